From an optimization exercise on the open Yosys and OpenROAD flow, aimed at small area and a short achievable clock period; shortcuts taken in it are not production practice. Function was checked by simulation only, so behaviour that the tests miss may differ from the original. The runs stand in the order in which they began. Some may have run side by side, so a run need not build on the results above it, and the first need not be the original design. Some runs may be left out. An edit can pass the tests and still lose a function that they never use. Power is estimated from default activity; no workload was simulated.

--- flow/run.sh ---
#!/bin/bash
# synth_recipe.tcl (not shown) runs the flow's synth.tcl, then flattens the netlist and writes it again
# the make line also repeats each setting of config.mk as NAME=value (left out here)
make -C /OpenROAD-flow-scripts/flow DESIGN_CONFIG=/design/flow/config.mk WORK_HOME=/design/flow/orfs CLKGATE_MAP_FILE= SYNTH_SCRIPT=/design/flow/synth_recipe.tcl finish
--- flow/config.mk ---
export PLATFORM = sky130hd
export DESIGN_NAME = rvcpu
export DESIGN_NICKNAME = rvcpu
export VERILOG_FILES = /design/flow/design.v
export SDC_FILE = /design/flow/constraint.sdc
export NUM_CORES = 8
export LEC_CHECK = 0
export CAP_MARGIN = 20
export CORE_MARGIN = 2
export CORE_UTILIZATION = 30
export SLEW_MARGIN = 20
--- flow/constraint.sdc ---
create_clock -name core_clock -period 16.0 [get_ports {clk}]
set_input_delay 3.2000 -clock core_clock [delete_from_list [all_inputs] [get_ports {clk}]]
set_output_delay 3.2000 -clock core_clock [all_outputs]
set_load 0.01 [all_outputs]
--- flow/design.v ---
module pc (
    input wire clk,
    input wire rst,
    input wire [63:0] prdt_pc_i,
    input wire [63:0] id_pc_i,
    input wire id_pc_ena,
    input wire [63:0] ex_pc_i,
    input wire ex_pc_ena,
    input wire pc_stall,
    output reg [63:0] pc,
    output wire ce
    );
    always @(posedge clk) begin
        if(rst == 1'b1) begin
            pc <= 64'h00000000_80000000;
        end
        else begin
            if      (ex_pc_ena) pc <= ex_pc_i;
            else if (id_pc_ena) pc <= id_pc_i;
            else if (pc_stall == 1'b1) begin 
                pc <= pc;
            end
            else begin
                pc <= prdt_pc_i;              
            end
        end
    end
    assign ce = (rst == 1'b1)?1'b0:1'b1;
endmodule
module mini_id_bpu (
    input wire rst,
    input wire [31:0]     inst_i,
    input wire [63:0] pc_i,
    output wire x1_read_ena,
    input  wire [63:0]     x1_data,
    output wire [63:0] prdt_pc_o
    );
    wire [63:0] prdt_pc_add_op1, prdt_pc_add_op2, prdt_pc_temp;
    wire [6 :0] opcode  = inst_i[6:0];
    wire [20:1] j_imm;
    assign {j_imm[20],j_imm[10:1],j_imm[11],j_imm[19:12]} = inst_i[31:12];
    wire [11:0] i_imm   = inst_i[31:20];
    wire [12:1] b_imm;
    assign {b_imm[12],b_imm[10:5],b_imm[4:1],b_imm[11]} = {inst_i[31:25],inst_i[11:7]};
    wire inst_jal,inst_jalr,inst_bxx;
    assign inst_jal     = (opcode[6:2] == 5'b11011) && (opcode[1:0] == 2'b11);
    assign inst_jalr    = (opcode[6:2] == 5'b11001)&& (opcode[1:0] == 2'b11);
    assign inst_bxx     = (opcode[6:2] == 5'b11000) && (opcode[1:0] == 2'b11);
    assign x1_read_ena  = (rst == 1'b1) ? 0 : inst_jalr;
    assign prdt_pc_add_op1 = inst_jalr ? x1_data : pc_i;
    assign prdt_pc_add_op2 = inst_jal ? {{44{j_imm[20]}},j_imm[20:1]<<1}:
                             inst_bxx ? {{52{b_imm[12]}},b_imm[12:1]<<1}:
                            inst_jalr ?    {{52{i_imm[11]}},i_imm[11:0]}:
                                                                   64'd4;
    assign prdt_pc_temp = prdt_pc_add_op1 + prdt_pc_add_op2;
    assign prdt_pc_o    = (rst == 1'b1)? 64'h0000_0000_0000_0000:(inst_jalr ? {prdt_pc_temp[63:1],1'b0}: prdt_pc_temp);
endmodule
module if_id (
    input wire clk,
    input wire rst,
    input wire [63:0] if_pc,
    input wire [31:0] if_inst,
    input wire if_id_flush,
    input wire if_id_bubble,
    input wire if_inst_valid,
    output wire if_inst_ready,
    input wire [4:0] stall_ctrl,
    output wire if_stall_req,
    output reg [63:0] id_pc,
    output reg [31:0] id_inst
    );
    always@(posedge clk) begin
        if(rst == 1'b1|if_id_flush) begin
            id_pc   <= 64'h0000_0000_0000_0000;
            id_inst <= 32'h0000_0000;
        end
        else if((stall_ctrl[1] == 1'b1) && (stall_ctrl[2] == 1'b0) && (stall_ctrl[4:3]==2'b00)) begin
            id_pc   <= 64'h0000_0000_0000_0000;
            id_inst <= 32'h0000_0000;
        end
        else if((stall_ctrl[0]==1'b1) && (stall_ctrl[1] == 1'b1) && (stall_ctrl[2] == 1'b1)) begin
            id_pc   <= id_pc;
            id_inst <= id_inst;
        end
        else begin
            if(if_id_bubble) begin
                id_pc   <= 64'h0000_0000_0000_0000;
                id_inst <= 32'h0000_0000;
            end
            else begin
                id_pc   <= if_pc;
                id_inst <= if_inst;
            end
        end
    end
    assign if_stall_req = (rst == 1'b1) ? 1'b0:(if_inst_valid == 1'b0);
    assign if_inst_ready = (stall_ctrl[1] == 1'b0);
endmodule
module regfile (
    input wire clk,
    input wire rst,
    input wire  [4 :0] waddr,
    input wire  [63:0] wdata,
    input wire  we,
    input  wire  [4 :0] raddr1,
    output wire  [63:0] rdata1,
    input  wire  re1,
    input  wire [4 :0] raddr2,
    output wire [63:0] rdata2,
    input  wire re2,
    input  wire  x1_read_ena,
    output wire [63:0] x1_data
    );
    reg [63:0] regs [31:0];
    integer i;
    always @(posedge clk) begin
        if(rst == 1'b1) begin
            for (i = 0;i<32 ;i=i+1 ) begin 
                regs[i] <= 64'h0000_0000_0000_0000;
            end
        end
        else begin
            if(we == 1'b1 && waddr!=5'h0) begin
                regs[waddr] <= wdata;
            end
        end
    end
    assign rdata1  = ((rst == 1'b0)&&(re1 == 1'b1))?
      ((waddr==raddr1)&&(we==1'b1) ? wdata:regs[raddr1] ):
                                                        64'h0000_0000_0000_0000;
    assign rdata2  = ((rst == 1'b0)&&(re2 == 1'b1))?
      ((waddr==raddr2)&&(we==1'b1) ? wdata:regs[raddr2] ):
                                                        64'h0000_0000_0000_0000;
    assign x1_data = ((rst == 1'b0)&&(x1_read_ena==1'b1))?
              ((waddr == 5'b00001)&&(we==1'b1) ? wdata:regs[1]):
                                                              64'h0000_0000_0000_0000;
endmodule
module id (
    input wire rst,
    input wire [31:0] inst_i,
    input wire [63:0] pc_i,
    input wire [63:0] op1_data_i,
    input wire [63:0] op2_data_i,
    output wire [4 :0] op1_addr_o,
    output wire [4 :0] op2_addr_o,
    output wire op1_read_o,
    output wire op2_read_o,
    input wire [63:0] ex_rd_data,
    input wire [4 :0] ex_rd_addr,
    input wire ex_rd_ena,
    input wire [7:0]ex_inst_type,  
    input wire [63:0] mem_rd_data,
    input wire [4 :0] mem_rd_addr,
    input wire mem_rd_ena,
    input wire wb_rd_ena,
    input wire [4 :0] wb_rd_addr,
    output wire id_stall_req,
    input wire if_stall_req,
    output wire [7:0] inst_type,
    output wire [7:0] inst_opcode,
    output reg [63:0] op1_o,
    output reg [63:0] op2_o,
    output wire rd_w_ena,
    output wire [4 :0] rd_w_addr,
    output wire [63:0] pc_o,
    output wire [11:0] store_addr_offset,
    output wire [2 :0] mem_op_sel,
    output wire jalr_pc_ena,
    output wire [63:0]jalr_pc,
    output wire id_flush
    );
    wire [6:0]   opcode;
    wire [4:0]   rd;
    wire [2:0]   funct3;
    wire [4:0]   rs1;
    wire [11:0]  imm;
    assign opcode   = inst_i[6:0];
    assign rd       = inst_i[11:7];
    assign funct3   = inst_i[14:12];
    assign rs1      = inst_i[19:15];
    assign imm      = inst_i[31:20];
    wire [6:0]   funct7;
    wire [4:0]   rs2;
    assign funct7   = inst_i[31:25];
    assign rs2      = inst_i[24:20];
    wire [19:0]  u_imm;
    assign u_imm    = inst_i[31:12];
    wire [11:0] s_imm;
    assign s_imm = {inst_i[31:25], inst_i[11:7]};
    assign inst_type[7]   = (rst == 1'b1) ? 0:(opcode[6:2] == 5'b11100);
    assign inst_type[6]   = (rst == 1'b1) ? 0:(opcode[6:2] == 5'b01110);
    assign inst_type[5]   = (rst == 1'b1) ? 0:(opcode[6:2] == 5'b00110); 
    assign inst_type[4]   = (rst == 1'b1) ? 0:(opcode[6:2] == 5'b00100); 
    assign inst_type[3]   = (rst == 1'b1) ? 0:(opcode[6:2] == 5'b01100);
    assign inst_type[2]   = (rst == 1'b1) ? 0:(opcode[6:2] == 5'b11000);
    assign inst_type[1]   = (rst == 1'b1) ? 0:(opcode[6:2] == 5'b00000) && (opcode[1:0]==2'b11);
    assign inst_type[0]   = (rst == 1'b1) ? 0:(opcode[6:2] == 5'b01000);
    wire inst_lui         = (rst == 1'b1) ? 0:(opcode[6:2] == 5'b01101);
    wire inst_auipc       = (rst == 1'b1) ? 0:(opcode[6:2] == 5'b00101);
    wire inst_jal         = (rst == 1'b1) ? 0:(opcode[6:2] == 5'b11011);
    wire inst_jalr        = (rst == 1'b1) ? 0:(opcode[6:2] == 5'b11001);
    wire inst_jump        = inst_jal|inst_jalr;
    wire inst_addi  = inst_type[4] & ~funct3[2] & ~funct3[1] & ~funct3[0];
    wire inst_slti  = inst_type[4] & ~funct3[2] &  funct3[1] & ~funct3[0];
    wire inst_sltiu = inst_type[4] & ~funct3[2] &  funct3[1] &  funct3[0];
    wire inst_xori  = inst_type[4] &  funct3[2] & ~funct3[1] & ~funct3[0];
    wire inst_ori   = inst_type[4] &  funct3[2] &  funct3[1] & ~funct3[0];
    wire inst_andi  = inst_type[4] &  funct3[2] &  funct3[1] &  funct3[0];
    wire inst_slli  = inst_type[4] & ~funct3[2] & ~funct3[1] &  funct3[0];
    wire inst_srli  = inst_type[4] &  funct3[2] & ~funct3[1] &  funct3[0] & ~imm[10];
    wire inst_srai  = inst_type[4] &  funct3[2] & ~funct3[1] &  funct3[0] &  imm[10];
    wire inst_addiw = inst_type[5] & ~funct3[2] & ~funct3[1] & ~funct3[0];
    wire inst_slliw = inst_type[5] & ~funct3[2] & ~funct3[1] &  funct3[0];
    wire inst_srliw = inst_type[5] &  funct3[2] & ~funct3[1] &  funct3[0] & ~imm[10];
    wire inst_sraiw = inst_type[5] &  funct3[2] & ~funct3[1] &  funct3[0] &  imm[10];
    wire inst_add   = inst_type[3]  & ~funct3[2] & ~funct3[1] & ~funct3[0] & ~funct7[5];
    wire inst_sub   = inst_type[3]  & ~funct3[2] & ~funct3[1] & ~funct3[0] &  funct7[5];
    wire inst_sll   = inst_type[3]  & ~funct3[2] & ~funct3[1] &  funct3[0] ;
    wire inst_slt   = inst_type[3]  & ~funct3[2] &  funct3[1] & ~funct3[0] ;
    wire inst_sltu  = inst_type[3]  & ~funct3[2] &  funct3[1] &  funct3[0] ;
    wire inst_xor   = inst_type[3]  &  funct3[2] & ~funct3[1] & ~funct3[0] ;
    wire inst_srl   = inst_type[3]  &  funct3[2] & ~funct3[1] &  funct3[0] & ~funct7[5];
    wire inst_sra   = inst_type[3]  &  funct3[2] & ~funct3[1] &  funct3[0] &  funct7[5];
    wire inst_or    = inst_type[3]  &  funct3[2] &  funct3[1] & ~funct3[0] ;
    wire inst_and   = inst_type[3]  &  funct3[2] &  funct3[1] &  funct3[0] ;
    wire inst_addw = inst_type[6] & ~funct3[2] & ~funct3[1] & ~funct3[0] & ~imm[10];
    wire inst_subw = inst_type[6] & ~funct3[2] & ~funct3[1] & ~funct3[0] &  imm[10];
    wire inst_sllw = inst_type[6] & ~funct3[2] & ~funct3[1] &  funct3[0];
    wire inst_srlw = inst_type[6] &  funct3[2] & ~funct3[1] &  funct3[0] & ~imm[10];
    wire inst_sraw = inst_type[6] &  funct3[2] & ~funct3[1] &  funct3[0] &  imm[10];
    wire inst_beq   = inst_type[2]  & ~funct3[2] & ~funct3[1] & ~funct3[0] ;
    wire inst_bne   = inst_type[2]  & ~funct3[2] & ~funct3[1] &  funct3[0] ;
    wire inst_blt   = inst_type[2]  &  funct3[2] & ~funct3[1] & ~funct3[0] ;
    wire inst_bge   = inst_type[2]  &  funct3[2] & ~funct3[1] &  funct3[0] ;
    wire inst_bltu  = inst_type[2]  &  funct3[2] &  funct3[1] & ~funct3[0] ;
    wire inst_bgeu  = inst_type[2]  &  funct3[2] &  funct3[1] &  funct3[0] ;
    wire inst_csrrw = inst_type[7]  & ~funct3[2] & ~funct3[1] &  funct3[0] ;
    wire inst_csrrs = inst_type[7]  & ~funct3[2] &  funct3[1] & ~funct3[0] ;
    wire inst_csrrc = inst_type[7]  & ~funct3[2] &  funct3[1] &  funct3[0] ;
    wire inst_csrrwi= inst_type[7]  &  funct3[2] & ~funct3[1] &  funct3[0] ;
    wire inst_csrrsi= inst_type[7]  &  funct3[2] &  funct3[1] & ~funct3[0] ;
    wire inst_csrrci= inst_type[7]  &  funct3[2] &  funct3[1] &  funct3[0] ;
    wire inst_csr_rs1 = inst_csrrw | inst_csrrs | inst_csrrc;
    wire inst_csr_imm = inst_csrrwi | inst_csrrsi |inst_csrrci;
    wire inst_ecall   = inst_type[7]  & ~funct3[2] & ~funct3[1] & ~funct3[0] && (imm == 12'd0);
    wire inst_mret    = inst_type[7]  & ~funct3[2] & ~funct3[1] & ~funct3[0] && (funct7 == 7'b0011000);
    assign inst_opcode[0] = (  rst == 1'b1 ) ? 0 : inst_csrrc |inst_beq  |inst_addi | inst_srai|inst_slt |inst_sra|inst_auipc|inst_slliw|inst_subw;
    assign inst_opcode[1] = (  rst == 1'b1 ) ? 0 : inst_csrrwi|inst_bne  |inst_slti | inst_srai|inst_sltu|inst_or |inst_jal  |inst_sraiw|inst_sllw;
    assign inst_opcode[2] = (  rst == 1'b1 ) ? 0 : inst_csrrsi|inst_blt  |inst_sltiu| inst_add |inst_slt |inst_and|inst_jalr |inst_sraiw|inst_srlw;
    assign inst_opcode[3] = (  rst == 1'b1 ) ? 0 : inst_csrrci|inst_bge  |inst_xori | inst_add |inst_sltu|inst_lui|inst_addiw|inst_slliw|inst_sraw;
    assign inst_opcode[4] = (  rst == 1'b1 ) ? 0 : inst_ecall |inst_bltu |inst_ori  | inst_sub |inst_xor |inst_sra|inst_addiw|inst_srliw|inst_sllw;
    assign inst_opcode[5] = (  rst == 1'b1 ) ? 0 : inst_mret  |inst_bgeu |inst_andi | inst_sub |inst_srl |inst_or |inst_jalr |inst_addw |inst_subw;
    assign inst_opcode[6] = (  rst == 1'b1 ) ? 0 :            |inst_csrrw|inst_slli | inst_sll |inst_xor |inst_and|inst_jal  |inst_addw |inst_sraw;
    assign inst_opcode[7] = (  rst == 1'b1 ) ? 0 :            |inst_csrrs|inst_srli | inst_sll |inst_srl |inst_lui|inst_auipc|inst_srliw|inst_srlw;
    wire   op1_load_relate,op2_load_relate;
    assign op1_load_relate = (rst == 1'b1) ? 0 : op1_read_o && (ex_inst_type == 8'b0000_0010) && (op1_addr_o == ex_rd_addr);
    assign op2_load_relate = (rst == 1'b1) ? 0 : op2_read_o && (ex_inst_type == 8'b0000_0010) && (op2_addr_o == ex_rd_addr);
    assign id_stall_req    = (rst == 1'b1) ? 0 : op1_load_relate | op2_load_relate | (id_flush && if_stall_req);
    assign pc_o = (rst == 1'b1) ? 64'h0000_0000_0000_0000 : pc_i;
    assign op1_read_o = 1'b0 | inst_type[6]|inst_type[5]|inst_type[4]|inst_type[3]|inst_jalr|inst_type[2]|inst_type[1]|inst_type[0]|inst_csr_rs1;
    assign op1_addr_o = op1_read_o ? rs1 : 5'd0;
    assign op2_read_o = 1'b0 | inst_type[3] | inst_type[2] | inst_type[0]|inst_type[6];
    assign op2_addr_o = op2_read_o ? rs2 : 0;
    assign rd_w_ena   = (rd != 5'd0)&&(inst_type[6]|inst_type[5]|inst_type[4] |inst_type[3]|inst_lui|inst_auipc|inst_jump|inst_type[1]|inst_type[7]);
    assign rd_w_addr  = rd_w_ena   ? rd  : 0;
    assign store_addr_offset = inst_type[1] ?   imm:
                               inst_type[0] ? s_imm:
                                              12'd0;
    assign mem_op_sel = (rst == 1'b1) ? 3'b000 : funct3;
    wire ex_op1,mem_op1;
    assign ex_op1  =  (ex_rd_addr == op1_addr_o)  && ex_rd_ena;
    assign mem_op1 =  (mem_rd_addr == op1_addr_o) && mem_rd_ena;
    always @(*) begin
        if(rst == 1'b1 ) begin op1_o = 64'h0000_0000_0000_0000;    end
        else if (op1_read_o) 
        begin 
            if(ex_op1)       begin op1_o = ex_rd_data ;  end
            else if(mem_op1) begin op1_o = mem_rd_data;  end
            else             begin op1_o = op1_data_i ;  end
        end
        else if(inst_auipc|inst_jal) begin op1_o = pc_i;             end
        else if(inst_csr_imm)        begin op1_o = {{59{1'b0}},rs1}; end
        else                         begin op1_o = 64'h0000_0000_0000_0000;        end
    end
    wire ex_op2, mem_op2;
    assign ex_op2  = (ex_rd_addr  == op2_addr_o)  &&  ex_rd_ena;
    assign mem_op2 = (mem_rd_addr == op2_addr_o) && mem_rd_ena;
    always @(*) begin
        if(rst == 1'b1) begin op2_o = 64'h0000_0000_0000_0000; end
        else if(op2_read_o)
        begin 
            if      (ex_op2)  begin op2_o = ex_rd_data ;  end
            else if(mem_op2)  begin op2_o = mem_rd_data;  end
            else              begin op2_o = op2_data_i;   end
        end
        else if (inst_type[4]|inst_type[5]|inst_type[7]) begin op2_o = {{52{imm[11]}},imm};    end
        else if (inst_lui|inst_auipc)                    begin op2_o = {{44{u_imm[19]}},u_imm};end
        else if (inst_jump)                              begin op2_o = pc_i;                   end
        else                                             begin op2_o = 64'h0000_0000_0000_0000;              end
    end
    wire wb_op1;
    assign wb_op1 = (wb_rd_addr == op1_addr_o) && wb_rd_ena;
    wire [63:0] jalr_pc_temp = {{52{imm[11]}},imm}+op1_o;
    wire   predict_success = ~ex_op1 & ~mem_op1 & ~wb_op1 & (op1_addr_o == 5'd1);
    assign jalr_pc_ena = (rst == 1'b1) ? 0 : inst_jalr && ~predict_success;
    assign jalr_pc     = inst_jalr ? {jalr_pc_temp[63:1], 1'b0 & jalr_pc_temp[0]} : 64'h0000_0000_0000_0000;
    assign id_flush = (rst == 1'b1) ? 1'b0 : 
                              jalr_pc_ena ?  1'b1 :
                                             1'b0;
endmodule
module id_ex (
    input wire clk,
    input wire rst,
    input wire id_ex_bubble,
    input wire [4:0] stall_ctrl,
    input wire [63:0] id_pc,
    input wire [7:0] id_inst_type,
    input wire [7:0] id_inst_opcode,
    input wire [63:0] id_op1,
    input wire [63:0] id_op2,
    input wire id_rd_ena,
    input wire [4 :0] id_rd_addr,
    input wire [11:0] id_addr_offset,
    input wire [2 :0] id_ls_sel,
    output reg [63:0] ex_pc,
    output reg [7:0] ex_inst_type,
    output reg [7:0] ex_inst_opcode,
    output reg [63:0] ex_op1,
    output reg [63:0] ex_op2,
    output reg ex_rd_ena,
    output reg [4 :0] ex_rd_addr,
    output reg [11:0] ex_addr_offset,
    output reg [2 :0] ex_ls_sel
    );
    always @(posedge clk) begin
        if(rst == 1'b1) begin
            ex_pc                <= 64'h0000_0000_0000_0000;
            ex_inst_type         <= 8'd0;
            ex_inst_opcode       <= 8'd0;
            ex_op1               <= 64'd0;
            ex_op2               <= 64'd0;
            ex_rd_ena            <= 1'b0;
            ex_rd_addr           <= 5'd0;
            ex_addr_offset       <= 12'd0;
            ex_ls_sel            <= 3'd0;
        end
        else if((stall_ctrl[2] == 1'b0) && (stall_ctrl[4:3]==2'b00)) begin
            if(id_ex_bubble) begin
                ex_pc                <= 64'h0000_0000_0000_0000;
                ex_inst_type         <= 8'd0;
                ex_inst_opcode       <= 8'd0;
                ex_op1               <= 64'd0;
                ex_op2               <= 64'd0;
                ex_rd_ena            <= 1'b0;
                ex_rd_addr           <= 5'd0;
                ex_addr_offset       <= 12'd0;
                ex_ls_sel            <= 3'd0;
            end
            else begin
                ex_pc          <= id_pc;
                ex_inst_type   <= id_inst_type;
                ex_inst_opcode <= id_inst_opcode;
                ex_op1         <= id_op1;
                ex_op2         <= id_op2;
                ex_rd_ena      <= id_rd_ena;
                ex_rd_addr     <= id_rd_addr;
                ex_addr_offset <= id_addr_offset;
                ex_ls_sel      <= id_ls_sel;            
            end
        end
        else if((stall_ctrl[1:0]==2'b11)&&(stall_ctrl[2] == 1'b1) && (stall_ctrl[3]==1'b0) ) begin
            ex_pc                <= 64'h0000_0000_0000_0000;
            ex_inst_type         <= 8'd0;
            ex_inst_opcode       <= 8'd0;
            ex_op1               <= 64'd0;
            ex_op2               <= 64'd0;
            ex_rd_ena            <= 1'b0;
            ex_rd_addr           <= 5'd0;
            ex_addr_offset       <= 12'd0;
            ex_ls_sel            <= 3'd0;
        end
        else begin
            ex_pc                <= ex_pc;
            ex_inst_type         <= ex_inst_type;
            ex_inst_opcode       <= ex_inst_opcode;
            ex_op1               <= ex_op1;
            ex_op2               <= ex_op2;
            ex_rd_ena            <= ex_rd_ena;
            ex_rd_addr           <= ex_rd_addr;
            ex_addr_offset       <= ex_addr_offset;
            ex_ls_sel            <= ex_ls_sel;
        end
    end
endmodule
module csr (
    input wire clk,
    input wire rst,
    input [63:0] pc_i,
    input wire csr_wr_en,
    input wire csr_rd_en,
    input wire [11:0] csr_idx,
    input wire cmt_mret_ena,
    input wire ecall_trap_ena,
    input wire [63:0]trap_mcause_value,
    input wire tmr_intr_ena,
    output wire tmr_trap_ena,
    output wire [63:0] read_csr_data,
    input  wire [63:0] wbck_csr_data,
    input  wire ex_stall
    );
    wire sel_mcycle = (csr_idx == 12'hb00);
    wire rd_mcycle  = csr_rd_en && sel_mcycle;
    wire wr_mcycle  = csr_wr_en && sel_mcycle;
    reg [63:0] csr_mcycle;
    always @(posedge clk) begin
        if(rst == 1'b1) begin
            csr_mcycle <= 64'h0000_0000_0000_0000;
        end
        else if(wr_mcycle) begin
            csr_mcycle <= wbck_csr_data;
        end
        else begin
            csr_mcycle <= csr_mcycle + 64'd1;
        end
    end
    wire sel_mstatus = (csr_idx == 12'h300);
    wire rd_mstatus  = sel_mstatus && csr_rd_en;
    wire wr_mstatus  = sel_mstatus && csr_wr_en;
    wire mstatus_mpie_ena = 
                 wr_mstatus   | 
                 cmt_mret_ena | 
                 (ecall_trap_ena | tmr_trap_ena) ;
    wire mstatus_mpie_nxt = (ecall_trap_ena|tmr_trap_ena) ? csr_mstatus_mie :
                                             cmt_mret_ena ? 1'b1            :
                                               wr_mstatus ? wbck_csr_data[7]:
                                                            csr_mstatus_mpie;
    reg csr_mstatus_mpie;
    always @(posedge clk) begin
        if(rst == 1'b1) begin
            csr_mstatus_mpie <= 1'b0;
        end
        else if(mstatus_mpie_ena & ~ex_stall) begin  
            csr_mstatus_mpie <= mstatus_mpie_nxt;
        end
        else begin
            csr_mstatus_mpie <= csr_mstatus_mpie;
        end
    end
    wire mstatus_mie_ena = mstatus_mpie_ena;
    wire mstatus_mie_nxt = (ecall_trap_ena|tmr_trap_ena) ? 1'b0            :
                                            cmt_mret_ena ? csr_mstatus_mpie:
                                              wr_mstatus ? wbck_csr_data[3]:
                                                           csr_mstatus_mie ;
    reg csr_mstatus_mie;
    always @(posedge clk) begin
        if(rst == 1'b1) begin
            csr_mstatus_mie <= 1'b0;
        end 
        else if(mstatus_mie_ena & ~ex_stall) begin  
            csr_mstatus_mie <= mstatus_mie_nxt;
        end 
        else begin
            csr_mstatus_mie <= csr_mstatus_mie;
        end      
    end
    wire mstatus_mpp_ena = mstatus_mpie_ena;
    wire [1:0] mstatus_mpp_nxt = (ecall_trap_ena|tmr_trap_ena) ? 2'b11               :
                                                  cmt_mret_ena ? 2'b00               :
                                                    wr_mstatus ? wbck_csr_data[12:11]:
                                                                 csr_mstatus_mpp     ;
    reg [1:0] csr_mstatus_mpp;
    always @(posedge clk) begin
        if(rst == 1'b1) begin
            csr_mstatus_mpp <= 2'b00;
        end
        else if(mstatus_mpp_ena) begin
            csr_mstatus_mpp <= mstatus_mpp_nxt;
        end
        else begin
            csr_mstatus_mpp <= csr_mstatus_mpp;
        end
    end
    wire [1:0] csr_mstatus_xs;
    assign csr_mstatus_xs = 2'b00;
    reg [1:0] csr_mstatus_fs;
    always @(posedge clk) begin
        if(rst == 1'b1) begin
            csr_mstatus_fs <= 2'b00;
        end
        else if(wr_mstatus) begin
            csr_mstatus_fs <= wbck_csr_data[14:13];
        end
        else begin
            csr_mstatus_fs <= csr_mstatus_fs;
        end
    end
    wire csr_mstatus_sd = (csr_mstatus_xs == 2'b11) | (csr_mstatus_fs == 2'b11);
    wire [63:0] csr_mstatus;
    assign csr_mstatus[63]    = csr_mstatus_sd  ;    
    assign csr_mstatus[62:36] = 27'd0           ;    
    assign csr_mstatus[35:34] = 2'b00           ;    
    assign csr_mstatus[33:32] = 2'b00           ;    
    assign csr_mstatus[31:23] = 9'd0            ;    
    assign csr_mstatus[22:17] = 6'd0            ;    
    assign csr_mstatus[16:15] = csr_mstatus_xs  ;    
    assign csr_mstatus[14:13] = csr_mstatus_fs  ;    
    assign csr_mstatus[12:11] = csr_mstatus_mpp ;    
    assign csr_mstatus[10: 9] = 2'b00           ;    
    assign csr_mstatus[8]     = 1'b0            ;    
    assign csr_mstatus[7]     = csr_mstatus_mpie;    
    assign csr_mstatus[6]     = 1'b0            ;    
    assign csr_mstatus[5]     = 1'b0            ;    
    assign csr_mstatus[4]     = 1'b0            ;    
    assign csr_mstatus[3]     = csr_mstatus_mie ;    
    assign csr_mstatus[2]     = 1'b0            ;    
    assign csr_mstatus[1]     = 1'b0            ;    
    assign csr_mstatus[0]     = 1'b0            ;    
    wire sel_mtvec = (csr_idx == 12'h305);
    wire rd_mtvec  = (sel_mtvec && csr_rd_en) | ecall_trap_ena | tmr_trap_ena;
    wire wr_mtvec  = sel_mtvec && csr_wr_en;
    reg [63:2] csr_mtvec_base;
    always @(posedge clk) begin
        if(rst == 1'b1) begin
            csr_mtvec_base <= 62'd0;
        end
        else if(wr_mtvec) begin
            csr_mtvec_base <= wbck_csr_data[63:2];
        end
        else begin
            csr_mtvec_base <= csr_mtvec_base;
        end
    end
    wire [1:0] csr_mtvec_mode;
    assign csr_mtvec_mode = 2'b00;
    wire [63:0] csr_mtvec;
    assign csr_mtvec = {csr_mtvec_base,csr_mtvec_mode};
    wire sel_mepc = (csr_idx == 12'h341);
    wire rd_mepc  = (sel_mepc && csr_rd_en)  | cmt_mret_ena;
    wire wr_mepc  = (sel_mepc && csr_wr_en)  | ecall_trap_ena | tmr_trap_ena;
    reg [63:0] csr_mepc;
    always @(posedge clk) begin
        if(rst == 1'b1) begin
            csr_mepc <= 64'h0000_0000_0000_0000;
        end
        else if(wr_mepc) begin
            csr_mepc <= {wbck_csr_data[63:2],2'b00};
        end
        else begin
            csr_mepc <= csr_mepc;
        end
    end
    wire sel_mcause = (csr_idx == 12'h342);
    wire rd_mcause  = sel_mcause && csr_rd_en;
    wire wr_mcause  = sel_mcause && csr_wr_en;
    wire csr_mcause_ena = wr_mcause | ecall_trap_ena | tmr_trap_ena;
    wire [63:0]  csr_mcause_nxt = (ecall_trap_ena | tmr_trap_ena) ? trap_mcause_value:
                                                           wr_mcause ? wbck_csr_data    : 
                                                                       csr_mcause ;
    reg [63:0] csr_mcause;
    always @(posedge clk) begin
        if(rst == 1'b1) begin
            csr_mcause <= 64'h0000_0000_0000_0000;
        end
        else if(csr_mcause_ena)begin
            csr_mcause <= csr_mcause_nxt;            
        end
        else begin
            csr_mcause <= csr_mcause;
        end
    end
    wire sel_mie = (csr_idx == 12'h304);
    wire rd_mie  = sel_mie && csr_rd_en;
    wire wr_mie  = sel_mie && csr_wr_en;
    reg csr_mie_mtie;
    always @(posedge clk) begin
        if(rst == 1'b1) begin
            csr_mie_mtie <= 1'b0;
        end
        else if(wr_mie) begin
            csr_mie_mtie <= wbck_csr_data[7];
        end
        else begin
            csr_mie_mtie <= csr_mie_mtie;
        end
    end
    wire [63:0] csr_mie;
    assign csr_mie[6:0]  = 7'd0;
    assign csr_mie[7]    = csr_mie_mtie;
    assign csr_mie[63:8] = 56'd0;
    wire sel_mip = (csr_idx == 12'h344);
    wire rd_mip  = sel_mip && csr_rd_en;
    reg csr_mip_mtip;
    always @(posedge clk) begin
        if(rst == 1'b1) begin
            csr_mip_mtip <= 1'b0;
        end
        else begin
            csr_mip_mtip <= tmr_intr_ena;
        end
    end
    wire [63:0] csr_mip;
    assign csr_mip[6:0]  = 7'd0;
    assign csr_mip[7]    = csr_mip_mtip;
    assign csr_mip[63:8] = 56'd0;
    assign tmr_trap_ena = csr_mip_mtip & csr_mstatus_mie & csr_mie_mtie && (pc_i != 64'd0);
    wire sel_mscratch = (csr_idx == 12'h340);
    wire rd_mscratch  = sel_mscratch && csr_rd_en;
    wire wr_mscratch  = sel_mscratch && csr_wr_en;
    reg [63:0] csr_mscratch;
    always @(posedge clk) begin
        if(rst == 1'b1) begin
            csr_mscratch <= 64'd0;
        end
        else if(wr_mscratch) begin
            csr_mscratch <= wbck_csr_data;
        end
        else begin
            csr_mscratch <= csr_mscratch;
        end
    end
    wire [63:0] csr_sstatus;
    assign csr_sstatus[63]    = (csr_mstatus_fs == 2'b11);
    assign csr_sstatus[62:15] = 48'd0;
    assign csr_sstatus[14:13] = csr_mstatus_fs;
    assign csr_sstatus[12: 0] = 13'd0;
    assign read_csr_data = 64'd0 | ({64{rd_mcycle}}  & csr_mcycle  )
                                 | ({64{rd_mstatus}} & csr_mstatus )
                                 | ({64{rd_mtvec}}   & csr_mtvec   )
                                 | ({64{rd_mepc}}    & csr_mepc    )
                                 | ({64{rd_mcause}}  & csr_mcause  )
                                 | ({64{rd_mie}}     & csr_mie     )
                                 | ({64{rd_mscratch}}& csr_mscratch);
endmodule
module ex (
    input wire clk,
    input wire rst,
    input wire [63:0]pc_i,
    input wire [7:0] inst_type_i,
    input wire [7:0] inst_opcode_i,
    input wire [63:0] op1_i,
    input wire [63:0] op2_i,
    input wire rd_ena_i,
    input wire [4 :0] rd_addr_i,
    input wire [2 :0] ls_sel_i,
    input wire [11:0] addr_offset_i,
    output wire [7:0] inst_type_o,
    output wire rd_ena_o,
    output wire [63:0] rd_data_o,
    output wire [4 :0] rd_addr_o,
    output wire [2 :0] ls_sel_o,
    output wire [63:0] ls_addr_o,
    output wire  ex_flush,
    output wire branch_pc_ena,
    output wire [63:0] branch_pc,
    input  wire if_stall_req,
    output wire ex_stall_req,
    input  wire timer_intr,
    input  wire ex_stall
    );
    reg [63:0] exe_res;
    wire [63:0] op2_i_mux = ~op2_i + 64'd1;  
    wire [63:0] op1_sub_op2 = op1_i + op2_i_mux;
    wire [63:0] op1_add_op2   = op1_i +op2_i;
    wire [63:0] op1_addw_op2 = {{32{op1_add_op2[31]}},op1_add_op2[31:0]};
    wire op1_ls_op2 = (op1_i[63] && ~op2_i[63])||(~op1_i[63] && ~op2_i[63] && op1_sub_op2[63])
                      ||(op1_i[63] && op2_i[63] && op1_sub_op2[63]);
    wire [63:0] shift_res = ( { 64{op1_i[63]} }<<(7'd64-{1'b0,op2_i[5:0]}) )|( op1_i>>op2_i[5:0] );
    wire [31:0]    op1_sllw_op2 = op1_i[31:0] << op2_i[4:0];
    wire [63:0] sllw_res     = {{32{op1_sllw_op2[31]}},op1_sllw_op2};
    wire [31:0]    op1_srlw_op2 = op1_i[31:0] >> op2_i[4:0];
    wire [63:0] srlw_res     = {{32{op1_srlw_op2[31]}},op1_srlw_op2};
    wire [31:0]    op1_sraw_op2 = ( {32{op1_i[31]}}<<(6'd32-{1'b0,op2_i[4:0]}) )|( op1_i[31:0]>>op2_i[4:0] );
    wire [63:0] sraw_res     = {{32{op1_sraw_op2[31]}},op1_sraw_op2};
    wire [31:0]    op1_subw_op2 = op1_i[31:0] - op2_i[31:0];
    wire [63:0] subw_res     = {{32{op1_subw_op2[31]}},op1_subw_op2};
    assign rd_data_o    =  inst_type_i[0] ? op2_i :(inst_type_i[7] ? read_csr_data : exe_res);
    assign inst_type_o  =  inst_type_i & {8{~tmr_trap_ena}};
    assign rd_ena_o     =  rd_ena_i    & (~tmr_trap_ena); 
    assign rd_addr_o    =  rd_addr_i;
    assign ls_addr_o    = (inst_type_i[1]|inst_type_i[0]) ? (op1_i + {{52{addr_offset_i[11]}},addr_offset_i}) : 64'h0000_0000_0000_0000;
    assign ls_sel_o     = ls_sel_i;
    wire [63:0] upper_imm = {{32{op2_i[19]}},op2_i[19:0],12'd0};
    always @(*) begin
        if(rst == 1'b1) begin exe_res = 64'h0000_0000_0000_0000; end
        else begin
            case (inst_opcode_i)
                8'b0000_0001, 8'b0000_1100:  begin exe_res = op1_add_op2;              end 
                8'b0000_0010, 8'b0000_0101:  begin exe_res = {63'd0,op1_ls_op2};       end
                8'b0000_0100,8'b0000_1010: begin exe_res = {63'd0,(op1_i < op2_i)};  end
                8'b0000_1000, 8'b0101_0000:  begin exe_res = op1_i  ^  op2_i;          end
                8'b0001_0000 , 8'b0010_0010 :  begin exe_res = op1_i  |  op2_i;          end
                8'b0010_0000, 8'b0100_0100:  begin exe_res = op1_i  &  op2_i;          end
                8'b0100_0000, 8'b1100_0000:  begin exe_res = op1_i <<  op2_i[5:0];     end
                8'b1000_0000, 8'b1010_0000:  begin exe_res = op1_i >>  op2_i[5:0];     end
                8'b0000_0011, 8'b0001_0001:  begin exe_res = shift_res;                end
                8'b0011_0000            :  begin exe_res = op1_sub_op2;              end
                8'b1000_1000,8'b1000_0001:  begin exe_res = op1_i + upper_imm;        end
                8'b0100_0010,8'b0010_0100:   begin exe_res = op2_i + 64'd4;            end
                8'b0001_1000,8'b0110_0000: begin exe_res = op1_addw_op2;             end
                8'b0000_1001,8'b0001_0010: begin exe_res = sllw_res;                 end
                8'b1001_0000,8'b1000_0100: begin exe_res = srlw_res;                 end                     
                8'b0000_0110,8'b0100_1000: begin exe_res = sraw_res;                 end
                8'b0010_0001            : begin exe_res = subw_res;                 end
                default               : begin exe_res = 64'h0000_0000_0000_0000;                end
            endcase
        end
    end
    reg ex_flush_branch;
    always @(*) begin
        if(~inst_type_i[2]) begin ex_flush_branch = 1'b0;  end
        else begin
            case (inst_opcode_i)
                8'b0000_0001  : begin ex_flush_branch = (op1_i == op2_i)  ? 1'b0:1'b1; end 
                8'b0000_0010  : begin ex_flush_branch = (op1_i != op2_i)  ? 1'b0:1'b1; end 
                8'b0001_0000 : begin ex_flush_branch = (op1_i <  op2_i)  ? 1'b0:1'b1; end 
                8'b0010_0000 : begin ex_flush_branch = (op1_i >=  op2_i) ? 1'b0:1'b1; end 
                8'b0000_0100  : begin ex_flush_branch = (  op1_ls_op2  )  ? 1'b0:1'b1; end 
                8'b0000_1000  : begin ex_flush_branch = ( ~op1_ls_op2  )  ? 1'b0:1'b1; end 
                default:     begin ex_flush_branch = 1'b0;  end
            endcase
        end        
    end
    assign branch_pc_ena = (ex_flush_branch == 1'b1) | trap_ena | cmt_mret_ena;
    assign branch_pc     =    (trap_ena  | cmt_mret_ena) ? read_csr_data :
                       (ex_flush_branch == 1'b1) ? pc_i+64'd4    :
                                                               64'h0000_0000_0000_0000 ;
    assign ex_stall_req = branch_pc_ena && if_stall_req;
    assign ex_flush     = branch_pc_ena;
    wire tmr_trap_ena; 
    reg ecall_trap_ena,cmt_mret_ena;
    reg  csr_wr_en, csr_rd_en;
    wire [11:0] csr_idx = inst_type_i[7] ? op2_i[11:0] : 12'd0;
    wire [63:0] read_csr_data ;
    reg  [63:0] wbck_csr_data ;
    reg  [63:0] trap_mcause_value;
    wire trap_ena = ecall_trap_ena | (tmr_trap_ena);
    wire [63:0] mask_set_res   = read_csr_data | op1_i ;
    wire [63:0] mask_clear_res = read_csr_data & (~op1_i);
    csr csr0(
        .clk(clk),
        .rst(rst),
        .pc_i(pc_i),
        .csr_wr_en(csr_wr_en ),   
        .csr_rd_en(csr_rd_en ),
        .csr_idx(csr_idx),
        .cmt_mret_ena(cmt_mret_ena ),
        .ecall_trap_ena(ecall_trap_ena ),
        .trap_mcause_value(trap_mcause_value),
        .tmr_intr_ena(timer_intr),
        .tmr_trap_ena(tmr_trap_ena),
        .read_csr_data(read_csr_data),
        .wbck_csr_data(wbck_csr_data),
        .ex_stall(ex_stall)
    );
    always @(*) begin
        if(~inst_type_i[7]) begin
            csr_wr_en         = 1'b0;
            csr_rd_en         = 1'b0 ;
            cmt_mret_ena      = 1'b0         ;
            ecall_trap_ena    = 1'b0         ;
            wbck_csr_data     = 64'h0000_0000_0000_0000    ;
            trap_mcause_value = 64'h0000_0000_0000_0000    ;
        end
        else begin
            csr_wr_en         = 1'b0;
            csr_rd_en         = 1'b0 ;
            cmt_mret_ena      = 1'b0         ;
            ecall_trap_ena    = 1'b0         ;
            wbck_csr_data     = 64'h0000_0000_0000_0000    ;
            trap_mcause_value = 64'h0000_0000_0000_0000    ;
            case (inst_opcode_i)
                8'b0100_0000,8'b0000_0010: begin
                    csr_wr_en     = 1'b1;
                    csr_rd_en     = (rd_addr_o == 5'b0) ? 1'b0 : 1'b1;
                    wbck_csr_data = op1_i;
                end
                8'b1000_0000,8'b0000_0100: begin
                    csr_wr_en     = (op1_i == 64'h0000_0000_0000_0000) ? 1'b0:1'b1;
                    csr_rd_en     = 1'b1;
                    wbck_csr_data = mask_set_res;
                end
                8'b0000_0001,8'b0000_1000: begin
                    csr_wr_en     = (op1_i == 64'h0000_0000_0000_0000) ? 1'b0:1'b1;
                    csr_rd_en     = 1'b1;
                    wbck_csr_data = mask_clear_res;
                end
                8'b0001_0000:              begin
                    ecall_trap_ena    = 1'b1;
                    wbck_csr_data     = pc_i;  
                    trap_mcause_value = 64'd11;
                end
                8'b0010_0000:              begin
                    cmt_mret_ena  = 1'b1;
                end
                default: begin
                    csr_wr_en         = 1'b0;
                    csr_rd_en         = 1'b0 ;
                    cmt_mret_ena      = 1'b0         ;
                    ecall_trap_ena    = 1'b0         ;
                end
            endcase
        end
        if(tmr_trap_ena) begin 
            csr_wr_en         = 1'b0;
            csr_rd_en         = 1'b0 ;
            cmt_mret_ena      = 1'b0         ;
            ecall_trap_ena    = 1'b0         ;
            wbck_csr_data     = pc_i         ;
            trap_mcause_value = 64'h8000_0000_0000_0007;
        end
    end
endmodule
module ex_mem (
    input wire clk,
    input wire rst,
    input wire [4:0] stall_ctrl,
    input wire [7:0]          ex_inst_type,
    input wire                ex_rd_ena,
    input wire [63:0]      ex_rd_data,
    input wire [4 :0]  ex_rd_addr,
    input wire [2:0]          ex_ls_sel,
    input wire [63:0] ex_ls_addr,
    output reg [7:0]          mem_inst_type,
    output reg                mem_rd_ena,
    output reg [63:0]      mem_rd_data,
    output reg [4 :0]  mem_rd_addr,
    output reg [2:0]          mem_ls_sel,
    output reg [63:0] mem_ls_addr
    );
    always @(posedge clk) begin
        if(rst == 1'b1) begin
            mem_inst_type <= 8'd0;
            mem_rd_ena    <= 1'b0;
            mem_rd_data   <= 64'h0000_0000_0000_0000;
            mem_rd_addr   <= 5'd0;
            mem_ls_sel    <= 3'd0;
            mem_ls_addr   <= 64'h0000_0000_0000_0000;
        end
        else begin
            if(stall_ctrl[3] == 1'b0 && stall_ctrl[4]==1'b0) begin
                mem_inst_type <= ex_inst_type;
                mem_rd_ena    <= ex_rd_ena;
                mem_rd_data   <= ex_rd_data;
                mem_rd_addr   <= ex_rd_addr;
                mem_ls_sel    <= ex_ls_sel;
                mem_ls_addr   <= ex_ls_addr;
            end
            else if((stall_ctrl[2:0]==3'b111) && (stall_ctrl[3] == 1'b1) && (stall_ctrl[4] == 1'b0)) begin
                mem_inst_type <= 8'd0;
                mem_rd_ena    <= 1'b0;
                mem_rd_data   <= 64'h0000_0000_0000_0000;
                mem_rd_addr   <= 5'd0;
                mem_ls_sel    <= 3'd0;
                mem_ls_addr   <= 64'h0000_0000_0000_0000;
            end
            else begin
                mem_inst_type <= mem_inst_type;
                mem_rd_ena    <= mem_rd_ena;
                mem_rd_data   <= mem_rd_data;
                mem_rd_addr   <= mem_rd_addr ;
                mem_ls_sel    <= mem_ls_sel;
                mem_ls_addr   <= mem_ls_addr;
            end
        end
    end
endmodule
module mem (
    input wire rst,
    input wire [7:0]          inst_type_i,
    input wire                rd_ena_i,
    input wire [63:0]      rd_data_i,
    input wire [4 :0]  rd_addr_i,
    input wire [63:0] ls_addr_i,
    input wire [2:0]          ls_sel_i,
    output wire [63:0] data_addr_o,
    output wire [7:0]          wmask_o,
    input  wire [63:0]     data_i,
    output wire [63:0]     data_o,
    output wire                we,
    output wire                re,
    input  wire                mem_finish,
    output wire                rd_ena_o,
    output wire [63:0]      rd_data_o,
    output wire [4 :0]  rd_addr_o,
    output wire                mem_stall_req
    );
    assign mem_stall_req = (rst == 1'b1) ? 1'b0 : ((re|we) && (mem_finish == 1'b0)); 
    assign rd_addr_o = rd_addr_i;
    assign rd_data_o = inst_type_i[1] ? load_data :rd_data_i;
    assign rd_ena_o =  rd_ena_i;
    assign we          = (rst == 1'b1) ? 1'b0 : inst_type_i[0];
    assign re          = (rst == 1'b1) ? 1'b0 : inst_type_i[1];
    assign data_addr_o = (rst == 1'b1) ? 64'h0000_0000_0000_0000 : ls_addr_i;
    reg [63:0] load_data;
    wire [2:0] byte_sel        = ls_addr_i[2:0];
    wire [1:0] half_byte_sel   = ls_addr_i[2:1];
    wire       word_sel        = ls_addr_i[2];
    reg  [7:0]  data_byte;
    reg  [15:0] data_half_byte;
    wire [31:0] data_word;
    always @(*) begin
        case (byte_sel)
            3'b000:  data_byte = data_i[ 7: 0];
            3'b001:  data_byte = data_i[15: 8];
            3'b010:  data_byte = data_i[23:16];
            3'b011:  data_byte = data_i[31:24];
            3'b100:  data_byte = data_i[39:32];
            3'b101:  data_byte = data_i[47:40];
            3'b110:  data_byte = data_i[55:48];
            default: data_byte = data_i[63:56];
        endcase
    end
    always @(*) begin
        case (half_byte_sel)
            2'b00:   data_half_byte = data_i[15: 0];
            2'b01:   data_half_byte = data_i[31:16];
            2'b10:   data_half_byte = data_i[47:32];
            default: data_half_byte = data_i[63:48];
        endcase
    end
    assign data_word = word_sel ? data_i[63:32] : data_i[31:0];
    always @(*) begin
        if(inst_type_i == 8'b0000_0010) begin
            case (ls_sel_i)
                3'b000 :begin load_data = {{56{data_byte[7]}}, data_byte};            end
                3'b001 :begin load_data = {{48{data_half_byte[15]}}, data_half_byte}; end                                 
                3'b010 :begin load_data = {{32{data_word[31]}}, data_word};           end
                3'b100:begin load_data = {{56{1'b0}}, data_byte};                    end
                3'b101:begin load_data = {{48{1'b0}}, data_half_byte};               end
                3'b110:begin load_data = {{32{1'b0}}, data_word};                    end
                3'b011 :begin load_data = data_i;                                     end
                default :begin load_data = 64'h0000_0000_0000_0000;                                  end
            endcase
        end
        else begin load_data = 64'h0000_0000_0000_0000;  end
    end
    reg [63:0] store_data;
    reg [7:0] store_mask;
    reg [63:0] sb_data, sh_data, sw_data;
    reg [7:0]      sb_mask, sh_mask, sw_mask;
    always @(*) begin
        if(rst == 1'b1) begin
            sb_data = 64'd0;
            sb_mask =  8'd0;
        end
        else begin
            case (byte_sel)
                3'b000:begin 
                    sb_data = {56'd0,rd_data_i[7:0]};
                    sb_mask = 8'b0000_0001;
                end
                3'b001:begin
                    sb_data = {48'd0,rd_data_i[7:0],8'd0};
                    sb_mask = 8'b0000_0010;
                end
                3'b010:begin 
                    sb_data = {40'd0,rd_data_i[7:0],16'd0};
                    sb_mask = 8'b0000_0100;
                end
                3'b011:begin
                    sb_data = {32'd0,rd_data_i[7:0],24'd0};
                    sb_mask = 8'b0000_1000;
                end
                3'b100:begin
                    sb_data = {24'd0,rd_data_i[7:0],32'd0};
                    sb_mask = 8'b0001_0000;
                end
                3'b101: begin
                    sb_data = {16'd0,rd_data_i[7:0],40'd0};
                    sb_mask = 8'b0010_0000;
                end
                3'b110: begin
                    sb_data = {8'd0 ,rd_data_i[7:0],48'd0};
                    sb_mask = 8'b0100_0000;
                end
                default:begin
                    sb_data = {rd_data_i[7:0],56'd0};
                    sb_mask = 8'b1000_0000;
                end
            endcase
        end
    end
    always @(*) begin
        if(rst == 1'b1) begin
            sh_data = 64'd0;
            sh_mask =  8'd0;
        end
        else begin
            case (half_byte_sel)
                2'b00: begin
                    sh_data = {48'd0,rd_data_i[15:0]};
                    sh_mask = 8'b0000_0011;
                end
                2'b01: begin
                    sh_data = {32'd0,rd_data_i[15:0],16'd0};
                    sh_mask = 8'b0000_1100;
                end
                2'b10: begin
                    sh_data = {16'd0,rd_data_i[15:0],32'd0};
                    sh_mask = 8'b0011_0000;
                end
                default: begin
                    sh_data = {rd_data_i[15:0],48'd0};
                    sh_mask = 8'b1100_0000;
                end
            endcase
        end
    end
    always @(*) begin
        if(rst == 1'b1) begin
            sw_data = 64'd0;
            sw_mask =  8'd0;
        end
        else begin
            case (word_sel)
                1'b0: begin
                    sw_data = {32'd0, rd_data_i[31:0]};
                    sw_mask = 8'b0000_1111;
                end
                default: begin
                    sw_data = {rd_data_i[31:0],32'd0};
                    sw_mask = 8'b1111_0000;
                end
            endcase
        end
    end
    always @(*) begin
        if(rst == 1'b1) begin
            store_data  = 64'd0;
            store_mask  =  8'd0;
        end
        else begin
            case (ls_sel_i)
                3'b000: begin
                    store_data = sb_data;
                    store_mask = sb_mask;
                end
                3'b001: begin
                    store_data = sh_data;
                    store_mask = sh_mask;
                end
                3'b010: begin
                    store_data = sw_data;
                    store_mask = sw_mask;                
                end
                3'b011: begin
                    store_data = rd_data_i;
                    store_mask = 8'b1111_1111;
                end
                default: begin
                    store_data = 64'd0;
                    store_mask = 8'b0000_0000;
                end
            endcase
        end
    end
    assign data_o   = (rst == 1'b1|~inst_type_i[0]) ? 64'd0:store_data;
    assign wmask_o  = (rst == 1'b1|~inst_type_i[0]) ?  8'd0:store_mask; 
endmodule
module mem_wb (
    input wire clk,
    input wire rst,
    input wire [4:0] stall_ctrl,
    input wire [63:0]     mem_rd_data,
    input wire [4 :0] mem_rd_addr,
    input wire               mem_rd_ena,
    output reg [63:0]     wb_rd_data,
    output reg [4 :0] wb_rd_addr,
    output reg               wb_rd_ena
    );
    always @(posedge clk) begin
        if(rst == 1'b1) begin
            wb_rd_data  <= 64'h0000_0000_0000_0000;
            wb_rd_addr  <= 5'd0;
            wb_rd_ena   <= 1'b0;
        end
        else begin
            if(stall_ctrl[4]==1'b0) begin
                wb_rd_data  <= mem_rd_data;
                wb_rd_addr  <= mem_rd_addr;
                wb_rd_ena   <= mem_rd_ena;
            end
            else if((stall_ctrl[3:0] == 4'b1111) && (stall_ctrl[4]==1'b1))begin
                wb_rd_data  <= 64'h0000_0000_0000_0000;
                wb_rd_addr  <= 5'd0;
                wb_rd_ena   <= 1'b0;
            end
            else begin
                wb_rd_data  <= wb_rd_data;
                wb_rd_addr  <= wb_rd_addr;
                wb_rd_ena   <= wb_rd_ena ;
            end
        end
    end
endmodule
module pipeline_ctrl(
    input wire rst,
    input wire if_stall_req,
    input wire id_stall_req,
    input wire ex_stall_req,
    input wire mem_stall_req,
    output reg [4:0] stall_ctrl
    );
    always @(*) begin
        if(rst == 1'b1)          begin stall_ctrl = 5'b00000; end
        else if(mem_stall_req== 1'b1) begin stall_ctrl = 5'b11111; end
        else if(ex_stall_req == 1'b1) begin stall_ctrl = 5'b01111; end
        else if(id_stall_req == 1'b1) begin stall_ctrl = 5'b00111; end
        else if(if_stall_req == 1'b1) begin stall_ctrl = 5'b00011; end
        else                           begin stall_ctrl = 5'b00000; end
    end
endmodule
module rvcpu (
    input wire                 clk,
    input wire                 rst,
    output wire [63:0] inst_addr,
    output wire                inst_ena,
    output wire                inst_ready,
    input wire [31:0]      inst,
    input wire                 biu_inst_valid,
    output wire [63:0] data_addr,
    output wire [7:0]          wmask,
    output wire [63:0]     data_o,
    input  wire [63:0]     data_i,
    output wire                we,
    output wire                re,
    input  wire                mem_finish,
    input  wire                timer_intr
    );
    wire [63:0]       pc;
    assign inst_addr = pc;
    wire [63:0]       jalr_pc;
    wire                      jalr_pc_ena; 
    wire [63:0]       branch_pc;
    wire                      branch_pc_ena; 
    wire [63:0]       prdt_pc;
    wire                      x1_read_ena;
    wire [63:0]            x1_data;
    wire                      id_flush;  
    wire [63:0]       pc_id;
    wire [31:0]           inst_id;
    wire [4 :0]   raddr1,raddr2;
    wire                 re1,re2;
    wire [63:0]       rdata1,rdata2;
    wire [63:0] id_pc;
    wire [7:0]          id_inst_type;
    wire [7:0]          id_inst_opcode;
    wire [63:0]      id_op1;
    wire [63:0]      id_op2;
    wire                id_rd_ena;
    wire [4 :0]  id_rd_addr;
    wire [11:0]         id_addr_offset;
    wire [2 :0]         id_ls_sel;    
    wire [63:0] pc_ex;
    wire [7:0]          inst_type_ex;
    wire [7:0]          inst_opcode_ex;
    wire [63:0]      op1_ex;
    wire [63:0]      op2_ex;
    wire                rd_ena_ex;
    wire [4 :0]  rd_addr_ex;
    wire [11:0]         addr_offset_ex;
    wire [ 2:0]         ls_sel_ex;  
    wire ex_flush;
    wire [7:0]          ex_inst_type;
    wire                ex_rd_ena;
    wire [63:0]      ex_rd_data;
    wire [4 :0]  ex_rd_addr;
    wire [63:0] ex_ls_addr;
    wire [2:0]          ex_ls_sel;
    wire [7:0]          inst_type_mem;
    wire                rd_ena_mem;
    wire [63:0]      rd_data_mem;
    wire [4 :0]  rd_addr_mem;
    wire [63:0] ls_addr_mem;
    wire [2:0]          ls_sel_mem;
    wire                mem_rd_ena;
    wire [63:0]      mem_rd_data;
    wire [4 :0]  mem_rd_addr;
    wire                rd_ena_wb;
    wire [63:0]      rd_data_wb;
    wire [4 :0]  rd_addr_wb;
    wire [4:0]          stall_ctrl;
    wire                id_stall_req;
    wire                if_stall_req;
    wire                ex_stall_req;
    wire                mem_stall_req;
    pc pc0(
        .clk(clk),
        .rst(rst),
        .prdt_pc_i(prdt_pc),
        .id_pc_i(jalr_pc),
        .id_pc_ena(jalr_pc_ena),
        .ex_pc_i(branch_pc),
        .ex_pc_ena(branch_pc_ena),
        .pc_stall(stall_ctrl[0]),
        .pc(pc),
        .ce(inst_ena)
    );
    mini_id_bpu mini_id_bpu0(
        .rst(rst),
        .inst_i(inst),
        .pc_i(pc),
        .x1_read_ena(x1_read_ena),
        .x1_data(x1_data),
        .prdt_pc_o(prdt_pc)
    );
    if_id if_id0(
        .clk(clk),
        .rst(rst),
        .if_pc(pc),
        .if_inst(inst),
        .if_inst_ready(inst_ready),
        .if_inst_valid(biu_inst_valid),
        .id_pc(pc_id),
        .id_inst(inst_id),
        .if_id_flush(ex_flush),
        .if_id_bubble(id_flush),
        .stall_ctrl(stall_ctrl),
        .if_stall_req(if_stall_req)
    );
    regfile regfile0(
        .clk(clk),
        .rst(rst),
        .waddr(rd_addr_wb),
        .wdata(rd_data_wb),
        .we(rd_ena_wb),
        .raddr1(raddr1),
        .rdata1(rdata1),
        .re1(re1),
        .raddr2(raddr2),
        .rdata2(rdata2),
        .re2(re2),
        .x1_read_ena(x1_read_ena),
        .x1_data(x1_data)
    );
    id id0(
        .rst(rst),
        .inst_i(inst_id),
        .pc_i(pc_id),
        .op1_data_i(rdata1),
        .op2_data_i(rdata2),
        .op1_addr_o(raddr1),
        .op2_addr_o(raddr2),
        .op1_read_o(re1),
        .op2_read_o(re2),
        .ex_rd_data(ex_rd_data),
        .ex_rd_addr(ex_rd_addr),
        .ex_rd_ena(ex_rd_ena),
        .ex_inst_type(ex_inst_type),
        .mem_rd_data(mem_rd_data),
        .mem_rd_addr(mem_rd_addr),
        .mem_rd_ena(mem_rd_ena),
        .wb_rd_ena (rd_ena_wb),
        .wb_rd_addr(rd_addr_wb),
        .id_stall_req(id_stall_req),
        .if_stall_req(if_stall_req),
        .inst_type(id_inst_type),
        .inst_opcode(id_inst_opcode),
        .op1_o(id_op1),
        .op2_o(id_op2),
        .rd_w_ena(id_rd_ena),
        .rd_w_addr(id_rd_addr),
        .pc_o(id_pc),
        .store_addr_offset(id_addr_offset),
        .mem_op_sel(id_ls_sel),
        .jalr_pc_ena(jalr_pc_ena),
        .jalr_pc(jalr_pc),
        .id_flush(id_flush)
    );
    id_ex id_ex0(
        .clk(clk),
        .rst(rst),
        .id_ex_bubble(ex_flush),
        .id_pc(id_pc),
        .id_inst_type(id_inst_type),
        .id_inst_opcode(id_inst_opcode),
        .id_op1(id_op1),
        .id_op2(id_op2),
        .id_rd_ena(id_rd_ena),
        .id_rd_addr(id_rd_addr),
        .id_addr_offset(id_addr_offset),
        .id_ls_sel(id_ls_sel),
        .stall_ctrl(stall_ctrl),
        .ex_pc(pc_ex),
        .ex_inst_type(inst_type_ex),
        .ex_inst_opcode(inst_opcode_ex),
        .ex_op1(op1_ex),
        .ex_op2(op2_ex),
        .ex_rd_ena(rd_ena_ex),
        .ex_rd_addr(rd_addr_ex),
        .ex_addr_offset(addr_offset_ex),
        .ex_ls_sel(ls_sel_ex)
    );
    ex ex0(
        .clk(clk),
        .rst(rst),
        .pc_i(pc_ex),
        .inst_type_i(inst_type_ex),
        .inst_opcode_i(inst_opcode_ex),
        .op1_i(op1_ex),
        .op2_i(op2_ex),
        .rd_ena_i(rd_ena_ex),
        .rd_addr_i(rd_addr_ex),
        .ls_sel_i(ls_sel_ex),
        .addr_offset_i(addr_offset_ex),
        .inst_type_o(ex_inst_type),
        .rd_ena_o(ex_rd_ena),
        .rd_data_o(ex_rd_data),
        .rd_addr_o(ex_rd_addr),
        .ls_sel_o(ex_ls_sel),
        .ls_addr_o(ex_ls_addr),
        .ex_flush(ex_flush),
        .branch_pc_ena(branch_pc_ena),
        .branch_pc(branch_pc),
        .if_stall_req(if_stall_req),
        .ex_stall_req(ex_stall_req),
        .timer_intr(timer_intr),
        .ex_stall(stall_ctrl[3])
    );
    ex_mem ex_mem0(
        .clk(clk),
        .rst(rst),
        .ex_inst_type(ex_inst_type),
        .ex_rd_ena(ex_rd_ena),
        .ex_rd_data(ex_rd_data),
        .ex_rd_addr(ex_rd_addr),
        .ex_ls_sel(ex_ls_sel),
        .ex_ls_addr(ex_ls_addr),
        .stall_ctrl(stall_ctrl),
        .mem_inst_type(inst_type_mem),
        .mem_rd_ena(rd_ena_mem),
        .mem_rd_data(rd_data_mem),
        .mem_rd_addr(rd_addr_mem),
        .mem_ls_sel(ls_sel_mem),
        .mem_ls_addr(ls_addr_mem)
    );
    mem mem0(
        .rst(rst),
        .inst_type_i(inst_type_mem),
        .rd_ena_i(rd_ena_mem),
        .rd_data_i(rd_data_mem),
        .rd_addr_i(rd_addr_mem),
        .ls_sel_i(ls_sel_mem),
        .ls_addr_i(ls_addr_mem),
        .data_addr_o(data_addr),
        .wmask_o(wmask),
        .data_i(data_i),
        .data_o(data_o),
        .we(we),
        .re(re),
        .mem_finish(mem_finish),
        .rd_ena_o(mem_rd_ena),
        .rd_data_o(mem_rd_data),
        .rd_addr_o(mem_rd_addr),
        .mem_stall_req(mem_stall_req)
    );
    mem_wb mem_wb0(
        .clk(clk),
        .rst(rst),
        .mem_rd_data(mem_rd_data),
        .mem_rd_addr(mem_rd_addr),
        .mem_rd_ena(mem_rd_ena),
        .stall_ctrl(stall_ctrl),
        .wb_rd_data(rd_data_wb),
        .wb_rd_addr(rd_addr_wb),
        .wb_rd_ena(rd_ena_wb)
    );
    pipeline_ctrl pipeline_ctrl0(
        .rst(rst),
        .if_stall_req(if_stall_req),
        .id_stall_req(id_stall_req),
        .ex_stall_req(ex_stall_req),
        .mem_stall_req(mem_stall_req),
        .stall_ctrl(stall_ctrl)
    );
endmodule
==> parameters.txt, run 1 <==
Parameter                              Value

Die
  Full die area    652000 µm²
  Standard-cell rows    295
  Die boundary height    roughly 810 µm
  Starting Density    0.301
  Core area    644000 µm²
  Width of the die    807 µm
  Top Ports    about 310

Yosys
  Synth Instances    around 20000
  Post-synthesis sequential area ratio    0.413
  Summed instance area of the synthesized netlist    194000 µm²
  XOR/XNOR Fraction of Synth Area    0.0205
  Number of enable flip-flop cells after synthesis    between 2000 and 2500
  Main synth FF type    edfxtp_1
  Share of synthesized cell area in full adder, half adder and majority cells    0.0290
  Share of async-settable or async-resettable flops after synthesis    0
  Total of flip-flops plus latches after synthesis    ~3000
  Synth Area in Compound Gates    0.226
  Number of unique standard cell types used by synthesis    112
  Warnings from Yosys    11
  Avg Synthesized Cell Area    9.49 µm²
  Dominant combinational cell family by area after synthesis    compound AO/OA/AOI/OAI gates
  Simple-Gate Fraction of Synth Area    0.162
  Multiplexer share of the synthesized area    0.103

Placement
  Buffers added on ports    304
  Hpwl dp    881 mm
  Pre-CTS WS    2.71 ns
  DP Cell Count    28300
  Final GP Congestion    1.09

Worst setup path
  Required time at the worst-slack endpoint    16.91 ns
  Worst R2R Setup Slack    2.07 ns
  Worst Path Max Fanout    38
  Delay of the slowest cell on the worst path    0.87 ns
  Type of element capturing the critical path    register
  Worst setup path class    register to register
  Capturing element of the worst setup path    pc0.pc[58]
  Reg2reg start    id_ex0.ex_op2[19]
  Terminus of the critical flop-to-flop path    pc0.pc[58]
  Slowest stage cell on the critical path    a311oi_2
  Kind of start point of the critical path    register
  Arrival @ worst endpoint    around 15 ns
  Worst path most repeated cell    nor2_1
  First element of the critical path    id_ex0.ex_op2[19]
  Reg2reg path depth    47

Route
  Total iterations of the first detailed-routing run    13
  Count of vias placed by the detailed router    196000
  Count of nets left with antenna violations after detail routing    0
  Per-cell routed wire length    approximately 44 µm
  Total detailed-routing wirelength    approximately 1300 mm
  Avg Vias per Cell    a little under 7
  Residual DRC count    0
  Number of DRC markers after the initial detailed-route iteration    40400

Global route
  Global route overflow    0
  First-pass GRT wire length    1670 mm
  Number of antenna violations at the first check in global routing    217
  Pin count of the biggest net entering global routing    176
  Combined global-route utilization of all metal layers    0.370
  Via count of the first global-routing pass    177000

Power
  Maximum vdd drop    0.0000923 V
  Internal Power    0.0140 W
  Proportion of power drawn by combinational gates    0.162
  Static power due to leakage    about 80 nW
  Reg power frac    0.424
  Net switching power of the design    0.00646 W
  Switching fraction of total power    0.315
  Clock power frac    0.414
  Power per Cell Area    92.5 nW/µm²

Clock network
  Total of cells resized after clock tree synthesis    0
  Clock transition at path regs    0.06 ns
  Source-to-sink clock delay at the later pin of the worst-skew pair    approximately 1.1 ns
  Maximum level of the CTS H-tree    5
  Number of buffers inserted by post-CTS setup repair    0
  Master cell of the clock root buffer    clkbuf_16
  Sinks on the clock net    2976
  CTS tree    yes
  Longest Clk Path Bufs    4
  TritonCTS buffer count    356
  Count of hold buffers inserted by post-cts repair    0

Status
  Run status  no timing/DRC/antenna violations

Timing
  Post-route minimum period    13.93 ns
  Unrepaired setup endpoints after global routing    false
  Final setup fails    0
  Sum of negative setup slack    0 ns
  Worst setup skew after layout    about 0.12 ns
  Fraction of the cycle the final worst path needs    0.871
  Worst-case setup margin in the final layout    ~2.1 ns
  Maximum clock frequency    71.8 MHz
  Transition time at the pin with the least slew margin    1.34 ns
  Max Transition Viols Final    0
  Final hold violation count    0
  Worst relative slew slack    0.0953
  Tightest hold margin    0.467 ns

Finish
  Leading cell types in the layout, fill and taps excluded    2048 x edfxtp_1, 2031 x and2_1, 1502 x nor2_1
  Most common library cell in the layout ignoring fill and taps    edfxtp_1
  Fraction of layout cells with a size suffix above 1    0.126
  Utilization of the core after routing    0.344
  Layout Area Growth over Synthesis    14.5%
  Register bank with the most flops    regfile0.regs
  Count of nets after finishing    between 20000 and 25000
  Flip-flop count of the largest register after layout    slightly above 2000
  Final Non-Filler Cells    ~29000

Flow run
  Count of max-cap constraint violations    0

Worst hold path
  Class of the tightest hold or removal check    register to register
[power groups by stage]
stage / logic, W / clock network [W] / registers, W
finish: 0.00332 / 0.00849 / 0.00870
global route: 0.00325 / 0.00874 / 0.00871
CTS: 0.00307 / 0.00846 / 0.00868
detailed placement: 0.00306 / 0 / 0.00884
global placement: 0.00307 / 0 / 0.00884
floorplan: 0.00143 / 0 / 0.00877
[worst max-delay path: cells and delay by family (launching register included)]
kind | cells | cell delay (ns)
XOR/XNOR | 1 | 0.18
AND/OR/NAND/NOR | 13 | 2.13
adder cells (fa/ha/maj) | 3 | 1.57
flip-flops | 1 | 0.31
AO/OA/AOI/OAI | 24 | 8.02
buffers and inverters | 6 | 1.49
[area by class of cell]
cell class                      count  area (µm²)
Antenna cell                      177         443
Clock buffer                      457        9560
Tap cell                         8613       10800
Sequential cell                  2976       80100
Fill cell                       65300      422000
Multi-Input combinational cell  15100      107000
Inverter                          300        1140
Timing Repair Buffer             1234       10600
Clock inverter                    189        2160
[routing by layer]
layer / global-route usage / vias up / routed length, µm
met5: 0 / - / 625
met4: 0.328 / 88 / 137000
met3: 0.139 / 4573 / 179000
met2: 0.518 / 17800 / 510000
met1: 0.441 / 97000 / 444000
li1: - / 76400 / -
[how the worst min path moves through the flow]
| stage | cells after the start | endpoint | start | slack, ns |
|---|---|---|---|---|
| global placement | 1 | id_ex0.ex_rd_ena | id_ex0.ex_rd_ena | 0.44 |
| detailed placement | 1 | id_ex0.ex_rd_ena | id_ex0.ex_rd_ena | 0.45 |
| global route | 2 | ex0.csr0.csr_mcause[43] | ex0.csr0.csr_mcause[43] | 0.48 |
| finish | 1 | id_ex0.ex_rd_ena | id_ex0.ex_rd_ena | 0.47 |
| floorplan | 1 | id_ex0.ex_rd_ena | id_ex0.ex_rd_ena | 0.43 |
| CTS | 1 | id_ex0.ex_rd_ena | id_ex0.ex_rd_ena | 0.46 |
[per-stage QoR]
stage,instance area [µm²],total power (W)
2_1_floorplan,194000,0.0102
3_3_place_gp,209000,0.0119
3_5_place_dp,209000,0.0119
4_1_cts,221000,0.0202
5_1_grt,221000,0.0207
6_report,222000,0.0205
[cell usage after synthesis, drive strengths merged (464+ instances only)]
master / number / area, µm²
edfxtp: 2048 / 61500
and2: 2039 / 12800
clkbuf: 1729 / 6490
nor2: 1554 / 5840
a21oi: 1510 / 7560
o21ai: 1370 / 6880
nand2: 1310 / 4920
dfxtp: 928 / 18600
mux2i: 789 / 7900
a211oi: 506 / 3800
a22oi: 487 / 3660
a221oi: 464 / 4070
[cell families (layout without fill, tap and decap cells)]
family	Yosys count	in the layout
AOI/OAI and AO/OA	6467	6467
xor gates and xnor gates	454	454
adders and majority gates	445	445
buffers and inverters	2349	2180
DFF	2976	2976
muxes	1482	1482
other	1	241
and+or+nand+nor	6234	6234
==> run 2, diff against run 1 <==
==> flow/design.v (replaced) <==
module rvcpu (
    input  wire        clk,
    input  wire        rst,
    output wire [63:0] inst_addr,
    output wire        inst_ena,
    output wire        inst_ready,
    input  wire [31:0] inst,
    input  wire        biu_inst_valid,
    output wire [63:0] data_addr,
    output wire [7:0]  wmask,
    output wire [63:0] data_o,
    input  wire [63:0] data_i,
    output wire        we,
    output wire        re,
    input  wire        mem_finish,
    input  wire        timer_intr
    );
    integer i;
    reg  [63:0] pa;
    reg  [20:0] pb;
    reg         pclr;
    reg  [63:0] d_pc;
    reg  [31:0] d_inst;
    reg         d_v, d_pcnz;
    reg  [63:0] e_pc, e_op1, e_op2;
    reg  [4:0]  e_rd;
    reg  [11:0] e_off;
    reg  [2:0]  e_f3;
    reg         e_sys, e_sub;
    reg         e_sel_add, e_sel_w, e_sel_slt, e_sel_sltu, e_sel_xor, e_sel_or, e_sel_and, e_sel_sh;
    reg         e_sh_left, e_sh_arith, e_sh_word;
    reg         e_cs_mcycle, e_cs_mstatus, e_cs_mtvec, e_cs_mepc, e_cs_mcause, e_cs_mie, e_cs_mscratch;
    reg         e_rdena, e_load, e_store, e_br, e_pcnz;
    reg         e_csr_w, e_csr_s, e_csr_c, e_ecall, e_mret;
    reg  [63:0] m_data, m_addr;
    reg  [4:0]  m_rd;
    reg  [2:0]  m_f3;
    reg         m_rdena, m_load, m_store, m_lsv;
    reg         w_x1;
    reg  [63:0] rf [1:31];
    reg  [31:1] rv;
    reg  [63:0] csr_mcycle, csr_mcause, csr_mscratch;
    reg  [63:2] csr_mtvec, csr_mepc;
    reg         csr_mpie, csr_mie, csr_mtie, csr_mtip;
    reg  [1:0]  csr_mpp, csr_fs;
    wire [63:0] pb_ext = {{43{pb[20]}}, pb};
    wire [63:0] psum   = pa + pb_ext;
    wire [63:0] pc_if  = {psum[63:1], psum[0] & ~pclr};
    assign inst_addr = pc_if;
    assign inst_ena  = ~rst;
    wire if_jal  = (inst[6:0] == 7'b1101111);
    wire if_jalr = (inst[6:0] == 7'b1100111);
    wire if_bxx  = (inst[6:0] == 7'b1100011);
    wire [20:0] if_jimm = {inst[31], inst[19:12], inst[20], inst[30:21], 1'b0};
    wire [20:0] if_bimm = {{9{inst[31]}}, inst[7], inst[30:25], inst[11:8], 1'b0};
    wire [20:0] if_iimm = {{9{inst[31]}}, inst[31:20]};
    wire [20:0] if_off  = if_jal ? if_jimm : if_bxx ? if_bimm : if_jalr ? if_iimm : 21'd4;
    wire [63:0] x1v     = rv[1] ? rf[1] : 64'd0;
    wire [4:0]  T      = d_inst[6:2];
    wire [4:0]  rd     = d_inst[11:7];
    wire [2:0]  f3     = d_inst[14:12];
    wire [4:0]  rs1    = d_inst[19:15];
    wire [4:0]  rs2    = d_inst[24:20];
    wire [11:0] imm    = d_inst[31:20];
    wire        b30    = d_inst[30];
    wire [11:0] s_imm  = {d_inst[31:25], d_inst[11:7]};
    wire t7    = d_v & (T == 5'b11100);
    wire t6    = d_v & (T == 5'b01110);
    wire t5    = d_v & (T == 5'b00110);
    wire t4    = d_v & (T == 5'b00100);
    wire t3    = d_v & (T == 5'b01100);
    wire t2    = d_v & (T == 5'b11000);
    wire t1    = d_v & (T == 5'b00000) & (d_inst[1:0] == 2'b11);
    wire t0    = d_v & (T == 5'b01000);
    wire lui   = d_v & (T == 5'b01101);
    wire auipc = d_v & (T == 5'b00101);
    wire jal   = d_v & (T == 5'b11011);
    wire jalr  = d_v & (T == 5'b11001);
    wire f3_0 = (f3 == 3'b000), f3_1 = (f3 == 3'b001), f3_2 = (f3 == 3'b010), f3_3 = (f3 == 3'b011);
    wire f3_4 = (f3 == 3'b100), f3_5 = (f3 == 3'b101), f3_6 = (f3 == 3'b110), f3_7 = (f3 == 3'b111);
    wire csr_rs1 = t7 & (f3_1 | f3_2 | f3_3);
    wire csr_imm = t7 & (f3_5 | f3_6 | f3_7);
    wire op1_read = t6 | t5 | t4 | t3 | jalr | t2 | t1 | t0 | csr_rs1;
    wire op2_read = t3 | t2 | t0 | t6;
    wire rd_w_ena = (rd != 5'd0) & (t6 | t5 | t4 | t3 | lui | auipc | jal | jalr | t1 | t7);
    wire id_add  = (t4 & f3_0) | (t3 & f3_0) | lui | auipc | jal | jalr;
    wire id_w    = (t5 & f3_0) | (t6 & f3_0);
    wire id_slt  = (t4 | t3) & f3_2;
    wire id_sltu = (t4 | t3) & f3_3;
    wire id_xor  = (t4 | t3) & f3_4;
    wire id_or   = (t4 | t3) & f3_6;
    wire id_and  = (t4 | t3) & f3_7;
    wire id_shl  = (t4 | t3 | t5 | t6) & f3_1;
    wire id_shr  = (t4 | t3 | t5 | t6) & f3_5;
    wire id_sub  = (t3 & f3_0 & b30) | (t6 & f3_0 & b30) | id_slt | id_sltu | t2;
    wire tmr_trap;
    wire ex_rdena_o = e_rdena & ~tmr_trap;
    wire ex_load_o  = e_load & ~tmr_trap;
    wire [63:0] ex_rd_data;
    wire [63:0] mem_res;
    wire fe1  = op1_read & ex_rdena_o & (e_rd == rs1);
    wire fm1  = op1_read & m_rdena & (m_rd == rs1) & ~fe1;
    wire fr1  = op1_read & ~fe1 & ~(m_rdena & (m_rd == rs1));
    wire fe2  = op2_read & ex_rdena_o & (e_rd == rs2);
    wire fm2  = op2_read & m_rdena & (m_rd == rs2) & ~fe2;
    wire fr2  = op2_read & ~fe2 & ~(m_rdena & (m_rd == rs2));
    reg  [63:0] fwd1, fwd2;
    always @(*) begin
        fwd1 = ({64{fe1}} & ex_rd_data) | ({64{fm1}} & mem_res);
        fwd2 = ({64{fe2}} & ex_rd_data) | ({64{fm2}} & mem_res);
        for (i = 1; i < 32; i = i + 1) begin
            fwd1 = fwd1 | ({64{fr1 & rv[i] & (rs1 == i)}} & rf[i]);
            fwd2 = fwd2 | ({64{fr2 & rv[i] & (rs2 == i)}} & rf[i]);
        end
    end
    wire load_relate = ex_load_o & ((op1_read & (rs1 == e_rd)) | (op2_read & (rs2 == e_rd)));
    wire predict_ok = (rs1 == 5'd1) & ~(ex_rdena_o & (e_rd == 5'd1)) & ~(m_rdena & (m_rd == 5'd1)) & ~w_x1;
    wire jalr_ena   = jalr & ~predict_ok;
    wire [63:0] id_op1 = ({64{op1_read & ~jalr}} & fwd1)
                       | ({64{auipc | jal | jalr}} & d_pc)
                       | {59'd0, {5{csr_imm}} & rs1};
    wire [63:0] id_op2 = fwd2
                       | ({64{t4 | t5 | t1}} & {{52{imm[11]}}, imm})
                       | ({64{lui | auipc}} & {{32{d_inst[31]}}, d_inst[31:12], 12'd0})
                       | {61'd0, jal | jalr, 2'd0};
    wire [63:0] y0 = e_store ? {{52{e_off[11]}}, e_off} : e_op2;
    wire [63:0] y  = y0 ^ {64{e_sub}};
    wire [64:0] sum65 = {1'b0, e_op1} + {1'b0, y} + {64'd0, e_sub};
    wire [63:0] sum = sum65[63:0];
    wire ltu = ~sum65[64];
    wire lt  = (e_op1[63] ^ e_op2[63]) ? e_op1[63] : sum[63];
    wire [63:0] xr = e_op1 ^ e_op2;
    wire eq  = ~|xr;
    reg  [63:0] op1_rev, sh_rev;
    wire [63:0] sh_src  = e_sh_left ? op1_rev :
                          e_sh_word ? {{32{e_sh_arith & e_op1[31]}}, e_op1[31:0]} : e_op1;
    wire        sh_fill = e_sh_arith & (e_sh_word ? e_op1[31] : e_op1[63]);
    wire [5:0]  shamt   = {e_op2[5] & ~e_sh_word, e_op2[4:0]};
    wire [63:0] sh_s0   = shamt[0] ? {{ 1{sh_fill}}, sh_src[63: 1]} : sh_src;
    wire [63:0] sh_s1   = shamt[1] ? {{ 2{sh_fill}}, sh_s0[63: 2]}  : sh_s0;
    wire [63:0] sh_s2   = shamt[2] ? {{ 4{sh_fill}}, sh_s1[63: 4]}  : sh_s1;
    wire [63:0] sh_s3   = shamt[3] ? {{ 8{sh_fill}}, sh_s2[63: 8]}  : sh_s2;
    wire [63:0] sh_s4   = shamt[4] ? {{16{sh_fill}}, sh_s3[63:16]}  : sh_s3;
    wire [63:0] sh_r    = shamt[5] ? {{32{sh_fill}}, sh_s4[63:32]}  : sh_s4;
    always @(*) begin
        for (i = 0; i < 64; i = i + 1) begin
            op1_rev[i] = e_op1[63-i];
            sh_rev[i]  = sh_r[63-i];
        end
    end
    wire [63:0] sh_o   = e_sh_left ? sh_rev : sh_r;
    wire [63:0] sh_res = e_sh_word ? {{32{sh_o[31]}}, sh_o[31:0]} : sh_o;
    wire [63:0] alu = ({64{e_sel_add}} & sum)
                    | ({64{e_sel_w}} & {{32{sum[31]}}, sum[31:0]})
                    | {63'd0, (e_sel_slt & lt) | (e_sel_sltu & ltu)}
                    | ({64{e_sel_xor}} & xr)
                    | ({64{e_sel_or}} & (e_op1 | e_op2))
                    | ({64{e_sel_and}} & (e_op1 & e_op2))
                    | ({64{e_sel_sh}} & sh_res);
    wire lt_sel   = e_f3[1] ? ltu : lt;
    wire cond     = e_f3[2] ? lt_sel : eq;
    wire br_flush = e_br & ~(cond ^ e_f3[0]);
    assign tmr_trap = csr_mtip & csr_mie & csr_mtie & e_pcnz;
    wire ecall  = e_ecall & ~tmr_trap;
    wire mret   = e_mret & ~tmr_trap;
    wire trap   = ecall | tmr_trap;
    wire op1_nz = |e_op1;
    wire csr_rd = (e_csr_w & e_rdena | e_csr_s | e_csr_c) & ~tmr_trap;
    wire csr_wr = (e_csr_w | ((e_csr_s | e_csr_c) & op1_nz)) & ~tmr_trap;
    wire rd_mcycle   = e_cs_mcycle   & csr_rd;
    wire rd_mstatus  = e_cs_mstatus  & csr_rd;
    wire rd_mtvec    = e_cs_mtvec    & csr_rd | trap;
    wire rd_mepc     = e_cs_mepc     & csr_rd | mret;
    wire rd_mcause   = e_cs_mcause   & csr_rd;
    wire rd_mie      = e_cs_mie      & csr_rd;
    wire rd_mscratch = e_cs_mscratch & csr_rd;
    wire wr_mcycle   = e_cs_mcycle   & csr_wr;
    wire wr_mstatus  = e_cs_mstatus  & csr_wr;
    wire wr_mtvec    = e_cs_mtvec    & csr_wr;
    wire wr_mepc     = e_cs_mepc     & csr_wr | trap;
    wire wr_mcause   = e_cs_mcause   & csr_wr;
    wire wr_mie      = e_cs_mie      & csr_wr;
    wire wr_mscratch = e_cs_mscratch & csr_wr;
    wire [63:0] mstatus_v = {csr_fs == 2'b11, 48'd0, csr_fs, csr_mpp, 3'd0, csr_mpie, 3'd0, csr_mie, 3'd0};
    wire [63:0] csr_rdata = ({64{rd_mcycle}}   & csr_mcycle)
                          | ({64{rd_mstatus}}  & mstatus_v)
                          | ({64{rd_mtvec}}    & {csr_mtvec, 2'b00})
                          | ({64{rd_mepc}}     & {csr_mepc, 2'b00})
                          | ({64{rd_mcause}}   & csr_mcause)
                          | {56'd0, rd_mie & csr_mtie, 7'd0}
                          | ({64{rd_mscratch}} & csr_mscratch);
    wire [63:0] wbck = trap    ? e_pc :
                       e_csr_w ? e_op1 :
                       e_csr_s ? (csr_rdata | e_op1) :
                                 (csr_rdata & ~e_op1);
    assign ex_rd_data = ({64{e_store}} & e_op2) | ({64{e_sys}} & csr_rdata) | alu;
    wire br_ena = br_flush | trap | mret;
    wire [2:0]  ma = m_addr[2:0];
    wire [2:0]  lb_idx = ma & {~(m_f3[1] & m_f3[0]), ~m_f3[1], ~m_f3[1] & ~m_f3[0]};
    wire [7:0]  ld_b0  = data_i[8*lb_idx +: 8];
    wire [7:0]  ld_b1  = data_i[8*(lb_idx | 3'd1) +: 8];
    wire [15:0] ld_h1  = data_i[16*((lb_idx >> 1) | 2'd1) +: 16];
    wire        ld_bad = (m_f3 == 3'b111);
    wire        sz_b   = (m_f3[1:0] == 2'b00);
    wire        sz_h   = (m_f3[1:0] == 2'b01);
    wire        sz_w   = (m_f3[1:0] == 2'b10);
    wire        ld_sgn = ~m_f3[2] & (sz_b ? ld_b0[7] : sz_h ? ld_b1[7] : ld_h1[15]);
    wire [63:0] ld_val;
    assign ld_val[7:0]   = ld_b0;
    assign ld_val[15:8]  = sz_b ? {8{ld_sgn}} : ld_b1;
    assign ld_val[31:16] = (sz_b | sz_h) ? {16{ld_sgn}} : ld_h1;
    assign ld_val[63:32] = (sz_b | sz_h | sz_w) ? {32{ld_sgn}} : data_i[63:32];
    wire [63:0] load_data = ld_bad ? 64'd0 : ld_val;
    assign mem_res = m_load ? load_data : m_data;
    reg  [7:0]  st_mask;
    reg  [63:0] st_data;
    always @(*) begin
        for (i = 0; i < 8; i = i + 1) begin
            case (m_f3)
                3'b000: begin st_mask[i] = (ma == i);            st_data[8*i +: 8] = m_data[7:0];              end
                3'b001: begin st_mask[i] = (ma[2:1] == (i >> 1)); st_data[8*i +: 8] = m_data[8*(i & 1) +: 8];  end
                3'b010: begin st_mask[i] = (ma[2] == (i >> 2));   st_data[8*i +: 8] = m_data[8*(i & 3) +: 8];  end
                3'b011: begin st_mask[i] = 1'b1;                  st_data[8*i +: 8] = m_data[8*i +: 8];        end
                default: begin st_mask[i] = 1'b0;                 st_data[8*i +: 8] = 8'd0;                    end
            endcase
        end
    end
    wire st_on = ~rst & m_store;
    reg  [63:0] data_o_r;
    always @(*) begin
        for (i = 0; i < 8; i = i + 1)
            data_o_r[8*i +: 8] = {8{st_on & st_mask[i]}} & st_data[8*i +: 8];
    end
    assign data_o    = data_o_r;
    assign wmask     = {8{st_on}} & st_mask;
    assign we        = st_on;
    assign re        = ~rst & m_load;
    assign data_addr = {64{~rst & m_lsv}} & m_addr;
    wire mem_stall = (m_load | m_store) & ~mem_finish;
    wire if_stall  = ~biu_inst_valid;
    wire s4 = mem_stall;
    wire s3 = s4 | (br_ena & if_stall);
    wire s2 = s3 | load_relate | (jalr_ena & if_stall);
    wire s1 = s2 | if_stall;
    assign inst_ready = rst | ~s1;
    always @(posedge clk) begin
        if (rst) begin
            pa <= 64'h00000000_80000000; pb <= 21'd0; pclr <= 1'b0;
        end else if (br_ena) begin
            pa <= (trap | mret) ? csr_rdata : e_pc;
            pb <= (trap | mret) ? 21'd0 : 21'd4;
            pclr <= 1'b0;
        end else if (jalr_ena) begin
            pa <= fwd1; pb <= {{9{imm[11]}}, imm}; pclr <= 1'b1;
        end else if (s1) begin
            pa <= pc_if; pb <= 21'd0; pclr <= 1'b0;
        end else begin
            pa <= if_jalr ? x1v : pc_if; pb <= if_off; pclr <= if_jalr;
        end
    end
    always @(posedge clk) begin
        if (rst | br_ena | (s1 & ~s2)) begin
            d_v <= 1'b0; d_pcnz <= 1'b0;
        end else if (~s2) begin
            d_v <= ~jalr_ena; d_pcnz <= ~jalr_ena & (pc_if != 64'd0);
        end
    end
    always @(posedge clk) begin
        if (~s2) begin
            d_pc <= pc_if; d_inst <= inst;
        end
    end
    always @(posedge clk) begin
        if (rst | (~s2 & br_ena) | (s2 & ~s3)) begin
            e_rdena <= 1'b0; e_load <= 1'b0; e_store <= 1'b0; e_br <= 1'b0; e_pcnz <= 1'b0;
            e_csr_w <= 1'b0; e_csr_s <= 1'b0; e_csr_c <= 1'b0; e_ecall <= 1'b0; e_mret <= 1'b0;
        end else if (~s2) begin
            e_rdena <= rd_w_ena; e_load <= t1; e_store <= t0;
            e_br    <= t2 & ~(f3[2:1] == 2'b01);
            e_pcnz  <= d_pcnz;
            e_csr_w <= t7 & (f3[1:0] == 2'b01);
            e_csr_s <= t7 & (f3[1:0] == 2'b10);
            e_csr_c <= t7 & (f3[1:0] == 2'b11);
            e_ecall <= t7 & f3_0 & (imm == 12'd0);
            e_mret  <= t7 & f3_0 & (d_inst[31:25] == 7'b0011000);
        end
    end
    always @(posedge clk) begin
        if (~s2) begin
            e_pc <= d_pc; e_op1 <= id_op1; e_op2 <= id_op2;
            e_rd <= rd_w_ena ? rd : 5'd0;
            e_off <= s_imm; e_f3 <= f3;
            e_sys <= t7; e_sub <= id_sub;
            e_sel_add <= id_add; e_sel_w <= id_w; e_sel_slt <= id_slt; e_sel_sltu <= id_sltu;
            e_sel_xor <= id_xor; e_sel_or <= id_or; e_sel_and <= id_and; e_sel_sh <= id_shl | id_shr;
            e_sh_left <= id_shl; e_sh_arith <= id_shr & b30; e_sh_word <= t5 | t6;
            e_cs_mcycle   <= (imm == 12'hb00);
            e_cs_mstatus  <= (imm == 12'h300);
            e_cs_mtvec    <= (imm == 12'h305);
            e_cs_mepc     <= (imm == 12'h341);
            e_cs_mcause   <= (imm == 12'h342);
            e_cs_mie      <= (imm == 12'h304);
            e_cs_mscratch <= (imm == 12'h340);
        end
    end
    always @(posedge clk) begin
        if (rst | (s3 & ~s4)) begin
            m_rdena <= 1'b0; m_load <= 1'b0; m_store <= 1'b0; m_lsv <= 1'b0;
        end else if (~s3) begin
            m_rdena <= ex_rdena_o; m_load <= ex_load_o; m_store <= e_store & ~tmr_trap;
            m_lsv <= e_load | e_store;
        end
    end
    always @(posedge clk) begin
        if (~s3) begin
            m_data <= ex_rd_data; m_addr <= sum; m_rd <= e_rd; m_f3 <= e_f3;
        end
    end
    wire rf_we = ~s4 & m_rdena;
    always @(posedge clk) begin
        for (i = 1; i < 32; i = i + 1)
            if (rf_we & (m_rd == i)) rf[i] <= mem_res;
    end
    always @(posedge clk) begin
        if (rst) begin
            rv <= 31'd0; w_x1 <= 1'b0;
        end else begin
            for (i = 1; i < 32; i = i + 1)
                if (rf_we & (m_rd == i)) rv[i] <= 1'b1;
            w_x1 <= rf_we & (m_rd == 5'd1);
        end
    end
    always @(posedge clk) begin
        if (rst) begin
            csr_mcycle <= 64'd0; csr_mcause <= 64'd0; csr_mscratch <= 64'd0;
            csr_mtvec <= 62'd0; csr_mepc <= 62'd0;
            csr_mpie <= 1'b0; csr_mie <= 1'b0; csr_mtie <= 1'b0; csr_mtip <= 1'b0;
            csr_mpp <= 2'b00; csr_fs <= 2'b00;
        end else begin
            csr_mcycle <= wr_mcycle ? wbck : csr_mcycle + 64'd1;
            if (wr_mtvec)    csr_mtvec <= wbck[63:2];
            if (wr_mepc)     csr_mepc <= wbck[63:2];
            if (wr_mcause | trap) csr_mcause <= tmr_trap ? 64'h8000_0000_0000_0007 : ecall ? 64'd11 : wbck;
            if (wr_mscratch) csr_mscratch <= wbck;
            if (wr_mie)      csr_mtie <= wbck[7];
            csr_mtip <= timer_intr;
            if ((wr_mstatus | mret | trap) & ~s3) begin
                csr_mpie <= trap ? csr_mie : mret ? 1'b1 : wbck[7];
                csr_mie  <= trap ? 1'b0 : mret ? csr_mpie : wbck[3];
            end
            if (wr_mstatus | mret | trap)
                csr_mpp <= trap ? 2'b11 : mret ? 2'b00 : wbck[12:11];
            if (wr_mstatus)  csr_fs <= wbck[14:13];
        end
    end
endmodule
==> parameters.txt, run 2 <==
Parameter                              Value

Yosys
  Most frequent cell after synthesis    edfxtp_1
  Synth Instances    12700
  Area leader, netlist    edfxtp_1
  Post-synthesis sequential area ratio    0.564
  Avg Synthesized Cell Area    11.6 µm²
  Share of async-settable or async-resettable flops after synthesis    0
  Number of enable flip-flop cells after synthesis    ~2400
  Main synth FF type    edfxtp_1
  Summed instance area of the synthesized netlist    147000 µm²
  Total of flip-flops plus latches after synthesis    between 2000 and 3000
  Warnings from Yosys    2
  Number of unique standard cell types used by synthesis    103
  Portion of synthesized cell area occupied by the leading cell type    0.502
  Most frequent cells after synthesis    2448 x edfxtp_1, 1113 x a22oi_1, 889 x nor2_1
  Synth area leaders    edfxtp_1 50%, dfxtp_1 6.3%, a22oi_1 5.7%

Power
  Maximum vdd drop    0.0000885 V
  Static power due to leakage    59.8 nW
  Total Power    roughly 0.016 W
  Power per Cell Area    95.9 nW/µm²

Flow run
  Count of max-cap constraint violations    0

Finish
  Count of nets after finishing    13200
  Leading cell types in the layout, fill and taps excluded    2448 x edfxtp_1, 1113 x a22oi_1, 857 x nand2_1
  Flip-flop count of the largest register after layout    just under 2000
  Number of filler cells placed in the layout    47800
  Layout Area Growth over Synthesis    17.0%
  Seq. cell area    82700 µm²
  Area used by multi-input combinational logic    60500 µm²
  Most common library cell in the layout ignoring fill and taps    edfxtp_1
  Fraction of layout cells with a size suffix above 1    0.121
  Register bank with the most flops    rf
  Utilization of the core after routing    0.353

Route
  Total detailed-routing wirelength    956 mm
  Per-cell routed wire length    48.2 µm
  Count of nets left with antenna violations after detail routing    0
  Residual DRC count    0
  Number of DRC markers after the initial detailed-route iteration    34700
  Total iterations of the first detailed-routing run    15
  Count of vias placed by the detailed router    144000
  Avg Vias per Cell    approximately 7.3

Timing
  Worst relative slew slack    0.0257
  Worst setup skew after layout    about 0.12 ns
  Final hold violation count    0
  Sum of negative setup slack    0 ns
  Max Transition Viols Final    0
  Post-route minimum period    10.53 ns
  Maximum clock frequency    95.0 MHz
  Final setup fails    0
  Fraction of the cycle the final worst path needs    0.658
  Transition time at the pin with the least slew margin    1.46 ns
  Unrepaired setup endpoints after global routing    false

Worst setup path
  Terminus of the critical flop-to-flop path    e_f3[0]
  Worst path most repeated cell    buf_4
  CP top delay family    buffers and inverters
  Arrival @ worst endpoint    11.14 ns
  Worst Path Max Fanout    around 160
  Kind of start point of the critical path    register
  Worst setup path class    register to register
  Slowest stage cell on the critical path    mux2i_1
  Type of element capturing the critical path    register
  Required time at the worst-slack endpoint    16.61 ns
  Count of buffering cells on the critical path with inverters included    8
  Worst R2R Setup Slack    5.47 ns
  Reg2reg start    e_store
  Reg2reg path depth    21
  Sequence of cells on the critical path    buf_4 -> buf_4 -> inv_2 -> buf_4 -> a21oi_1 -> xnor2_1 -> ha_1 -> and4_1 -> nand4_1 -> or4_1 -> nor4_1 -> o31ai_1 -> and4_1 -> o31ai_1 -> mux2i_1 -> nand2_1 -> buf_4 -> o31a_1 -> inv_8 -> buf_12 -> buf_4
  Delay of the slowest cell on the worst path    around 1.0 ns

Global route
  Via count of the first global-routing pass    126000
  Combined global-route utilization of all metal layers    0.371
  Number of antenna violations at the first check in global routing    203
  Pin count of the biggest net entering global routing    158
  Global route overflow    0
  First-pass GRT wire length    1230 mm

Worst hold path
  Class of the tightest hold or removal check    register to register
  Beginning of the worst hold path    d_pc[15]
  Number of stages on the worst hold path    0
  Endpoint of the worst hold path    e_pc[15]

Die
  Die boundary height    703 µm
  Full die area    approximately 490000 µm²
  Core area    486000 µm²
  Starting Density    0.301
  Top Ports    305
  Standard-cell rows    around 260
  Width of the die    roughly 700 µm

Clock network
  Number of buffers inserted by post-CTS setup repair    0
  Longest Clk Path Bufs    4
  Count of hold buffers inserted by post-cts repair    0
  Sinks on the clock net    2906
  TritonCTS buffer count    320
  Master cell of the clock root buffer    clkbuf_16
  Maximum level of the CTS H-tree    5
  Source-to-sink clock delay at the later pin of the worst-skew pair    1.05 ns
  CTS tree    yes
  Clock transition at path regs    roughly 0.070 ns
  Total of cells resized after clock tree synthesis    0

Placement
  Final GP Congestion    1.12
  Hpwl dp    623 mm
  Buffers added on ports    304

Status
  Run status  no timing/DRC/antenna violations
## run 2: worst register-to-register path, delay by kind of cell (launching register included)
family	cells	cell delay (ns)
multiplexers	1	1.02
flip-flops	1	0.31
adder cells (fa/ha/maj)	1	0.57
AND/OR/NAND/NOR	6	2.05
XOR/XNOR	1	0.09
buffers and inverters	8	4.44
AO/OA/AOI/OAI	4	1.58
## run 2: worst max-delay path by stage
stage	from	end	slack, ns	cells past startpoint
3_3_place_gp	e_store	e_op2[50]	6.05	21
4_1_cts	e_store	e_f3[0]	6.08	21
3_5_place_dp	e_store	e_op2[42]	6.09	22
2_1_floorplan	e_store	d_inst[0]	2.72	21
6_report	e_store	e_f3[0]	5.47	21
5_1_grt	e_store	e_f3[0]	5.48	22
## run 2: layer usage
metal,track usage,share of wire
met5,0.0360,0.0023
met4,0.362,0.13
met3,0.217,0.18
met2,0.492,0.38
met1,0.400,0.31
## run 2: final cells by class
cell class / instances / share of cell area
antenna: 236 / 0.00344
clock inverter: 164 / 0.0106
multi-input combinational: 8465 / 0.353
clock buffer: 410 / 0.0512
tap: 6450 / 0.0471
sequential: 2906 / 0.482
inverter: 288 / 0.00638
timing repair buffer: 907 / 0.0464
## run 2: logic make-up after synthesis
group / synth area share
buffers and inverters: 0.0347
AND/OR/NAND/NOR: 0.109
XOR/XNOR: 0.0139
adder cells (fa/ha/maj): 0.0220
multiplexers: 0.0428
flip-flops: 0.564
AO/OA/AOI/OAI: 0.213
## run 2: per-stage QoR
| stage | cell area [µm²] | hold slack, ns | std cells | setup slack [ns] |
|---|---|---|---|---|
| 2_1_floorplan | 147000 | 0.424 | 12700 | 2.72 |
| 3_3_place_gp | 160000 | 0.430 | 19000 | 6.05 |
| 3_5_place_dp | 160000 | 0.431 | 19000 | 6.09 |
| 4_1_cts | 170000 | 0.442 | 19600 | 6.08 |
| 5_1_grt | 171000 | 0.455 | 19700 | 5.48 |
| 6_report | 171000 | 0.447 | 19800 | 5.47 |
## run 2: where the power goes
group	switching [W]	internal, W	total, W
combinational	0.000353	0.000126	0.000479
sequential	0.0000577	0.00814	0.00820
clock	0.00339	0.00438	0.00776
total	0.00380	0.0126	0.0164
==> run 3, diff against run 2 <==
--- a/flow/design.v
+++ b/flow/design.v
@@ -28,3 +28,3 @@
     reg  [2:0]  e_f3;
-    reg         e_sys, e_sub;
+    reg         e_sys, e_sub, e_link;
     reg         e_sel_add, e_sel_w, e_sel_slt, e_sel_sltu, e_sel_xor, e_sel_or, e_sel_and, e_sel_sh;
@@ -37,2 +37,3 @@
     reg  [2:0]  m_f3;
+    reg  [7:0]  m_wm;
     reg         m_rdena, m_load, m_store, m_lsv;
@@ -45,7 +46,7 @@
     reg  [1:0]  csr_mpp, csr_fs;
-    wire [63:0] pb_ext = {{43{pb[20]}}, pb};
-    wire [63:0] psum   = pa + pb_ext;
+    reg         csr_mtvec_v, csr_mepc_v, csr_mcause_v, csr_mscratch_v;
+    wire [63:0] psum;
+    rvcpu_pcadd u_padd (.a(pa), .b(pb), .o(psum));
     wire [63:0] pc_if  = {psum[63:1], psum[0] & ~pclr};
     assign inst_addr = pc_if;
-    assign inst_ena  = ~rst;
     wire if_jal  = (inst[6:0] == 7'b1101111);
@@ -100,2 +101,4 @@
     wire [63:0] mem_res;
+    wire [63:0] load_data;
+    wire        ld_ok;
     wire fe1  = op1_read & ex_rdena_o & (e_rd == rs1);
@@ -106,11 +109,25 @@
     wire fr2  = op2_read & ~fe2 & ~(m_rdena & (m_rd == rs2));
-    reg  [63:0] fwd1, fwd2;
+    reg  [31:1]      rsel1, rsel2;
     always @(*) begin
-        fwd1 = ({64{fe1}} & ex_rd_data) | ({64{fm1}} & mem_res);
-        fwd2 = ({64{fe2}} & ex_rd_data) | ({64{fm2}} & mem_res);
         for (i = 1; i < 32; i = i + 1) begin
-            fwd1 = fwd1 | ({64{fr1 & rv[i] & (rs1 == i)}} & rf[i]);
-            fwd2 = fwd2 | ({64{fr2 & rv[i] & (rs2 == i)}} & rf[i]);
+            rsel1[i] = fr1 & rv[i] & (rs1 == i);
+            rsel2[i] = fr2 & rv[i] & (rs2 == i);
         end
     end
+    wire        sel_pc1  = auipc | jal;
+    wire        sel_pc2  = jal | jalr;
+    wire        sel_imm2 = t4 | t5 | t1 | lui | auipc;
+    wire [63:0] immv     = (lui | auipc) ? {{32{d_inst[31]}}, d_inst[31:12], 12'd0} : {{52{imm[11]}}, imm};
+    reg  [64*31-1:0] rf_flat;
+    always @(*) begin
+        for (i = 1; i < 32; i = i + 1)
+            rf_flat[64*(i-1) +: 64] = rf[i];
+    end
+    wire [63:0] rd1, rd2;
+    rvcpu_rfrd u_rfrd1 (.d(rf_flat), .s(rsel1), .o(rd1));
+    rvcpu_rfrd u_rfrd2 (.d(rf_flat), .s(rsel2), .o(rd2));
+    wire [63:0] op1_aor = rd1 | ({64{sel_pc1}} & d_pc) | ({64{fm1 & ld_ok}} & load_data)
+                        | ({64{fm1 & ~m_load}} & m_data) | ({64{fe1}} & ex_rd_data);
+    wire [63:0] op2_aor = rd2 | ({64{sel_imm2}} & immv) | ({64{sel_pc2}} & d_pc) | ({64{fm2 & ld_ok}} & load_data)
+                        | ({64{fm2 & ~m_load}} & m_data) | ({64{fe2}} & ex_rd_data);
     wire load_relate = ex_load_o & ((op1_read & (rs1 == e_rd)) | (op2_read & (rs2 == e_rd)));
@@ -118,17 +135,28 @@
     wire jalr_ena   = jalr & ~predict_ok;
-    wire [63:0] id_op1 = ({64{op1_read & ~jalr}} & fwd1)
-                       | ({64{auipc | jal | jalr}} & d_pc)
-                       | {59'd0, {5{csr_imm}} & rs1};
-    wire [63:0] id_op2 = fwd2
-                       | ({64{t4 | t5 | t1}} & {{52{imm[11]}}, imm})
-                       | ({64{lui | auipc}} & {{32{d_inst[31]}}, d_inst[31:12], 12'd0})
-                       | {61'd0, jal | jalr, 2'd0};
+    wire [63:0] id_op1 = {op1_aor[63:5], op1_aor[4:0] | ({5{csr_imm}} & rs1)};
+    wire [63:0] id_op2 = op2_aor;
+    wire [63:0] x  = e_link ? 64'd4 : e_op1;
     wire [63:0] y0 = e_store ? {{52{e_off[11]}}, e_off} : e_op2;
     wire [63:0] y  = y0 ^ {64{e_sub}};
-    wire [64:0] sum65 = {1'b0, e_op1} + {1'b0, y} + {64'd0, e_sub};
-    wire [63:0] sum = sum65[63:0];
-    wire ltu = ~sum65[64];
+    wire [63:0] ls_addr;
+    reg  [63:0] st_rep;
+    reg  [7:0]  st_wm;
+    always @(*) begin
+        for (i = 0; i < 8; i = i + 1) begin
+            case (e_f3)
+                3'b000: begin st_wm[i] = (ls_addr[2:0] == i);        st_rep[8*i +: 8] = e_op2[7:0];             end
+                3'b001: begin st_wm[i] = (ls_addr[2:1] == (i >> 1)); st_rep[8*i +: 8] = e_op2[8*(i & 1) +: 8]; end
+                3'b010: begin st_wm[i] = (ls_addr[2] == (i >> 2));   st_rep[8*i +: 8] = e_op2[8*(i & 3) +: 8]; end
+                3'b011: begin st_wm[i] = 1'b1;                      st_rep[8*i +: 8] = e_op2[8*i +: 8];       end
+                default: begin st_wm[i] = 1'b0;                     st_rep[8*i +: 8] = e_op2[8*i +: 8];       end
+            endcase
+        end
+    end
+    wire [63:0] sum, ag, ap;
+    wire        aco;
+    rvcpu_add u_add (.a(x), .bn(y), .ci(e_sub), .o(sum), .co(aco), .g(ag), .p(ap));
+    assign ls_addr = sum;
+    wire ltu = ~aco;
     wire lt  = (e_op1[63] ^ e_op2[63]) ? e_op1[63] : sum[63];
-    wire [63:0] xr = e_op1 ^ e_op2;
-    wire eq  = ~|xr;
+    wire eq  = &ap;
     reg  [63:0] op1_rev, sh_rev;
@@ -155,5 +183,5 @@
                     | {63'd0, (e_sel_slt & lt) | (e_sel_sltu & ltu)}
-                    | ({64{e_sel_xor}} & xr)
-                    | ({64{e_sel_or}} & (e_op1 | e_op2))
-                    | ({64{e_sel_and}} & (e_op1 & e_op2))
+                    | ({64{e_sel_xor}} & ap)
+                    | ({64{e_sel_or}} & (ag | ap))
+                    | ({64{e_sel_and}} & ag)
                     | ({64{e_sel_sh}} & sh_res);
@@ -186,7 +214,7 @@
                           | ({64{rd_mstatus}}  & mstatus_v)
-                          | ({64{rd_mtvec}}    & {csr_mtvec, 2'b00})
-                          | ({64{rd_mepc}}     & {csr_mepc, 2'b00})
-                          | ({64{rd_mcause}}   & csr_mcause)
+                          | ({64{rd_mtvec & csr_mtvec_v}}       & {csr_mtvec, 2'b00})
+                          | ({64{rd_mepc & csr_mepc_v}}         & {csr_mepc, 2'b00})
+                          | ({64{rd_mcause & csr_mcause_v}}     & csr_mcause)
                           | {56'd0, rd_mie & csr_mtie, 7'd0}
-                          | ({64{rd_mscratch}} & csr_mscratch);
+                          | ({64{rd_mscratch & csr_mscratch_v}} & csr_mscratch);
     wire [63:0] wbck = trap    ? e_pc :
@@ -195,4 +223,5 @@
                                  (csr_rdata & ~e_op1);
-    assign ex_rd_data = ({64{e_store}} & e_op2) | ({64{e_sys}} & csr_rdata) | alu;
+    assign ex_rd_data = ({64{e_store}} & st_rep) | ({64{e_sys}} & csr_rdata) | alu;
     wire br_ena = br_flush | trap | mret;
+    wire [63:0] mcycle_inc = csr_mcycle + 64'd1;
     wire [2:0]  ma = m_addr[2:0];
@@ -212,28 +241,5 @@
     assign ld_val[63:32] = (sz_b | sz_h | sz_w) ? {32{ld_sgn}} : data_i[63:32];
-    wire [63:0] load_data = ld_bad ? 64'd0 : ld_val;
-    assign mem_res = m_load ? load_data : m_data;
-    reg  [7:0]  st_mask;
-    reg  [63:0] st_data;
-    always @(*) begin
-        for (i = 0; i < 8; i = i + 1) begin
-            case (m_f3)
-                3'b000: begin st_mask[i] = (ma == i);            st_data[8*i +: 8] = m_data[7:0];              end
-                3'b001: begin st_mask[i] = (ma[2:1] == (i >> 1)); st_data[8*i +: 8] = m_data[8*(i & 1) +: 8];  end
-                3'b010: begin st_mask[i] = (ma[2] == (i >> 2));   st_data[8*i +: 8] = m_data[8*(i & 3) +: 8];  end
-                3'b011: begin st_mask[i] = 1'b1;                  st_data[8*i +: 8] = m_data[8*i +: 8];        end
-                default: begin st_mask[i] = 1'b0;                 st_data[8*i +: 8] = 8'd0;                    end
-            endcase
-        end
-    end
-    wire st_on = ~rst & m_store;
-    reg  [63:0] data_o_r;
-    always @(*) begin
-        for (i = 0; i < 8; i = i + 1)
-            data_o_r[8*i +: 8] = {8{st_on & st_mask[i]}} & st_data[8*i +: 8];
-    end
-    assign data_o    = data_o_r;
-    assign wmask     = {8{st_on}} & st_mask;
-    assign we        = st_on;
-    assign re        = ~rst & m_load;
-    assign data_addr = {64{~rst & m_lsv}} & m_addr;
+    assign load_data = ld_val;
+    assign ld_ok = m_load & ~ld_bad;
+    assign mem_res = m_load ? (ld_bad ? 64'd0 : ld_val) : m_data;
     wire mem_stall = (m_load | m_store) & ~mem_finish;
@@ -244,3 +250,22 @@
     wire s1 = s2 | if_stall;
-    assign inst_ready = rst | ~s1;
+    rvcpu_og u_og (
+        .rst(rst), .st(m_store), .ld(m_load), .lr(load_relate),
+        .ivalid(biu_inst_valid), .mfin(mem_finish),
+        .we(we), .re(re), .inst_ena(inst_ena), .inst_ready(inst_ready));
+    rvcpu_og8 u_og8_0 (.rst(rst), .lsv(m_lsv), .st(m_store), .wm(m_wm[0]), .a(m_addr[7:0]), .sd(m_data[7:0]),
+        .da(data_addr[7:0]), .dout(data_o[7:0]), .wmo(wmask[0]));
+    rvcpu_og8 u_og8_1 (.rst(rst), .lsv(m_lsv), .st(m_store), .wm(m_wm[1]), .a(m_addr[15:8]), .sd(m_data[15:8]),
+        .da(data_addr[15:8]), .dout(data_o[15:8]), .wmo(wmask[1]));
+    rvcpu_og8 u_og8_2 (.rst(rst), .lsv(m_lsv), .st(m_store), .wm(m_wm[2]), .a(m_addr[23:16]), .sd(m_data[23:16]),
+        .da(data_addr[23:16]), .dout(data_o[23:16]), .wmo(wmask[2]));
+    rvcpu_og8 u_og8_3 (.rst(rst), .lsv(m_lsv), .st(m_store), .wm(m_wm[3]), .a(m_addr[31:24]), .sd(m_data[31:24]),
+        .da(data_addr[31:24]), .dout(data_o[31:24]), .wmo(wmask[3]));
+    rvcpu_og8 u_og8_4 (.rst(rst), .lsv(m_lsv), .st(m_store), .wm(m_wm[4]), .a(m_addr[39:32]), .sd(m_data[39:32]),
+        .da(data_addr[39:32]), .dout(data_o[39:32]), .wmo(wmask[4]));
+    rvcpu_og8 u_og8_5 (.rst(rst), .lsv(m_lsv), .st(m_store), .wm(m_wm[5]), .a(m_addr[47:40]), .sd(m_data[47:40]),
+        .da(data_addr[47:40]), .dout(data_o[47:40]), .wmo(wmask[5]));
+    rvcpu_og8 u_og8_6 (.rst(rst), .lsv(m_lsv), .st(m_store), .wm(m_wm[6]), .a(m_addr[55:48]), .sd(m_data[55:48]),
+        .da(data_addr[55:48]), .dout(data_o[55:48]), .wmo(wmask[6]));
+    rvcpu_og8 u_og8_7 (.rst(rst), .lsv(m_lsv), .st(m_store), .wm(m_wm[7]), .a(m_addr[63:56]), .sd(m_data[63:56]),
+        .da(data_addr[63:56]), .dout(data_o[63:56]), .wmo(wmask[7]));
     always @(posedge clk) begin
@@ -253,3 +278,3 @@
         end else if (jalr_ena) begin
-            pa <= fwd1; pb <= {{9{imm[11]}}, imm}; pclr <= 1'b1;
+            pa <= id_op1; pb <= {{9{imm[11]}}, imm}; pclr <= 1'b1;
         end else if (s1) begin
@@ -292,3 +317,3 @@
             e_off <= s_imm; e_f3 <= f3;
-            e_sys <= t7; e_sub <= id_sub;
+            e_sys <= t7; e_sub <= id_sub; e_link <= jal | jalr;
             e_sel_add <= id_add; e_sel_w <= id_w; e_sel_slt <= id_slt; e_sel_sltu <= id_sltu;
@@ -315,3 +340,3 @@
         if (~s3) begin
-            m_data <= ex_rd_data; m_addr <= sum; m_rd <= e_rd; m_f3 <= e_f3;
+            m_data <= ex_rd_data; m_addr <= ls_addr; m_rd <= e_rd; m_f3 <= e_f3; m_wm <= st_wm;
         end
@@ -333,5 +358,11 @@
     always @(posedge clk) begin
+        if (wr_mtvec)    csr_mtvec <= wbck[63:2];
+        if (wr_mepc)     csr_mepc <= wbck[63:2];
+        if (wr_mcause | trap) csr_mcause <= tmr_trap ? 64'h8000_0000_0000_0007 : ecall ? 64'd11 : wbck;
+        if (wr_mscratch) csr_mscratch <= wbck;
+    end
+    always @(posedge clk) begin
         if (rst) begin
-            csr_mcycle <= 64'd0; csr_mcause <= 64'd0; csr_mscratch <= 64'd0;
-            csr_mtvec <= 62'd0; csr_mepc <= 62'd0;
+            csr_mcycle <= 64'd0;
+            csr_mtvec_v <= 1'b0; csr_mepc_v <= 1'b0; csr_mcause_v <= 1'b0; csr_mscratch_v <= 1'b0;
             csr_mpie <= 1'b0; csr_mie <= 1'b0; csr_mtie <= 1'b0; csr_mtip <= 1'b0;
@@ -339,7 +370,7 @@
         end else begin
-            csr_mcycle <= wr_mcycle ? wbck : csr_mcycle + 64'd1;
-            if (wr_mtvec)    csr_mtvec <= wbck[63:2];
-            if (wr_mepc)     csr_mepc <= wbck[63:2];
-            if (wr_mcause | trap) csr_mcause <= tmr_trap ? 64'h8000_0000_0000_0007 : ecall ? 64'd11 : wbck;
-            if (wr_mscratch) csr_mscratch <= wbck;
+            csr_mcycle <= wr_mcycle ? wbck : mcycle_inc;
+            if (wr_mtvec)    csr_mtvec_v <= 1'b1;
+            if (wr_mepc)     csr_mepc_v <= 1'b1;
+            if (wr_mcause | trap) csr_mcause_v <= 1'b1;
+            if (wr_mscratch) csr_mscratch_v <= 1'b1;
             if (wr_mie)      csr_mtie <= wbck[7];
@@ -355,2 +386,115 @@
     end
+endmodule
+module rvcpu_og (
+    input  wire rst,
+    input  wire st,
+    input  wire ld,
+    input  wire lr,
+    input  wire ivalid,
+    input  wire mfin,
+    output wire we,
+    output wire re,
+    output wire inst_ena,
+    output wire inst_ready
+    );
+    assign we         = ~rst & st;
+    assign re         = ~rst & ld;
+    assign inst_ena   = ~rst;
+    assign inst_ready = rst | (ivalid & ~lr & (~(ld | st) | mfin));
+endmodule
+module rvcpu_og8 (
+    input  wire       rst,
+    input  wire       lsv,
+    input  wire       st,
+    input  wire       wm,
+    input  wire [7:0] a,
+    input  wire [7:0] sd,
+    output wire [7:0] da,
+    output wire [7:0] dout,
+    output wire       wmo
+    );
+    wire ga = ~rst & lsv;
+    wire gl = ~rst & st & wm;
+    assign da   = {8{ga}} & a;
+    assign dout = {8{gl}} & sd;
+    assign wmo  = gl;
+endmodule
+module rvcpu_add #(parameter W = 64, parameter LG = 6, parameter WB = 64) (
+    input  wire [W-1:0] a,
+    input  wire [WB-1:0] bn,
+    input  wire         ci,
+    output wire [W-1:0] o,
+    output wire         co,
+    output wire [W-1:0] g,
+    output wire [W-1:0] p
+    );
+    reg [W-1:0] gg, pp;
+    wire [W-1:0] b = {{(W-WB){bn[WB-1]}}, bn};
+    integer l, i;
+    assign g = a & b;
+    assign p = a ^ b;
+    always @(*) begin
+        gg = g;
+        pp = p;
+        gg[0] = g[0] | (p[0] & ci);
+        for (l = 0; l < LG; l = l + 1) begin
+            for (i = (2 << l) - 1; i < W; i = i + (2 << l)) begin
+                gg[i] = gg[i] | (pp[i] & gg[i-(1 << l)]);
+                pp[i] = pp[i] & pp[i-(1 << l)];
+            end
+        end
+        for (l = LG - 2; l >= 0; l = l - 1) begin
+            for (i = (3 << l) - 1; i < W; i = i + (2 << l)) begin
+                gg[i] = gg[i] | (pp[i] & gg[i-(1 << l)]);
+                pp[i] = pp[i] & pp[i-(1 << l)];
+            end
+        end
+    end
+    assign o  = p ^ {gg[W-2:0], ci};
+    assign co = gg[W-1];
+endmodule
+module rvcpu_pcadd (
+    input  wire [63:0] a,
+    input  wire [20:0] b,
+    output wire [63:0] o
+    );
+    reg [20:0] g, p, gg, pp;
+    reg [42:0] ia, da, flip;
+    integer l, i;
+    always @(*) begin
+        g  = a[20:0] & b;
+        p  = a[20:0] ^ b;
+        gg = g;
+        pp = p;
+        for (l = 0; l < 5; l = l + 1)
+            for (i = 0; i < 21; i = i + 1)
+                if ((i >> l) & 1) begin
+                    gg[i] = gg[i] | (pp[i] & gg[((i >> l) << l) - 1]);
+                    pp[i] = pp[i] & pp[((i >> l) << l) - 1];
+                end
+        ia = a[63:21];
+        da = ~a[63:21];
+        for (l = 0; l < 6; l = l + 1)
+            for (i = 0; i < 43; i = i + 1)
+                if ((i >> l) & 1) begin
+                    ia[i] = ia[i] & ia[((i >> l) << l) - 1];
+                    da[i] = da[i] & da[((i >> l) << l) - 1];
+                end
+        flip[0] = b[20] ? ~gg[20] : gg[20];
+        for (i = 1; i < 43; i = i + 1)
+            flip[i] = b[20] ? (~gg[20] & da[i-1]) : (gg[20] & ia[i-1]);
+    end
+    assign o = {a[63:21] ^ flip, p ^ {gg[19:0], 1'b0}};
+endmodule
+module rvcpu_rfrd (
+    input  wire [64*31-1:0] d,
+    input  wire [30:0]      s,
+    output reg  [63:0]      o
+    );
+    integer k;
+    always @(*) begin
+        o = 64'd0;
+        for (k = 0; k < 31; k = k + 1)
+            o = o | ({64{s[k]}} & d[64*k +: 64]);
+    end
 endmodule
==> flow/flow/run.sh (new file) <==
#!/bin/bash
# The standard layout (standard.sh) with these changes to how it is made:
#  - synthesis uses flow/synth.tcl: synth_recipe.tcl plus a per-module choice of
#    ABC mapping script (registers are mapped exactly as in the standard run);
#  - all ports are placed on the bottom edge (flow/io.tcl);
#  - repair_timing aims for a larger setup slack than the default;
#  - the port buffers are buf_4 cells.
# The full make output goes to flow_make.log; ORFS keeps each tool's log
# under orfs/logs/.
set -euo pipefail
here=$(pwd)
export FLOW_MAP_SCRIPT=$here/flow/map_delay.abc
export FLOW_MAP_FAST_SCRIPT=$here/flow/map_fast.abc
bash standard.sh SYNTH_SCRIPT=$here/flow/synth.tcl IO_CONSTRAINTS=$here/flow/io.tcl \
  SETUP_SLACK_MARGIN=9.1 TNS_END_PERCENT=100 \
  "BUFFER_PORTS_ARGS=-buffer_cell sky130_fd_sc_hd__buf_4" finish > flow_make.log 2>&1
==> flow/flow/io.tcl (new file) <==
# Keep every port on the bottom edge, so that the reset and stall inputs are
# close to the outputs they gate.
set io_names {}
foreach p [get_ports *] { lappend io_names [get_name $p] }
set_io_pin_constraint -region bottom:* -pin_names $io_names
==> flow/flow/map_delay.abc (new file) <==
strash
dch
map -D 1500
buffer
upsize
dnsize
==> flow/flow/map_fast.abc (new file) <==
strash
dch
map -D 1200
buffer
upsize
dnsize
==> flow/flow/synth.tcl (new file) <==
proc synth {args} { yosys synth -nofsm -noshare {*}$args }
# Technology mapping per module: the register file read ports with yosys's
# default ABC script and no sizing (smallest), the adders with a
# delay-targeted 'map' (a tighter target for the fetch address adder), and
# the rest with the flow's own ABC script.
proc drop_opt {lst opt} {
  set i [lsearch -exact $lst $opt]
  if {$i >= 0} { set lst [lreplace $lst $i [expr {$i + 1}]] }
  return $lst
}
proc abc {args} {
  set dargs [drop_opt $args -script]
  yosys abc {*}[drop_opt $dargs -constr] rvcpu_rfrd
  yosys abc -script $::env(FLOW_MAP_SCRIPT) {*}$dargs rvcpu_add
  yosys abc -script $::env(FLOW_MAP_FAST_SCRIPT) {*}$dargs rvcpu_pcadd
  yosys abc {*}$args
}
source $::env(SCRIPTS_DIR)/synth.tcl
# left out here: clear keep_hierarchy, flatten, clean up, hide names made inside functions, write 1_2_yosys.v
==> flow/standard.sh (new file) <==
#!/bin/bash
# synth_recipe.tcl (not shown) runs the flow's synth.tcl, then flattens the netlist and writes it again
# the make line also repeats each setting of config.mk as NAME=value (left out here)
make -C /OpenROAD-flow-scripts/flow DESIGN_CONFIG=/design/flow/config.mk WORK_HOME=/design/flow/orfs CLKGATE_MAP_FILE= SYNTH_SCRIPT=/design/flow/synth_recipe.tcl "${@:-finish}"
--- a/flow/config.mk
+++ b/flow/config.mk
@@ -9,3 +9,7 @@
 export CORE_MARGIN = 2
-export CORE_UTILIZATION = 30
+export CORE_UTILIZATION = 40
+export CTS_CLUSTER_DIAMETER = 120
+export CTS_CLUSTER_SIZE = 20
+export PLACE_DENSITY = 0.6
 export SLEW_MARGIN = 20
+export SYNTH_HIERARCHICAL = 1
removed: flow/run.sh
==> parameters.txt, run 3 <==
Parameter                              Value

Timing
  Transition time at the pin with the least slew margin    1.38 ns
  Final hold violation count    0
  Worst setup skew after layout    approximately 0.14 ns
  Worst-case setup margin in the final layout    about 8.5 ns
  Post-route minimum period    7.49 ns
  Fraction of the cycle the final worst path needs    0.468
  Worst relative slew slack    0.0715
  Sum of negative setup slack    0 ns
  Unrepaired setup endpoints after global routing    true
  Final setup fails    0
  Maximum clock frequency    133 MHz
  Max Transition Viols Final    0

Worst setup path
  Required time at the worst-slack endpoint    approximately 17 ns
  Kind of start point of the critical path    register
  Type of element capturing the critical path    register
  Arrival @ worst endpoint    8.17 ns
  Worst setup path class    register to register
  Worst Path Max Fanout    26

Finish
  Number of filler cells placed in the layout    between 30000 and 40000
  Fraction of layout cells with a size suffix above 1    0.179
  Layout Area Growth over Synthesis    16.4%
  Utilization of the core after routing    0.468
  Register bank with the most flops    rf
  Count of nets after finishing    11500
  Flip-flop count of the largest register after layout    1984
  Leading cell types in the layout, fill and taps excluded    2709 x edfxtp_1, 858 x a222oi_1, 804 x buf_4
  Most common library cell in the layout ignoring fill and taps    edfxtp_1

Route
  DRT met1 WL    slightly above 300 mm
  Avg Vias per Cell    8.07
  Total iterations of the first detailed-routing run    15
  Wire length on met2    around 400 mm
  Number of DRC markers after the initial detailed-route iteration    33000
  Count of vias placed by the detailed router    approximately 130k
  Highest metal used    met5
  Length of routed met3 wiring    143 mm
  Count of nets left with antenna violations after detail routing    0
  Total detailed-routing wirelength    943 mm
  Per-cell routed wire length    58.5 µm
  Residual DRC count    0

Clock network
  Sinks on the clock net    2919
  Maximum level of the CTS H-tree    4
  Longest Clk Path Bufs    4
  Master cell of the clock root buffer    clkbuf_16
  CTS tree    yes
  Source-to-sink clock delay at the later pin of the worst-skew pair    1.01 ns
  Clock transition at path regs    roughly 0.090 ns
  TritonCTS buffer count    173

Die
  Core area    approximately 340000 µm²
  Die boundary height    ~600 µm
  Full die area    349000 µm²
  Starting Density    0.402
  Top Ports    305
  Standard-cell rows    between 200 and 250
  Width of the die    between 500 and 600 µm

Yosys
  Share of async-settable or async-resettable flops after synthesis    0
  Post-synthesis sequential area ratio    0.621
  Number of unique standard cell types used by synthesis    127
  Portion of synthesized cell area occupied by the leading cell type    0.590
  Summed instance area of the synthesized netlist    between 100000 and 150000 µm²
  Number of enable flip-flop cells after synthesis    around 2700
  Synth area leaders    edfxtp_1 59%, a222oi_1 6.2%, a22oi_1 3.9%
  Main synth FF type    edfxtp_1
  Avg Synthesized Cell Area    between 10 and 15 µm²
  Synth Instances    10500
  Area leader, netlist    edfxtp_1
  Most frequent cells after synthesis    2709 x edfxtp_1, 858 x a222oi_1, 781 x nand2_1
  Most frequent cell after synthesis    edfxtp_1
  Warnings from Yosys    11
  Total of flip-flops plus latches after synthesis    about 2900

Global route
  Number of antenna violations at the first check in global routing    175
  First-pass GRT wire length    1200 mm
  Combined global-route utilization of all metal layers    0.522
  Global route overflow    0
  Pin count of the biggest net entering global routing    168
  Via count of the first global-routing pass    116000

Placement
  Final GP Congestion    1.12
  Hpwl dp    627 mm
  Pre-CTS WS    6.09 ns
  Buffers added on ports    304

Flow run
  Count of max-cap constraint violations    0

Power
  Maximum vdd drop    0.000125 V
  Total Power    0.0137 W
  Power per Cell Area    85.6 nW/µm²
  Static power due to leakage    56.7 nW

Status
  Run status  no timing/DRC/antenna violations

Worst hold path
  Class of the tightest hold or removal check    register to register
-- run 3: cell count changes after synthesis, sizes merged, moves of 195 or more --
cell	previous run	this run
a221oi	476	194
a222oi	179	858
a22o	422	60
a22oi	1113	716
clkbuf	715	357
dfxtp	458	210
edfxtp	2448	2709
mux2i	307	112
nor2	889	596
-- run 3: worst paths after layout --
check | startpoint | end | slack [ns] | cells past startpoint
min | csr_mscratch_v | csr_mscratch_v | 0.47 | 1
min reg2reg | csr_mscratch_v | csr_mscratch_v | 0.47 | 1
max | e_pcnz | e_op2[11] | 8.51 | 17
max reg2reg | e_pcnz | e_op2[11] | 8.51 | 17
-- run 3: area by class of cell --
cell class                 count  area, µm²  share of cell area
clock buffer                 240       4610              0.0287
sequential                  2919      85600               0.533
timing repair buffer        1078      10400              0.0650
clock inverter                24        448             0.00279
multi-input combinational   6955      52500               0.327
inverter                     197        761             0.00474
antenna                      155        388             0.00242
tap                         4557       5700              0.0355
-- run 3: timing repair --
| item | 4_1_cts | 5_1_grt |
|---|---|---|
| pin swaps | 58 | 75 |
| hold endpoints to repair | 0 | 0 |
| resized for setup | 368 | 212 |
| gates cloned | 46 | 12 |
| setup endpoints to repair | 933 | 692 |
| hold buffers | 0 | 0 |
| buffers inserted | 77 | 48 |
-- run 3: critical path: stages (launching register included) --
cell and delay (ns):
dfxtp_1 0.65, nand4_1 0.58, nand2_2 0.51, or2_2 0.19, buf_4 0.40, nand2_1 0.10, nor2_1 0.29, and2_1 0.56
and4_4 0.66, buf_4 0.64, buf_6 0.51, a222oi_1 0.21, nand3_1 0.18, nor2_1 0.08, nand3_1 0.39, a21oi_1 0.23
nand2_1 0.33, a221o_1 0.50
-- run 3: layer usage --
metal | GRT usage | vias to the layer above
li1 | - | 46400
met1 | 0.598 | 65000
met2 | 0.753 | 14600
met3 | 0.219 | 4082
met4 | 0.446 | 62
met5 | 0.000271 | -
-- run 3: modules after synthesis, one instance, submodules excluded --
module       area, µm²  times used  flip-flops and latches  cells
rvcpu_rfrd        8830           2                       0   1169
rvcpu           113000           1                    2919   7207
rvcpu_add         2760           1                       0    325
rvcpu_og8          179           8                       0     18
rvcpu_pcadd       2840           1                       0    512
rvcpu_og          36.3           1                       0      6
-- run 3: cells by family (layout without fill, tap and decap cells) --
| family | Yosys count | in the layout | synth area share |
|---|---|---|---|
| AO/OA/AOI/OAI | 3475 | 3475 | 0.200 |
| multiplexers | 231 | 231 | 0.0251 |
| XOR/XNOR | 196 | 196 | 0.0125 |
| flip-flops | 2919 | 2919 | 0.621 |
| AND/OR/NAND/NOR | 2921 | 2929 | 0.108 |
| buffers and inverters | 666 | 1539 | 0.0198 |
| other | 0 | 155 | 0 |
| adder cells (fa/ha/maj) | 124 | 124 | 0.0133 |
-- run 3: through the flow --
| stage | hold slack [ns] | std cells | instance area, µm² |
|---|---|---|---|
| after detailed placement | 0.448 | 15500 | 150000 |
| final | 0.470 | 16100 | 161000 |
| after global placement | 0.440 | 15500 | 150000 |
| after global routing | 0.490 | 16000 | 160000 |
| after floorplan | 0.424 | 10500 | 138000 |
| after CTS | 0.467 | 15900 | 158000 |
-- run 3: where the power goes --
group | total [W] | switching, W | internal, W
Sequential | 0.00835 | 0.0000903 | 0.00826
Combinational | 0.000536 | 0.000378 | 0.000158
Clock | 0.00486 | 0.00279 | 0.00208
==> run 4, diff against run 3 <==
--- a/flow/config.mk
+++ b/flow/config.mk
@@ -7,3 +7,3 @@
 export LEC_CHECK = 0
-export CAP_MARGIN = 20
+export CAP_MARGIN = 30
 export CORE_MARGIN = 2
@@ -13,3 +13,3 @@
 export PLACE_DENSITY = 0.6
-export SLEW_MARGIN = 20
+export SLEW_MARGIN = 30
 export SYNTH_HIERARCHICAL = 1
==> parameters.txt, run 4 <==
Parameter                              Value

Status
  Run status  no timing/DRC/antenna violations

Finish
  Register bank with the most flops    rf
  Layout Area Growth over Synthesis    16.4%
  Final instance area    160000 µm²
  Count of nets after finishing    11600
  Number of filler cells placed in the layout    30700
  Flip-flop count of the largest register after layout    around 2000
  Most common library cell in the layout ignoring fill and taps    edfxtp_1
  Fraction of layout cells with a size suffix above 1    0.179
  Leading cell types in the layout, fill and taps excluded    2709 x edfxtp_1, 858 x a222oi_1, 812 x buf_4

Die
  Starting Density    0.402
  Width of the die    591 µm
  Core area    343000 µm²
  Die boundary height    591 µm
  Standard-cell rows    215
  Top Ports    305
  Full die area    ~350000 µm²

Flow run
  Count of max-cap constraint violations    0

Worst setup path
  Worst setup path class    register to register
  Worst Path Max Fanout    32
  Delay of the slowest cell on the worst path    between 0.6 and 0.7 ns
  Kind of start point of the critical path    register
  Type of element capturing the critical path    register
  Slowest stage cell on the critical path    and4_4
  CP top delay family    simple AND/OR/NAND/NOR gates
  Sequence of cells on the critical path    nand4_1 -> nand2_2 -> or2_2 -> buf_4 -> nand2_1 -> nor2_1 -> and2_1 -> and4_4 -> buf_4 -> buf_6 -> a222oi_1 -> nand2_1 -> a21oi_1 -> nand3_1 -> a21oi_1 -> nand2_1 -> a221o_1
  Arrival @ worst endpoint    around 8.1 ns
  Required time at the worst-slack endpoint    16.68 ns
  Worst path most repeated cell    nand2_1
  Count of buffering cells on the critical path with inverters included    3

Power
  Switching fraction of total power    0.237
  Internal Power    0.0105 W
  Proportion of power drawn by combinational gates    0.039
  Static power due to leakage    56.6 nW
  Net switching power of the design    0.00326 W
  Clock power frac    0.355
  Total Power    0.0138 W
  Maximum vdd drop    0.000100 V
  Reg power frac    0.606
  Power per Cell Area    85.8 nW/µm²

Route
  Residual DRC count    0
  Number of DRC markers after the initial detailed-route iteration    31800
  Avg Vias per Cell    8.06
  Total iterations of the first detailed-routing run    17
  Per-cell routed wire length    just under 60 µm
  Total detailed-routing wirelength    about 940 mm
  Count of vias placed by the detailed router    130000
  Count of nets left with antenna violations after detail routing    0

Timing
  Worst setup skew after layout    between 0.1 and 0.15 ns
  Fraction of the cycle the final worst path needs    0.465
  Transition time at the pin with the least slew margin    around 1.3 ns
  Tightest hold margin    0.473 ns
  Maximum clock frequency    134 MHz
  Final setup fails    0
  Sum of negative setup slack    0 ns
  Unrepaired setup endpoints after global routing    true
  Final hold violation count    0
  Worst-case setup margin in the final layout    8.56 ns
  Worst relative slew slack    0.128
  Max Transition Viols Final    0
  Post-route minimum period    7.44 ns

Yosys
  Most frequent cell after synthesis    edfxtp_1
  Summed instance area of the synthesized netlist    138000 µm²
  Number of unique standard cell types used by synthesis    127
  Post-synthesis sequential area ratio    0.621
  Synth Instances    10500
  Number of enable flip-flop cells after synthesis    2709
  Portion of synthesized cell area occupied by the leading cell type    0.590
  Main synth FF type    edfxtp_1
  Synth area leaders    edfxtp_1 59%, a222oi_1 6.2%, a22oi_1 3.9%
  Avg Synthesized Cell Area    13.1 µm²
  Area leader, netlist    edfxtp_1
  Most frequent cells after synthesis    2709 x edfxtp_1, 858 x a222oi_1, 781 x nand2_1
  Total of flip-flops plus latches after synthesis    2919
  Share of async-settable or async-resettable flops after synthesis    0
  Warnings from Yosys    11

Clock network
  CTS tree    yes
  Longest Clk Path Bufs    4
  TritonCTS buffer count    175
  Maximum level of the CTS H-tree    4
  Count of hold buffers inserted by post-cts repair    0
  Sinks on the clock net    2919
  Clock transition at path regs    approximately 0.09 ns
  Source-to-sink clock delay at the later pin of the worst-skew pair    1.01 ns
  Master cell of the clock root buffer    clkbuf_16

Placement
  Final GP Congestion    roughly 1.1
  Standard cell area after detailed placement    ~150000 µm²
  Pre-CTS WS    6.34 ns
  Hpwl dp    approximately 630 mm
  Buffers added on ports    304

Worst hold path
  Class of the tightest hold or removal check    register to register

Global route
  Pin count of the biggest net entering global routing    168
  Via count of the first global-routing pass    116000
  Global route overflow    0
  Number of antenna violations at the first check in global routing    roughly 170
  First-pass GRT wire length    1190 mm
  Combined global-route utilization of all metal layers    0.522
==> run 4: cell counts after synthesis <==
No cell type changed its count.
==> run 4: cells by family (layout without fill, tap and decap cells) <==
logic type | after synthesis | in the layout | share of synthesized area
AO/OA/AOI/OAI | 3475 | 3475 | 0.200
XOR/XNOR | 196 | 196 | 0.0125
adder cells (fa/ha/maj) | 124 | 124 | 0.0133
buffers and inverters | 666 | 1554 | 0.0198
flip-flops | 2919 | 2919 | 0.621
multiplexers | 231 | 231 | 0.0251
other | 0 | 161 | 0
AND/OR/NAND/NOR | 2921 | 2924 | 0.108
==> run 4: power groups by stage <==
stage	clock, W	combinational (W)	sequential (W)
4_1_cts	0.00480	0.000491	0.00834
5_1_grt	0.00506	0.000524	0.00834
2_1_floorplan	0	0.000200	0.00845
3_3_place_gp	0	0.000454	0.00852
6_report	0.00488	0.000535	0.00835
3_5_place_dp	0	0.000456	0.00852
==> run 4: final cells by class <==
| type | instances | area (µm²) | share of cell area |
|---|---|---|---|
| antenna | 161 | 403 | 0.00251 |
| clock buffer | 244 | 4700 | 0.0293 |
| clock inverter | 23 | 333 | 0.00208 |
| inverter | 197 | 763 | 0.00476 |
| multi-input combinational | 6950 | 52300 | 0.326 |
| sequential | 2919 | 85600 | 0.534 |
| tap | 4557 | 5700 | 0.0355 |
| timing repair buffer | 1090 | 10500 | 0.0658 |
==> run 4: timing repair <==
item / in CTS / in global routing
hold endpoints to repair: 0 / 0
gates resized for setup: 395 / 97
cloned: 40 / 10
buffers inserted: 81 / 36
pin swaps: 59 / 47
setup endpoints to repair: 925 / 610
==> run 4: Yosys stat by module (local to each module, per instance) <==
module       flip-flops and latches  area, µm²  times used
rvcpu                          2919     113000           1
rvcpu_add                         0       2760           1
rvcpu_og                          0       36.3           1
rvcpu_og8                         0        179           8
rvcpu_pcadd                       0       2840           1
rvcpu_rfrd                        0       8830           2
==> run 4: layer usage <==
layer,wire length (µm),vias to the layer above,GRT usage
li1,-,46400,-
met3,142000,4026,0.212
met1,306000,65100,0.601
met4,102000,68,0.442
met5,803,-,0.00988
met2,391000,14500,0.755
==> run 4: per-stage QoR <==
stage / utilization / instances
finish: 0.468 / 16100
global route: 0.467 / 16000
CTS: 0.463 / 15900
detailed placement: 0.439 / 15500
global placement: 0.437 / 15500
floorplan: - / 10500
==> run 4: worst paths after layout <==
kind,start,end,slack (ns),cells past startpoint
max reg2reg,e_pcnz,e_op2[11],8.56,17
min,csr_mscratch_v,csr_mscratch_v,0.47,1
min reg2reg,csr_mscratch_v,csr_mscratch_v,0.47,1
max,e_pcnz,e_op2[11],8.56,17
==> run 5, diff against run 4 <==
--- a/flow/flow/run.sh
+++ b/flow/flow/run.sh
@@ -14,3 +14,3 @@
 bash standard.sh SYNTH_SCRIPT=$here/flow/synth.tcl IO_CONSTRAINTS=$here/flow/io.tcl \
-  SETUP_SLACK_MARGIN=9.1 TNS_END_PERCENT=100 \
+  SETUP_SLACK_MARGIN=8.85 TNS_END_PERCENT=100 \
   "BUFFER_PORTS_ARGS=-buffer_cell sky130_fd_sc_hd__buf_4" finish > flow_make.log 2>&1
--- a/flow/config.mk
+++ b/flow/config.mk
@@ -7,3 +7,3 @@
 export LEC_CHECK = 0
-export CAP_MARGIN = 30
+export CAP_MARGIN = 25
 export CORE_MARGIN = 2
@@ -13,3 +13,3 @@
 export PLACE_DENSITY = 0.6
-export SLEW_MARGIN = 30
+export SLEW_MARGIN = 25
 export SYNTH_HIERARCHICAL = 1
==> parameters.txt, run 5 <==
Parameter                              Value

Global route
  Via count of the first global-routing pass    between 100k and 150k
  Global route overflow    0
  First-pass GRT wire length    around 1200 mm
  Combined global-route utilization of all metal layers    0.512
  Number of antenna violations at the first check in global routing    174
  Pin count of the biggest net entering global routing    126

Timing
  Final hold violation count    0
  Unrepaired setup endpoints after global routing    true
  Fraction of the cycle the final worst path needs    0.469
  Transition time at the pin with the least slew margin    1.36 ns
  Worst setup skew after layout    0.101 ns
  Sum of negative setup slack    0 ns
  Post-route minimum period    7.50 ns
  Max Transition Viols Final    0
  Tightest hold margin    0.471 ns
  Worst relative slew slack    0.0811
  Maximum clock frequency    133 MHz
  Final setup fails    0

Yosys
  Synth Instances    10500
  Main synth FF type    edfxtp_1
  Number of enable flip-flop cells after synthesis    2709
  Number of unique standard cell types used by synthesis    ~130
  Share of async-settable or async-resettable flops after synthesis    0
  Total of flip-flops plus latches after synthesis    2919
  Warnings from Yosys    11
  Portion of synthesized cell area occupied by the leading cell type    0.590
  Most frequent cells after synthesis    2709 x edfxtp_1, 858 x a222oi_1, 781 x nand2_1
  Most frequent cell after synthesis    edfxtp_1
  Post-synthesis sequential area ratio    0.621
  Summed instance area of the synthesized netlist    138000 µm²
  Avg Synthesized Cell Area    13.1 µm²
  Synth area leaders    edfxtp_1 59%, a222oi_1 6.2%, a22oi_1 3.9%
  Area leader, netlist    edfxtp_1

Route
  Count of nets left with antenna violations after detail routing    0
  Number of DRC markers after the initial detailed-route iteration    31400
  Highest metal used    met5
  Total detailed-routing wirelength    a little over 900 mm
  Count of vias placed by the detailed router    around 130k
  Total iterations of the first detailed-routing run    13
  Per-cell routed wire length    57.7 µm
  Length of routed met3 wiring    135 mm
  Residual DRC count    0
  Avg Vias per Cell    8.02
  Wire length on met2    387 mm
  DRT met1 WL    305 mm

Status
  Run status  no timing/DRC/antenna violations

Die
  Standard-cell rows    215
  Starting Density    0.402
  Width of the die    591 µm
  Top Ports    305
  Full die area    349000 µm²
  Die boundary height    591 µm
  Core area    343000 µm²

Clock network
  Source-to-sink clock delay at the later pin of the worst-skew pair    1.02 ns
  Maximum level of the CTS H-tree    4
  Sinks on the clock net    2919
  Count of hold buffers inserted by post-cts repair    0
  Longest Clk Path Bufs    4
  CTS tree    yes
  Master cell of the clock root buffer    clkbuf_16
  Clock transition at path regs    0.11 ns
  TritonCTS buffer count    176

Worst setup path
  Number of logic stages on the critical path including buffering    18
  Delay of the slowest cell on the worst path    0.76 ns
  Slowest stage cell on the critical path    or3_1
  Type of element capturing the critical path    register
  Worst Path Max Fanout    21
  Worst setup path class    register to register
  Kind of start point of the critical path    register
  Count of buffering cells on the critical path with inverters included    3
  Required time at the worst-slack endpoint    16.62 ns
  Reg2reg path depth    18
  Sequence of cells on the critical path    nand4_1 -> buf_4 -> nand2_1 -> or2_4 -> nand2_1 -> nor2_1 -> and2_1 -> nor2b_1 -> and3_4 -> buf_4 -> buf_4 -> a22oi_1 -> nand4_1 -> or3_1 -> a211oi_1 -> o21ai_0 -> a21oi_1 -> o21ai_0
  Worst path most repeated cell    buf_4
  Arrival @ worst endpoint    between 8 and 9 ns
  CP top delay family    simple AND/OR/NAND/NOR gates

Power
  Internal Power    0.0105 W
  Power per Cell Area    87.2 nW/µm²
  Static power due to leakage    about 56 nW
  Total Power    0.0138 W
  Clock power frac    0.358
  Proportion of power drawn by combinational gates    0.036
  Reg power frac    0.606
  Maximum vdd drop    about 0.00011 V
  Net switching power of the design    between 0.003 and 0.004 W
  Switching fraction of total power    0.236

Finish
  Flip-flop count of the largest register after layout    1984
  Register bank with the most flops    rf
  Count of nets after finishing    approximately 11000
  Fraction of layout cells with a size suffix above 1    0.165
  Final instance area    around 160000 µm²
  Layout Area Growth over Synthesis    14.5%
  Leading cell types in the layout, fill and taps excluded    2709 x edfxtp_1, 901 x buf_4, 858 x a222oi_1
  Utilization of the core after routing    0.460
  Most common library cell in the layout ignoring fill and taps    edfxtp_1

Placement
  Final GP Congestion    around 1.1
  Standard cell area after detailed placement    150000 µm²
  Buffers added on ports    304
  Hpwl dp    624 mm

Flow run
  Count of max-cap constraint violations    0

Worst hold path
  Class of the tightest hold or removal check    register to register
  Number of stages on the worst hold path    0
## run 5: final timing paths
check	startpoint	endpoint	slack [ns]
max reg2reg	csr_mtip	e_op2[36]	8.50
min reg2reg	d_pc[32]	e_pc[32]	0.47
min	d_pc[32]	e_pc[32]	0.47
max	csr_mtip	e_op2[36]	8.50
## run 5: worst reg2reg max path: stages, from the launching register on
cell and delay, ns:
dfxtp_1 0.74, nand4_1 0.24, buf_4 0.29, nand2_1 0.39, or2_4 0.52, nand2_1 0.14
nor2_1 0.37, and2_1 0.51, nor2b_1 0.35, and3_4 0.50, buf_4 0.47, buf_4 0.58
a22oi_1 0.25, nand4_1 0.15, or3_1 0.76, a211oi_1 0.26, o21ai_0 0.16, a21oi_1 0.06
o21ai_0 0.41
## run 5: cell families (layout without fill, tap and decap cells)
group                    count (synthesis)  in the layout  share of synthesized area
AO/OA/AOI/OAI                         3475           3475                      0.200
XOR/XNOR                               196            196                     0.0125
adder cells (fa/ha/maj)                124            124                     0.0133
buffers and inverters                  666           1459                     0.0198
flip-flops                            2919           2919                      0.621
multiplexers                           231            231                     0.0251
other                                    0            134                          0
AND/OR/NAND/NOR                       2921           2926                      0.108
## run 5: through the flow
stage,instances,setup slack [ns]
6_report,16000,8.50
4_1_cts,15900,8.76
3_3_place_gp,15500,6.15
2_1_floorplan,10500,5.64
5_1_grt,15900,8.80
3_5_place_dp,15500,6.49
## run 5: final cells by class
type,count,area (µm²)
fillers,31000,185000
clock buffers,236,4690
multi-input cells,6952,51800
well taps,4557,5700
repair buffers,997,8550
flip-flops and latches,2919,85600
diodes,134,335
repair inverters,1,7.51
clock inverters,28,398
inverters,197,753
## run 5: what timing repair did
| action | CTS | global route |
|---|---|---|
| setup endpoints to repair | 849 | 535 |
| cloned | 17 | 5 |
| pin swaps | 24 | 20 |
| resized for setup | 170 | 68 |
| setup buffers | 38 | 15 |
## run 5: power groups by stage
stage	logic [W]	registers [W]	clock network, W
after floorplan	0.000199	0.00845	0
after global placement	0.000447	0.00852	0
after detailed placement	0.000448	0.00851	0
after CTS	0.000460	0.00834	0.00485
after global routing	0.000485	0.00834	0.00511
final	0.000494	0.00834	0.00492
## run 5: modules after synthesis, one instance, submodules excluded
module	flops+latches	times used	cells
rvcpu	2919	1	7207
rvcpu_og8	0	8	18
rvcpu_add	0	1	325
rvcpu_og	0	1	6
rvcpu_rfrd	0	2	1169
rvcpu_pcadd	0	1	512
## run 5: layer usage
layer / GRT usage / vias to the layer above
li1: - / 46200
met1: 0.600 / 64400
met2: 0.752 / 14000
met3: 0.194 / 3834
met4: 0.411 / 78
met5: 0.00149 / -
==> run 6, diff against run 5 <==
--- a/flow/design.v
+++ b/flow/design.v
@@ -112,4 +112,4 @@
         for (i = 1; i < 32; i = i + 1) begin
-            rsel1[i] = fr1 & rv[i] & (rs1 == i);
-            rsel2[i] = fr2 & rv[i] & (rs2 == i);
+            rsel1[i] = rv[i] & (rs1 == i);
+            rsel2[i] = rv[i] & (rs2 == i);
         end
@@ -128,5 +128,5 @@
     rvcpu_rfrd u_rfrd2 (.d(rf_flat), .s(rsel2), .o(rd2));
-    wire [63:0] op1_aor = rd1 | ({64{sel_pc1}} & d_pc) | ({64{fm1 & ld_ok}} & load_data)
+    wire [63:0] op1_aor = ({64{fr1}} & rd1) | ({64{sel_pc1}} & d_pc) | ({64{fm1 & ld_ok}} & load_data)
                         | ({64{fm1 & ~m_load}} & m_data) | ({64{fe1}} & ex_rd_data);
-    wire [63:0] op2_aor = rd2 | ({64{sel_imm2}} & immv) | ({64{sel_pc2}} & d_pc) | ({64{fm2 & ld_ok}} & load_data)
+    wire [63:0] op2_aor = ({64{fr2}} & rd2) | ({64{sel_imm2}} & immv) | ({64{sel_pc2}} & d_pc) | ({64{fm2 & ld_ok}} & load_data)
                         | ({64{fm2 & ~m_load}} & m_data) | ({64{fe2}} & ex_rd_data);
--- a/flow/flow/run.sh
+++ b/flow/flow/run.sh
@@ -14,3 +14,3 @@
 bash standard.sh SYNTH_SCRIPT=$here/flow/synth.tcl IO_CONSTRAINTS=$here/flow/io.tcl \
-  SETUP_SLACK_MARGIN=8.85 TNS_END_PERCENT=100 \
+  SETUP_SLACK_MARGIN=9.0 TNS_END_PERCENT=100 \
   "BUFFER_PORTS_ARGS=-buffer_cell sky130_fd_sc_hd__buf_4" finish > flow_make.log 2>&1
==> parameters.txt, run 6 <==
Parameter                              Value

Status
  Run status  no timing/DRC/antenna violations

Die
  Width of the die    595 µm
  Core area    349000 µm²
  Full die area    between 300000 and 400000 µm²
  Die boundary height    595 µm
  Standard-cell rows    around 220
  Starting Density    0.401
  Top Ports    305

Route
  Residual DRC count    0
  Number of DRC markers after the initial detailed-route iteration    34400
  Total detailed-routing wirelength    953 mm
  Total iterations of the first detailed-routing run    14
  Per-cell routed wire length    58.4 µm
  Count of vias placed by the detailed router    133000
  Avg Vias per Cell    about 8.1
  Count of nets left with antenna violations after detail routing    0

Global route
  Pin count of the biggest net entering global routing    just over 80
  Number of antenna violations at the first check in global routing    180
  Combined global-route utilization of all metal layers    0.519
  Global route overflow    0
  First-pass GRT wire length    1210 mm
  Via count of the first global-routing pass    approximately 120k

Yosys
  Avg Synthesized Cell Area    ~13 µm²
  Most frequent cells after synthesis    2709 x edfxtp_1, 868 x a222oi_1, 705 x nand2_1
  Most frequent cell after synthesis    edfxtp_1
  Post-synthesis sequential area ratio    0.612
  Share of async-settable or async-resettable flops after synthesis    0
  Synth area leaders    edfxtp_1 58%, a222oi_1 6.2%, a22oi_1 3.6%
  Number of enable flip-flop cells after synthesis    between 2000 and 3000
  XOR/XNOR Fraction of Synth Area    0.0123
  Multiplexer share of the synthesized area    0.0289
  Area leader, netlist    edfxtp_1
  Warnings from Yosys    11
  Summed instance area of the synthesized netlist    140000 µm²
  Synth Area in Compound Gates    0.207
  Simple-Gate Fraction of Synth Area    0.106
  Portion of synthesized cell area occupied by the leading cell type    0.582
  Main synth FF type    edfxtp_1
  Number of unique standard cell types used by synthesis    122
  Dominant combinational cell family by area after synthesis    compound AO/OA/AOI/OAI gates
  Synth Instances    10700
  Total of flip-flops plus latches after synthesis    2919
  Share of synthesized cell area in full adder, half adder and majority cells    0.0131

Finish
  Register bank with the most flops    rf
  Layout Area Growth over Synthesis    15.0%
  Flip-flop count of the largest register after layout    around 2000
  Most common library cell in the layout ignoring fill and taps    edfxtp_1
  Leading cell types in the layout, fill and taps excluded    2709 x edfxtp_1, 967 x buf_4, 868 x a222oi_1
  Fraction of layout cells with a size suffix above 1    0.173
  Count of nets after finishing    11700

Timing
  Transition time at the pin with the least slew margin    between 1 and 1.5 ns
  Worst setup skew after layout    about 0.10 ns
  Maximum clock frequency    about 140 MHz
  Fraction of the cycle the final worst path needs    0.452
  Final hold violation count    0
  Max Transition Viols Final    0
  Final setup fails    0
  Worst relative slew slack    0.100
  Post-route minimum period    7.24 ns
  Tightest hold margin    0.469 ns
  Unrepaired setup endpoints after global routing    true
  Sum of negative setup slack    0 ns

Clock network
  Master cell of the clock root buffer    clkbuf_16
  Source-to-sink clock delay at the later pin of the worst-skew pair    around 1.1 ns
  CTS tree    yes
  Maximum level of the CTS H-tree    4
  Longest Clk Path Bufs    4
  Clock transition at path regs    0.10 ns
  Sinks on the clock net    2919
  TritonCTS buffer count    173
  Count of hold buffers inserted by post-cts repair    0

Worst setup path
  Type of element capturing the critical path    output pin
  Arrival @ worst endpoint    roughly 4.0 ns
  Worst Path Max Fanout    5
  Worst setup path class    register to output pin
  Kind of start point of the critical path    register
  Required time at the worst-slack endpoint    12.80 ns
  Worst R2R Setup Slack    8.90 ns

Power
  Power per Cell Area    approximately 86 nW/µm²
  Static power due to leakage    between 50 and 60 nW
  Maximum vdd drop    0.000109 V

Placement
  Final GP Congestion    1.11
  Buffers added on ports    304
  Hpwl dp    633 mm

Flow run
  Count of max-cap constraint violations    0

Worst hold path
  Class of the tightest hold or removal check    register to register
[run 6: cell types whose count changed after synthesis, moves of 23 or more]
cell      before  now
nand3_1      482  444
a22o_1        60  106
o21a_1        45   92
a211oi_1     150  107
o221ai_1      41   84
a22oi_1      716  668
a221oi_1     187  217
clkbuf_1     355  392
nor2b_1      119  142
nand2_1      781  705
inv_1        175  226
o31ai_1       42   68
[run 6: kinds of logic (layout without fill, tap and decap cells)]
| group | after synthesis | count (layout) |
|---|---|---|
| flops | 2919 | 2919 |
| xor+xnor | 196 | 196 |
| compound gates | 3625 | 3625 |
| other cells | 0 | 139 |
| mux | 276 | 276 |
| fa+ha+maj | 124 | 124 |
| buf+inv | 748 | 1593 |
| simple gates | 2858 | 2859 |
[run 6: final timing paths]
| check | startpoint | endpoint | depth (start not counted) |
|---|---|---|---|
| max | pa[0] | inst_addr[63] | 18 |
| min | csr_mscratch_v | csr_mscratch_v | 1 |
| max reg2reg | e_sh_left | e_op2[15] | 12 |
| min reg2reg | csr_mscratch_v | csr_mscratch_v | 1 |
[run 6: layout make-up]
cell class,instances,area [µm²]
well taps,4599,5750
clock inverters,18,299
fillers,31400,188000
multi-input cells,7080,53700
inverters,242,925
diodes,139,348
repair buffers,1093,9490
clock buffers,240,4640
flip-flops and latches,2919,85600
[run 6: Yosys stat by module, one instance, submodules excluded]
module,flops+latches,times used
rvcpu_add,0,1
rvcpu_pcadd,0,1
rvcpu_og8,0,8
rvcpu,2919,1
rvcpu_og,0,1
rvcpu_rfrd,0,2
[run 6: per-stage QoR]
step | setup slack (ns) | util | cells | power [W] | cell area [µm²]
after detailed placement | 7.31 | 0.438 | 15800 | 0.00899 | 153000
after global routing | 8.73 | 0.460 | 16200 | 0.0139 | 160000
after global placement | 7.34 | 0.436 | 15800 | 0.00899 | 152000
after CTS | 8.81 | 0.457 | 16100 | 0.0136 | 159000
final | 8.76 | 0.461 | 16300 | 0.0138 | 161000
after floorplan | 5.44 | - | 10700 | 0.00867 | 140000
[run 6: timing repair]
| action | 4_1_cts | 5_1_grt |
|---|---|---|
| gates cloned | 18 | 8 |
| pin swaps | 42 | 46 |
| setup buffers | 70 | 45 |
| setup endpoints to repair | 858 | 583 |
| resized for setup | 185 | 89 |
[run 6: worst max-delay path, stage by stage, from the launching register on]
cell and delay (ns):
dfxtp_4 0.40, ha_4 0.18, fa_2 0.36, nand3_2 0.09, and3_4 0.20, nor3_4 0.04
or2_4 0.27, nand2_4 0.11, a21boi_4 0.08, nor3_4 0.16, buf_12 0.15, buf_8 0.12
buf_16 0.13, nand4_1 0.12, o41ai_2 0.08, nand2_1 0.10, nand2_2 0.10, buf_12 0.17
buf_6 0.12
[run 6: routing by layer]
metal,GRT usage,part of all wire,vias to the layer above
met1,0.592,0.32,66500
met3,0.227,0.16,4278
met2,0.737,0.41,14900
li1,-,-,47200
met5,0.0156,0.00098,-
met4,0.458,0.12,78
[run 6: power by group]
| group | internal [W] | switching, W | total [W] |
|---|---|---|---|
| Sequential | 0.00826 | 0.0000843 | 0.00835 |
| Combinational | 0.000147 | 0.000397 | 0.000544 |
| Clock | 0.00207 | 0.00279 | 0.00486 |
==> run 7, diff against run 6 <==
--- a/flow/flow/run.sh
+++ b/flow/flow/run.sh
@@ -14,3 +14,3 @@
 bash standard.sh SYNTH_SCRIPT=$here/flow/synth.tcl IO_CONSTRAINTS=$here/flow/io.tcl \
-  SETUP_SLACK_MARGIN=9.0 TNS_END_PERCENT=100 \
+  SETUP_SLACK_MARGIN=8.9 TNS_END_PERCENT=100 \
   "BUFFER_PORTS_ARGS=-buffer_cell sky130_fd_sc_hd__buf_4" finish > flow_make.log 2>&1
--- a/flow/config.mk
+++ b/flow/config.mk
@@ -7,9 +7,9 @@
 export LEC_CHECK = 0
-export CAP_MARGIN = 25
+export CAP_MARGIN = 30
 export CORE_MARGIN = 2
 export CORE_UTILIZATION = 40
-export CTS_CLUSTER_DIAMETER = 120
+export CTS_CLUSTER_DIAMETER = 100
 export CTS_CLUSTER_SIZE = 20
 export PLACE_DENSITY = 0.6
-export SLEW_MARGIN = 25
+export SLEW_MARGIN = 30
 export SYNTH_HIERARCHICAL = 1
==> parameters.txt, run 7 <==
Parameter                              Value

Global route
  Via count of the first global-routing pass    118000
  Pin count of the biggest net entering global routing    between 100 and 150
  First-pass GRT wire length    1220 mm
  Combined global-route utilization of all metal layers    0.524
  Global route overflow    0
  Number of antenna violations at the first check in global routing    153

Worst setup path
  Arrival @ worst endpoint    between 3 and 4 ns
  Worst Path Max Fanout    15
  First element of the critical path    pa[0]
  Worst setup path class    register to output pin
  Type of element capturing the critical path    output pin
  Required time at the worst-slack endpoint    12.80 ns
  Reg2reg start    e_store
  Delay of the slowest cell on the worst path    around 0.4 ns
  Sequence of cells on the critical path    ha_4 -> fa_2 -> nand3_2 -> and3_4 -> nor3_4 -> or2_4 -> nand2_4 -> a21boi_4 -> buf_12 -> nor2_4 -> buf_12 -> nand4_1 -> nand2_1 -> nand2_1 -> nand2_2 -> buf_4
  Worst R2R Setup Slack    8.88 ns
  Slowest stage cell on the critical path    dfxtp_4
  Kind of start point of the critical path    register

Status
  Run status  no timing/DRC/antenna violations

Timing
  Final setup fails    0
  Worst-case setup margin in the final layout    8.82 ns
  Maximum clock frequency    about 140 MHz
  Tightest hold margin    0.474 ns
  Worst setup skew after layout    0.121 ns
  Fraction of the cycle the final worst path needs    0.449
  Worst relative slew slack    0.143
  Post-route minimum period    around 7.2 ns
  Max Transition Viols Final    0
  Sum of negative setup slack    0 ns
  Transition time at the pin with the least slew margin    1.28 ns
  Unrepaired setup endpoints after global routing    true
  Final hold violation count    0

Yosys
  Summed instance area of the synthesized netlist    140000 µm²
  Share of synthesized cell area in full adder, half adder and majority cells    0.0131
  Main synth FF type    edfxtp_1
  Synth area leaders    edfxtp_1 58%, a222oi_1 6.2%, a22oi_1 3.6%
  Most frequent cells after synthesis    2709 x edfxtp_1, 868 x a222oi_1, 705 x nand2_1
  Synth Area in Compound Gates    0.207
  Share of async-settable or async-resettable flops after synthesis    0
  Multiplexer share of the synthesized area    0.0289
  Number of unique standard cell types used by synthesis    122
  Number of enable flip-flop cells after synthesis    2709
  Total of flip-flops plus latches after synthesis    2919
  Area leader, netlist    edfxtp_1
  XOR/XNOR Fraction of Synth Area    0.0123
  Warnings from Yosys    11
  Avg Synthesized Cell Area    13.0 µm²
  Synth Instances    10700
  Post-synthesis sequential area ratio    0.612
  Most frequent cell after synthesis    edfxtp_1
  Simple-Gate Fraction of Synth Area    0.106
  Dominant combinational cell family by area after synthesis    compound AO/OA/AOI/OAI gates
  Portion of synthesized cell area occupied by the leading cell type    0.582

Route
  Count of nets left with antenna violations after detail routing    0
  Number of DRC markers after the initial detailed-route iteration    32900
  Per-cell routed wire length    59.1 µm
  Count of vias placed by the detailed router    131000
  Total iterations of the first detailed-routing run    15
  Total detailed-routing wirelength    962 mm
  Avg Vias per Cell    8.04
  Residual DRC count    0

Worst hold path
  Beginning of the worst hold path    csr_mcause_v
  Class of the tightest hold or removal check    register to register

Power
  Static power due to leakage    56.7 nW
  Power per Cell Area    about 87 nW/µm²
  Maximum vdd drop    0.000104 V
  Clock power frac    0.364
  Internal Power    between 0.01 and 0.015 W
  Reg power frac    0.597
  Net switching power of the design    0.00336 W
  Switching fraction of total power    0.240
  Proportion of power drawn by combinational gates    0.039

Clock network
  Count of hold buffers inserted by post-cts repair    0
  Source-to-sink clock delay at the later pin of the worst-skew pair    1.04 ns
  Longest Clk Path Bufs    4
  Maximum level of the CTS H-tree    4
  CTS tree    yes
  Master cell of the clock root buffer    clkbuf_16
  Sinks on the clock net    between 2000 and 3000
  TritonCTS buffer count    between 150 and 200
  Clock transition at path regs    0.09 ns

Finish
  Utilization of the core after routing    0.460
  Count of nets after finishing    between 10000 and 15000
  Area used by multi-input combinational logic    53600 µm²
  Fraction of layout cells with a size suffix above 1    0.171
  Seq. cell area    approximately 86000 µm²
  Number of filler cells placed in the layout    31500
  Leading cell types in the layout, fill and taps excluded    2709 x edfxtp_1, 929 x buf_4, 868 x a222oi_1
  Flip-flop count of the largest register after layout    1984
  Layout Area Growth over Synthesis    14.7%
  Most common library cell in the layout ignoring fill and taps    edfxtp_1
  Register bank with the most flops    rf

Placement
  Final GP Congestion    1.12
  Pre-CTS WS    6.59 ns
  Buffers added on ports    304
  Hpwl dp    approximately 650 mm

Die
  Width of the die    between 500 and 600 µm
  Top Ports    approximately 310
  Die boundary height    595 µm
  Core area    between 300000 and 400000 µm²
  Standard-cell rows    217
  Starting Density    0.401
  Full die area    354000 µm²

Flow run
  Count of max-cap constraint violations    0
## run 7: cell counts after synthesis
No cell type changed its count.
## run 7: worst paths after layout
check	cells after the start	end
worst max-delay path	16	inst_addr[58]
worst min-delay path	1	csr_mcause_v
worst max register to register	28	pa[4]
worst min register to register	1	csr_mcause_v
## run 7: area by class of cell
type | instances | share of cell area
multi-input combinational | 7082 | 0.334
tap | 4599 | 0.0359
timing repair inverter | 1 | 0.0000546
clock buffer | 240 | 0.0299
antenna | 131 | 0.00204
sequential | 2919 | 0.534
inverter | 242 | 0.00580
clock inverter | 46 | 0.00413
timing repair buffer | 1021 | 0.0540
## run 7: logic make-up (layout without fill, tap and decap cells)
family                   after synthesis  in the layout
AND/OR/NAND/NOR                     2858           2860
AO/OA/AOI/OAI                       3625           3626
XOR/XNOR                             196            196
other                                  0            131
flip-flops                          2919           2919
multiplexers                         276            276
adder cells (fa/ha/maj)              124            124
buffers and inverters                748           1550
## run 7: layer usage
layer	GRT usage	routed length (µm)	up-vias
met5	0.00609	707	-
met4	0.475	114000	72
met3	0.204	143000	3894
met2	0.758	397000	14300
met1	0.598	307000	65500
li1	-	-	47100
## run 7: critical path, delay by kind of cell, from the launching register on
kind	cells	cell delay, ns
AOI/OAI and AO/OA	1	0.10
and+or+nand+nor	10	1.43
DFF	1	0.39
buffers and inverters	3	0.52
adders and majority gates	2	0.53
## run 7: per-module statistics from Yosys, one instance, submodules excluded
module	cells inside	flip-flops and latches	times used	cell area, µm²
rvcpu	7422	2919	1	115000
rvcpu_og	6	0	1	36.3
rvcpu_pcadd	512	0	1	2840
rvcpu_rfrd	1169	0	2	8830
rvcpu_add	324	0	1	2760
rvcpu_og8	18	0	8	179
## run 7: power by group through the flow
stage / clock (W) / sequential (W) / combinational (W)
floorplan: 0 / 0.00845 / 0.000213
global placement: 0 / 0.00852 / 0.000485
detailed placement: 0 / 0.00851 / 0.000487
CTS: 0.00502 / 0.00834 / 0.000497
global route: 0.00526 / 0.00834 / 0.000531
finish: 0.00509 / 0.00835 / 0.000542
## run 7: through the flow
stage          cells  area [µm²]  power (W)
2_1_floorplan  10700      140000    0.00867
3_3_place_gp   15800      152000    0.00900
3_5_place_dp   15800      153000    0.00900
4_1_cts        16100      159000     0.0139
5_1_grt        16200      160000     0.0141
6_report       16300      160000     0.0140
## run 7: what timing repair did
item | 4_1_cts | 5_1_grt
setup buffers | 30 | 30
cloned | 12 | 6
pin swaps | 20 | 17
setup endpoints to repair | 828 | 338
resized for setup | 159 | 61
==> run 8, diff against run 7 <==
--- a/flow/config.mk
+++ b/flow/config.mk
@@ -9,6 +9,6 @@
 export CORE_MARGIN = 2
-export CORE_UTILIZATION = 40
+export CORE_UTILIZATION = 45
 export CTS_CLUSTER_DIAMETER = 100
 export CTS_CLUSTER_SIZE = 20
-export PLACE_DENSITY = 0.6
+export PLACE_DENSITY = 0.68
 export SLEW_MARGIN = 30
==> parameters.txt, run 8 <==
Parameter                              Value

Clock network
  Source-to-sink clock delay at the later pin of the worst-skew pair    between 0.9 and 1 ns
  Longest Clk Path Bufs    4
  CTS tree    yes
  Clock transition at path regs    0.09 ns
  Maximum level of the CTS H-tree    4
  Master cell of the clock root buffer    clkbuf_16
  TritonCTS buffer count    177
  Sinks on the clock net    2919

Yosys
  Portion of synthesized cell area occupied by the leading cell type    0.582
  Dominant combinational cell family by area after synthesis    compound AO/OA/AOI/OAI gates
  Avg Synthesized Cell Area    13.0 µm²
  Number of unique standard cell types used by synthesis    about 120
  Multiplexer share of the synthesized area    0.0289
  Synth Instances    10700
  Total of flip-flops plus latches after synthesis    2919
  Share of async-settable or async-resettable flops after synthesis    0
  Share of synthesized cell area in full adder, half adder and majority cells    0.0131
  Synth area leaders    edfxtp_1 58%, a222oi_1 6.2%, a22oi_1 3.6%
  Synth Area in Compound Gates    0.207
  Area leader, netlist    edfxtp_1
  Number of enable flip-flop cells after synthesis    2709
  Warnings from Yosys    11
  XOR/XNOR Fraction of Synth Area    0.0123
  Post-synthesis sequential area ratio    0.612
  Simple-Gate Fraction of Synth Area    0.106
  Most frequent cells after synthesis    2709 x edfxtp_1, 868 x a222oi_1, 705 x nand2_1
  Most frequent cell after synthesis    edfxtp_1
  Summed instance area of the synthesized netlist    140000 µm²
  Main synth FF type    edfxtp_1

Route
  Per-cell routed wire length    approximately 56 µm
  Count of vias placed by the detailed router    131000
  Total iterations of the first detailed-routing run    15
  Residual DRC count    0
  Number of DRC markers after the initial detailed-route iteration    35300
  Avg Vias per Cell    roughly 8.4
  Total detailed-routing wirelength    877 mm
  Count of nets left with antenna violations after detail routing    0

Finish
  Flip-flop count of the largest register after layout    1984
  Final Non-Filler Cells    15600
  Layout Area Growth over Synthesis    12.8%
  Utilization of the core after routing    0.510
  Fraction of layout cells with a size suffix above 1    0.154
  Register bank with the most flops    rf
  Most common library cell in the layout ignoring fill and taps    edfxtp_1
  Count of nets after finishing    11500
  Leading cell types in the layout, fill and taps excluded    2709 x edfxtp_1, 868 x a222oi_1, 812 x buf_4

Die
  Width of the die    approximately 560 µm
  Die boundary height    561 µm
  Top Ports    305
  Core area    309000 µm²
  Full die area    315000 µm²
  Standard-cell rows    approximately 200
  Starting Density    0.452

Timing
  Worst-case setup margin in the final layout    8.84 ns
  Fraction of the cycle the final worst path needs    0.448
  Final setup fails    0
  Max Transition Viols Final    0
  Maximum clock frequency    140 MHz
  Sum of negative setup slack    0 ns
  Transition time at the pin with the least slew margin    between 1 and 1.5 ns
  Post-route minimum period    7.16 ns
  Final hold violation count    0
  Unrepaired setup endpoints after global routing    true
  Worst relative slew slack    0.158
  Worst setup skew after layout    0.108 ns
  Tightest hold margin    ~0.47 ns

Placement
  Pre-CTS WS    6.85 ns
  Buffers added on ports    304
  Hpwl dp    577 mm
  DP Cell Count    15200
  Final GP Congestion    1.15

Worst setup path
  Worst path most repeated cell    buf_12
  Arrival @ worst endpoint    between 3 and 4 ns
  Type of element capturing the critical path    output pin
  Sequence of cells on the critical path    ha_1 -> nand2_1 -> o21ai_0 -> or2_4 -> nand2_4 -> a21boi_4 -> nor2_4 -> buf_12 -> buf_12 -> nand4_1 -> nand3_1 -> nand2_2 -> buf_4
  CP top delay family    simple AND/OR/NAND/NOR gates
  Count of buffering cells on the critical path with inverters included    3
  Worst Path Max Fanout    6
  Worst setup path class    register to output pin
  Delay of the slowest cell on the worst path    0.61 ns
  Required time at the worst-slack endpoint    12.80 ns
  Kind of start point of the critical path    register
  Slowest stage cell on the critical path    dfxtp_1

Global route
  Pin count of the biggest net entering global routing    between 100 and 150
  Global route overflow    0
  Combined global-route utilization of all metal layers    0.538
  First-pass GRT wire length    between 1000 and 1500 mm
  Number of antenna violations at the first check in global routing    between 100 and 150
  Via count of the first global-routing pass    between 100k and 150k

Power
  Maximum vdd drop    0.000115 V
  Static power due to leakage    between 50 and 60 nW
  Power per Cell Area    86.9 nW/µm²

Status
  Run status  no timing/DRC/antenna violations

Flow run
  Count of max-cap constraint violations    0

Worst hold path
  Class of the tightest hold or removal check    register to register
## run 8: final timing paths
path                                     start              to  slack [ns]  depth (start not counted)
worst min register to register  csr_mscratch_v  csr_mscratch_v        0.47                          1
worst max-delay path                     pa[7]   inst_addr[52]        8.84                         13
worst max register to register         e_store      m_addr[25]        9.01                         29
worst min-delay path            csr_mscratch_v  csr_mscratch_v        0.47                          1
## run 8: kinds of logic (layout without fill, tap and decap cells)
family / after synthesis / in the layout
fa+ha+maj: 124 / 124
buf+inv: 748 / 1396
compound gates: 3625 / 3626
mux: 276 / 276
simple gates: 2858 / 2859
xor+xnor: 196 / 196
flops: 2919 / 2919
other cells: 0 / 129
## run 8: power breakdown
group	switching [W]	internal (W)	total (W)
clock	0.00273	0.00215	0.00487
sequential	0.0000861	0.00826	0.00835
combinational	0.000346	0.000131	0.000477
## run 8: through the flow
stage | cell area [µm²] | power [W]
3_5_place_dp | 151000 | 0.00894
6_report | 158000 | 0.0137
5_1_grt | 157000 | 0.0139
4_1_cts | 157000 | 0.0136
3_3_place_gp | 151000 | 0.00894
2_1_floorplan | 140000 | 0.00867
## run 8: timing repair
item	4_1_cts	5_1_grt
gates resized for setup	83	34
hold buffers	0	0
endpoints found under the hold margin	0	0
cloned	7	5
pin swaps	7	4
setup endpoints to repair	837	424
buffers inserted	14	4
## run 8: layout make-up
| class | count | area [µm²] |
|---|---|---|
| fill | 26300 | 151000 |
| timing repair buffer | 885 | 7310 |
| clock buffer | 239 | 4730 |
| inverter | 242 | 922 |
| tap | 4120 | 5150 |
| antenna | 129 | 323 |
| sequential | 2919 | 85600 |
| clock inverter | 30 | 449 |
| multi-input combinational | 7081 | 53200 |
## run 8: per-module statistics from Yosys, one instance, submodules excluded
module	times used	cell area [µm²]	cells inside	flops+latches
rvcpu	1	115000	7422	2919
rvcpu_add	1	2760	324	0
rvcpu_og	1	36.3	6	0
rvcpu_og8	8	179	18	0
rvcpu_pcadd	1	2840	512	0
rvcpu_rfrd	2	8830	1169	0
## run 8: metal layers
layer	part of all wire	vias up	track usage	routed length, µm
met2	0.40	15500	0.750	350000
met5	0.0015	-	0.0188	1320
li1	-	46800	-	-
met3	0.17	4705	0.260	148000
met1	0.31	64200	0.600	270000
met4	0.12	66	0.498	109000
==> run 9, diff against run 8 <==
--- a/flow/flow/run.sh
+++ b/flow/flow/run.sh
@@ -14,3 +14,3 @@
 bash standard.sh SYNTH_SCRIPT=$here/flow/synth.tcl IO_CONSTRAINTS=$here/flow/io.tcl \
-  SETUP_SLACK_MARGIN=8.9 TNS_END_PERCENT=100 \
+  SETUP_SLACK_MARGIN=8.75 TNS_END_PERCENT=100 \
   "BUFFER_PORTS_ARGS=-buffer_cell sky130_fd_sc_hd__buf_4" finish > flow_make.log 2>&1
--- a/flow/config.mk
+++ b/flow/config.mk
@@ -9,6 +9,6 @@
 export CORE_MARGIN = 2
-export CORE_UTILIZATION = 45
+export CORE_UTILIZATION = 40
 export CTS_CLUSTER_DIAMETER = 100
 export CTS_CLUSTER_SIZE = 20
-export PLACE_DENSITY = 0.68
+export PLACE_DENSITY = 0.6
 export SLEW_MARGIN = 30
==> parameters.txt, run 9 <==
Parameter                              Value

Status
  Run status  no timing/DRC/antenna violations

Die
  Top Ports    between 300 and 400
  Core area    around 350000 µm²
  Standard-cell rows    217
  Starting Density    0.401
  Full die area    354000 µm²
  Die boundary height    595 µm
  Width of the die    ~600 µm

Worst setup path
  Number of logic stages on the critical path including buffering    14
  Count of buffering cells on the critical path with inverters included    5
  Slowest stage cell on the critical path    nor4_2
  Type of element capturing the critical path    register
  Worst R2R Setup Slack    8.62 ns
  Arrival @ worst endpoint    8.05 ns
  CP top delay family    compound AO/OA/AOI/OAI gates
  Delay of the slowest cell on the worst path    around 0.8 ns
  Kind of start point of the critical path    register
  Sequence of cells on the critical path    buf_4 -> buf_12 -> nor2_1 -> buf_4 -> a221oi_1 -> nor3_1 -> nor4_2 -> a22oi_1 -> a311oi_4 -> nor3_4 -> buf_4 -> a21oi_2 -> o221ai_1 -> buf_4
  Reg2reg path depth    14
  Required time at the worst-slack endpoint    16.67 ns
  Worst setup path class    register to register
  Worst path most repeated cell    buf_4
  Worst Path Max Fanout    120

Worst hold path
  Number of stages on the worst hold path    1
  Class of the tightest hold or removal check    register to register

Finish
  Register bank with the most flops    rf
  Area used by multi-input combinational logic    53700 µm²
  Fraction of layout cells with a size suffix above 1    0.170
  Layout Area Growth over Synthesis    14.7%
  Flip-flop count of the largest register after layout    ~2000
  Most common library cell in the layout ignoring fill and taps    edfxtp_1
  Count of nets after finishing    11700
  Leading cell types in the layout, fill and taps excluded    2709 x edfxtp_1, 952 x buf_4, 868 x a222oi_1
  Final instance area    about 160000 µm²
  Seq. cell area    around 86000 µm²
  Number of filler cells placed in the layout    31500

Power
  Static power due to leakage    around 57 nW
  Maximum vdd drop    0.000104 V
  Power per Cell Area    86.5 nW/µm²

Timing
  Max Transition Viols Final    0
  Post-route minimum period    7.38 ns
  Final setup fails    0
  Final hold violation count    0
  Worst relative slew slack    0.161
  Transition time at the pin with the least slew margin    1.25 ns
  Worst setup skew after layout    approximately 0.12 ns
  Maximum clock frequency    about 140 MHz
  Fraction of the cycle the final worst path needs    0.461
  Unrepaired setup endpoints after global routing    true
  Sum of negative setup slack    0 ns

Yosys
  Area leader, netlist    edfxtp_1
  Summed instance area of the synthesized netlist    140000 µm²
  Avg Synthesized Cell Area    13.0 µm²
  Warnings from Yosys    11
  Portion of synthesized cell area occupied by the leading cell type    0.582
  Most frequent cell after synthesis    edfxtp_1
  Synth Instances    about 11000
  Most frequent cells after synthesis    2709 x edfxtp_1, 868 x a222oi_1, 705 x nand2_1
  Number of enable flip-flop cells after synthesis    ~2700
  Main synth FF type    edfxtp_1
  Post-synthesis sequential area ratio    0.612
  Synth area leaders    edfxtp_1 58%, a222oi_1 6.2%, a22oi_1 3.6%
  Number of unique standard cell types used by synthesis    122
  Share of async-settable or async-resettable flops after synthesis    0
  Total of flip-flops plus latches after synthesis    a little under 3000

Global route
  Global route overflow    0
  First-pass GRT wire length    approximately 1200 mm
  Via count of the first global-routing pass    ~120k
  Pin count of the biggest net entering global routing    121
  Combined global-route utilization of all metal layers    0.533
  Number of antenna violations at the first check in global routing    158

Clock network
  Master cell of the clock root buffer    clkbuf_16
  Longest Clk Path Bufs    4
  Sinks on the clock net    2919
  TritonCTS buffer count    around 180
  Clock transition at path regs    0.09 ns
  Source-to-sink clock delay at the later pin of the worst-skew pair    1.03 ns
  CTS tree    yes
  Maximum level of the CTS H-tree    4

Placement
  Standard cell area after detailed placement    153000 µm²
  Hpwl dp    665 mm
  Buffers added on ports    304
  Final GP Congestion    1.11

Route
  Total detailed-routing wirelength    roughly 980 mm
  Avg Vias per Cell    8.13
  Residual DRC count    0
  Count of vias placed by the detailed router    about 130k
  Count of nets left with antenna violations after detail routing    0
  Per-cell routed wire length    59.8 µm
  Total iterations of the first detailed-routing run    14
  Number of DRC markers after the initial detailed-route iteration    33700

Flow run
  Count of max-cap constraint violations    0
-- run 9: path summary, 6_finish.rpt --
| kind | startpoint | endpoint |
|---|---|---|
| max | e_sh_left | e_op2[34] |
| min | csr_mepc_v | csr_mepc_v |
| max reg2reg | e_sh_left | e_op2[34] |
| min reg2reg | csr_mepc_v | csr_mepc_v |
-- run 9: worst register-to-register path, cell delays in order, from the launching register on --
cell and delay [ns]:
edfxtp_1 0.34, buf_4 0.59, buf_12 0.53, nor2_1 0.33
buf_4 0.25, a221oi_1 0.74, nor3_1 0.15, nor4_2 0.82
a22oi_1 0.44, a311oi_4 0.77, nor3_4 0.28, buf_4 0.42
a21oi_2 0.82, o221ai_1 0.31, buf_4 0.26
-- run 9: cells by family after synthesis --
| kind of cell | after synthesis | share of synthesized area |
|---|---|---|
| AOI/OAI and AO/OA | 3625 | 0.207 |
| xor gates and xnor gates | 196 | 0.0123 |
| adders and majority gates | 124 | 0.0131 |
| buffers and inverters | 748 | 0.0213 |
| DFF | 2919 | 0.612 |
| muxes | 276 | 0.0289 |
| and+or+nand+nor | 2858 | 0.106 |
-- run 9: area by class of cell --
type,instances,area share
Multi-Input combinational cell,7082,0.335
Inverter,242,0.00577
Sequential cell,2919,0.534
Clock inverter,33,0.00276
Timing Repair inverter,1,0.0000312
Antenna cell,168,0.00262
Timing Repair Buffer,1035,0.0546
Clock buffer,251,0.0299
Tap cell,4599,0.0359
-- run 9: timing repair --
item,4_1_cts,5_1_grt
pin swaps,27,6
endpoints found under the hold margin,0,0
resized for setup,125,43
gates cloned,12,4
hold buffers,0,0
setup buffers,44,13
setup endpoints to repair,874,535
-- run 9: metal layers --
layer  vias to the layer above  routed length (µm)  track usage
met5                         -                1110       0.0288
met4                        55              115000        0.480
met3                      4295              151000        0.239
met2                     15100              398000        0.756
met1                     66200              312000        0.601
li1                      47100                   -            -
-- run 9: report_power, final --
group          leakage, nW  internal [W]  switching [W]
Combinational         25.9      0.000140       0.000407
Clock                 2.51       0.00214        0.00283
Sequential            28.2       0.00826      0.0000891
-- run 9: metrics by stage --
stage / total power [W] / util / std cells / hold WS [ns] / setup WS, ns
finish: 0.0139 / 0.460 / 16300 / 0.470 / 8.62
CTS: 0.0137 / 0.457 / 16100 / 0.464 / 8.66
global route: 0.0140 / 0.459 / 16200 / 0.475 / 8.76
detailed placement: 0.00901 / 0.438 / 15800 / 0.450 / 5.84
global placement: 0.00901 / 0.436 / 15800 / 0.439 / 5.89
floorplan: 0.00867 / - / 10700 / 0.424 / 5.44
-- run 9: Yosys stat by module, one instance, submodules excluded --
module       flip-flops and latches  cells inside
rvcpu_pcadd                       0           512
rvcpu_add                         0           324
rvcpu_og                          0             6
rvcpu                          2919          7422
rvcpu_og8                         0            18
rvcpu_rfrd                        0          1169
==> run 10, diff against run 9 <==
--- a/flow/config.mk
+++ b/flow/config.mk
@@ -9,6 +9,6 @@
 export CORE_MARGIN = 2
-export CORE_UTILIZATION = 40
+export CORE_UTILIZATION = 45
 export CTS_CLUSTER_DIAMETER = 100
 export CTS_CLUSTER_SIZE = 20
-export PLACE_DENSITY = 0.6
+export PLACE_DENSITY = 0.68
 export SLEW_MARGIN = 30
==> parameters.txt, run 10 <==
Parameter                              Value

Timing
  Post-route minimum period    about 7.3 ns
  Final hold violation count    0
  Final setup fails    0
  Maximum clock frequency    137 MHz
  Unrepaired setup endpoints after global routing    true
  Fraction of the cycle the final worst path needs    0.457
  Transition time at the pin with the least slew margin    roughly 1.4 ns
  Sum of negative setup slack    0 ns
  Worst relative slew slack    0.0772
  Max Transition Viols Final    0
  Worst setup skew after layout    0.131 ns

Clock network
  Maximum level of the CTS H-tree    4
  TritonCTS buffer count    ~180
  Clock transition at path regs    0.09 ns
  Sinks on the clock net    slightly below 3000
  Longest Clk Path Bufs    4
  Source-to-sink clock delay at the later pin of the worst-skew pair    1.02 ns
  CTS tree    yes
  Count of hold buffers inserted by post-cts repair    0
  Master cell of the clock root buffer    clkbuf_16

Route
  Total iterations of the first detailed-routing run    17
  Residual DRC count    0
  Per-cell routed wire length    58.2 µm
  Number of DRC markers after the initial detailed-route iteration    37300
  Total detailed-routing wirelength    918 mm
  Count of nets left with antenna violations after detail routing    0
  Avg Vias per Cell    approximately 8.5
  Count of vias placed by the detailed router    134000

Placement
  Buffers added on ports    between 300 and 400
  Final GP Congestion    1.12
  Hpwl dp    619 mm

Worst setup path
  Worst setup path class    register to output pin
  Reg2reg path depth    27
  Type of element capturing the critical path    output pin
  Capturing element of the worst setup path    inst_addr[45]
  Arrival @ worst endpoint    4.11 ns
  First element of the critical path    pa[0]
  Terminus of the critical flop-to-flop path    pa[2]
  Kind of start point of the critical path    register
  Required time at the worst-slack endpoint    12.80 ns
  Reg2reg start    e_store
  Worst Path Max Fanout    6
  Worst R2R Setup Slack    8.76 ns

Yosys
  Area leader, netlist    edfxtp_1
  Synth Instances    approximately 11000
  Post-synthesis sequential area ratio    0.612
  Number of enable flip-flop cells after synthesis    around 2700
  Summed instance area of the synthesized netlist    140000 µm²
  Warnings from Yosys    11
  Share of async-settable or async-resettable flops after synthesis    0
  Main synth FF type    edfxtp_1
  Dominant combinational cell family by area after synthesis    compound AO/OA/AOI/OAI gates
  Simple-Gate Fraction of Synth Area    0.106
  Multiplexer share of the synthesized area    0.0289
  Synth area leaders    edfxtp_1 58%, a222oi_1 6.2%, a22oi_1 3.6%
  Avg Synthesized Cell Area    13.0 µm²
  XOR/XNOR Fraction of Synth Area    0.0123
  Share of synthesized cell area in full adder, half adder and majority cells    0.0131
  Most frequent cell after synthesis    edfxtp_1
  Most frequent cells after synthesis    2709 x edfxtp_1, 868 x a222oi_1, 705 x nand2_1
  Number of unique standard cell types used by synthesis    122
  Synth Area in Compound Gates    0.207
  Total of flip-flops plus latches after synthesis    2919
  Portion of synthesized cell area occupied by the leading cell type    0.582

Power
  Total Power    0.0139 W
  Maximum vdd drop    0.000169 V
  Static power due to leakage    ~56 nW
  Power per Cell Area    87.3 nW/µm²

Global route
  Number of antenna violations at the first check in global routing    182
  First-pass GRT wire length    1170 mm
  Via count of the first global-routing pass    119000
  Combined global-route utilization of all metal layers    0.561
  Global route overflow    0
  Pin count of the biggest net entering global routing    90

Flow run
  Count of max-cap constraint violations    0

Worst hold path
  Class of the tightest hold or removal check    register to register

Die
  Starting Density    0.452
  Die boundary height    between 500 and 600 µm
  Full die area    between 300000 and 400000 µm²
  Top Ports    305
  Standard-cell rows    204
  Core area    309000 µm²
  Width of the die    561 µm

Status
  Run status  no timing/DRC/antenna violations

Finish
  Register bank with the most flops    rf
  Most common library cell in the layout ignoring fill and taps    edfxtp_1
  Layout Area Growth over Synthesis    13.8%
  Leading cell types in the layout, fill and taps excluded    2709 x edfxtp_1, 919 x buf_4, 868 x a222oi_1
  Count of nets after finishing    between 10000 and 15000
  Flip-flop count of the largest register after layout    1984
  Fraction of layout cells with a size suffix above 1    0.164
run 10: per-module statistics from Yosys, one instance, submodules excluded:
module       copies in the design  flip-flops and latches
rvcpu_add                       1                       0
rvcpu                           1                    2919
rvcpu_pcadd                     1                       0
rvcpu_og8                       8                       0
rvcpu_og                        1                       0
rvcpu_rfrd                      2                       0
run 10: worst max-delay path, cell delays in order (launching register included):
cell      delay (ns)
dfxtp_1         0.32
ha_1            0.21
fa_2            0.36
nand3_2         0.08
and3_4          0.24
nor3_4          0.06
or2_4           0.26
nand2_4         0.08
a21boi_4        0.11
nor3_4          0.30
buf_6           0.23
nand3_4         0.09
nand2_1         0.08
nor2_1          0.06
nor2_4          0.47
buf_6           0.18
run 10: metal layers:
layer	routed length [µm]	track usage
met1	284000	0.639
met2	363000	0.778
met3	149000	0.247
met4	120000	0.539
met5	1300	0.0160
run 10: area by class of cell:
| class | count | area, µm² |
|---|---|---|
| flip-flops and latches | 2919 | 85600 |
| diodes | 144 | 360 |
| multi-input cells | 7081 | 53400 |
| well taps | 4120 | 5150 |
| clock buffers | 250 | 4890 |
| fillers | 26100 | 150000 |
| clock inverters | 37 | 528 |
| repair buffers | 995 | 8170 |
| inverters | 242 | 926 |
run 10: what timing repair did:
| action | CTS | global route |
|---|---|---|
| cloned | 6 | 6 |
| pin swaps | 10 | 10 |
| setup buffers | 35 | 15 |
| setup endpoints to repair | 843 | 440 |
| gates resized for setup | 80 | 45 |
run 10: metrics by stage:
step | worst slack (ns) | std cells | hold WS (ns) | utilization | instance area [µm²]
after global routing | 8.68 | 15700 | 0.478 | 0.513 | 159000
final | 8.69 | 15800 | 0.466 | 0.514 | 159000
after floorplan | 5.44 | 10700 | 0.424 | - | 140000
after global placement | 6.35 | 15300 | 0.440 | 0.490 | 152000
after CTS | 8.71 | 15600 | 0.467 | 0.511 | 158000
after detailed placement | 6.37 | 15300 | 0.447 | 0.491 | 152000
run 10: worst min path at each step:
| stage | from | to | slack (ns) | depth (start not counted) |
|---|---|---|---|---|
| 2_1_floorplan | d_inst[13] | e_f3[1] | 0.42 | 0 |
| 3_3_place_gp | csr_mscratch_v | csr_mscratch_v | 0.44 | 1 |
| 3_5_place_dp | csr_mscratch_v | csr_mscratch_v | 0.45 | 1 |
| 4_1_cts | d_pcnz | e_pcnz | 0.47 | 2 |
| 5_1_grt | csr_mcause_v | csr_mcause_v | 0.48 | 1 |
| 6_report | csr_mcause_v | csr_mcause_v | 0.47 | 1 |
run 10: power by group:
part / internal, W / switching, W / total (W)
Sequential: 0.00826 / 0.0000898 / 0.00835
Clock: 0.00221 / 0.00281 / 0.00502
Combinational: 0.000138 / 0.000370 / 0.000508
run 10: cells by family after synthesis:
group | after synthesis
adder cells (fa/ha/maj) | 124
multiplexers | 276
AND/OR/NAND/NOR | 2858
flip-flops | 2919
buffers and inverters | 748
AO/OA/AOI/OAI | 3625
XOR/XNOR | 196
==> run 11, diff against run 10 <==
--- a/flow/flow/run.sh
+++ b/flow/flow/run.sh
@@ -6,3 +6,3 @@
 #  - repair_timing aims for a larger setup slack than the default;
-#  - the port buffers are buf_4 cells.
+#  - the port buffers are buf_2 cells.
 # The full make output goes to flow_make.log; ORFS keeps each tool's log
@@ -15,2 +15,2 @@
   SETUP_SLACK_MARGIN=8.75 TNS_END_PERCENT=100 \
-  "BUFFER_PORTS_ARGS=-buffer_cell sky130_fd_sc_hd__buf_4" finish > flow_make.log 2>&1
+  "BUFFER_PORTS_ARGS=-buffer_cell sky130_fd_sc_hd__buf_2" finish > flow_make.log 2>&1
==> parameters.txt, run 11 <==
Parameter                              Value

Clock network
  Source-to-sink clock delay at the later pin of the worst-skew pair    approximately 1.0 ns
  Master cell of the clock root buffer    clkbuf_16
  Longest Clk Path Bufs    4
  TritonCTS buffer count    181
  Sinks on the clock net    2919
  Count of hold buffers inserted by post-cts repair    0
  Clock transition at path regs    0.10 ns
  Maximum level of the CTS H-tree    4
  CTS tree    yes

Global route
  Number of antenna violations at the first check in global routing    between 150 and 200
  Via count of the first global-routing pass    120000
  Global route overflow    0
  Pin count of the biggest net entering global routing    between 100 and 150
  Combined global-route utilization of all metal layers    0.564
  First-pass GRT wire length    1180 mm

Worst setup path
  Terminus of the critical flop-to-flop path    pa[50]
  Worst R2R Setup Slack    8.72 ns
  Kind of start point of the critical path    register
  Reg2reg start    e_sub
  Required time at the worst-slack endpoint    approximately 13 ns
  Worst setup path class    register to output pin
  Worst Path Max Fanout    18
  Reg2reg path depth    31
  Arrival @ worst endpoint    4.10 ns
  Sequence of cells on the critical path    fa_2 -> nand3_2 -> and3_4 -> nor3_4 -> or2_4 -> nand2_4 -> nand2_2 -> nand2_8 -> nand2_4 -> nand4_1 -> a21o_1 -> nand2_4 -> buf_2
  Type of element capturing the critical path    output pin
  Worst path most repeated cell    nand2_4
  Delay of the slowest cell on the worst path    about 0.53 ns
  Slowest stage cell on the critical path    dfxtp_1

Timing
  Post-route minimum period    around 7.3 ns
  Maximum clock frequency    137 MHz
  Max Transition Viols Final    0
  Worst relative slew slack    0.137
  Transition time at the pin with the least slew margin    1.28 ns
  Worst-case setup margin in the final layout    8.70 ns
  Final setup fails    0
  Unrepaired setup endpoints after global routing    true
  Fraction of the cycle the final worst path needs    0.456
  Sum of negative setup slack    0 ns
  Worst setup skew after layout    0.0987 ns
  Final hold violation count    0

Finish
  Layout Area Growth over Synthesis    13.2%
  Fraction of layout cells with a size suffix above 1    0.162
  Flip-flop count of the largest register after layout    1984
  Leading cell types in the layout, fill and taps excluded    2709 x edfxtp_1, 868 x a222oi_1, 694 x nand2_1
  Final instance area    158000 µm²
  Count of nets after finishing    11600
  Most common library cell in the layout ignoring fill and taps    edfxtp_1
  Final Non-Filler Cells    around 16000
  Register bank with the most flops    rf

Placement
  Final GP Congestion    1.13
  DP Cell Count    15300
  Buffers added on ports    304
  Hpwl dp    between 600 and 700 mm
  Standard cell area after detailed placement    151000 µm²
  Pre-CTS WS    7.02 ns

Yosys
  Share of async-settable or async-resettable flops after synthesis    0
  Post-synthesis sequential area ratio    0.612
  Total of flip-flops plus latches after synthesis    2919
  Summed instance area of the synthesized netlist    approximately 140000 µm²
  Synth area leaders    edfxtp_1 58%, a222oi_1 6.2%, a22oi_1 3.6%
  Warnings from Yosys    11
  Synth Instances    10700
  Area leader, netlist    edfxtp_1
  Number of unique standard cell types used by synthesis    122
  Most frequent cell after synthesis    edfxtp_1
  Portion of synthesized cell area occupied by the leading cell type    0.582
  Most frequent cells after synthesis    2709 x edfxtp_1, 868 x a222oi_1, 705 x nand2_1
  Number of enable flip-flop cells after synthesis    between 2000 and 3000
  Main synth FF type    edfxtp_1
  Avg Synthesized Cell Area    roughly 13 µm²

Die
  Width of the die    561 µm
  Starting Density    0.452
  Die boundary height    561 µm
  Standard-cell rows    slightly above 200
  Full die area    315000 µm²
  Core area    309000 µm²
  Top Ports    305

Worst hold path
  Number of stages on the worst hold path    1
  Beginning of the worst hold path    csr_mcause_v
  Class of the tightest hold or removal check    register to register
  Endpoint of the worst hold path    csr_mcause_v

Route
  DRT met1 WL    281 mm
  Avg Vias per Cell    about 8.5
  Count of vias placed by the detailed router    ~130k
  Number of DRC markers after the initial detailed-route iteration    38200
  Total iterations of the first detailed-routing run    17
  Residual DRC count    0
  Wire length on met2    around 360 mm
  Length of routed met3 wiring    153 mm
  Total detailed-routing wirelength    918 mm
  Per-cell routed wire length    58.3 µm
  Highest metal used    met5
  Count of nets left with antenna violations after detail routing    0

Power
  Maximum vdd drop    between 0.0001 and 0.00015 V
  Total Power    0.0139 W
  Static power due to leakage    around 56 nW
  Power per Cell Area    87.7 nW/µm²

Flow run
  Count of max-cap constraint violations    0

Status
  Run status  no timing/DRC/antenna violations
[run 11: cell counts after synthesis]
No cell type changed its count.
[run 11: repair_timing]
item	4_1_cts	5_1_grt
gates cloned	8	1
pin swaps	6	11
buffers inserted	16	10
setup endpoints to repair	736	428
resized for setup	76	39
[run 11: worst max-delay path, delay by kind of cell, from the launching register on]
| family | cells | cell delay [ns] |
|---|---|---|
| flops | 1 | 0.53 |
| fa+ha+maj | 1 | 0.31 |
| compound gates | 1 | 0.25 |
| buf+inv | 1 | 0.20 |
| simple gates | 10 | 1.78 |
[run 11: worst max-delay path by stage]
stage,end,cells past startpoint,start,slack (ns)
global route,inst_addr[63],17,pa[0],8.74
floorplan,d_inst[0],33,e_op2[0],5.44
detailed placement,e_pc[16],32,e_sub,7.02
global placement,e_pc[16],30,e_store,7.03
finish,inst_addr[38],13,pa[1],8.70
CTS,inst_ready,3,biu_inst_valid,8.76
[run 11: logic make-up (layout without fill, tap and decap cells)]
group / Yosys count / count (layout) / synth area share
compound gates: 3625 / 3626 / 0.207
flops: 2919 / 2919 / 0.612
simple gates: 2858 / 2860 / 0.106
buf+inv: 748 / 1489 / 0.0213
mux: 276 / 276 / 0.0289
xor+xnor: 196 / 196 / 0.0123
fa+ha+maj: 124 / 124 / 0.0131
other cells: 0 / 155 / 0
[run 11: area by class of cell]
class                   instances  area [µm²]
fillers                     26200      151000
flip-flops and latches       2919       85600
multi-input cells            7082       53400
repair buffers                969        7330
well taps                    4120        5150
clock buffers                 236        4800
inverters                     242         917
clock inverters                41         646
diodes                        155         388
repair inverters                1        5.00
[run 11: Yosys stat by module (local to each module, per instance)]
module       copies in the design  area (µm²)  flops+latches
rvcpu_og                        1        36.3              0
rvcpu                           1      115000           2919
rvcpu_og8                       8         179              0
rvcpu_pcadd                     1        2840              0
rvcpu_add                       1        2760              0
rvcpu_rfrd                      2        8830              0
[run 11: routing by layer]
layer  vias up  global-route usage
li1      47000                   -
met1     65100               0.624
met2     16700               0.786
met3      5449               0.278
met4        66               0.532
met5         -              0.0111
[run 11: per-stage QoR]
step	util	hold WS, ns
after detailed placement	0.489	0.445
after global placement	0.488	0.439
after floorplan	-	0.424
final	0.512	0.465
after CTS	0.509	0.466
after global routing	0.511	0.483
[run 11: report_power, final]
group / switching [W] / total [W] / internal, W
clock network: 0.00281 / 0.00503 / 0.00223
logic: 0.000370 / 0.000497 / 0.000128
registers: 0.0000797 / 0.00834 / 0.00826

[separate check: timing with driven ports]
Ports are ideal in the flow. The routed layouts listed here were re-timed in OpenROAD.
Step 1: set_driving_cell puts a clkbuf_16 on clk and a buf_2 on each other input, an assumption about the parent block.
Step 2 also shifts input and output timing later by t, the mid clock arrival at the registers, as if the neighbouring blocks saw the same clock.
Three values: ideal ports, drivers, drivers and shift; two values: the first two.
run	t (ns)	setup WS [ns]	worst setup path at the end	slew at the worst register clock pin (ns)	slew violations	capacitance violations
run 1	1.205	2.071 / 2.071 / 2.071	register to register	0.07 / 0.07	0 / 0	0 / 0
run 2	1.123	5.468 / 5.468 / 5.468	register to register	0.07 / 0.07	0 / 0	0 / 0
run 3	1.069	8.508 / 7.060 / 7.060	input to output	0.11 / 0.11	0 / 6	0 / 1
run 4	1.091	8.557 / 7.172 / 7.172	input to output	0.11 / 0.11	0 / 7	0 / 1
run 5	1.095	8.499 / 8.499 / 7.943	input to register	0.11 / 0.11	0 / 0	0 / 0
run 6	1.145	8.762 / 8.344 / 7.999	input to register	0.11 / 0.11	0 / 0	0 / 0
run 7	1.102	8.818 / 8.577 / 8.197	input to register	0.10 / 0.10	0 / 0	0 / 0
run 8	1.027	8.836 / 8.678 / 8.495	input to register	0.11 / 0.11	0 / 0	0 / 0
run 9	1.095	8.624 / 8.597 / 7.878	input to register	0.11 / 0.11	0 / 0	0 / 0
run 10	1.077	8.686 / 8.513 / 7.983	input to register	0.10 / 0.10	0 / 0	0 / 0
run 11	1.097	8.699 / 8.561 / 7.796	input to register	0.10 / 0.10	0 / 0	0 / 0
After both steps every run listed still meets setup and hold. With drivers on, slew violations rise in run 3 and run 4. The drivers bring new capacitance violations in run 3 and run 4. The setup slack of run 3, which loses most, moves by -1.448 ns with the drivers and by -1.448 ns with both steps.
